This is an optimization exercise on Yosys and OpenROAD, whose aim is small area, a short achievable clock period and few clock cycles per item, not a production implementation.
Where RTL was checked, it was by simulation tests only, not by an equivalence proof against the original.
Runs are listed by start time; runs that overlapped did not see each other's results, and the first one shown may already differ from the original design.
Some runs may be left out. An edit can pass the tests and still lose a function that they never use.
Only the layout flow was run in runs 10, 15, 18 and 19; the RTL was not checked for function there.
No activity file was given, so power comes from the tool's default toggle rates.

<file path="design/flow/flow/run.sh">
#!/bin/bash
# Standard layout, but with the smallest buffer on every port instead of
# the delay buffer that buffer_ports picks by default.
set -euo pipefail
export BUFFER_PORTS_ARGS="-buffer_cell sky130_fd_sc_hd__buf_1"
bash standard.sh > standard.log 2>&1
</file>
<file path="design/flow/standard.sh">
#!/bin/bash
# synth_recipe.tcl (not shown) runs the flow's synth.tcl, then flattens the netlist and writes it again
# the make line also repeats each setting of config.mk as NAME=value (left out here)
make -C /OpenROAD-flow-scripts/flow DESIGN_CONFIG=/design/flow/config.mk WORK_HOME=/design/flow/orfs CLKGATE_MAP_FILE= SYNTH_SCRIPT=/design/flow/synth_recipe.tcl "${@:-finish}"
</file>
<file path="design/flow/config.mk">
export PLATFORM = sky130hd
export DESIGN_NAME = bin2bcd
export DESIGN_NICKNAME = bin2bcd
export VERILOG_FILES = /design/flow/design.v
export SDC_FILE = /design/flow/constraint.sdc
export NUM_CORES = 4
export LEC_CHECK = 0
export ABC_AREA = 1
export CAP_MARGIN = 20
export CORE_AREA = 2.3 2.72 63.7 63.28
export CTS_BUF_LIST = sky130_fd_sc_hd__clkbuf_8
export CTS_CLUSTER_DIAMETER = 100
export CTS_CLUSTER_SIZE = 30
export DIE_AREA = 0 0 66 66
export PLACE_DENSITY = 0.6
export SLEW_MARGIN = 20
</file>
<file path="design/flow/constraint.sdc">
create_clock -name core_clock -period 5.0 [get_ports {clk}]
set_input_delay 1.0000 -clock core_clock [delete_from_list [all_inputs] [get_ports {clk}]]
set_output_delay 1.0000 -clock core_clock [all_outputs]
set_load 0.01 [all_outputs]
</file>
<file path="design/flow/design.v">
module bin2bcd(bin, en, clk, reset, bcd_out, rdy);
	input [11:0] bin;
	input clk;
	input en;
	output [15:0] bcd_out;
	output rdy;
	input reset;
	reg [14:0] mid;     
	reg result_rdy;
	wire [12:0] front_o;
	wire [14:0] back_o;
	front u_front(.v(bin[11:2]), .o(front_o));
	always @(posedge clk)
		mid <= {front_o, bin[1:0]};
	always @(posedge clk or posedge reset) begin
		if (reset) result_rdy <= 1'b0;
		else result_rdy <= en;
	end
	back u_back(.m(mid[14:2]), .l(mid[1:0]), .o(back_o));
	assign bcd_out = {1'b0, back_o};
	assign rdy = result_rdy;
endmodule
module front(v, o);
	input [9:0] v;
	output [12:0] o;
	wire new_n24, new_n25, new_n26, new_n27, new_n28, new_n29, new_n30, new_n31, new_n32, new_n33, new_n34, new_n35, new_n36, new_n37, new_n38, new_n39, new_n40, new_n41, new_n42, new_n43, new_n44, new_n45, new_n46, new_n47, new_n48, new_n49, new_n50, new_n51, new_n52, new_n53, new_n54, new_n55, new_n56, new_n57, new_n58, new_n59, new_n60, new_n61, new_n62, new_n63, new_n64, new_n65, new_n66, new_n67, new_n68, new_n69, new_n70, new_n71, new_n72, new_n73, new_n74, new_n75, new_n76, new_n77, new_n78, new_n79, new_n80, new_n81, new_n82, new_n83, new_n84, new_n85, new_n86, new_n87, new_n88, new_n89, new_n90, new_n91, new_n92, new_n93, new_n94, new_n95, new_n96, new_n97, new_n98, new_n100, new_n101, new_n103, new_n104, new_n105, new_n107, new_n108, new_n110, new_n111, new_n112, new_n113, new_n114, new_n115, new_n116, new_n117, new_n118, new_n119, new_n120, new_n121, new_n122, new_n123, new_n124, new_n125, new_n126, new_n127, new_n129, new_n130, new_n131, new_n132, new_n133, new_n134, new_n135, new_n136, new_n137, new_n138, new_n139, new_n140, new_n141, new_n142, new_n143, new_n144, new_n146, new_n147, new_n149, new_n150, new_n151, new_n153, new_n154;
	assign new_n24 = ~v[7] & v[9];
	assign new_n25 = ~v[8] & new_n24;
	assign new_n26 = v[6] & new_n25;
	assign new_n27 = v[8] & ~new_n24;
	assign new_n28 = ~v[6] & new_n27;
	assign new_n29 = v[7] & ~v[9];
	assign new_n30 = ~v[7] & ~v[8];
	assign new_n31 = v[9] & ~new_n30;
	assign new_n32 = ~v[7] & new_n31;
	assign new_n33 = ~new_n29 & ~new_n32;
	assign new_n34 = new_n28 & new_n33;
	assign new_n35 = ~new_n26 & ~new_n34;
	assign new_n36 = v[5] & ~new_n35;
	assign new_n37 = ~v[6] & new_n25;
	assign new_n38 = ~new_n28 & ~new_n33;
	assign new_n39 = ~new_n37 & ~new_n38;
	assign new_n40 = ~v[5] & ~new_n39;
	assign new_n41 = ~v[6] & ~new_n29;
	assign new_n42 = new_n27 & ~new_n41;
	assign new_n43 = ~new_n25 & ~new_n42;
	assign new_n44 = v[6] & ~new_n43;
	assign new_n45 = ~v[6] & new_n43;
	assign new_n46 = ~new_n44 & ~new_n45;
	assign new_n47 = new_n40 & ~new_n46;
	assign new_n48 = ~new_n36 & ~new_n47;
	assign new_n49 = v[4] & ~new_n48;
	assign new_n50 = ~v[5] & ~new_n35;
	assign new_n51 = ~new_n40 & new_n46;
	assign new_n52 = ~new_n50 & ~new_n51;
	assign new_n53 = ~v[5] & ~new_n46;
	assign new_n54 = ~new_n39 & ~new_n53;
	assign new_n55 = new_n35 & ~new_n54;
	assign new_n56 = v[5] & ~new_n55;
	assign new_n57 = ~v[5] & new_n55;
	assign new_n58 = ~new_n56 & ~new_n57;
	assign new_n59 = ~v[4] & ~new_n58;
	assign new_n60 = ~new_n52 & new_n59;
	assign new_n61 = ~new_n49 & ~new_n60;
	assign new_n62 = v[3] & ~new_n61;
	assign new_n63 = ~v[4] & ~new_n48;
	assign new_n64 = ~v[4] & ~new_n52;
	assign new_n65 = new_n58 & ~new_n64;
	assign new_n66 = ~new_n63 & ~new_n65;
	assign new_n67 = ~v[3] & ~new_n66;
	assign new_n68 = ~new_n52 & ~new_n59;
	assign new_n69 = new_n48 & ~new_n68;
	assign new_n70 = v[4] & ~new_n69;
	assign new_n71 = ~v[4] & new_n69;
	assign new_n72 = ~new_n70 & ~new_n71;
	assign new_n73 = new_n67 & ~new_n72;
	assign new_n74 = ~new_n62 & ~new_n73;
	assign new_n75 = ~v[2] & ~new_n74;
	assign new_n76 = ~v[3] & ~new_n61;
	assign new_n77 = ~new_n67 & new_n72;
	assign new_n78 = ~new_n76 & ~new_n77;
	assign new_n79 = ~v[2] & ~new_n78;
	assign new_n80 = ~v[3] & ~new_n72;
	assign new_n81 = ~new_n66 & ~new_n80;
	assign new_n82 = new_n61 & ~new_n81;
	assign new_n83 = v[3] & ~new_n82;
	assign new_n84 = ~v[3] & new_n82;
	assign new_n85 = ~new_n83 & ~new_n84;
	assign new_n86 = ~new_n79 & new_n85;
	assign new_n87 = ~new_n75 & ~new_n86;
	assign new_n88 = ~v[2] & ~new_n85;
	assign new_n89 = ~new_n78 & ~new_n88;
	assign new_n90 = new_n74 & ~new_n89;
	assign new_n91 = v[2] & ~new_n90;
	assign new_n92 = ~v[2] & new_n90;
	assign new_n93 = ~new_n91 & ~new_n92;
	assign new_n94 = ~v[1] & ~new_n93;
	assign new_n95 = ~new_n87 & ~new_n94;
	assign new_n96 = v[2] & ~new_n74;
	assign new_n97 = new_n79 & ~new_n85;
	assign new_n98 = ~new_n96 & ~new_n97;
	assign o[4] = new_n95 | ~new_n98;
	assign new_n100 = ~v[1] & o[4];
	assign new_n101 = v[1] & ~o[4];
	assign o[1] = new_n100 | new_n101;
	assign new_n103 = ~v[1] & ~new_n98;
	assign new_n104 = ~v[1] & ~new_n87;
	assign new_n105 = new_n93 & ~new_n104;
	assign o[2] = new_n103 | new_n105;
	assign new_n107 = v[1] & ~new_n98;
	assign new_n108 = ~new_n87 & new_n94;
	assign o[3] = new_n107 | new_n108;
	assign new_n110 = new_n43 & new_n55;
	assign new_n111 = new_n31 & new_n110;
	assign new_n112 = ~new_n69 & new_n111;
	assign new_n113 = ~new_n31 & ~new_n43;
	assign new_n114 = new_n31 & ~new_n55;
	assign new_n115 = new_n31 & ~new_n110;
	assign new_n116 = new_n55 & ~new_n115;
	assign new_n117 = ~new_n114 & ~new_n116;
	assign new_n118 = new_n69 & ~new_n117;
	assign new_n119 = new_n113 & new_n118;
	assign new_n120 = ~new_n112 & ~new_n119;
	assign new_n121 = new_n82 & ~new_n120;
	assign new_n122 = new_n69 & new_n111;
	assign new_n123 = new_n69 & new_n113;
	assign new_n124 = new_n117 & ~new_n123;
	assign new_n125 = ~new_n122 & ~new_n124;
	assign new_n126 = new_n82 & ~new_n125;
	assign new_n127 = new_n113 & ~new_n118;
	assign o[10] = new_n111 | new_n127;
	assign new_n129 = ~new_n69 & ~o[10];
	assign new_n130 = new_n69 & o[10];
	assign new_n131 = ~new_n129 & ~new_n130;
	assign new_n132 = ~new_n126 & ~new_n131;
	assign new_n133 = ~new_n121 & ~new_n132;
	assign new_n134 = new_n82 & new_n131;
	assign new_n135 = ~new_n125 & ~new_n134;
	assign new_n136 = new_n120 & ~new_n135;
	assign new_n137 = new_n82 & ~new_n136;
	assign new_n138 = ~new_n82 & new_n136;
	assign new_n139 = ~new_n137 & ~new_n138;
	assign new_n140 = new_n90 & new_n139;
	assign new_n141 = ~new_n133 & ~new_n140;
	assign new_n142 = ~new_n82 & ~new_n120;
	assign new_n143 = new_n126 & new_n131;
	assign new_n144 = ~new_n142 & ~new_n143;
	assign o[8] = new_n141 | ~new_n144;
	assign new_n146 = new_n90 & o[8];
	assign new_n147 = ~new_n90 & ~o[8];
	assign o[5] = new_n146 | new_n147;
	assign new_n149 = new_n90 & ~new_n144;
	assign new_n150 = new_n90 & ~new_n133;
	assign new_n151 = ~new_n139 & ~new_n150;
	assign o[6] = new_n149 | new_n151;
	assign new_n153 = ~new_n90 & ~new_n144;
	assign new_n154 = ~new_n133 & new_n140;
	assign o[7] = new_n153 | new_n154;
	assign o[9] = ~new_n115 & ~new_n136;
	assign o[11] = new_n115 & new_n136;
	assign o[12] = new_n115 & ~new_n136;
	assign o[0] = v[0];
endmodule
module back(m, l, o);
	input [12:0] m;
	input [1:0] l;
	output [14:0] o;
	wire new_n31, new_n32, new_n33, new_n34, new_n35, new_n36, new_n37, new_n38, new_n39, new_n40, new_n41, new_n42, new_n43, new_n44, new_n45, new_n47, new_n48, new_n50, new_n51, new_n52, new_n54, new_n55, new_n57, new_n58, new_n59, new_n60, new_n61, new_n62, new_n63, new_n64, new_n65, new_n66, new_n67, new_n68, new_n69, new_n70, new_n71, new_n73, new_n74, new_n76, new_n77, new_n78, new_n80, new_n81, new_n83, new_n84, new_n85, new_n86, new_n87, new_n88, new_n90, new_n91, new_n92, new_n93, new_n94, new_n95, new_n96, new_n97, new_n99, new_n100, new_n102, new_n103, new_n104, new_n106, new_n107;
	assign new_n31 = ~m[0] & m[3];
	assign new_n32 = ~m[0] & m[2];
	assign new_n33 = m[1] & ~new_n32;
	assign new_n34 = ~new_n31 & ~new_n33;
	assign new_n35 = ~m[0] & ~m[1];
	assign new_n36 = m[2] & ~new_n35;
	assign new_n37 = ~m[3] & ~new_n36;
	assign new_n38 = m[0] & ~new_n37;
	assign new_n39 = ~m[0] & new_n37;
	assign new_n40 = ~new_n38 & ~new_n39;
	assign new_n41 = ~l[1] & ~new_n40;
	assign new_n42 = ~new_n34 & ~new_n41;
	assign new_n43 = m[0] & m[3];
	assign new_n44 = m[2] & new_n35;
	assign new_n45 = ~new_n43 & ~new_n44;
	assign o[4] = new_n42 | ~new_n45;
	assign new_n47 = ~l[1] & o[4];
	assign new_n48 = l[1] & ~o[4];
	assign o[1] = new_n47 | new_n48;
	assign new_n50 = ~l[1] & ~new_n45;
	assign new_n51 = ~l[1] & ~new_n34;
	assign new_n52 = new_n40 & ~new_n51;
	assign o[2] = new_n50 | new_n52;
	assign new_n54 = l[1] & ~new_n45;
	assign new_n55 = ~new_n40 & new_n51;
	assign o[3] = new_n54 | new_n55;
	assign new_n57 = ~m[4] & m[7];
	assign new_n58 = ~m[4] & m[6];
	assign new_n59 = m[5] & ~new_n58;
	assign new_n60 = ~new_n57 & ~new_n59;
	assign new_n61 = ~m[4] & ~m[5];
	assign new_n62 = m[6] & ~new_n61;
	assign new_n63 = ~m[7] & ~new_n62;
	assign new_n64 = ~m[4] & ~new_n63;
	assign new_n65 = m[4] & new_n63;
	assign new_n66 = ~new_n64 & ~new_n65;
	assign new_n67 = new_n37 & new_n66;
	assign new_n68 = ~new_n60 & ~new_n67;
	assign new_n69 = m[4] & m[7];
	assign new_n70 = ~m[5] & new_n58;
	assign new_n71 = ~new_n69 & ~new_n70;
	assign o[8] = new_n68 | ~new_n71;
	assign new_n73 = new_n37 & o[8];
	assign new_n74 = ~new_n37 & ~o[8];
	assign o[5] = new_n73 | new_n74;
	assign new_n76 = new_n37 & ~new_n71;
	assign new_n77 = new_n37 & ~new_n60;
	assign new_n78 = ~new_n66 & ~new_n77;
	assign o[6] = new_n76 | new_n78;
	assign new_n80 = ~new_n37 & ~new_n71;
	assign new_n81 = ~new_n60 & new_n67;
	assign o[7] = new_n80 | new_n81;
	assign new_n83 = ~m[8] & m[11];
	assign new_n84 = ~m[8] & m[10];
	assign new_n85 = m[9] & ~new_n84;
	assign new_n86 = ~new_n83 & ~new_n85;
	assign new_n87 = ~m[8] & ~m[9];
	assign new_n88 = m[10] & ~new_n87;
	assign o[13] = m[11] | new_n88;
	assign new_n90 = m[8] & o[13];
	assign new_n91 = ~m[8] & ~o[13];
	assign new_n92 = ~new_n90 & ~new_n91;
	assign new_n93 = new_n63 & ~new_n92;
	assign new_n94 = ~new_n86 & ~new_n93;
	assign new_n95 = m[8] & m[11];
	assign new_n96 = m[10] & new_n87;
	assign new_n97 = ~new_n95 & ~new_n96;
	assign o[12] = new_n94 | ~new_n97;
	assign new_n99 = new_n63 & o[12];
	assign new_n100 = ~new_n63 & ~o[12];
	assign o[9] = new_n99 | new_n100;
	assign new_n102 = new_n63 & ~new_n97;
	assign new_n103 = new_n63 & ~new_n86;
	assign new_n104 = new_n92 & ~new_n103;
	assign o[10] = new_n102 | new_n104;
	assign new_n106 = ~new_n63 & ~new_n97;
	assign new_n107 = ~new_n92 & new_n103;
	assign o[11] = new_n106 | new_n107;
	assign o[0] = l[0];
	assign o[14] = m[12];
endmodule
</file>
==> flow_summary.json, run 1 <==
{
  "status": "complete, no violations",
  "cts_sinks": 16,
  "die-area_mm2": 0.004356,
  "place_inst": 285,
  "met3_usage_pct": 0.5111,
  "start_util_pct": 35.61,
  "crit_arrival_ps": 3110,
  "post-route-cell-area_mm2": 0.001499,
  "dp_hpwl_um": 1915,
  "gr-usage-met1_pct": 14.61,
  "drv_cap": 0,
  "rsz0062_at_grt": "false",
  "portBuffers": 30,
  "clk_pin_slew_ps": 60,
  "ys_seq_area_share_pct": 24.95,
  "ios": 32,
  "hold_class": "input pin to asynchronous set/reset pin",
  "netlist_instances": 210,
  "cp.required_ps": 5140,
  "overflow": 0,
  "coreArea_mm2": 0.003661,
  "syn_nets": 225,
  "hold_viol": 0,
  "path_class": "input pin to flop",
  "cts_root_buf": "clkbuf_8",
  "fin_crit_sh_pct": 59.41,
  "end_kind": "flop",
  "layout.cells.most_common": "inv_1",
  "n_antenna_cell": 0,
  "placed_area_mm2": 0.001454,
  "syn_avg_cell_area_um2": 6.208,
  "gp_congestion": 0.8360,
  "cts-resized-gates": 0,
  "period_minus_slack_ps": 2971,
  "cts_buffers": 3,
  "syn2layout_area_growth_pct": 14.97,
  "wl_per_cell_um": 7.837,
  "grt_pass1_wl_um": 3995,
  "htreeDepth": 1,
  "layoutNonFillerInstCount": 289,
  "busiest_layer": "met2",
  "ys_warn_count": 1,
  "vdd_drop_max_mv": 0.1383,
  "drt.antenna.violating_nets": 0,
  "startpoint_type": "input pin",
  "final_max_slew_viol_count": 0,
  "ys_seq_elements": 16,
  "finalSetupTns_ps": 0,
  "num_vias": 1280,
  "nFillCells": 387,
  "cp_max_fo": 5,
  "drc": 0,
  "final_cell_mix": "inv_1 (41), nand2_1 (37), buf_1 (30)",
  "layout-drive-gt1-share_pct": 15.35,
  "syn_area_mm2": 0.001304,
  "chipWidth_um": 66,
  "fmax_mhz": 336.6,
  "ctsHoldBuffers": 0,
  "nNetsFinal": 257,
  "dr.pass1.iters": 4,
  "power_density_mw_per_mm2": 437.5,
  "grtUsageTotal_pct": 11.11,
  "viasPerCell": 4.429,
  "grt_pass1_vias": 1073,
  "setup_violations": 0,
  "synth.distinct_cells": 25,
  "std_cell_rows": 22,
  "use_met2_pct": 18.56,
  "drt_iter0_markers": 42,
  "p_leak_nw": 0.7436,
  "clock_path_buffers": 2,
  "fp.dieH_um": 66,
  "cts_setup_buffers": 0,
  "wirelength_um": 2265,
  "grt_max_degree": 10,
  "antenna_found_initial": 0,
  "cts_tree": "built"
}
-- power by group --
group | switching (mW) | internal, mW
combinational | 0.246 | 0.138
clock | 0.0385 | 0.0543
sequential | 0.0189 | 0.159
total | 0.304 | 0.352
-- cell usage after synthesis, drive strengths merged --
| master | instances | area, um^2 |
|---|---|---|
| buf | 3 | 22.52 |
| nand4 | 3 | 18.77 |
| conb | 1 | 3.750 |
| o21ai | 24 | 131.4 |
| nor2 | 21 | 81.33 |
| xor2 | 6 | 52.55 |
| dfxtp | 15 | 300.3 |
| or2 | 1 | 6.260 |
| o21bai | 2 | 15.01 |
| a21oi | 2 | 10.01 |
| inv | 45 | 168.9 |
| a22oi | 4 | 30.03 |
| o22ai | 10 | 62.56 |
| nand2 | 57 | 274.0 |
| o211ai | 1 | 7.510 |
| nand3 | 13 | 85.08 |
| a22o | 1 | 8.760 |
| dfrtp | 1 | 25.02 |
-- stage by stage --
step                      setup slack, ps  hold slack, ps  util (%)  power [mW]
final                                2029           547.9     40.94      0.6558
after global routing                 1706           557.5     40.94      0.7348
after CTS                            2001           541.9     40.94      0.6674
after detailed placement             1767           812.0     39.71      0.5702
after global placement               1791           809.1     39.71      0.5643
after floorplan                      2174           728.7         -      0.4768
-- cell type report --
type,count,area [um^2],share of cell area (%)
Inverter,45,168.9,11.27
Tap cell,48,60.06,4.007
Sequential cell,16,325.3,21.70
Timing Repair Buffer,30,112.6,7.513
Multi-Input combinational cell,146,787.0,52.50
Clock buffer,3,41.29,2.755
Clock inverter,1,3.754,0.2504
-- worst max-delay path, cell delays in order --
cell     delay [ps]
buf_1           130
inv_2            60
nand2_2          70
nand2_1          70
nand2_1         100
nand2_2          80
nand2_2          70
nand3_2          60
nand2_2         100
nand2_4          70
nand2_2         100
nand3_2          70
nand2_2          90
nand2_4          70
nand2_2          80
nand3_1          70
nand2_1          80
nand2_2          80
nand2_2          70
nand3_1          60
nand2_1          70
nand2_2          90
nand2_2          90
nand3_2          70
nand2_2          70
nand2_2          50
nand2_1          50
nand2_1          40
-- registers in the layout, summed over array words and instances, names as in the netlist --
name        cells
mid            15
result_rdy      1
-- layer usage --
| layer | part of all wire [%] | wire [um] |
|---|---|---|
| met5 | 0 | 0 |
| met4 | 1.4 | 32 |
| met3 | 3.1 | 71 |
| met2 | 45 | 1020 |
| met1 | 50 | 1140 |
-- worst max path at each step --
stage | from | endpoint | slack, ps | cells after the start
final | bin[11] | mid[3]$_DFF_P_ | 2030 | 28
after global routing | bin[11] | mid[4]$_DFF_P_ | 1710 | 24
after CTS | mid[2]$_DFF_P_ | bcd_out[1] | 2000 | 7
after detailed placement | bin[11] | mid[3]$_DFF_P_ | 1770 | 28
after global placement | bin[11] | mid[3]$_DFF_P_ | 1790 | 28
after floorplan | bin[8] | mid[3]$_DFF_P_ | 2170 | 26
-- cell families after synthesis --
logic type | share of synthesized area (%)
flops | 24.95
xor+xnor | 4.031
compound gates | 20.35
buf+inv | 14.68
other cells | 0.2876
simple gates | 35.70
Testbench counts, summed over its fixed seeds: cycles 2,056, items 2,048.
==> run 2: changes to the inputs <==
--- a/design/flow/config.mk
+++ b/design/flow/config.mk
@@ -8,9 +8,7 @@
 export ABC_AREA = 1
 export CAP_MARGIN = 20
 export CORE_AREA = 2.3 2.72 63.7 63.28
-export CTS_BUF_LIST = sky130_fd_sc_hd__clkbuf_8
-export CTS_CLUSTER_DIAMETER = 100
-export CTS_CLUSTER_SIZE = 30
+export CTS_BUF_LIST = sky130_fd_sc_hd__clkbuf_4
 export DIE_AREA = 0 0 66 66
 export PLACE_DENSITY = 0.6
 export SLEW_MARGIN = 20
==> run 2 against run 1 <==
Against the previous run: combinational power hardly changed; final cell count stayed put; non-clock buffer count stayed put; hold slack worse by 34 ps; count of clock-buffer cells in the layout is 1 higher; global-route usage is 0.11 points lower; routed wire length is 1.7% lower; worst setup slack better by 10 ps; sequential cell count stayed put; largest cell class unchanged.
==> flow_summary.json, run 2 <==
{
  "status": "complete, no violations",
  "cts_sinks": 16,
  "cp_max_fo": 6,
  "synth_common_cells": "inv_1 (40), nand2_1 (37), nor2_1 (20), nand2_2 (18), o21ai_0 (16)",
  "rsz0062_at_grt": "false",
  "layout-drive-gt1-share_pct": 15.77,
  "utilization_pct": 40.53,
  "cts_root_buf": "clkbuf_4",
  "gp_congestion": 0.8360,
  "drt.antenna.violating_nets": 0,
  "p_leak_nw": 0.7351,
  "drc": 0,
  "dp_hpwl_um": 1915,
  "netlist_instances": 210,
  "place_ws_ps": 1767,
  "ios": 32,
  "overflow": 0,
  "fin_crit_sh_pct": 59.21,
  "num_vias": 1271,
  "chipWidth_um": 66,
  "fp.dieH_um": 66,
  "cts-resized-gates": 0,
  "layout.cells.most_common": "inv_1",
  "synth_edf_count": 0,
  "n_antenna_cell": 0,
  "hold_class": "input pin to asynchronous set/reset pin",
  "fmax_mhz": 337.8,
  "end_kind": "output pin",
  "htreeDepth": 1,
  "cts_tree": "built",
  "ys.flop_type": "dfxtp_1",
  "coreArea_mm2": 0.003661,
  "async_flop_share_pct": 6.250,
  "synth.distinct_cells": 25,
  "die-area_mm2": 0.004356,
  "ctsHoldBuffers": 0,
  "start_util_pct": 35.61,
  "grt_max_degree": 10,
  "syn2layout_area_growth_pct": 13.82,
  "syn_avg_cell_area_um2": 6.208,
  "cp.required_ps": 4000,
  "wl_per_cell_um": 7.702,
  "crit_arrival_ps": 1960,
  "syn_nets": 225,
  "synth_most_common_cell": "inv_1",
  "worst_slack_ps": 2040,
  "ys_seq_elements": 16,
  "grtUsageTotal_pct": 11.00,
  "clock_path_buffers": 2,
  "antenna_found_initial": 0,
  "wirelength_um": 2226,
  "power_density_mw_per_mm2": 426.2,
  "hold_viol": 0,
  "dr.pass1.iters": 4,
  "grt_pass1_wl_um": 3974,
  "cts_buffers": 3,
  "synth_top_area_share_pct": 23.03,
  "path_class": "flop to output pin",
  "grt_pass1_vias": 1078,
  "portBuffers": 30,
  "final_max_slew_viol_count": 0,
  "post-route-cell-area_mm2": 0.001484,
  "ys_warn_count": 1,
  "largest_register": "mid",
  "cts_setup_buffers": 0,
  "placed_area_mm2": 0.001454,
  "syn_area_mm2": 0.001304,
  "viasPerCell": 4.398,
  "setup_violations": 0,
  "layoutNonFillerInstCount": 289,
  "drt_iter0_markers": 50,
  "largestRegisters": "mid: 15 flops, result_rdy: 1 flops",
  "nNetsFinal": 257,
  "startpoint_type": "flop",
  "synth.area.top_cells": "dfxtp_1 (23%), inv_1 (12%), nand2_1 (11%), nand2_2 (8.6%), o21ai_0 (6.1%)",
  "final_cell_mix": "inv_1 (40), nand2_1 (37), buf_1 (30)",
  "finalSetupTns_ps": 0,
  "drv_cap": 0,
  "place_inst": 285,
  "clk_pin_slew_ps": 80,
  "synth_top_cell_by_area": "dfxtp_1",
  "std_cell_rows": 22,
  "vdd_drop_max_mv": 0.09933,
  "period_minus_slack_ps": 2960,
  "largest_register_ffs": 15,
  "ys_seq_area_share_pct": 24.95,
  "nFillCells": 391
}
==> run 2: cell counts after synthesis <==
No cell type changed its count.
==> run 2: layer usage <==
metal	GRT usage [%]	share of wire, %
met5	0	0
met4	4.592	1.1
met3	0.5111	3.3
met2	18.81	45
met1	14.40	50
==> run 2: kinds of logic after synthesis <==
kind of cell	share of synthesized area, %
simple gates	35.70
xor+xnor	4.031
compound gates	20.35
flops	24.95
buf+inv	14.68
other cells	0.2876
==> run 2: where the power goes <==
part / internal [mW] / leakage (nW) / switching [mW]
registers: 0.159 / 0.137 / 0.0188
logic: 0.138 / 0.579 / 0.247
clock network: 0.0363 / 0.0184 / 0.0334
==> run 2: worst paths after layout <==
path                           startpoint                    to  slack, ps  depth (start not counted)
min                                 reset  result_rdy$_DFF_PP0_        510                          2
min in group core_clock                en  result_rdy$_DFF_PP0_        820                          1
max                        mid[2]$_DFF_P_            bcd_out[1]       2040                          7
max in group asynchronous           reset  result_rdy$_DFF_PP0_       4400                          2
==> run 2: cell type report <==
| type | count | area (um^2) | area share [%] |
|---|---|---|---|
| clock buffers | 4 | 30.03 | 2.024 |
| inverters | 45 | 168.9 | 11.38 |
| multi-input cells | 146 | 787.0 | 53.04 |
| flip-flops and latches | 16 | 325.3 | 21.92 |
| well taps | 48 | 60.06 | 4.047 |
| repair buffers | 30 | 112.6 | 7.589 |
==> run 2: metrics by stage <==
| step | power, mW | hold slack [ps] |
|---|---|---|
| final | 0.6324 | 514.1 |
| after global routing | 0.7118 | 506.0 |
| after CTS | 0.6428 | 504.9 |
| after detailed placement | 0.5702 | 812.0 |
| after global placement | 0.5643 | 809.1 |
| after floorplan | 0.4768 | 728.7 |
==> run 2: critical path: stages, from the launching register on <==
cell	delay, ps
dfxtp_1	390
nor2_1	80
o21bai_1	350
xor2_1	260
nor2_1	60
o21ai_0	230
xor2_1	160
buf_1	160
==> run 3: changes to the inputs <==
--- a/design/flow/flow/run.sh
+++ b/design/flow/flow/run.sh
@@ -3,4 +3,5 @@
 # the delay buffer that buffer_ports picks by default.
 set -euo pipefail
 export BUFFER_PORTS_ARGS="-buffer_cell sky130_fd_sc_hd__buf_1"
+export CTS_ARGS="-sink_clustering_enable -repair_clock_nets -buf_list sky130_fd_sc_hd__clkbuf_4 -root_buf sky130_fd_sc_hd__clkbuf_4 -sink_clustering_size 50 -sink_clustering_max_diameter 500"
 bash standard.sh > standard.log 2>&1
--- a/design/flow/config.mk
+++ b/design/flow/config.mk
@@ -8,7 +8,6 @@
 export ABC_AREA = 1
 export CAP_MARGIN = 20
 export CORE_AREA = 2.3 2.72 63.7 63.28
-export CTS_BUF_LIST = sky130_fd_sc_hd__clkbuf_4
 export DIE_AREA = 0 0 66 66
 export PLACE_DENSITY = 0.6
 export SLEW_MARGIN = 20
==> run 3 against run 2 <==
Against the previous run: still clean on timing, DRC and antenna; sequential power is essentially flat; area after synthesis is the same; final cell count is the same; global-route usage is the same; sequential cell count is the same; combinational power is essentially flat; maximum frequency is the same; hold slack is the same; largest power group unchanged.
==> flow_summary.json, run 3 <==
{
  "status": "complete, no violations",
  "gp_congestion": 0.8360,
  "place_inst": 285,
  "cts_setup_buffers": 0,
  "cp_max_fo": 6,
  "p_sw_share_pct": 47.26,
  "whs_ps": 514.1,
  "dp_hpwl_um": 1915,
  "synth_edf_count": 0,
  "grt_max_degree": 10,
  "cpMaxStageDelayCell": "dfxtp_1",
  "grt_pass1_vias": 1078,
  "cpPeakStageDelay_ps": 390,
  "dr.pass1.iters": 4,
  "worstSetupPathDepth": 7,
  "vdd_drop_max_mv": 0.09933,
  "finalSetupTns_ps": 0,
  "path_delay_family": "compound AO/OA/AOI/OAI gates",
  "grtUsageTotal_pct": 11.00,
  "portBuffers": 30,
  "p_clk_share_pct": 11.0,
  "antenna_found_initial": 0,
  "startpoint_type": "flop",
  "utilization_pct": 40.53,
  "hold_viol": 0,
  "synth.area.top_cells": "dfxtp_1 (23%), inv_1 (12%), nand2_1 (11%), nand2_2 (8.6%), o21ai_0 (6.1%)",
  "die-area_mm2": 0.004356,
  "layout-drive-gt1-share_pct": 15.77,
  "wl_per_cell_um": 7.702,
  "chipWidth_um": 66,
  "fp.dieH_um": 66,
  "hold_class": "input pin to asynchronous set/reset pin",
  "viasPerCell": 4.398,
  "cts-resized-gates": 0,
  "drc": 0,
  "fin_crit_sh_pct": 59.21,
  "power_frac_seq_pct": 28.1,
  "ys_seq_elements": 16,
  "coreArea_mm2": 0.003661,
  "cp.required_ps": 4000,
  "drt.antenna.violating_nets": 0,
  "std_cell_rows": 22,
  "largestRegisters": "mid: 15 flops, result_rdy: 1 flops",
  "synth_most_common_cell": "inv_1",
  "syn_avg_cell_area_um2": 6.208,
  "synth_top_cell_by_area": "dfxtp_1",
  "clk_pin_slew_ps": 80,
  "largest_register": "mid",
  "p_int_mw": 0.3335,
  "setup_violations": 0,
  "start_util_pct": 35.61,
  "fmax_mhz": 337.8,
  "layoutNonFillerInstCount": 289,
  "clock_path_buffers": 2,
  "synth.distinct_cells": 25,
  "synth_common_cells": "inv_1 (40), nand2_1 (37), nor2_1 (20), nand2_2 (18), o21ai_0 (16)",
  "period_minus_slack_ps": 2960,
  "p_leak_nw": 0.7351,
  "comb_power_share_pct": 60.9,
  "end_kind": "output pin",
  "ys_warn_count": 1,
  "fin_total_pwr_mw": 0.6324,
  "async_flop_share_pct": 6.250,
  "n_antenna_cell": 0,
  "syn2layout_area_growth_pct": 13.82,
  "wirelength_um": 2226,
  "drv_cap": 0,
  "power_density_mw_per_mm2": 426.2,
  "synth_top_area_share_pct": 23.03,
  "cts_sinks": 16,
  "syn_area_mm2": 0.001304,
  "cts_root_buf": "clkbuf_4",
  "rsz0062_at_grt": "false",
  "netlist_instances": 210,
  "layout.cells.most_common": "inv_1",
  "htreeDepth": 1,
  "nFillCells": 391,
  "ys.flop_type": "dfxtp_1",
  "largest_register_ffs": 15,
  "ys_seq_area_share_pct": 24.95,
  "cp_cell_sequence": "nor2_1, o21bai_1, xor2_1, nor2_1, o21ai_0, xor2_1, buf_1",
  "syn_nets": 225,
  "path_buf_inv": 1,
  "ios": 32,
  "nNetsFinal": 257,
  "crit_arrival_ps": 1960,
  "cts_tree": "built",
  "grt_pass1_wl_um": 3974,
  "final_cell_mix": "inv_1 (40), nand2_1 (37), buf_1 (30)",
  "drt_iter0_markers": 50,
  "final_max_slew_viol_count": 0,
  "overflow": 0,
  "cts_buffers": 3,
  "ctsHoldBuffers": 0,
  "path_class": "flop to output pin",
  "num_vias": 1271,
  "p_switching_mw": 0.2989
}
## run 3: power groups by stage
stage / sequential, mW / clock, mW / combinational (mW)
global route: 0.183 / 0.0806 / 0.448
global placement: 0.181 / 0 / 0.384
finish: 0.178 / 0.0697 / 0.385
detailed placement: 0.181 / 0 / 0.389
floorplan: 0.177 / 0 / 0.300
CTS: 0.178 / 0.0746 / 0.390
## run 3: worst max path at each step
stage                     end  slack, ps      startpoint
6_report           bcd_out[1]       2040  mid[2]$_DFF_P_
3_3_place_gp   mid[3]$_DFF_P_       1790         bin[11]
3_5_place_dp   mid[3]$_DFF_P_       1770         bin[11]
4_1_cts            bcd_out[1]       1960  mid[2]$_DFF_P_
2_1_floorplan  mid[3]$_DFF_P_       2170          bin[8]
5_1_grt            bcd_out[1]       1670  mid[2]$_DFF_P_
## run 3: final cells by class
type	count	area (um^2)	area share (%)
flip-flops and latches	16	325.3	21.92
repair buffers	30	112.6	7.589
clock buffers	4	30.03	2.024
well taps	48	60.06	4.047
inverters	45	168.9	11.38
multi-input cells	146	787.0	53.04
## run 3: per-stage QoR
step / setup WS (ps) / cell area (um^2)
final: 2040 / 1484
after global routing: 1671 / 1484
after CTS: 1963 / 1484
after detailed placement: 1767 / 1454
after global placement: 1791 / 1454
after floorplan: 2174 / 1304
## run 3: kinds of logic after synthesis
logic type	share of synthesized area (%)
simple gates	35.70
buf+inv	14.68
compound gates	20.35
flops	24.95
xor+xnor	4.031
other cells	0.2876
## run 3: per-layer routing
layer  up-vias  share of wire, %  GRT usage, %
li1        726                 -             -
met1       522                50         14.40
met2        21                45         18.81
met3         2               3.3        0.5111
met4         0               1.1         4.592
met5         -                 0             0
==> run 4: changes to the inputs <==
==> design/flow/flow/run.sh (replaced) <==
#!/bin/bash
# Standard layout, but with the smallest buffer on every port instead of
# the delay buffer that buffer_ports picks by default.
set -euo pipefail
export BUFFER_PORTS_ARGS="-buffer_cell sky130_fd_sc_hd__buf_1"
export CTS_ARGS="-repair_clock_nets -buf_list sky130_fd_sc_hd__clkbuf_4 -root_buf sky130_fd_sc_hd__clkbuf_4"
bash standard.sh > standard.log 2>&1
==> run 4 against run 3 <==
Against the previous run: maximum frequency is the same; count of clock-buffer cells in the layout unchanged; synthesized cell count stayed put; combinational power about the same; global-route usage unchanged; routed wire length unchanged; largest cell class unchanged; largest power group unchanged.
==> flow_summary.json, run 4 <==
{
  "startpoint": "mid[2]$_DFF_P_",
  "drv_cap": 0,
  "period_minus_slack_ps": 2960,
  "end_kind": "output pin",
  "largest_register": "mid",
  "grt_pass1_wl_um": 3974,
  "cp_max_fo": 6,
  "syn_nets": 225,
  "layout.cells.most_common": "inv_1",
  "hold_viol": 0,
  "ys_seq_elements": 16,
  "nNetsFinal": 257,
  "clock_path_buffers": 2,
  "coreArea_mm2": 0.003661,
  "fin_crit_sh_pct": 59.21,
  "synth_common_cells": "inv_1 (40), nand2_1 (37), nor2_1 (20), nand2_2 (18), o21ai_0 (16)",
  "drt_iter0_markers": 50,
  "synth_edf_count": 0,
  "grt_max_degree": 10,
  "fmax_mhz": 337.8,
  "netlist_instances": 210,
  "drc": 0,
  "final_max_slew_viol_count": 0,
  "cts_sinks": 16,
  "clk_pin_slew_ps": 80,
  "wirelength_um": 2226,
  "fp.dieH_um": 66,
  "hold_class": "input pin to asynchronous set/reset pin",
  "portBuffers": 30,
  "ys.flop_type": "dfxtp_1",
  "p_leak_nw": 0.7351,
  "utilization_pct": 40.53,
  "cts-resized-gates": 0,
  "setup_violations": 0,
  "htreeDepth": 1,
  "syn_area_mm2": 0.001304,
  "gp_congestion": 0.8360,
  "syn2layout_area_growth_pct": 13.82,
  "chipWidth_um": 66,
  "finalSetupTns_ps": 0,
  "grtUsageTotal_pct": 11.00,
  "path_class": "flop to output pin",
  "synth.distinct_cells": 25,
  "drt.antenna.violating_nets": 0,
  "crit_arrival_ps": 1960,
  "viasPerCell": 4.398,
  "vdd_drop_max_mv": 0.09933,
  "ctsHoldBuffers": 0,
  "synth_most_common_cell": "inv_1",
  "die-area_mm2": 0.004356,
  "rsz0062_at_grt": "false",
  "cts_tree": "built",
  "status": "complete, no violations",
  "cts_setup_buffers": 0,
  "final_cell_mix": "inv_1 (40), nand2_1 (37), buf_1 (30)",
  "power_density_mw_per_mm2": 426.2,
  "antenna_found_initial": 0,
  "synth_top_cell_by_area": "dfxtp_1",
  "wl_per_cell_um": 7.702,
  "num_vias": 1271,
  "nFillCells": 391,
  "ys_warn_count": 1,
  "n_antenna_cell": 0,
  "std_cell_rows": 22,
  "start_util_pct": 35.61,
  "largest_register_ffs": 15,
  "layout-drive-gt1-share_pct": 15.77,
  "largestRegisters": "mid: 15 flops, result_rdy: 1 flops",
  "grt_pass1_vias": 1078,
  "async_flop_share_pct": 6.250,
  "ios": 32,
  "cp.required_ps": 4000,
  "cts_buffers": 3,
  "syn_avg_cell_area_um2": 6.208,
  "synth.area.top_cells": "dfxtp_1 (23%), inv_1 (12%), nand2_1 (11%), nand2_2 (8.6%), o21ai_0 (6.1%)",
  "dr.pass1.iters": 4,
  "cts_root_buf": "clkbuf_4",
  "fin_total_pwr_mw": 0.6324,
  "startpoint_type": "flop",
  "ys_seq_area_share_pct": 24.95,
  "dp_hpwl_um": 1915,
  "overflow": 0,
  "synth_top_area_share_pct": 23.03
}
==> run 4: report_power, final <==
part | internal [mW] | switching, mW
combinational | 0.138 | 0.247
clock | 0.0363 | 0.0334
sequential | 0.159 | 0.0188
total | 0.334 | 0.299
==> run 4: worst max path at each step <==
stage	slack, ps	to	depth (start not counted)
floorplan	2170	mid[3]$_DFF_P_	26
global placement	1790	mid[3]$_DFF_P_	28
detailed placement	1770	mid[3]$_DFF_P_	28
CTS	1960	bcd_out[1]	7
global route	1670	bcd_out[1]	7
finish	2040	bcd_out[1]	7
==> run 4: cell type report <==
class                      instances  area (um^2)  share of cell area, %
clock buffer                       4        30.03                  2.024
inverter                          45        168.9                  11.38
multi-input combinational        146        787.0                  53.04
sequential                        16        325.3                  21.92
tap                               48        60.06                  4.047
timing repair buffer              30        112.6                  7.589
==> run 4: kinds of logic after synthesis <==
| logic type | share of synthesized area, % |
|---|---|
| and+or+nand+nor | 35.70 |
| buffers and inverters | 14.68 |
| AOI/OAI and AO/OA | 20.35 |
| DFF | 24.95 |
| xor gates and xnor gates | 4.031 |
| other | 0.2876 |
==> run 4: metrics by stage <==
| step | std cells | instance area, um^2 | setup WS, ps | hold WS (ps) |
|---|---|---|---|---|
| 6_report | 289 | 1484 | 2040 | 514.1 |
| 5_1_grt | 289 | 1484 | 1671 | 506.0 |
| 4_1_cts | 289 | 1484 | 1963 | 504.9 |
| 3_5_place_dp | 285 | 1454 | 1767 | 812.0 |
| 3_3_place_gp | 285 | 1454 | 1791 | 809.1 |
| 2_1_floorplan | 210 | 1304 | 2174 | 728.7 |
==> run 4: layer usage <==
metal  up-vias  global-route usage (%)  routed length [um]
met5         -                       0                   0
met4         0                   4.592                  25
met3         2                  0.5111                  73
met2        21                   18.81                1003
met1       522                   14.40                1124
li1        726                       -                   -
==> run 4: worst max-delay path, cell delays in order, from the launching register on <==
cell and delay [ps]:
dfxtp_1 390, nor2_1 80, o21bai_1 350, xor2_1 260, nor2_1 60, o21ai_0 230, xor2_1 160, buf_1 160
==> run 5: changes to the inputs <==
==> design/flow/flow/run.sh (replaced) <==
#!/bin/bash
# Standard layout, but with the smallest buffer on every port instead of
# the delay buffer that buffer_ports picks by default.
set -euo pipefail
export BUFFER_PORTS_ARGS="-buffer_cell sky130_fd_sc_hd__buf_1"
export CTS_ARGS="-sink_clustering_enable -repair_clock_nets -dont_use_dummy_load -buf_list sky130_fd_sc_hd__clkbuf_4 -root_buf sky130_fd_sc_hd__clkbuf_4"
bash standard.sh > standard.log 2>&1
==> run 5 against run 4 <==
Against the previous run: still clean on timing, DRC and antenna; maximum frequency barely moved; synthesized cell count unchanged; final cell count decreased by 0.35%; worst setup slack lost 0.71 ps; global-route usage barely moved; final area fell by 0.51%; critical path type unchanged.
==> flow_summary.json, run 5 <==
{
  "startpoint_type": "flop",
  "status": "complete, no violations",
  "cts_root_buf": "clkbuf_4",
  "std_cell_rows": 22,
  "synth_top_area_share_pct": 23.03,
  "hold_viol": 0,
  "grt_max_degree": 9,
  "syn_nets": 225,
  "cts_buffers": 3,
  "cts_setup_buffers": 0,
  "grt_pass1_vias": 1074,
  "p_leak_nw": 0.7305,
  "ys.flop_type": "dfxtp_1",
  "nFillCells": 390,
  "seqCellArea_um2": 325.3,
  "cp.required_ps": 4000,
  "chipWidth_um": 66,
  "p_clk_share_pct": 9.6,
  "period_minus_slack_ps": 2961,
  "drt_iter0_markers": 42,
  "ys_warn_count": 1,
  "hold_class": "input pin to asynchronous set/reset pin",
  "fin_crit_sh_pct": 59.22,
  "netlist_instances": 210,
  "ctsHoldBuffers": 0,
  "cts_tree": "built",
  "multiInputGateArea_um2": 787.0,
  "largest_register_ffs": 15,
  "fmax_mhz": 337.7,
  "layout-drive-gt1-share_pct": 15.42,
  "cpPeakStageDelay_ps": 390,
  "setup_violations": 0,
  "cts_sinks": 16,
  "syn_avg_cell_area_um2": 6.208,
  "cp_max_fo": 6,
  "grt_pass1_wl_um": 3967,
  "cts-resized-gates": 0,
  "coreArea_mm2": 0.003661,
  "crit_arrival_ps": 1960,
  "dp_hpwl_um": 1915,
  "clk_pin_slew_ps": 80,
  "largestRegisters": "mid: 15 flops, result_rdy: 1 flops",
  "p_int_mw": 0.3251,
  "viasPerCell": 4.410,
  "synth_edf_count": 0,
  "synth_common_cells": "inv_1 (40), nand2_1 (37), nor2_1 (20), nand2_2 (18), o21ai_0 (16)",
  "whs_ps": 519.8,
  "p_sw_share_pct": 47.79,
  "wl_per_cell_um": 7.740,
  "power_density_mw_per_mm2": 421.7,
  "layout.cells.most_common": "inv_1",
  "dr.pass1.iters": 4,
  "nNetsFinal": 257,
  "synth.distinct_cells": 25,
  "p_switching_mw": 0.2976,
  "cp_cell_sequence": "nor2_1, o21bai_1, xor2_1, nor2_1, o21ai_0, xor2_1, buf_1",
  "antenna_found_initial": 0,
  "drv_cap": 0,
  "final_max_slew_viol_count": 0,
  "syn2layout_area_growth_pct": 13.24,
  "rsz0062_at_grt": "false",
  "portBuffers": 30,
  "fp.dieH_um": 66,
  "n_antenna_cell": 0,
  "start_util_pct": 35.61,
  "grtUsageTotal_pct": 10.97,
  "num_vias": 1270,
  "synth_most_common_cell": "inv_1",
  "ys_seq_area_share_pct": 24.95,
  "synth.area.top_cells": "dfxtp_1 (23%), inv_1 (12%), nand2_1 (11%), nand2_2 (8.6%), o21ai_0 (6.1%)",
  "comb_power_share_pct": 61.9,
  "final_cell_mix": "inv_1 (40), nand2_1 (37), buf_1 (30)",
  "end_kind": "output pin",
  "clock_path_buffers": 2,
  "ios": 32,
  "finalSetupTns_ps": 0,
  "drc": 0,
  "syn_area_mm2": 0.001304,
  "async_flop_share_pct": 6.250,
  "gp_congestion": 0.8360,
  "path_class": "flop to output pin",
  "power_frac_seq_pct": 28.5,
  "htreeDepth": 1,
  "vdd_drop_max_mv": 0.09547,
  "ys_seq_elements": 16,
  "wirelength_um": 2229,
  "largest_register": "mid",
  "die-area_mm2": 0.004356,
  "synth_top_cell_by_area": "dfxtp_1",
  "cpMaxStageDelayCell": "dfxtp_1",
  "drt.antenna.violating_nets": 0,
  "overflow": 0
}
[run 5: cell counts after synthesis]
Identical to the previous run, type by type.
[run 5: cells by family after synthesis]
group                     after synthesis  synth area share, %
other                                   1               0.2876
AOI/OAI and AO/OA                      44                20.35
xor gates and xnor gates                6                4.031
DFF                                    16                24.95
buffers and inverters                  48                14.68
and+or+nand+nor                        95                35.70
[run 5: power by group through the flow]
stage | registers (mW) | clock network (mW) | logic (mW)
after floorplan | 0.177 | 0 | 0.300
after global placement | 0.181 | 0 | 0.384
after detailed placement | 0.181 | 0 | 0.389
after CTS | 0.178 | 0.0655 | 0.390
after global routing | 0.183 | 0.0697 | 0.448
final | 0.178 | 0.0599 | 0.385
[run 5: worst max-delay path: cells and delay by family, from the launching register on]
family | cells | cell delay [ps]
XOR/XNOR | 2 | 420
buffers and inverters | 1 | 160
AND/OR/NAND/NOR | 2 | 140
flip-flops | 1 | 390
AO/OA/AOI/OAI | 2 | 580
[run 5: metal layers]
layer | track usage [%] | wire length, um | part of all wire [%] | up-vias
met3 | 0.5111 | 73 | 3.3 | 2
met5 | 0 | 0 | 0 | -
met1 | 14.40 | 1126 | 51 | 521
met2 | 18.69 | 1003 | 45 | 21
met4 | 4.592 | 25 | 1.1 | 0
li1 | - | - | - | 726
[run 5: final timing paths]
check                                from                   end  slack [ps]
min in group core_clock            bin[1]        mid[1]$_DFF_P_         820
max in group asynchronous           reset  result_rdy$_DFF_PP0_        4390
setup / recovery           mid[2]$_DFF_P_            bcd_out[1]        2040
hold / removal                      reset  result_rdy$_DFF_PP0_         520
[run 5: through the flow]
step                worst slack [ps]  std cells  area (um^2)  util [%]  power [mW]
floorplan                       2174        210         1304         -      0.4768
global placement                1791        285         1454     39.71      0.5643
detailed placement              1767        285         1454     39.71      0.5702
CTS                             1962        288         1476     40.33      0.6337
global route                    1671        288         1476     40.33      0.7008
finish                          2039        288         1476     40.33      0.6226
[run 5: area by class of cell]
class / instances / share of cell area (%)
sequential: 16 / 22.03
timing repair buffer: 30 / 7.627
multi-input combinational: 146 / 53.30
inverter: 45 / 11.44
clock buffer: 3 / 1.525
tap: 48 / 4.068
==> run 6: changes to the inputs <==
--- a/design/flow/config.mk
+++ b/design/flow/config.mk
@@ -9,5 +9,5 @@
 export CAP_MARGIN = 20
 export CORE_AREA = 2.3 2.72 63.7 63.28
 export DIE_AREA = 0 0 66 66
-export PLACE_DENSITY = 0.6
+export PLACE_DENSITY = 0.85
 export SLEW_MARGIN = 20
==> run 6 against run 5 <==
Against the previous run: global-route usage rose by 0.35 points; first-iteration DRC count fell by 48%; via count rose by 1.1%; largest cell class unchanged; hold slack improved by 8.9 ps; largest power group unchanged; still clean on timing, DRC and antenna; die area did not move; area after synthesis did not move; worst setup slack got worse by 33 ps; highest routed layer is now met3; sequential power barely moved; synthesized cell count did not move.
==> flow_summary.json, run 6 <==
{
  "ctsHoldBuffers": 0,
  "startpoint_type": "flop",
  "finalSetupTns_ps": 0,
  "synth_top_area_share_pct": 23.03,
  "gp_congestion": 0.8403,
  "start_util_pct": 35.61,
  "synth.area.top_cells": "dfxtp_1 (23%), inv_1 (12%), nand2_1 (11%), nand2_2 (8.6%), o21ai_0 (6.1%)",
  "grt_pass1_vias": 1155,
  "drv_cap": 0,
  "cp_max_fo": 6,
  "n_antenna_cell": 0,
  "largest_register": "mid",
  "viasPerCell": 4.458,
  "syn_nets": 225,
  "rsz0062_at_grt": "false",
  "fin_total_pwr_mw": 0.6254,
  "cts_tree": "built",
  "crit_arrival_ps": 1990,
  "grtUsageTotal_pct": 11.32,
  "chipWidth_um": 66,
  "cts_sinks": 16,
  "path_buf_inv": 1,
  "ys_seq_elements": 16,
  "wirelength_um": 2277,
  "netlist_instances": 210,
  "ys_warn_count": 1,
  "final_max_slew_viol_count": 0,
  "seqCellArea_um2": 325.3,
  "cts_buffers": 3,
  "async_flop_share_pct": 6.250,
  "cts_setup_buffers": 0,
  "drc": 0,
  "synth_edf_count": 0,
  "synth_top_cell_by_area": "dfxtp_1",
  "period_minus_slack_ps": 2995,
  "p_leak_nw": 0.7305,
  "multiInputGateArea_um2": 787.0,
  "drt_iter0_markers": 22,
  "place_ws_ps": 1786,
  "end_kind": "output pin",
  "overflow": 0,
  "clock_path_buffers": 2,
  "syn2layout_area_growth_pct": 13.24,
  "path_delay_family": "compound AO/OA/AOI/OAI gates",
  "worst_slack_ps": 2005,
  "cp_cell_sequence": "nor2_1, o21bai_1, xor2_1, nor2_1, o21ai_0, xor2_1, buf_1",
  "fp.dieH_um": 66,
  "drt.antenna.violating_nets": 0,
  "dp_hpwl_um": 1958,
  "die-area_mm2": 0.004356,
  "layout-drive-gt1-share_pct": 15.42,
  "hold_viol": 0,
  "path_class": "flop to output pin",
  "utilization_pct": 40.33,
  "wl_per_cell_um": 7.906,
  "final_cell_mix": "inv_1 (40), nand2_1 (37), buf_1 (30)",
  "status": "complete, no violations",
  "largest_register_ffs": 15,
  "vdd_drop_max_mv": 0.1198,
  "largestRegisters": "mid: 15 flops, result_rdy: 1 flops",
  "portBuffers": 30,
  "grt_max_degree": 10,
  "setup_violations": 0,
  "num_vias": 1284,
  "cts-resized-gates": 0,
  "clk_pin_slew_ps": 80,
  "synth_most_common_cell": "inv_1",
  "power_density_mw_per_mm2": 423.6,
  "whs_ps": 528.7,
  "hold_class": "input pin to asynchronous set/reset pin",
  "ios": 32,
  "std_cell_rows": 22,
  "ys_seq_area_share_pct": 24.95,
  "layout.cells.most_common": "inv_1",
  "coreArea_mm2": 0.003661,
  "htreeDepth": 1,
  "dr.pass1.iters": 4,
  "nNetsFinal": 257,
  "fmax_mhz": 333.9,
  "syn_avg_cell_area_um2": 6.208,
  "synth.distinct_cells": 25,
  "cpMaxStageDelayCell": "dfxtp_1",
  "synth_common_cells": "inv_1 (40), nand2_1 (37), nor2_1 (20), nand2_2 (18), o21ai_0 (16)",
  "fin_crit_sh_pct": 59.89,
  "cp.required_ps": 4000,
  "nFillCells": 400,
  "grt_pass1_wl_um": 4098,
  "ys.flop_type": "dfxtp_1",
  "cts_root_buf": "clkbuf_4",
  "antenna_found_initial": 0,
  "syn_area_mm2": 0.001304,
  "cpPeakStageDelay_ps": 390
}
## run 6: area by class of cell
type / count / share of cell area, %
multi-input cells: 146 / 53.30
flip-flops and latches: 16 / 22.03
inverters: 45 / 11.44
repair buffers: 30 / 7.627
well taps: 48 / 4.068
clock buffers: 3 / 1.525
## run 6: layer usage
| metal | GRT usage [%] | vias to the layer above | share of wire [%] |
|---|---|---|---|
| li1 | - | 722 | - |
| met1 | 12.62 | 541 | 47 |
| met2 | 22.10 | 21 | 49 |
| met3 | 0.5111 | 0 | 3.5 |
| met4 | 4.592 | 0 | 0 |
| met5 | 0 | - | 0 |
## run 6: worst max-delay path by stage
stage,to,startpoint,slack [ps],cells after the start
6_report,bcd_out[1],mid[2]$_DFF_P_,2010,7
5_1_grt,bcd_out[1],mid[2]$_DFF_P_,1710,7
4_1_cts,bcd_out[1],mid[2]$_DFF_P_,1960,7
3_5_place_dp,mid[3]$_DFF_P_,bin[11],1790,28
3_3_place_gp,mid[8]$_DFF_P_,bin[11],1870,22
2_1_floorplan,mid[3]$_DFF_P_,bin[8],2170,26
## run 6: kinds of logic after synthesis
kind of cell | Yosys count | share of synthesized area, %
AOI/OAI and AO/OA | 44 | 20.35
DFF | 16 | 24.95
xor gates and xnor gates | 6 | 4.031
and+or+nand+nor | 95 | 35.70
other | 1 | 0.2876
buffers and inverters | 48 | 14.68
## run 6: power by group
| group | internal (mW) | leakage (nW) | total (mW) | switching [mW] |
|---|---|---|---|---|
| Clock | 0.0278 | 0.0138 | 0.0612 | 0.0333 |
| Combinational | 0.138 | 0.579 | 0.387 | 0.248 |
| Sequential | 0.159 | 0.137 | 0.178 | 0.0189 |
## run 6: per-stage QoR
| stage | instance area, um^2 | cells |
|---|---|---|
| final | 1476 | 288 |
| after detailed placement | 1454 | 285 |
| after global routing | 1476 | 288 |
| after CTS | 1476 | 288 |
| after global placement | 1454 | 285 |
| after floorplan | 1304 | 210 |
==> run 7: changes to the inputs <==
--- a/design/flow/config.mk
+++ b/design/flow/config.mk
@@ -9,5 +9,5 @@
 export CAP_MARGIN = 20
 export CORE_AREA = 2.3 2.72 63.7 63.28
 export DIE_AREA = 0 0 66 66
-export PLACE_DENSITY = 0.85
+export PLACE_DENSITY = 0.4
 export SLEW_MARGIN = 20
==> run 7 against run 6 <==
Against the previous run: sequential power about the same; core utilization unchanged; critical path depth unchanged; power increased by 0.60%; combinational power about the same; area after synthesis unchanged; critical path type unchanged.
==> flow_summary.json, run 7 <==
{
  "status": "complete, no violations",
  "syn_area_mm2": 0.001304,
  "antenna_found_initial": 0,
  "grt_pass1_wl_um": 4188,
  "portBuffers": 30,
  "layout.cells.most_common": "inv_1",
  "drv_cap": 0,
  "rsz0062_at_grt": "false",
  "viasPerCell": 4.608,
  "wl_per_cell_um": 8.191,
  "synth_top_cell_by_area": "dfxtp_1",
  "fin_crit_sh_pct": 59.90,
  "cpMaxStageDelayCell": "dfxtp_1",
  "drt.antenna.violating_nets": 0,
  "ys_seq_elements": 16,
  "synth_top_area_share_pct": 23.03,
  "gp_congestion": 0.7289,
  "coreArea_mm2": 0.003661,
  "drt_iter0_markers": 23,
  "seqCellArea_um2": 325.3,
  "cp_cell_sequence": "nor2_1, o21bai_1, xor2_1, nor2_1, o21ai_0, xor2_1, buf_1",
  "synth_edf_count": 0,
  "finalSetupTns_ps": 0,
  "syn_avg_cell_area_um2": 6.208,
  "grt_max_degree": 10,
  "cts-resized-gates": 0,
  "clk_pin_slew_ps": 90,
  "ctsHoldBuffers": 0,
  "ys.flop_type": "dfxtp_1",
  "synth_most_common_cell": "inv_1",
  "setup_violations": 0,
  "largest_register": "mid",
  "path_class": "flop to output pin",
  "chipWidth_um": 66,
  "layout-drive-gt1-share_pct": 15.42,
  "fin_total_pwr_mw": 0.6292,
  "die-area_mm2": 0.004356,
  "cts_tree": "built",
  "fmax_mhz": 333.9,
  "p_sw_share_pct": 48.33,
  "grtUsageTotal_pct": 11.99,
  "async_flop_share_pct": 6.250,
  "overflow": 0,
  "dr.pass1.iters": 4,
  "cp.required_ps": 4000,
  "hold_class": "input pin to asynchronous set/reset pin",
  "startpoint_type": "flop",
  "n_antenna_cell": 0,
  "p_int_mw": 0.3251,
  "wirelength_um": 2359,
  "cp_max_fo": 6,
  "multiInputGateArea_um2": 787.0,
  "vdd_drop_max_mv": 0.1019,
  "whs_ps": 516.4,
  "largest_register_ffs": 15,
  "ys_seq_area_share_pct": 24.95,
  "hold_viol": 0,
  "place_inst": 285,
  "cts_root_buf": "clkbuf_4",
  "synth.distinct_cells": 25,
  "cts_buffers": 3,
  "syn_nets": 225,
  "layoutNonFillerInstCount": 288,
  "comb_power_share_pct": 62.0,
  "end_kind": "output pin",
  "clock_path_buffers": 2,
  "p_clk_share_pct": 9.7,
  "crit_arrival_ps": 2000,
  "post-route-cell-area_mm2": 0.001476,
  "p_switching_mw": 0.3041,
  "placed_area_mm2": 0.001454,
  "final_max_slew_viol_count": 0,
  "ys_warn_count": 1,
  "syn2layout_area_growth_pct": 13.24,
  "htreeDepth": 1,
  "cts_setup_buffers": 0,
  "synth_common_cells": "inv_1 (40), nand2_1 (37), nor2_1 (20), nand2_2 (18), o21ai_0 (16)",
  "fp.dieH_um": 66,
  "start_util_pct": 35.61,
  "std_cell_rows": 22,
  "largestRegisters": "mid: 15 flops, result_rdy: 1 flops",
  "path_buf_inv": 1,
  "path_delay_family": "compound AO/OA/AOI/OAI gates",
  "drc": 0,
  "nFillCells": 422,
  "dp_hpwl_um": 2074,
  "power_frac_seq_pct": 28.2,
  "final_cell_mix": "inv_1 (40), nand2_1 (37), buf_1 (30)",
  "synth.area.top_cells": "dfxtp_1 (23%), inv_1 (12%), nand2_1 (11%), nand2_2 (8.6%), o21ai_0 (6.1%)",
  "grt_pass1_vias": 1170,
  "num_vias": 1327,
  "ios": 32,
  "period_minus_slack_ps": 2995,
  "cpPeakStageDelay_ps": 380,
  "nNetsFinal": 257,
  "netlist_instances": 210,
  "cts_sinks": 16,
  "power_density_mw_per_mm2": 426.1,
  "p_leak_nw": 0.7305
}
run 7: cells by family (layout without fill, tap and decap cells):
logic type / count (synthesis) / in the layout / share of synthesized area, %
compound gates: 44 / 44 / 20.35
flops: 16 / 16 / 24.95
simple gates: 95 / 95 / 35.70
other cells: 1 / 1 / 0.2876
xor+xnor: 6 / 6 / 4.031
buf+inv: 48 / 78 / 14.68
run 7: cell type report:
type,count,share of cell area [%]
repair buffers,30,7.627
flip-flops and latches,16,22.03
clock buffers,3,1.525
inverters,45,11.44
well taps,48,4.068
multi-input cells,146,53.30
run 7: stage by stage:
stage	utilization, %	setup slack [ps]
global placement	39.71	1819
CTS	40.33	1979
floorplan	-	2174
finish	40.33	2005
global route	40.33	1691
detailed placement	39.71	1778
run 7: power groups by stage:
stage / clock network, mW / registers (mW) / logic, mW
3_5_place_dp: 0 / 0.181 / 0.395
2_1_floorplan: 0 / 0.177 / 0.300
3_3_place_gp: 0 / 0.181 / 0.384
6_report: 0.0612 / 0.178 / 0.390
5_1_grt: 0.0736 / 0.182 / 0.454
4_1_cts: 0.0655 / 0.178 / 0.395
run 7: how the worst max path moves through the flow:
stage	cells after the start	to	slack, ps	from
finish	7	bcd_out[1]	2000	mid[2]$_DFF_P_
global route	22	mid[4]$_DFF_P_	1690	bin[9]
detailed placement	28	mid[3]$_DFF_P_	1780	bin[11]
global placement	28	mid[3]$_DFF_P_	1820	bin[11]
floorplan	26	mid[3]$_DFF_P_	2170	bin[8]
CTS	7	bcd_out[1]	1980	mid[2]$_DFF_P_
run 7: per-layer routing:
| layer | GRT usage, % | wire, um | up-vias |
|---|---|---|---|
| li1 | - | - | 732 |
| met1 | 12.41 | 1133 | 569 |
| met2 | 23.23 | 1104 | 24 |
| met3 | 1.533 | 91 | 2 |
| met4 | 6.122 | 30 | 0 |
| met5 | 0 | 0 | - |
==> run 8: changes to the inputs <==
--- a/design/flow/config.mk
+++ b/design/flow/config.mk
@@ -9,5 +9,6 @@
 export CAP_MARGIN = 20
 export CORE_AREA = 2.3 2.72 63.7 63.28
 export DIE_AREA = 0 0 66 66
-export PLACE_DENSITY = 0.4
+export PLACE_DENSITY = 0.6
+export SETUP_SLACK_MARGIN = 2.15
 export SLEW_MARGIN = 20
==> run 8 against run 7 <==
Against the previous run: critical path type is now input pin to flop; critical path depth rose by 17; area after synthesis did not move; hold slack improved by 3.6 ps; highest routed layer unchanged; via count rose by 3.1%.
==> flow_summary.json, run 8 <==
{
  "status": "complete, no violations",
  "layout-drive-gt1-share_pct": 34.40,
  "path_buf_inv": 2,
  "grt_pass1_vias": 1111,
  "nNetsFinal": 267,
  "cpPeakStageDelay_ps": 210,
  "drv_cap": 0,
  "cp_cell_sequence": "buf_12, inv_6, nand2_4, nand2_4, nand2_4, nand2_4, nand2_4, nand3_4, nand2_4, nand2_4, nor2_2, nor2_2, o21ai_1, nand2_2, nand2_2, nand2_2, nand2_1, nand2_1, o211ai_1, nand2_1, nand2_2, nand2_2, nand3_1, nand2_1",
  "viasPerCell": 4.591,
  "ios": 32,
  "largest_register_ffs": 15,
  "path_delay_family": "simple AND/OR/NAND/NOR gates",
  "synthMuxAreaShare_pct": 0,
  "vdd_drop_max_mv": 0.1027,
  "synth.area.top_cells": "dfxtp_1 (23%), inv_1 (12%), nand2_1 (11%), nand2_2 (8.6%), o21ai_0 (6.1%)",
  "cts_root_buf": "clkbuf_4",
  "largestRegisters": "mid: 15 flops, result_rdy: 1 flops",
  "coreArea_mm2": 0.003661,
  "n_antenna_cell": 0,
  "clk_pin_slew_ps": 80,
  "finalSetupTns_ps": 0,
  "ctsHoldBuffers": 0,
  "setup_violations": 0,
  "synth.distinct_cells": 25,
  "ys.flop_type": "dfxtp_1",
  "synth_common_cells": "inv_1 (40), nand2_1 (37), nor2_1 (20), nand2_2 (18), o21ai_0 (16)",
  "syn_area_mm2": 0.001304,
  "hold_viol": 0,
  "cts_buffers": 3,
  "grt_max_degree": 9,
  "cpMaxStageDelayCell": "o21ai_1",
  "final_cell_mix": "inv_1 (35), nand2_1 (31), buf_1 (25)",
  "std_cell_rows": 22,
  "nFillCells": 364,
  "final_max_slew_viol_count": 0,
  "overflow": 0,
  "power_density_mw_per_mm2": 390.3,
  "syn_nets": 225,
  "syn_avg_cell_area_um2": 6.208,
  "num_vias": 1368,
  "synth_simple_gate_area_share_pct": 35.70,
  "period_minus_slack_ps": 2906,
  "cp.required_ps": 5170,
  "synth_top_family_by_area": "simple AND/OR/NAND/NOR gates",
  "die-area_mm2": 0.004356,
  "wirelength_um": 2845,
  "async_flop_share_pct": 6.250,
  "cp_max_fo": 4,
  "drt_iter0_markers": 32,
  "grtUsageTotal_pct": 11.50,
  "drc": 0,
  "cts_sinks": 16,
  "p_leak_nw": 0.8768,
  "dp_hpwl_um": 1915,
  "dr.pass1.iters": 4,
  "fin_crit_sh_pct": 58.11,
  "synth_most_common_cell": "inv_1",
  "cp_common_cell": "nand2_4",
  "synth_edf_count": 0,
  "hold_class": "input pin to asynchronous set/reset pin",
  "synth_top_area_share_pct": 23.03,
  "layout.cells.most_common": "inv_1",
  "syn2layout_area_growth_pct": 38.20,
  "portBuffers": 30,
  "start_util_pct": 35.61,
  "ys_seq_elements": 16,
  "rsz0062_at_grt": "true",
  "whs_ps": 519.9,
  "synth-compound-area-share_pct": 20.35,
  "path_class": "input pin to flop",
  "synth_xor_area_share_pct": 4.031,
  "antenna_found_initial": 0,
  "synth_top_cell_by_area": "dfxtp_1",
  "crit_arrival_ps": 3080,
  "ys_seq_area_share_pct": 24.95,
  "cts_tree": "built",
  "fp.dieH_um": 66,
  "wl_per_cell_um": 9.547,
  "largest_register": "mid",
  "drt.antenna.violating_nets": 0,
  "grt_pass1_wl_um": 4167,
  "netlist_instances": 210,
  "clock_path_buffers": 2,
  "htreeDepth": 1,
  "end_kind": "flop",
  "startpoint_type": "input pin",
  "synth_adder_area_share_pct": 0,
  "gp_congestion": 0.8360,
  "chipWidth_um": 66,
  "fmax_mhz": 344.2,
  "ys_warn_count": 1
}
==> run 8: cell types whose count changed in the layout (fill, tap and decap cells not counted), sizes merged <==
cell | before | now
clkbuf | 3 | 4
buf | 30 | 39
==> run 8: final cells by class <==
class / count / area, um^2 / area share (%)
Clock buffer: 3 / 22.52 / 1.250
Multi-Input combinational cell: 146 / 977.2 / 54.24
Inverter: 45 / 181.4 / 10.07
Timing Repair Buffer: 40 / 231.5 / 12.85
Tap cell: 48 / 60.06 / 3.333
Sequential cell: 16 / 329.1 / 18.26
==> run 8: kinds of logic (layout without fill, tap and decap cells) <==
kind of cell              after synthesis  in the layout
DFF                                    16             16
other                                   1              1
and+or+nand+nor                        95             95
buffers and inverters                  48             88
xor gates and xnor gates                6              6
AOI/OAI and AO/OA                      44             44
==> run 8: timing repair <==
action / 4_1_cts / 5_1_grt
resized for setup: 9 / 68
endpoints found under the setup margin: 8 / 15
setup buffers: 2 / 8
pin swaps: 4 / 18
gates cloned: 0 / 0
==> run 8: per-stage QoR <==
stage               instances  cell area [um^2]  utilization [%]  setup WS [ps]  power [mW]
floorplan                 210              1304                -           2174      0.4768
global placement          285              1454            39.71           1791      0.5643
detailed placement        285              1454            39.71           1767      0.5702
CTS                       290              1514            41.35           2155      0.6446
global route              298              1802            49.21           1961      0.7813
finish                    298              1802            49.21           2094      0.7031
==> run 8: power breakdown <==
| part | total, mW | switching [mW] | internal, mW |
|---|---|---|---|
| clock | 0.0603 | 0.0324 | 0.0278 |
| sequential | 0.182 | 0.0212 | 0.160 |
| combinational | 0.461 | 0.282 | 0.179 |
==> run 8: per-layer routing <==
layer / part of all wire (%) / vias up / global-route usage [%]
met4: 0.88 / 0 / 4.847
li1: - / 745 / -
met3: 2.5 / 2 / 0.5111
met1: 44 / 600 / 14.92
met2: 52 / 21 / 19.82
met5: 0 / - / 0
==> run 8: path summary, 6_finish.rpt <==
| path | startpoint | endpoint | slack (ps) | depth (start not counted) |
|---|---|---|---|---|
| max | bin[11] | mid[7]$_DFF_P_ | 2090 | 24 |
| min | reset | result_rdy$_DFF_PP0_ | 520 | 2 |
| max in group asynchronous | reset | result_rdy$_DFF_PP0_ | 4390 | 2 |
| min in group core_clock | bin[1] | mid[1]$_DFF_P_ | 820 | 1 |
==> run 9: changes to the inputs <==
--- a/design/flow/config.mk
+++ b/design/flow/config.mk
@@ -10,5 +10,5 @@
 export CORE_AREA = 2.3 2.72 63.7 63.28
 export DIE_AREA = 0 0 66 66
 export PLACE_DENSITY = 0.6
-export SETUP_SLACK_MARGIN = 2.15
+export SETUP_SLACK_MARGIN = 2.3
 export SLEW_MARGIN = 20
==> run 9 against run 8 <==
Against the previous run: via count rose by 5.9%; sequential cell count unchanged; worst setup slack improved by 31 ps; final area up 5.9%; count of clock-buffer cells in the layout unchanged; maximum frequency is 1.1% higher; area after synthesis is the same; highest routed layer unchanged; global-route usage is 1.6 points higher; critical path depth decreased by 4.
==> flow_summary.json, run 9 <==
{
  "status": "complete, no violations",
  "utilization_pct": 52.12,
  "ys.flop_type": "dfxtp_1",
  "ios": 32,
  "clk_pin_slew_ps": 80,
  "htreeDepth": 1,
  "largest_register": "mid",
  "startpoint_type": "input pin",
  "ys_seq_elements": 16,
  "finalSetupTns_ps": 0,
  "p_leak_nw": 0.9590,
  "final_max_slew_viol_count": 0,
  "layout-drive-gt1-share_pct": 39.77,
  "synth_top_cell_by_area": "dfxtp_1",
  "grtUsageTotal_pct": 13.10,
  "wirelength_um": 2861,
  "syn_area_mm2": 0.001304,
  "portBuffers": 30,
  "place_ws_ps": 1589,
  "layoutNonFillerInstCount": 312,
  "syn_nets": 225,
  "place_inst": 285,
  "synth_edf_count": 0,
  "coreArea_mm2": 0.003661,
  "nFillCells": 377,
  "final_cell_mix": "inv_1 (35), nand2_1 (32), buf_4 (23)",
  "setup_violations": 0,
  "ys_warn_count": 1,
  "wl_per_cell_um": 9.170,
  "synth_common_cells": "inv_1 (40), nand2_1 (37), nor2_1 (20), nand2_2 (18), o21ai_0 (16)",
  "grt_pass1_vias": 1254,
  "syn2layout_area_growth_pct": 46.35,
  "cts_root_buf": "clkbuf_4",
  "rsz0062_at_grt": "true",
  "synth_top_area_share_pct": 23.03,
  "crit_arrival_ps": 3080,
  "start_util_pct": 35.61,
  "async_flop_share_pct": 6.250,
  "viasPerCell": 4.644,
  "clock_path_buffers": 2,
  "n_antenna_cell": 0,
  "cp_max_fo": 5,
  "path_class": "input pin to flop",
  "fp.dieH_um": 66,
  "fmax_mhz": 347.8,
  "grt_max_degree": 10,
  "overflow": 0,
  "gp_congestion": 0.7929,
  "dp_hpwl_um": 1983,
  "hold_viol": 0,
  "antenna_found_initial": 0,
  "hold_class": "input pin to asynchronous set/reset pin",
  "fin_crit_sh_pct": 57.50,
  "std_cell_rows": 22,
  "drt_iter0_markers": 39,
  "die-area_mm2": 0.004356,
  "cts_buffers": 3,
  "dr.pass1.iters": 4,
  "syn_avg_cell_area_um2": 6.208,
  "chipWidth_um": 66,
  "num_vias": 1449,
  "cts_tree": "built",
  "cts_sinks": 16,
  "period_minus_slack_ps": 2875,
  "drc": 0,
  "grt_pass1_wl_um": 4685,
  "synth_most_common_cell": "inv_1",
  "vdd_drop_max_mv": 0.1169,
  "synth.distinct_cells": 25,
  "synth.area.top_cells": "dfxtp_1 (23%), inv_1 (12%), nand2_1 (11%), nand2_2 (8.6%), o21ai_0 (6.1%)",
  "cp.required_ps": 5200,
  "drv_cap": 0,
  "worst_slack_ps": 2125,
  "largestRegisters": "mid: 15 flops, result_rdy: 1 flops",
  "largest_register_ffs": 15,
  "layout.cells.most_common": "inv_1",
  "drt.antenna.violating_nets": 0,
  "ctsHoldBuffers": 0,
  "end_kind": "flop",
  "power_density_mw_per_mm2": 401.9,
  "ys_seq_area_share_pct": 24.95,
  "netlist_instances": 210,
  "nNetsFinal": 281
}
==> run 9: final cells by class <==
type	count	area, um^2	share of cell area [%]
sequential	16	330.3	17.31
inverter	45	188.9	9.902
clock buffer	3	22.52	1.180
multi-input combinational	146	957.2	50.16
tap	48	60.06	3.148
timing repair buffer	54	349.1	18.30
==> run 9: cell families (layout without fill, tap and decap cells) <==
group                     after synthesis  count (layout)  synth area share (%)
other                                   1               1                0.2876
AOI/OAI and AO/OA                      44              44                 20.35
DFF                                    16              16                 24.95
xor gates and xnor gates                6               6                 4.031
and+or+nand+nor                        95              95                 35.70
buffers and inverters                  48             102                 14.68
==> run 9: how the worst max path moves through the flow <==
stage | from | end | slack, ps | depth (start not counted)
floorplan | bin[11] | mid[3]$_DFF_P_ | 2180 | 27
global placement | bin[11] | mid[3]$_DFF_P_ | 1630 | 24
detailed placement | bin[11] | mid[3]$_DFF_P_ | 1590 | 28
CTS | bin[11] | mid[3]$_DFF_P_ | 2220 | 28
global route | bin[11] | mid[7]$_DFF_P_ | 1990 | 25
finish | bin[11] | mid[8]$_DFF_P_ | 2130 | 20
==> run 9: repair_timing <==
item / CTS / global route
endpoints found under the setup margin: 16 / 16
gates resized for setup: 40 / 35
setup buffers: 14 / 10
pin swaps: 20 / 21
==> run 9: routing by layer <==
metal,routed length [um],up-vias,GRT usage [%]
met1,1217,650,14.99
met2,1514,20,24.37
met4,50,0,6.122
li1,-,775,-
met5,0,-,0
met3,79,4,1.022
==> run 9: through the flow <==
step	hold WS, ps	instance area (um^2)	power, mW
after floorplan	728.7	1340	0.4800
after global placement	808.5	1490	0.5696
after detailed placement	807.6	1490	0.5741
after CTS	502.2	1728	0.6944
after global routing	486.6	1908	0.8504
final	516.6	1908	0.7669
==> run 9: critical path, stage by stage <==
cell and delay [ps]:
buf_12 120, a21oi_4 160, nand2_4 70, nand2_2 80
nand2_2 60, nand3_2 80, nand2_4 60, nand2_4 100
nand2_4 60, buf_6 110, a22o_1 200, o21ai_2 80
inv_1 80, o21ai_1 150, nand2_1 100, nand2_2 90
nand2_4 80, buf_4 130, buf_4 120, o22ai_2 150
==> run 9: power by group <==
group	leakage (nW)	internal (mW)	switching (mW)	total [mW]
sequential	0.138	0.161	0.0224	0.184
combinational	0.808	0.228	0.293	0.521
clock	0.0138	0.0278	0.0342	0.0620
total	0.959	0.417	0.350	0.767
==> run 10: changes to the inputs <==
--- a/design/flow/design.v
+++ b/design/flow/design.v
@@ -165,7 +165,7 @@
 	input [12:0] m;
 	input [1:0] l;
 	output [14:0] o;
-	wire new_n31, new_n32, new_n33, new_n34, new_n35, new_n36, new_n37, new_n38, new_n39, new_n40, new_n41, new_n42, new_n43, new_n44, new_n45, new_n47, new_n48, new_n50, new_n51, new_n52, new_n54, new_n55, new_n57, new_n58, new_n59, new_n60, new_n61, new_n62, new_n63, new_n64, new_n65, new_n66, new_n67, new_n68, new_n69, new_n70, new_n71, new_n73, new_n74, new_n76, new_n77, new_n78, new_n80, new_n81, new_n83, new_n84, new_n85, new_n86, new_n87, new_n88, new_n90, new_n91, new_n92, new_n93, new_n94, new_n95, new_n96, new_n97, new_n99, new_n100, new_n102, new_n103, new_n104, new_n106, new_n107;
+	wire new_n31, new_n32, new_n33, new_n34, new_n35, new_n36, new_n37, new_n38, new_n39, new_n40, new_n41, new_n42, new_n43, new_n44, new_n45, new_n47, new_n48, new_n50, new_n51, new_n52, new_n54, new_n55, new_n57, new_n58, new_n59, new_n60, new_n61, new_n62, new_n63, new_n64, new_n65, new_n66, new_n67, new_n68, new_n69, new_n70, new_n71, new_n73, new_n74, new_n76, new_n77, new_n78, new_n79, new_n80, new_n81, new_n83, new_n84, new_n86, new_n87, new_n88, new_n89, new_n90, new_n91, new_n93, new_n94, new_n95, new_n96, new_n97, new_n98, new_n99, new_n100, new_n102, new_n103, new_n105, new_n106, new_n107, new_n109, new_n110;
 	assign new_n31 = ~m[0] & m[3];
 	assign new_n32 = ~m[0] & m[2];
 	assign new_n33 = m[1] & ~new_n32;
@@ -173,77 +173,80 @@
 	assign new_n35 = ~m[0] & ~m[1];
 	assign new_n36 = m[2] & ~new_n35;
 	assign new_n37 = ~m[3] & ~new_n36;
-	assign new_n38 = m[0] & ~new_n37;
-	assign new_n39 = ~m[0] & new_n37;
+	assign new_n38 = ~m[0] & ~new_n37;
+	assign new_n39 = m[0] & new_n37;
 	assign new_n40 = ~new_n38 & ~new_n39;
-	assign new_n41 = ~l[1] & ~new_n40;
+	assign new_n41 = ~l[1] & new_n40;
 	assign new_n42 = ~new_n34 & ~new_n41;
 	assign new_n43 = m[0] & m[3];
 	assign new_n44 = m[2] & new_n35;
 	assign new_n45 = ~new_n43 & ~new_n44;
 	assign o[4] = new_n42 | ~new_n45;
-	assign new_n47 = ~l[1] & o[4];
-	assign new_n48 = l[1] & ~o[4];
-	assign o[1] = new_n47 | new_n48;
+	assign new_n47 = l[1] & o[4];
+	assign new_n48 = ~l[1] & ~o[4];
+	assign o[1] = ~new_n47 & ~new_n48;
 	assign new_n50 = ~l[1] & ~new_n45;
 	assign new_n51 = ~l[1] & ~new_n34;
-	assign new_n52 = new_n40 & ~new_n51;
+	assign new_n52 = ~new_n40 & ~new_n51;
 	assign o[2] = new_n50 | new_n52;
 	assign new_n54 = l[1] & ~new_n45;
-	assign new_n55 = ~new_n40 & new_n51;
+	assign new_n55 = new_n40 & new_n51;
 	assign o[3] = new_n54 | new_n55;
-	assign new_n57 = ~m[4] & m[7];
+	assign new_n57 = m[4] & m[7];
 	assign new_n58 = ~m[4] & m[6];
-	assign new_n59 = m[5] & ~new_n58;
+	assign new_n59 = ~m[5] & new_n58;
 	assign new_n60 = ~new_n57 & ~new_n59;
-	assign new_n61 = ~m[4] & ~m[5];
-	assign new_n62 = m[6] & ~new_n61;
-	assign new_n63 = ~m[7] & ~new_n62;
-	assign new_n64 = ~m[4] & ~new_n63;
-	assign new_n65 = m[4] & new_n63;
-	assign new_n66 = ~new_n64 & ~new_n65;
-	assign new_n67 = new_n37 & new_n66;
-	assign new_n68 = ~new_n60 & ~new_n67;
-	assign new_n69 = m[4] & m[7];
-	assign new_n70 = ~m[5] & new_n58;
-	assign new_n71 = ~new_n69 & ~new_n70;
-	assign o[8] = new_n68 | ~new_n71;
-	assign new_n73 = new_n37 & o[8];
-	assign new_n74 = ~new_n37 & ~o[8];
-	assign o[5] = new_n73 | new_n74;
-	assign new_n76 = new_n37 & ~new_n71;
-	assign new_n77 = new_n37 & ~new_n60;
-	assign new_n78 = ~new_n66 & ~new_n77;
-	assign o[6] = new_n76 | new_n78;
-	assign new_n80 = ~new_n37 & ~new_n71;
-	assign new_n81 = ~new_n60 & new_n67;
-	assign o[7] = new_n80 | new_n81;
-	assign new_n83 = ~m[8] & m[11];
-	assign new_n84 = ~m[8] & m[10];
-	assign new_n85 = m[9] & ~new_n84;
-	assign new_n86 = ~new_n83 & ~new_n85;
-	assign new_n87 = ~m[8] & ~m[9];
-	assign new_n88 = m[10] & ~new_n87;
-	assign o[13] = m[11] | new_n88;
-	assign new_n90 = m[8] & o[13];
-	assign new_n91 = ~m[8] & ~o[13];
-	assign new_n92 = ~new_n90 & ~new_n91;
-	assign new_n93 = new_n63 & ~new_n92;
-	assign new_n94 = ~new_n86 & ~new_n93;
-	assign new_n95 = m[8] & m[11];
-	assign new_n96 = m[10] & new_n87;
-	assign new_n97 = ~new_n95 & ~new_n96;
-	assign o[12] = new_n94 | ~new_n97;
-	assign new_n99 = new_n63 & o[12];
-	assign new_n100 = ~new_n63 & ~o[12];
-	assign o[9] = new_n99 | new_n100;
-	assign new_n102 = new_n63 & ~new_n97;
-	assign new_n103 = new_n63 & ~new_n86;
-	assign new_n104 = new_n92 & ~new_n103;
-	assign o[10] = new_n102 | new_n104;
-	assign new_n106 = ~new_n63 & ~new_n97;
-	assign new_n107 = ~new_n92 & new_n103;
-	assign o[11] = new_n106 | new_n107;
+	assign new_n61 = ~m[4] & m[7];
+	assign new_n62 = m[5] & ~new_n58;
+	assign new_n63 = ~new_n61 & ~new_n62;
+	assign new_n64 = ~m[4] & ~m[5];
+	assign new_n65 = m[6] & ~new_n64;
+	assign new_n66 = ~m[7] & ~new_n65;
+	assign new_n67 = m[4] & new_n66;
+	assign new_n68 = ~m[4] & ~new_n66;
+	assign new_n69 = new_n37 & ~new_n68;
+	assign new_n70 = ~new_n67 & new_n69;
+	assign new_n71 = ~new_n63 & ~new_n70;
+	assign o[8] = ~new_n60 | new_n71;
+	assign new_n73 = new_n37 & ~o[8];
+	assign new_n74 = ~new_n37 & o[8];
+	assign o[5] = ~new_n73 & ~new_n74;
+	assign new_n76 = new_n37 & ~new_n60;
+	assign new_n77 = new_n37 & ~new_n63;
+	assign new_n78 = m[4] & ~new_n66;
+	assign new_n79 = ~m[4] & new_n66;
+	assign new_n80 = ~new_n78 & ~new_n79;
+	assign new_n81 = ~new_n77 & new_n80;
+	assign o[6] = new_n76 | new_n81;
+	assign new_n83 = ~new_n37 & ~new_n60;
+	assign new_n84 = ~new_n63 & new_n70;
+	assign o[7] = new_n83 | new_n84;
+	assign new_n86 = ~m[8] & m[11];
+	assign new_n87 = ~m[8] & m[10];
+	assign new_n88 = m[9] & ~new_n87;
+	assign new_n89 = ~new_n86 & ~new_n88;
+	assign new_n90 = ~m[8] & ~m[9];
+	assign new_n91 = m[10] & ~new_n90;
+	assign o[13] = m[11] | new_n91;
+	assign new_n93 = ~m[8] & o[13];
+	assign new_n94 = m[8] & ~o[13];
+	assign new_n95 = ~new_n93 & ~new_n94;
+	assign new_n96 = new_n66 & new_n95;
+	assign new_n97 = ~new_n89 & ~new_n96;
+	assign new_n98 = m[8] & m[11];
+	assign new_n99 = m[10] & new_n90;
+	assign new_n100 = ~new_n98 & ~new_n99;
+	assign o[12] = new_n97 | ~new_n100;
+	assign new_n102 = ~new_n66 & o[12];
+	assign new_n103 = new_n66 & ~o[12];
+	assign o[9] = ~new_n102 & ~new_n103;
+	assign new_n105 = new_n66 & ~new_n100;
+	assign new_n106 = new_n66 & ~new_n89;
+	assign new_n107 = ~new_n95 & ~new_n106;
+	assign o[10] = new_n105 | new_n107;
+	assign new_n109 = ~new_n66 & ~new_n100;
+	assign new_n110 = new_n95 & new_n106;
+	assign o[11] = new_n109 | new_n110;
 	assign o[0] = l[0];
 	assign o[14] = m[12];
 endmodule
--- a/design/flow/config.mk
+++ b/design/flow/config.mk
@@ -10,5 +10,4 @@
 export CORE_AREA = 2.3 2.72 63.7 63.28
 export DIE_AREA = 0 0 66 66
 export PLACE_DENSITY = 0.6
-export SETUP_SLACK_MARGIN = 2.3
 export SLEW_MARGIN = 20
==> run 10 against run 9 <==
Against the previous run: power is 19% lower; global-route usage is 1.4 points lower; worst setup slack worse by 89 ps; final area is 22% lower; largest power group unchanged; sequential power is 3% lower; first-iteration DRC count is 18% lower; critical endpoint is now bcd_out[1]; final cell count is 9.3% lower; critical path type is now flop to output pin; sequential cell count stayed put; via count is 12% lower; largest cell class unchanged.
==> flow_summary.json, run 10 <==
{
  "drc": 0,
  "wl_per_cell_um": 7.823,
  "drt.antenna.violating_nets": 0,
  "largestRegisters": "mid: 15 flops, result_rdy: 1 flops",
  "setup_violations": 0,
  "cts_tree": "built",
  "p_leak_nw": 0.7244,
  "fmax_mhz": 337.4,
  "portBuffers": 30,
  "netlist_instances": 205,
  "cts_setup_buffers": 0,
  "hold_viol": 0,
  "largest_register": "mid",
  "n_antenna_cell": 0,
  "finalSetupTns_ps": 0,
  "comb_power_share_pct": 61.7,
  "gp_congestion": 0.8477,
  "place_inst": 280,
  "syn_area_mm2": 0.001310,
  "synth_top_cell_by_area": "dfxtp_1",
  "synth.distinct_cells": 26,
  "std_cell_rows": 22,
  "clock_path_buffers": 2,
  "ios": 32,
  "path_class": "flop to output pin",
  "drt_iter0_markers": 32,
  "drv_cap": 0,
  "period_minus_slack_ps": 2964,
  "layout-drive-gt1-share_pct": 16.60,
  "nNetsFinal": 254,
  "syn2layout_area_growth_pct": 13.18,
  "cpMaxStageDelayCell": "o21bai_1",
  "p_int_mw": 0.3232,
  "p_switching_mw": 0.2974,
  "syn_nets": 222,
  "slew_headroom_pct": 66.37,
  "fp.dieH_um": 66,
  "dr.pass1.iters": 4,
  "clk_pin_slew_ps": 80,
  "power_density_mw_per_mm2": 418.5,
  "layoutNonFillerInstCount": 283,
  "final_max_slew_viol_count": 0,
  "tightest_slew_ps": 503.4,
  "grt_pass1_wl_um": 4243,
  "cp_cell_sequence": "nor2_1, o21bai_1, xor2_1, inv_1, nor2_1, o21ai_0, xor2_1, buf_1",
  "synth_common_cells": "nand2_1 (38), inv_1 (35), nand2_2 (18), nor2_1 (18), dfxtp_1 (15)",
  "async_flop_share_pct": 6.250,
  "overflow": 0,
  "p_sw_share_pct": 47.92,
  "cp.required_ps": 4000,
  "synth_edf_count": 0,
  "synth_most_common_cell": "nand2_1",
  "ys_seq_area_share_pct": 24.83,
  "dp_hpwl_um": 1950,
  "start_util_pct": 35.78,
  "cts_sinks": 16,
  "syn_avg_cell_area_um2": 6.390,
  "layout.cells.most_common": "nand2_1",
  "cts-resized-gates": 0,
  "power_frac_seq_pct": 28.6,
  "ctsHoldBuffers": 0,
  "vdd_drop_max_mv": 0.09653,
  "crit_arrival_ps": 1960,
  "synth_top_area_share_pct": 22.92,
  "status": "complete, no violations",
  "cts_buffers": 3,
  "grt_pass1_vias": 1146,
  "viasPerCell": 4.498,
  "ys_warn_count": 1,
  "end_kind": "output pin",
  "grt_max_degree": 9,
  "startpoint_type": "flop",
  "multiInputGateArea_um2": 812.0,
  "p_clk_share_pct": 9.6,
  "wirelength_um": 2214,
  "cpPeakStageDelay_ps": 410,
  "htreeDepth": 1,
  "synth.area.top_cells": "dfxtp_1 (23%), nand2_1 (11%), inv_1 (10%), nand2_2 (8.6%), nor2_1 (5.2%)",
  "cp_max_fo": 6,
  "ys_seq_elements": 16,
  "antenna_found_initial": 0,
  "final_cell_mix": "nand2_1 (38), inv_1 (35), buf_1 (30)",
  "rsz0062_at_grt": "false",
  "chipWidth_um": 66,
  "fin_crit_sh_pct": 59.28,
  "cts_root_buf": "clkbuf_4",
  "ys.flop_type": "dfxtp_1",
  "grtUsageTotal_pct": 11.74,
  "hold_class": "input pin to asynchronous set/reset pin",
  "coreArea_mm2": 0.003661,
  "nFillCells": 409,
  "num_vias": 1273,
  "seqCellArea_um2": 325.3,
  "largest_register_ffs": 15,
  "die-area_mm2": 0.004356
}
## run 10: cell count changes after synthesis, moves of 2 or more
cell | before | now
nand3_2 | 4 | 2
o21ai_0 | 16 | 13
o21ai_2 | 3 | 7
inv_1 | 40 | 35
nor2_1 | 20 | 18
ha_1 | 0 | 2
## run 10: how the worst max path moves through the flow
stage / from / end / slack (ps) / cells after the start
floorplan: bin[8] / mid[3]$_DFF_P_ / 2200 / 26
global placement: bin[11] / mid[3]$_DFF_P_ / 1860 / 18
detailed placement: bin[11] / mid[8]$_DFF_P_ / 1830 / 24
CTS: mid[2]$_DFF_P_ / bcd_out[1] / 1980 / 8
global route: bin[11] / mid[8]$_DFF_P_ / 1730 / 24
finish: mid[2]$_DFF_P_ / bcd_out[1] / 2040 / 8
## run 10: cell families (layout without fill, tap and decap cells)
| group | count (synthesis) | after routing | synth area share, % |
|---|---|---|---|
| buffers and inverters | 43 | 73 | 13.18 |
| adder cells (fa/ha/maj) | 2 | 2 | 1.910 |
| AND/OR/NAND/NOR | 92 | 92 | 33.52 |
| flip-flops | 16 | 16 | 24.83 |
| AO/OA/AOI/OAI | 46 | 46 | 22.92 |
| other | 1 | 1 | 0.2863 |
| XOR/XNOR | 5 | 5 | 3.343 |
## run 10: per-layer routing
layer	wire length [um]	track usage, %	vias up
met5	0	0	-
met2	1040	21.34	17
li1	-	-	720
met3	50	0.5111	2
met4	23	4.592	0
met1	1100	14.46	534
## run 10: critical path, delay by kind of cell (launching register included)
| kind | cells | cell delay, ps |
|---|---|---|
| flip-flops | 1 | 350 |
| buffers and inverters | 2 | 240 |
| AND/OR/NAND/NOR | 2 | 110 |
| AO/OA/AOI/OAI | 2 | 650 |
| XOR/XNOR | 2 | 350 |
## run 10: layout make-up
class | count | share of cell area [%]
multi-input cells | 146 | 54.77
clock buffers | 3 | 1.519
well taps | 48 | 4.051
repair buffers | 30 | 7.595
flip-flops and latches | 16 | 21.94
inverters | 40 | 10.13
## run 10: power groups by stage
stage                     sequential, mW  combinational, mW  clock, mW
after floorplan                    0.177              0.296          0
after global placement             0.181              0.380          0
after detailed placement           0.181              0.386          0
after CTS                          0.178              0.387     0.0642
after global routing               0.184              0.450     0.0710
final                              0.178              0.383     0.0598
## run 10: per-stage QoR
stage                     hold WS (ps)  util (%)  area, um^2  setup WS [ps]  power [mW]
after floorplan                  728.7         -        1310           2202      0.4727
after global placement           807.1     39.88        1460           1864      0.5612
after detailed placement         809.0     39.88        1460           1831      0.5674
after CTS                        510.9     40.50        1483           1979      0.6295
after global routing             499.8     40.50        1483           1734      0.7048
final                            520.8     40.50        1483           2036      0.6205
==> run 11: changes to the inputs <==
==> design/flow/design.v (replaced) <==
module bin2bcd(bin, en, clk, reset, bcd_out, rdy);
	input [11:0] bin;
	input clk;
	input en;
	output [15:0] bcd_out;
	output rdy;
	input reset;
	reg [14:0] mid;     
	reg result_rdy;
	wire [12:0] front_o;
	wire [14:0] back_o;
	front u_front(.v(bin[11:2]), .o(front_o));
	always @(posedge clk)
		mid <= {front_o, bin[1:0]};
	always @(posedge clk or posedge reset) begin
		if (reset) result_rdy <= 1'b0;
		else result_rdy <= en;
	end
	back u_back(.m(mid[14:2]), .l(mid[1:0]), .o(back_o));
	assign bcd_out = {1'b0, back_o};
	assign rdy = result_rdy;
endmodule
module front(v, o);
	input [9:0] v;
	output [12:0] o;
	wire new_n24, new_n25, new_n26, new_n27, new_n28, new_n29, new_n30, new_n31, new_n32, new_n33, new_n34, new_n35, new_n36, new_n37, new_n38, new_n39, new_n40, new_n41, new_n42, new_n43, new_n44, new_n45, new_n46, new_n47, new_n48, new_n49, new_n50, new_n51, new_n52, new_n53, new_n54, new_n55, new_n56, new_n57, new_n58, new_n59, new_n60, new_n61, new_n62, new_n63, new_n64, new_n65, new_n66, new_n67, new_n68, new_n69, new_n70, new_n71, new_n72, new_n73, new_n74, new_n75, new_n76, new_n77, new_n78, new_n79, new_n80, new_n81, new_n82, new_n83, new_n84, new_n85, new_n86, new_n87, new_n88, new_n89, new_n90, new_n91, new_n92, new_n93, new_n94, new_n95, new_n97, new_n98, new_n100, new_n101, new_n102, new_n104, new_n105, new_n107, new_n108, new_n109, new_n110, new_n111, new_n112, new_n113, new_n114, new_n115, new_n116, new_n117, new_n118, new_n119, new_n120, new_n121, new_n122, new_n123, new_n124, new_n125, new_n126, new_n128, new_n129, new_n130, new_n131, new_n132, new_n133, new_n134, new_n135, new_n136, new_n137, new_n138, new_n139, new_n140, new_n141, new_n142, new_n143, new_n145, new_n146, new_n148, new_n149, new_n150, new_n152, new_n153;
	assign new_n24 = ~v[7] & v[9];
	assign new_n25 = v[7] & ~v[9];
	assign new_n26 = ~v[6] & ~new_n25;
	assign new_n27 = ~new_n24 & ~new_n26;
	assign new_n28 = v[6] & ~v[8];
	assign new_n29 = v[8] & ~new_n24;
	assign new_n30 = ~new_n28 & ~new_n29;
	assign new_n31 = ~new_n27 & ~new_n30;
	assign new_n32 = v[5] & new_n31;
	assign new_n33 = new_n24 & ~new_n28;
	assign new_n34 = ~v[6] & v[8];
	assign new_n35 = new_n25 & ~new_n34;
	assign new_n36 = ~new_n33 & ~new_n35;
	assign new_n37 = ~v[5] & ~new_n36;
	assign new_n38 = ~new_n26 & new_n29;
	assign new_n39 = ~v[8] & new_n24;
	assign new_n40 = ~new_n38 & ~new_n39;
	assign new_n41 = v[6] & ~new_n40;
	assign new_n42 = ~v[6] & new_n40;
	assign new_n43 = ~new_n41 & ~new_n42;
	assign new_n44 = new_n37 & ~new_n43;
	assign new_n45 = ~new_n32 & ~new_n44;
	assign new_n46 = v[4] & ~new_n45;
	assign new_n47 = ~v[5] & new_n31;
	assign new_n48 = ~new_n37 & new_n43;
	assign new_n49 = ~new_n47 & ~new_n48;
	assign new_n50 = ~v[5] & ~new_n43;
	assign new_n51 = ~new_n36 & ~new_n50;
	assign new_n52 = ~new_n31 & ~new_n51;
	assign new_n53 = v[5] & ~new_n52;
	assign new_n54 = ~v[5] & new_n52;
	assign new_n55 = ~new_n53 & ~new_n54;
	assign new_n56 = ~v[4] & ~new_n55;
	assign new_n57 = ~new_n49 & new_n56;
	assign new_n58 = ~new_n46 & ~new_n57;
	assign new_n59 = v[3] & ~new_n58;
	assign new_n60 = ~v[4] & ~new_n45;
	assign new_n61 = ~v[4] & ~new_n49;
	assign new_n62 = new_n55 & ~new_n61;
	assign new_n63 = ~new_n60 & ~new_n62;
	assign new_n64 = ~v[3] & ~new_n63;
	assign new_n65 = ~new_n49 & ~new_n56;
	assign new_n66 = new_n45 & ~new_n65;
	assign new_n67 = v[4] & ~new_n66;
	assign new_n68 = ~v[4] & new_n66;
	assign new_n69 = ~new_n67 & ~new_n68;
	assign new_n70 = new_n64 & ~new_n69;
	assign new_n71 = ~new_n59 & ~new_n70;
	assign new_n72 = ~v[2] & ~new_n71;
	assign new_n73 = ~v[3] & ~new_n58;
	assign new_n74 = ~new_n64 & new_n69;
	assign new_n75 = ~new_n73 & ~new_n74;
	assign new_n76 = ~v[2] & ~new_n75;
	assign new_n77 = ~v[3] & ~new_n69;
	assign new_n78 = ~new_n63 & ~new_n77;
	assign new_n79 = new_n58 & ~new_n78;
	assign new_n80 = v[3] & ~new_n79;
	assign new_n81 = ~v[3] & new_n79;
	assign new_n82 = ~new_n80 & ~new_n81;
	assign new_n83 = ~new_n76 & new_n82;
	assign new_n84 = ~new_n72 & ~new_n83;
	assign new_n85 = ~v[2] & ~new_n82;
	assign new_n86 = ~new_n75 & ~new_n85;
	assign new_n87 = new_n71 & ~new_n86;
	assign new_n88 = ~v[2] & ~new_n87;
	assign new_n89 = v[2] & new_n87;
	assign new_n90 = ~new_n88 & ~new_n89;
	assign new_n91 = ~v[1] & new_n90;
	assign new_n92 = ~new_n84 & ~new_n91;
	assign new_n93 = v[2] & ~new_n71;
	assign new_n94 = new_n76 & ~new_n82;
	assign new_n95 = ~new_n93 & ~new_n94;
	assign o[4] = new_n92 | ~new_n95;
	assign new_n97 = ~v[1] & o[4];
	assign new_n98 = v[1] & ~o[4];
	assign o[1] = new_n97 | new_n98;
	assign new_n100 = ~v[1] & ~new_n95;
	assign new_n101 = ~v[1] & ~new_n84;
	assign new_n102 = ~new_n90 & ~new_n101;
	assign o[2] = new_n100 | new_n102;
	assign new_n104 = v[1] & ~new_n95;
	assign new_n105 = ~new_n84 & new_n91;
	assign o[3] = new_n104 | new_n105;
	assign new_n107 = ~v[7] & ~v[8];
	assign new_n108 = v[9] & ~new_n107;
	assign new_n109 = new_n40 & new_n52;
	assign new_n110 = new_n108 & new_n109;
	assign new_n111 = ~new_n66 & new_n110;
	assign new_n112 = ~new_n40 & ~new_n108;
	assign new_n113 = ~new_n52 & new_n108;
	assign new_n114 = new_n108 & ~new_n109;
	assign new_n115 = new_n52 & ~new_n114;
	assign new_n116 = ~new_n113 & ~new_n115;
	assign new_n117 = new_n66 & ~new_n116;
	assign new_n118 = new_n112 & new_n117;
	assign new_n119 = ~new_n111 & ~new_n118;
	assign new_n120 = new_n79 & ~new_n119;
	assign new_n121 = new_n66 & new_n110;
	assign new_n122 = new_n66 & new_n112;
	assign new_n123 = new_n116 & ~new_n122;
	assign new_n124 = ~new_n121 & ~new_n123;
	assign new_n125 = new_n79 & ~new_n124;
	assign new_n126 = new_n112 & ~new_n117;
	assign o[10] = new_n110 | new_n126;
	assign new_n128 = ~new_n66 & ~o[10];
	assign new_n129 = new_n66 & o[10];
	assign new_n130 = ~new_n128 & ~new_n129;
	assign new_n131 = ~new_n125 & ~new_n130;
	assign new_n132 = ~new_n120 & ~new_n131;
	assign new_n133 = new_n79 & new_n130;
	assign new_n134 = ~new_n124 & ~new_n133;
	assign new_n135 = new_n119 & ~new_n134;
	assign new_n136 = new_n79 & ~new_n135;
	assign new_n137 = ~new_n79 & new_n135;
	assign new_n138 = ~new_n136 & ~new_n137;
	assign new_n139 = new_n87 & new_n138;
	assign new_n140 = ~new_n132 & ~new_n139;
	assign new_n141 = ~new_n79 & ~new_n119;
	assign new_n142 = new_n125 & new_n130;
	assign new_n143 = ~new_n141 & ~new_n142;
	assign o[8] = new_n140 | ~new_n143;
	assign new_n145 = new_n87 & o[8];
	assign new_n146 = ~new_n87 & ~o[8];
	assign o[5] = new_n145 | new_n146;
	assign new_n148 = new_n87 & ~new_n143;
	assign new_n149 = new_n87 & ~new_n132;
	assign new_n150 = ~new_n138 & ~new_n149;
	assign o[6] = new_n148 | new_n150;
	assign new_n152 = ~new_n87 & ~new_n143;
	assign new_n153 = ~new_n132 & new_n139;
	assign o[7] = new_n152 | new_n153;
	assign o[9] = ~new_n114 & ~new_n135;
	assign o[11] = new_n114 & new_n135;
	assign o[12] = new_n114 & ~new_n135;
	assign o[0] = v[0];
endmodule
module back(m, l, o);
	input [12:0] m;
	input [1:0] l;
	output [14:0] o;
	wire new_n31, new_n32, new_n33, new_n34, new_n35, new_n36, new_n37, new_n38, new_n39, new_n40, new_n41, new_n42, new_n43, new_n44, new_n45, new_n47, new_n48, new_n50, new_n51, new_n52, new_n54, new_n55, new_n57, new_n58, new_n59, new_n60, new_n61, new_n62, new_n63, new_n64, new_n65, new_n66, new_n67, new_n68, new_n69, new_n70, new_n71, new_n73, new_n74, new_n76, new_n77, new_n78, new_n79, new_n80, new_n81, new_n83, new_n84, new_n86, new_n87, new_n88, new_n89, new_n90, new_n91, new_n93, new_n94, new_n95, new_n96, new_n97, new_n98, new_n99, new_n100, new_n102, new_n103, new_n105, new_n106, new_n107, new_n109, new_n110;
	assign new_n31 = ~m[0] & m[3];
	assign new_n32 = ~m[0] & m[2];
	assign new_n33 = m[1] & ~new_n32;
	assign new_n34 = ~new_n31 & ~new_n33;
	assign new_n35 = ~m[0] & ~m[1];
	assign new_n36 = m[2] & ~new_n35;
	assign new_n37 = ~m[3] & ~new_n36;
	assign new_n38 = ~m[0] & ~new_n37;
	assign new_n39 = m[0] & new_n37;
	assign new_n40 = ~new_n38 & ~new_n39;
	assign new_n41 = ~l[1] & new_n40;
	assign new_n42 = ~new_n34 & ~new_n41;
	assign new_n43 = m[0] & m[3];
	assign new_n44 = m[2] & new_n35;
	assign new_n45 = ~new_n43 & ~new_n44;
	assign o[4] = new_n42 | ~new_n45;
	assign new_n47 = l[1] & o[4];
	assign new_n48 = ~l[1] & ~o[4];
	assign o[1] = ~new_n47 & ~new_n48;
	assign new_n50 = ~l[1] & ~new_n45;
	assign new_n51 = ~l[1] & ~new_n34;
	assign new_n52 = ~new_n40 & ~new_n51;
	assign o[2] = new_n50 | new_n52;
	assign new_n54 = l[1] & ~new_n45;
	assign new_n55 = new_n40 & new_n51;
	assign o[3] = new_n54 | new_n55;
	assign new_n57 = m[4] & m[7];
	assign new_n58 = ~m[4] & m[6];
	assign new_n59 = ~m[5] & new_n58;
	assign new_n60 = ~new_n57 & ~new_n59;
	assign new_n61 = ~m[4] & m[7];
	assign new_n62 = m[5] & ~new_n58;
	assign new_n63 = ~new_n61 & ~new_n62;
	assign new_n64 = ~m[4] & ~m[5];
	assign new_n65 = m[6] & ~new_n64;
	assign new_n66 = ~m[7] & ~new_n65;
	assign new_n67 = m[4] & new_n66;
	assign new_n68 = ~m[4] & ~new_n66;
	assign new_n69 = new_n37 & ~new_n68;
	assign new_n70 = ~new_n67 & new_n69;
	assign new_n71 = ~new_n63 & ~new_n70;
	assign o[8] = ~new_n60 | new_n71;
	assign new_n73 = new_n37 & ~o[8];
	assign new_n74 = ~new_n37 & o[8];
	assign o[5] = ~new_n73 & ~new_n74;
	assign new_n76 = new_n37 & ~new_n60;
	assign new_n77 = new_n37 & ~new_n63;
	assign new_n78 = m[4] & ~new_n66;
	assign new_n79 = ~m[4] & new_n66;
	assign new_n80 = ~new_n78 & ~new_n79;
	assign new_n81 = ~new_n77 & new_n80;
	assign o[6] = new_n76 | new_n81;
	assign new_n83 = ~new_n37 & ~new_n60;
	assign new_n84 = ~new_n63 & new_n70;
	assign o[7] = new_n83 | new_n84;
	assign new_n86 = ~m[8] & m[11];
	assign new_n87 = ~m[8] & m[10];
	assign new_n88 = m[9] & ~new_n87;
	assign new_n89 = ~new_n86 & ~new_n88;
	assign new_n90 = ~m[8] & ~m[9];
	assign new_n91 = m[10] & ~new_n90;
	assign o[13] = m[11] | new_n91;
	assign new_n93 = ~m[8] & o[13];
	assign new_n94 = m[8] & ~o[13];
	assign new_n95 = ~new_n93 & ~new_n94;
	assign new_n96 = new_n66 & new_n95;
	assign new_n97 = ~new_n89 & ~new_n96;
	assign new_n98 = m[8] & m[11];
	assign new_n99 = m[10] & new_n90;
	assign new_n100 = ~new_n98 & ~new_n99;
	assign o[12] = new_n97 | ~new_n100;
	assign new_n102 = ~new_n66 & o[12];
	assign new_n103 = new_n66 & ~o[12];
	assign o[9] = ~new_n102 & ~new_n103;
	assign new_n105 = new_n66 & ~new_n100;
	assign new_n106 = new_n66 & ~new_n89;
	assign new_n107 = ~new_n95 & ~new_n106;
	assign o[10] = new_n105 | new_n107;
	assign new_n109 = ~new_n66 & ~new_n100;
	assign new_n110 = new_n95 & new_n106;
	assign o[11] = new_n109 | new_n110;
	assign o[0] = l[0];
	assign o[14] = m[12];
endmodule
==> run 11 against run 10 <==
Against the previous run: clock power grew 3%; final cell count grew 0.71%; first-iteration DRC count grew 22%; routed wire length shrank 1.5%; still clean on timing, DRC and antenna; maximum frequency grew 0.29%; synthesized cell count grew 0.98%; power shrank 0.94%; core utilization shrank 0.55 points; critical endpoint unchanged; hold slack gained 2.2 ps.
==> flow_summary.json, run 11 <==
{
  "status": "complete, no violations",
  "largestRegisters": "mid: 15 flops, result_rdy: 1 flops",
  "syn2layout_area_growth_pct": 13.38,
  "syn_area_mm2": 0.001290,
  "cpPeakStageDelay_ps": 410,
  "synth_xor_area_share_pct": 3.395,
  "nNetsFinal": 256,
  "drt.antenna.violating_nets": 0,
  "synth_top_family_by_area": "simple AND/OR/NAND/NOR gates",
  "clock_path_buffers": 2,
  "largest_register_ffs": 15,
  "p_int_mw": 0.3215,
  "ios": 32,
  "synth_common_cells": "nand2_1 (44), inv_1 (35), dfxtp_1 (15), nor2_1 (15), o21ai_0 (15)",
  "n_antenna_cell": 0,
  "p_sw_share_pct": 47.69,
  "grt_pass1_vias": 1194,
  "ys_seq_elements": 16,
  "htreeDepth": 1,
  "final_cell_mix": "nand2_1 (44), inv_1 (35), buf_1 (30)",
  "wl_per_cell_um": 7.649,
  "largest_register": "mid",
  "synth-compound-area-share_pct": 22.79,
  "coreArea_mm2": 0.003661,
  "dr.pass1.iters": 4,
  "start_util_pct": 35.24,
  "synth_top_area_share_pct": 23.28,
  "num_vias": 1278,
  "wirelength_um": 2180,
  "p_clk_share_pct": 10.0,
  "overflow": 0,
  "cp_max_fo": 6,
  "final_max_slew_viol_count": 0,
  "power_frac_seq_pct": 29.0,
  "drt_iter0_markers": 39,
  "cts_buffers": 3,
  "cp_cell_sequence": "inv_1, o21bai_1, xor2_1, inv_1, nor2_1, o21ai_0, xor2_1, buf_1",
  "async_flop_share_pct": 6.250,
  "cp.required_ps": 4000,
  "synthMuxAreaShare_pct": 0,
  "cts_sinks": 16,
  "drc": 0,
  "netlist_instances": 207,
  "fin_total_pwr_mw": 0.6147,
  "fp.dieH_um": 66,
  "period_minus_slack_ps": 2956,
  "startpoint_type": "flop",
  "hold_viol": 0,
  "synth_top_cell_by_area": "dfxtp_1",
  "synth.area.top_cells": "dfxtp_1 (23%), nand2_1 (13%), inv_1 (10%), nand2_2 (6.8%), o21ai_0 (5.8%)",
  "synth_edf_count": 0,
  "comb_power_share_pct": 61.1,
  "syn_avg_cell_area_um2": 6.232,
  "ys_seq_area_share_pct": 25.22,
  "hold_class": "input pin to asynchronous set/reset pin",
  "grtUsageTotal_pct": 11.95,
  "gp_congestion": 0.7930,
  "std_cell_rows": 22,
  "chipWidth_um": 66,
  "grt_max_degree": 10,
  "viasPerCell": 4.484,
  "antenna_found_initial": 0,
  "cts-resized-gates": 0,
  "synth_adder_area_share_pct": 1.940,
  "path_delay_family": "compound AO/OA/AOI/OAI gates",
  "cts_tree": "built",
  "p_switching_mw": 0.2932,
  "ys.flop_type": "dfxtp_1",
  "setup_violations": 0,
  "layout-drive-gt1-share_pct": 13.08,
  "portBuffers": 30,
  "rsz0062_at_grt": "false",
  "cts_root_buf": "clkbuf_4",
  "grt_pass1_wl_um": 4333,
  "fin_crit_sh_pct": 59.11,
  "cpMaxStageDelayCell": "o21bai_1",
  "clk_pin_slew_ps": 80,
  "fmax_mhz": 338.3,
  "ys_warn_count": 1,
  "path_class": "flop to output pin",
  "drv_cap": 0,
  "syn_nets": 224,
  "synth_simple_gate_area_share_pct": 32.69,
  "end_kind": "output pin",
  "synth.distinct_cells": 29,
  "layout.cells.most_common": "nand2_1",
  "die-area_mm2": 0.004356,
  "nFillCells": 436,
  "cts_setup_buffers": 0,
  "finalSetupTns_ps": 0,
  "dp_hpwl_um": 1910,
  "path_buf_inv": 3,
  "crit_arrival_ps": 1960,
  "ctsHoldBuffers": 0,
  "p_leak_nw": 0.7200,
  "synth_most_common_cell": "nand2_1",
  "vdd_drop_max_mv": 0.1031,
  "power_density_mw_per_mm2": 420.3
}
run 11: layout make-up:
type / instances / area (um^2) / area share [%]
Inverter: 41 / 153.9 / 10.52
Sequential cell: 16 / 325.3 / 22.24
Tap cell: 48 / 60.06 / 4.106
Clock buffer: 3 / 22.52 / 1.540
Timing Repair Buffer: 30 / 112.6 / 7.699
Multi-Input combinational cell: 147 / 788.3 / 53.89
run 11: metrics by stage:
step	utilization (%)	hold slack [ps]	cell area, um^2	worst slack [ps]	std cells
finish	39.95	523.0	1463	2044	285
global route	39.95	499.8	1463	1731	285
CTS	39.95	514.3	1463	1988	285
detailed placement	39.34	813.0	1440	1840	282
global placement	39.34	805.3	1440	1863	282
floorplan	-	728.7	1290	2198	207
run 11: power groups by stage:
stage | registers (mW) | clock network (mW) | logic [mW]
4_1_cts | 0.178 | 0.0650 | 0.381
3_3_place_gp | 0.181 | 0 | 0.377
3_5_place_dp | 0.182 | 0 | 0.380
6_report | 0.178 | 0.0613 | 0.375
2_1_floorplan | 0.177 | 0 | 0.291
5_1_grt | 0.184 | 0.0731 | 0.443
run 11: final timing paths:
check | start | endpoint | cells after the start
min in group core_clock | bin[1] | mid[1]$_DFF_P_ | 1
min | reset | result_rdy$_DFF_PP0_ | 2
max | mid[4]$_DFF_P_ | bcd_out[1] | 8
max in group asynchronous | reset | result_rdy$_DFF_PP0_ | 2
run 11: kinds of logic (layout without fill, tap and decap cells):
family | Yosys count | count (layout)
other cells | 1 | 1
xor+xnor | 5 | 5
buf+inv | 44 | 74
flops | 16 | 16
fa+ha+maj | 2 | 2
compound gates | 47 | 47
simple gates | 92 | 92
run 11: metal layers:
layer / part of all wire, % / GRT usage [%] / up-vias / wire [um]
met1: 49 / 14.57 / 527 / 1078
met2: 44 / 21.59 / 23 / 964
met3: 3.9 / 0.5111 / 5 / 84
li1: - / - / 723 / -
met5: 0 / 0 / - / 0
met4: 2.4 / 5.357 / 0 / 52
Testbench counts for the RTL of run 11, summed over its fixed seeds: cycles 2,056, items 2,048.
==> run 12: changes to the inputs <==
--- a/design/flow/flow/run.sh
+++ b/design/flow/flow/run.sh
@@ -4,4 +4,5 @@
 set -euo pipefail
 export BUFFER_PORTS_ARGS="-buffer_cell sky130_fd_sc_hd__buf_1"
 export CTS_ARGS="-sink_clustering_enable -repair_clock_nets -dont_use_dummy_load -buf_list sky130_fd_sc_hd__clkbuf_4 -root_buf sky130_fd_sc_hd__clkbuf_4"
+export SETUP_MOVE_SEQUENCE="sizeup,swap"
 bash standard.sh > standard.log 2>&1
--- a/design/flow/config.mk
+++ b/design/flow/config.mk
@@ -10,4 +10,5 @@
 export CORE_AREA = 2.3 2.72 63.7 63.28
 export DIE_AREA = 0 0 66 66
 export PLACE_DENSITY = 0.6
+export SETUP_SLACK_MARGIN = 2.1
 export SLEW_MARGIN = 20
==> run 12 against run 11 <==
Against the previous run: largest power group unchanged; sequential cell count unchanged; power increased by 11%; still clean on timing, DRC and antenna; combinational power increased by 18%; global-route usage unchanged; area after synthesis unchanged; sequential share of layout area decreased by 3.2 points; sequential power about the same; critical path depth increased by 19; synthesized cell count unchanged; final cell count unchanged; non-clock buffer count unchanged.
==> flow_summary.json, run 12 <==
{
  "vdd_drop_max_mv": 0.1174,
  "coreArea_mm2": 0.003661,
  "grt_pass1_wl_um": 4333,
  "start_util_pct": 35.24,
  "wirelength_um": 2427,
  "cpPeakStageDelay_ps": 120,
  "cts_sinks": 16,
  "status": "complete, no violations",
  "netlist_instances": 207,
  "layout-drive-gt1-share_pct": 30.80,
  "gr-usage-met1_pct": 14.57,
  "synth_common_cells": "nand2_1 (44), inv_1 (35), dfxtp_1 (15), nor2_1 (15), o21ai_0 (15)",
  "largest_register_ffs": 15,
  "num_vias": 1327,
  "syn_avg_cell_area_um2": 6.232,
  "async_flop_share_pct": 6.250,
  "period_minus_slack_ps": 2817,
  "cpMaxStageDelayCell": "buf_4",
  "largestRegisters": "mid: 15 flops, result_rdy: 1 flops",
  "ys.flop_type": "dfxtp_1",
  "viasPerCell": 4.656,
  "cts_tree": "built",
  "drv_cap": 0,
  "cp.required_ps": 5190,
  "std_cell_rows": 22,
  "startpoint_type": "input pin",
  "cts_root_buf": "clkbuf_4",
  "ios": 32,
  "overflow": 0,
  "htreeDepth": 1,
  "n_antenna_cell": 0,
  "setup_violations": 0,
  "largest_register": "mid",
  "drc": 0,
  "cp_common_cell": "nand2_2",
  "syn_nets": 224,
  "crit_arrival_ps": 3000,
  "grt_max_degree": 10,
  "antenna_found_initial": 0,
  "p_leak_nw": 0.8171,
  "dr.pass1.iters": 4,
  "ys_seq_area_share_pct": 25.22,
  "power_density_mw_per_mm2": 397.7,
  "clk_pin_slew_ps": 80,
  "fin_total_pwr_mw": 0.6832,
  "cp_max_fo": 5,
  "final_cell_mix": "inv_1 (31), nand2_1 (30), buf_1 (24)",
  "grt_pass1_vias": 1194,
  "ctsHoldBuffers": 0,
  "rsz0062_at_grt": "true",
  "gp_congestion": 0.7930,
  "hold_viol": 0,
  "fmax_mhz": 355.0,
  "ys_seq_elements": 16,
  "nNetsFinal": 256,
  "syn2layout_area_growth_pct": 33.17,
  "end_kind": "flop",
  "synth_most_common_cell": "nand2_1",
  "portBuffers": 30,
  "synth.area.top_cells": "dfxtp_1 (23%), nand2_1 (13%), inv_1 (10%), nand2_2 (6.8%), o21ai_0 (5.8%)",
  "cts_setup_buffers": 0,
  "syn_area_mm2": 0.001290,
  "dp_hpwl_um": 1910,
  "startpoint": "bin[10]",
  "die-area_mm2": 0.004356,
  "busiest_layer": "met2",
  "chipWidth_um": 66,
  "layout.cells.most_common": "inv_1",
  "finalSetupTns_ps": 0,
  "fp.dieH_um": 66,
  "clock_path_buffers": 2,
  "hold_class": "input pin to asynchronous set/reset pin",
  "final_max_slew_viol_count": 0,
  "synth_top_area_share_pct": 23.28,
  "cts_buffers": 3,
  "grtUsageTotal_pct": 11.95,
  "met3_usage_pct": 0.5111,
  "seqCellArea_um2": 326.6,
  "wl_per_cell_um": 8.516,
  "synth_top_cell_by_area": "dfxtp_1",
  "nFillCells": 400,
  "fin_crit_sh_pct": 56.34,
  "multiInputGateArea_um2": 980.9,
  "path_class": "input pin to flop",
  "ys_warn_count": 1,
  "use_met2_pct": 21.59,
  "drt_iter0_markers": 37,
  "drt.antenna.violating_nets": 0,
  "synth.distinct_cells": 29,
  "synth_edf_count": 0
}
-- run 12: changes by cell type in the layout (fill, tap and decap cells not counted), moves of 3 or more --
| cell | delta |
|---|---|
| inv_4 | +5 |
| nand2_4 | +12 |
| nand3_2 | +6 |
| o21ai_2 | +3 |
| nand3_1 | -6 |
| o21ai_0 | -6 |
| inv_1 | -4 |
| nand2_1 | -14 |
| buf_1 | -6 |
-- run 12: timing repair --
action | 4_1_cts | 5_1_grt
setup endpoints to repair | 2 | 16
gates resized for setup | 2 | 83
hold endpoints to repair | 0 | 0
pin swaps | 1 | 15
-- run 12: cell type report --
type                            count  share of cell area [%]
Inverter                           41                   10.12
Multi-Input combinational cell    147                   57.10
Tap cell                           48                   3.496
Timing Repair Buffer               30                   8.958
Clock buffer                        3                   1.311
Sequential cell                    16                   19.01
-- run 12: worst paths after layout --
kind	slack, ps	cells past startpoint	to
max	2180	27	mid[3]$_DFF_P_
min	520	2	result_rdy$_DFF_PP0_
max in group asynchronous	4390	2	result_rdy$_DFF_PP0_
min in group core_clock	810	1	mid[1]$_DFF_P_
-- run 12: per-stage QoR --
stage | worst slack [ps] | hold WS, ps | utilization [%] | area [um^2] | cells
detailed placement | 1840 | 813.0 | 39.34 | 1440 | 282
global placement | 1863 | 805.3 | 39.34 | 1440 | 282
CTS | 2130 | 514.3 | 40.19 | 1471 | 285
global route | 2004 | 499.8 | 46.92 | 1718 | 285
floorplan | 2198 | 728.7 | - | 1290 | 207
finish | 2183 | 523.1 | 46.92 | 1718 | 285
-- run 12: power by group --
part / switching (mW) / internal, mW
registers: 0.0195 / 0.160
logic: 0.275 / 0.167
clock network: 0.0339 / 0.0279
total: 0.329 / 0.355
-- run 12: kinds of logic (layout without fill, tap and decap cells) --
family	count (synthesis)	in the layout	synth area share, %
flip-flops	16	16	25.22
AND/OR/NAND/NOR	92	92	32.69
AO/OA/AOI/OAI	47	47	22.79
XOR/XNOR	5	5	3.395
buffers and inverters	44	74	13.68
adder cells (fa/ha/maj)	2	2	1.940
other	1	1	0.2907
-- run 12: critical path, delay by kind of cell --
kind | cells | cell delay [ps]
AO/OA/AOI/OAI | 1 | 40
buffers and inverters | 2 | 190
AND/OR/NAND/NOR | 24 | 1720
-- run 12: per-layer routing --
metal | vias to the layer above | share of wire (%)
met4 | 0 | 2.4
met2 | 29 | 50
li1 | 724 | -
met1 | 567 | 44
met3 | 7 | 3.7
met5 | - | 0
==> run 13: changes to the inputs <==
--- a/design/flow/config.mk
+++ b/design/flow/config.mk
@@ -10,5 +10,5 @@
 export CORE_AREA = 2.3 2.72 63.7 63.28
 export DIE_AREA = 0 0 66 66
 export PLACE_DENSITY = 0.6
-export SETUP_SLACK_MARGIN = 2.1
+export SETUP_SLACK_MARGIN = 2.3
 export SLEW_MARGIN = 20
==> run 13 against run 12 <==
Against the previous run: sequential cell count stayed put; final area is 3.1% higher; via count is 1.1% lower; global-route usage is 0.61 points lower.
==> flow_summary.json, run 13 <==
{
  "wirelength_um": 2523,
  "overflow": 0,
  "grt_pass1_vias": 1096,
  "htreeDepth": 1,
  "synth_most_common_cell": "nand2_1",
  "fmax_mhz": 358.9,
  "synth_top_cell_by_area": "dfxtp_1",
  "cts_tree": "built",
  "place_ws_ps": 1571,
  "wl_per_cell_um": 8.853,
  "viasPerCell": 4.607,
  "period_minus_slack_ps": 2786,
  "synth_edf_count": 0,
  "hold_class": "input pin to asynchronous set/reset pin",
  "cp_max_fo": 5,
  "post-route-cell-area_mm2": 0.001772,
  "layout.cells.most_common": "inv_1",
  "ios": 32,
  "grtUsageTotal_pct": 11.33,
  "ys.flop_type": "dfxtp_1",
  "synth_common_cells": "nand2_1 (44), inv_1 (35), dfxtp_1 (15), nor2_1 (15), o21ai_0 (15)",
  "cts_buffers": 3,
  "largest_register": "mid",
  "largestRegisters": "mid: 15 flops, result_rdy: 1 flops",
  "nFillCells": 385,
  "ys_seq_elements": 16,
  "async_flop_share_pct": 6.250,
  "utilization_pct": 48.39,
  "drc": 0,
  "clk_pin_slew_ps": 80,
  "start_util_pct": 35.24,
  "cts_setup_buffers": 0,
  "clock_path_buffers": 2,
  "num_vias": 1313,
  "gp_congestion": 0.8225,
  "dr.pass1.iters": 6,
  "std_cell_rows": 22,
  "cts_sinks": 16,
  "portBuffers": 30,
  "worst_slack_ps": 2214,
  "status": "complete, no violations",
  "synth.area.top_cells": "dfxtp_1 (23%), nand2_1 (13%), inv_1 (10%), nand2_2 (6.8%), o21ai_0 (5.8%)",
  "final_max_slew_viol_count": 0,
  "fp.dieH_um": 66,
  "ys_seq_area_share_pct": 25.22,
  "syn2layout_area_growth_pct": 37.34,
  "power_density_mw_per_mm2": 404.4,
  "drv_cap": 0,
  "chipWidth_um": 66,
  "path_class": "input pin to flop",
  "nNetsFinal": 256,
  "layout-drive-gt1-share_pct": 38.82,
  "fin_crit_sh_pct": 55.72,
  "cts_root_buf": "clkbuf_4",
  "syn_avg_cell_area_um2": 6.232,
  "whs_ps": 516.6,
  "setup_violations": 0,
  "place_inst": 282,
  "antenna_found_initial": 0,
  "netlist_instances": 207,
  "grt_max_degree": 9,
  "drt.antenna.violating_nets": 0,
  "final_cell_mix": "inv_1 (30), nand2_1 (29), nand2_2 (24)",
  "dp_hpwl_um": 1963,
  "n_antenna_cell": 0,
  "syn_nets": 224,
  "startpoint_type": "input pin",
  "syn_area_mm2": 0.001290,
  "fin_total_pwr_mw": 0.7165,
  "crit_arrival_ps": 2950,
  "largest_register_ffs": 15,
  "placed_area_mm2": 0.001501,
  "synth.distinct_cells": 29,
  "hold_viol": 0,
  "layoutNonFillerInstCount": 285,
  "die-area_mm2": 0.004356,
  "p_leak_nw": 0.8220,
  "finalSetupTns_ps": 0,
  "ys_warn_count": 1,
  "end_kind": "flop",
  "coreArea_mm2": 0.003661,
  "ctsHoldBuffers": 0,
  "cp.required_ps": 5160,
  "synth_top_area_share_pct": 23.28,
  "vdd_drop_max_mv": 0.1039,
  "grt_pass1_wl_um": 4008,
  "rsz0062_at_grt": "true",
  "drt_iter0_markers": 18
}
## run 13: path summary, 6_finish.rpt
| path | start | cells after the start | end |
|---|---|---|---|
| max in group asynchronous | reset | 2 | result_rdy$_DFF_PP0_ |
| worst max-delay path | bin[9] | 24 | mid[8]$_DFF_P_ |
| min in group core_clock | bin[0] | 1 | mid[0]$_DFF_P_ |
| worst min-delay path | reset | 2 | result_rdy$_DFF_PP0_ |
## run 13: what timing repair did
item	CTS	global route
setup endpoints to repair	17	15
pin swaps	18	19
gates resized for setup	37	48
## run 13: critical path, stage by stage
cell and delay [ps]:
buf_12 90, inv_6 30, a21oi_4 160, nand2_2 90, nand2_2 100, nand2_2 70
nand3_2 50, nand2_1 60, nand2_2 100, nand2_2 80, nand3_2 80, nand2_4 70
nand2_8 110, nand2_4 60, nand3_2 60, nand2_2 50, nand2_1 150, inv_2 70
nand2_1 90, nand2_1 70, o21ai_2 70, inv_1 70, nor2_1 90, o22ai_1 70
## run 13: metal layers
layer  part of all wire, %  GRT usage [%]
met4                     0          5.867
met1                    46          13.60
met3                   2.3          1.533
met2                    52          19.57
met5                     0              0
## run 13: cells by family (layout without fill, tap and decap cells)
logic type / count (synthesis) / in the layout / synth area share, %
AOI/OAI and AO/OA: 47 / 47 / 22.79
adders and majority gates: 2 / 2 / 1.940
and+or+nand+nor: 92 / 92 / 32.69
xor gates and xnor gates: 5 / 5 / 3.395
other: 1 / 1 / 0.2907
buffers and inverters: 44 / 74 / 13.68
DFF: 16 / 16 / 25.22
## run 13: area by class of cell
class / instances / area [um^2] / area share (%)
Clock buffer: 3 / 22.52 / 1.271
Inverter: 41 / 185.2 / 10.45
Multi-Input combinational cell: 147 / 1006 / 56.78
Sequential cell: 16 / 332.8 / 18.79
Tap cell: 48 / 60.06 / 3.390
Timing Repair Buffer: 30 / 165.2 / 9.322
## run 13: report_power, final
group	total [mW]	internal, mW	switching, mW
clock network	0.0610	0.0279	0.0332
registers	0.186	0.162	0.0241
logic	0.469	0.184	0.285
total	0.716	0.374	0.342
==> run 14: changes to the inputs <==
--- a/design/flow/flow/run.sh
+++ b/design/flow/flow/run.sh
@@ -4,5 +4,5 @@
 set -euo pipefail
 export BUFFER_PORTS_ARGS="-buffer_cell sky130_fd_sc_hd__buf_1"
 export CTS_ARGS="-sink_clustering_enable -repair_clock_nets -dont_use_dummy_load -buf_list sky130_fd_sc_hd__clkbuf_4 -root_buf sky130_fd_sc_hd__clkbuf_4"
-export SETUP_MOVE_SEQUENCE="sizeup,swap"
+export SETUP_MOVE_SEQUENCE="unbuffer,swap"
 bash standard.sh > standard.log 2>&1
--- a/design/flow/config.mk
+++ b/design/flow/config.mk
@@ -10,5 +10,5 @@
 export CORE_AREA = 2.3 2.72 63.7 63.28
 export DIE_AREA = 0 0 66 66
 export PLACE_DENSITY = 0.6
-export SETUP_SLACK_MARGIN = 2.3
+export SETUP_SLACK_MARGIN = 2.5
 export SLEW_MARGIN = 20
==> run 14 against run 13 <==
Against the previous run: still clean on timing, DRC and antenna; first-iteration DRC count grew to 2.9 times the previous value; sequential cell count stayed put; power is 12% lower; non-clock buffer count stayed put; routed wire length is 7.5% lower; synthesized cell count stayed put; count of clock-buffer cells in the layout stayed put; area after synthesis stayed put; global-route usage is 0.45 points higher; highest routed layer is now met4.
==> flow_summary.json, run 14 <==
{
  "num_vias": 1321,
  "grt_pass1_wl_um": 4284,
  "chipWidth_um": 66,
  "cpMaxStageDelayCell": "buf_1",
  "end_kind": "flop",
  "ys_seq_elements": 16,
  "cp_max_fo": 5,
  "cpPeakStageDelay_ps": 400,
  "syn_nets": 224,
  "layout.cells.most_common": "nand2_1",
  "path_class": "input pin to flop",
  "period_minus_slack_ps": 3136,
  "p_int_mw": 0.3267,
  "ys_seq_area_share_pct": 25.22,
  "top_layer": "met4",
  "syn2layout_area_growth_pct": 18.72,
  "setup_violations": 0,
  "drt_iter0_markers": 52,
  "layoutNonFillerInstCount": 285,
  "viasPerCell": 4.635,
  "ys.flop_type": "dfxtp_1",
  "dr.pass1.iters": 7,
  "cts_tree": "built",
  "final_max_slew_viol_count": 0,
  "ctsHoldBuffers": 0,
  "clk_pin_slew_ps": 80,
  "netlist_instances": 207,
  "synth.distinct_cells": 29,
  "cts_setup_buffers": 0,
  "dp_hpwl_um": 2044,
  "worst_slack_ps": 1864,
  "hold_viol": 0,
  "cp_common_cell": "nand2_1",
  "synth.area.top_cells": "dfxtp_1 (23%), nand2_1 (13%), inv_1 (10%), nand2_2 (6.8%), o21ai_0 (5.8%)",
  "largest_register_ffs": 15,
  "synth_top_area_share_pct": 23.28,
  "cts_sinks": 16,
  "p_clk_share_pct": 9.7,
  "vdd_drop_max_mv": 0.1080,
  "overflow": 0,
  "synthMuxAreaShare_pct": 0,
  "slew_headroom_pct": 65.28,
  "p_sw_share_pct": 48.09,
  "antenna_found_initial": 0,
  "route.met3.wl_um": 66,
  "startpoint_type": "input pin",
  "syn_avg_cell_area_um2": 6.232,
  "finalSetupTns_ps": 0,
  "synth-compound-area-share_pct": 22.79,
  "fp.dieH_um": 66,
  "grtUsageTotal_pct": 11.79,
  "start_util_pct": 35.24,
  "rsz0062_at_grt": "true",
  "die-area_mm2": 0.004356,
  "crit_arrival_ps": 3300,
  "clock_path_buffers": 2,
  "synth_edf_count": 0,
  "path_buf_inv": 1,
  "synth_top_family_by_area": "simple AND/OR/NAND/NOR gates",
  "cts_root_buf": "clkbuf_4",
  "place_inst": 282,
  "cp.required_ps": 5170,
  "post-route-cell-area_mm2": 0.001531,
  "largestRegisters": "mid: 15 flops, result_rdy: 1 flops",
  "ios": 32,
  "comb_power_share_pct": 62.0,
  "drt.antenna.violating_nets": 0,
  "power_frac_seq_pct": 28.3,
  "drv_cap": 0,
  "status": "complete, no violations",
  "synth_simple_gate_area_share_pct": 32.69,
  "place_ws_ps": 1565,
  "grt_pass1_vias": 1173,
  "synth_most_common_cell": "nand2_1",
  "synth_xor_area_share_pct": 3.395,
  "async_flop_share_pct": 6.250,
  "hold_class": "input pin to asynchronous set/reset pin",
  "met2_length_um": 1100,
  "synth_top_cell_by_area": "dfxtp_1",
  "coreArea_mm2": 0.003661,
  "utilization_pct": 41.83,
  "p_leak_nw": 0.7398,
  "wl_met1_um": 1142,
  "power_density_mw_per_mm2": 411.0,
  "nNetsFinal": 256,
  "largest_register": "mid",
  "placed_area_mm2": 0.001509,
  "wirelength_um": 2334,
  "portBuffers": 30,
  "fin_crit_sh_pct": 62.72,
  "layout-drive-gt1-share_pct": 17.72,
  "path_delay_family": "simple AND/OR/NAND/NOR gates",
  "fmax_mhz": 318.9,
  "synth_adder_area_share_pct": 1.940,
  "syn_area_mm2": 0.001290,
  "nFillCells": 410,
  "wl_per_cell_um": 8.189,
  "ys_warn_count": 1,
  "final_cell_mix": "nand2_1 (40), inv_1 (32), buf_1 (30)",
  "drc": 0,
  "grt_max_degree": 9,
  "n_antenna_cell": 0,
  "tightest_slew_ps": 520.8,
  "p_switching_mw": 0.3027,
  "std_cell_rows": 22,
  "htreeDepth": 1,
  "gp_congestion": 0.8213,
  "synth_common_cells": "nand2_1 (44), inv_1 (35), dfxtp_1 (15), nor2_1 (15), o21ai_0 (15)",
  "cts_buffers": 3
}
run 14: cell counts after synthesis:
No cell type changed its count.
run 14: how the worst max path moves through the flow:
| stage | start | to | slack, ps | cells past startpoint |
|---|---|---|---|---|
| final | bin[9] | mid[3]$_DFF_P_ | 1860 | 26 |
| after global routing | bin[11] | mid[3]$_DFF_P_ | 1520 | 26 |
| after CTS | bin[11] | mid[3]$_DFF_P_ | 1890 | 26 |
| after detailed placement | bin[9] | mid[3]$_DFF_P_ | 1560 | 26 |
| after global placement | bin[9] | mid[3]$_DFF_P_ | 1610 | 26 |
| after floorplan | bin[11] | mid[3]$_DFF_P_ | 2210 | 27 |
run 14: layout make-up:
type / instances / area [um^2] / area share, %
repair buffers: 30 / 112.6 / 7.353
inverters: 41 / 182.7 / 11.93
flip-flops and latches: 16 / 325.3 / 21.24
well taps: 48 / 60.06 / 3.922
multi-input cells: 147 / 828.3 / 54.08
clock buffers: 3 / 22.52 / 1.471
run 14: routing by layer:
metal  up-vias  GRT usage (%)
met4         0          4.592
met5         -              0
met1       575          14.72
met2        19          21.21
met3         2         0.5111
li1        725              -
run 14: logic make-up after synthesis:
logic type               after synthesis
buffers and inverters                 44
AND/OR/NAND/NOR                       92
adder cells (fa/ha/maj)                2
AO/OA/AOI/OAI                         47
XOR/XNOR                               5
other                                  1
flip-flops                            16
run 14: what timing repair did:
item / CTS / global route
gates resized for setup: 0 / 0
pin swaps: 16 / 17
setup endpoints to repair: 21 / 24
run 14: power by group through the flow:
stage	Clock, mW	Combinational, mW	Sequential, mW
5_1_grt	0.0709	0.458	0.184
2_1_floorplan	0	0.302	0.177
6_report	0.0607	0.391	0.178
3_5_place_dp	0	0.394	0.181
3_3_place_gp	0	0.389	0.181
4_1_cts	0.0644	0.395	0.178
run 14: metrics by stage:
stage | hold WS, ps | power (mW)
4_1_cts | 508.5 | 0.6378
3_5_place_dp | 813.7 | 0.5758
2_1_floorplan | 728.7 | 0.4789
5_1_grt | 515.1 | 0.7126
6_report | 518.5 | 0.6294
3_3_place_gp | 811.1 | 0.5701
==> run 15: changes to the inputs <==
--- a/design/flow/design.v
+++ b/design/flow/design.v
@@ -164,7 +164,7 @@
 	input [12:0] m;
 	input [1:0] l;
 	output [14:0] o;
-	wire new_n31, new_n32, new_n33, new_n34, new_n35, new_n36, new_n37, new_n38, new_n39, new_n40, new_n41, new_n42, new_n43, new_n44, new_n45, new_n47, new_n48, new_n50, new_n51, new_n52, new_n54, new_n55, new_n57, new_n58, new_n59, new_n60, new_n61, new_n62, new_n63, new_n64, new_n65, new_n66, new_n67, new_n68, new_n69, new_n70, new_n71, new_n73, new_n74, new_n76, new_n77, new_n78, new_n79, new_n80, new_n81, new_n83, new_n84, new_n86, new_n87, new_n88, new_n89, new_n90, new_n91, new_n93, new_n94, new_n95, new_n96, new_n97, new_n98, new_n99, new_n100, new_n102, new_n103, new_n105, new_n106, new_n107, new_n109, new_n110;
+	wire new_n31, new_n32, new_n33, new_n34, new_n35, new_n36, new_n37, new_n38, new_n39, new_n40, new_n41, new_n42, new_n43, new_n44, new_n45, new_n47, new_n48, new_n50, new_n51, new_n52, new_n54, new_n55, new_n57, new_n58, new_n59, new_n60, new_n61, new_n62, new_n63, new_n64, new_n65, new_n66, new_n67, new_n68, new_n69, new_n70, new_n71, new_n73, new_n74, new_n76, new_n77, new_n78, new_n80, new_n81, new_n83, new_n84, new_n85, new_n86, new_n87, new_n88, new_n90, new_n91, new_n92, new_n93, new_n94, new_n95, new_n96, new_n97, new_n99, new_n100, new_n102, new_n103, new_n104, new_n106, new_n107;
 	assign new_n31 = ~m[0] & m[3];
 	assign new_n32 = ~m[0] & m[2];
 	assign new_n33 = m[1] & ~new_n32;
@@ -172,80 +172,77 @@
 	assign new_n35 = ~m[0] & ~m[1];
 	assign new_n36 = m[2] & ~new_n35;
 	assign new_n37 = ~m[3] & ~new_n36;
-	assign new_n38 = ~m[0] & ~new_n37;
-	assign new_n39 = m[0] & new_n37;
+	assign new_n38 = m[0] & ~new_n37;
+	assign new_n39 = ~m[0] & new_n37;
 	assign new_n40 = ~new_n38 & ~new_n39;
-	assign new_n41 = ~l[1] & new_n40;
+	assign new_n41 = ~l[1] & ~new_n40;
 	assign new_n42 = ~new_n34 & ~new_n41;
 	assign new_n43 = m[0] & m[3];
-	assign new_n44 = m[2] & new_n35;
+	assign new_n44 = ~m[1] & new_n32;
 	assign new_n45 = ~new_n43 & ~new_n44;
 	assign o[4] = new_n42 | ~new_n45;
-	assign new_n47 = l[1] & o[4];
-	assign new_n48 = ~l[1] & ~o[4];
-	assign o[1] = ~new_n47 & ~new_n48;
+	assign new_n47 = ~l[1] & o[4];
+	assign new_n48 = l[1] & ~o[4];
+	assign o[1] = new_n47 | new_n48;
 	assign new_n50 = ~l[1] & ~new_n45;
 	assign new_n51 = ~l[1] & ~new_n34;
-	assign new_n52 = ~new_n40 & ~new_n51;
+	assign new_n52 = new_n40 & ~new_n51;
 	assign o[2] = new_n50 | new_n52;
 	assign new_n54 = l[1] & ~new_n45;
-	assign new_n55 = new_n40 & new_n51;
+	assign new_n55 = ~new_n40 & new_n51;
 	assign o[3] = new_n54 | new_n55;
-	assign new_n57 = m[4] & m[7];
+	assign new_n57 = ~m[4] & m[7];
 	assign new_n58 = ~m[4] & m[6];
-	assign new_n59 = ~m[5] & new_n58;
+	assign new_n59 = m[5] & ~new_n58;
 	assign new_n60 = ~new_n57 & ~new_n59;
-	assign new_n61 = ~m[4] & m[7];
-	assign new_n62 = m[5] & ~new_n58;
-	assign new_n63 = ~new_n61 & ~new_n62;
-	assign new_n64 = ~m[4] & ~m[5];
-	assign new_n65 = m[6] & ~new_n64;
-	assign new_n66 = ~m[7] & ~new_n65;
-	assign new_n67 = m[4] & new_n66;
-	assign new_n68 = ~m[4] & ~new_n66;
-	assign new_n69 = new_n37 & ~new_n68;
-	assign new_n70 = ~new_n67 & new_n69;
-	assign new_n71 = ~new_n63 & ~new_n70;
-	assign o[8] = ~new_n60 | new_n71;
-	assign new_n73 = new_n37 & ~o[8];
-	assign new_n74 = ~new_n37 & o[8];
+	assign new_n61 = ~m[4] & ~m[5];
+	assign new_n62 = m[6] & ~new_n61;
+	assign new_n63 = ~m[7] & ~new_n62;
+	assign new_n64 = ~m[4] & ~new_n63;
+	assign new_n65 = m[4] & new_n63;
+	assign new_n66 = ~new_n64 & ~new_n65;
+	assign new_n67 = new_n37 & new_n66;
+	assign new_n68 = ~new_n60 & ~new_n67;
+	assign new_n69 = m[4] & m[7];
+	assign new_n70 = m[6] & new_n61;
+	assign new_n71 = ~new_n69 & ~new_n70;
+	assign o[8] = new_n68 | ~new_n71;
+	assign new_n73 = ~new_n37 & o[8];
+	assign new_n74 = new_n37 & ~o[8];
 	assign o[5] = ~new_n73 & ~new_n74;
-	assign new_n76 = new_n37 & ~new_n60;
-	assign new_n77 = new_n37 & ~new_n63;
-	assign new_n78 = m[4] & ~new_n66;
-	assign new_n79 = ~m[4] & new_n66;
-	assign new_n80 = ~new_n78 & ~new_n79;
-	assign new_n81 = ~new_n77 & new_n80;
-	assign o[6] = new_n76 | new_n81;
-	assign new_n83 = ~new_n37 & ~new_n60;
-	assign new_n84 = ~new_n63 & new_n70;
-	assign o[7] = new_n83 | new_n84;
-	assign new_n86 = ~m[8] & m[11];
-	assign new_n87 = ~m[8] & m[10];
-	assign new_n88 = m[9] & ~new_n87;
-	assign new_n89 = ~new_n86 & ~new_n88;
-	assign new_n90 = ~m[8] & ~m[9];
-	assign new_n91 = m[10] & ~new_n90;
-	assign o[13] = m[11] | new_n91;
-	assign new_n93 = ~m[8] & o[13];
-	assign new_n94 = m[8] & ~o[13];
-	assign new_n95 = ~new_n93 & ~new_n94;
-	assign new_n96 = new_n66 & new_n95;
-	assign new_n97 = ~new_n89 & ~new_n96;
-	assign new_n98 = m[8] & m[11];
-	assign new_n99 = m[10] & new_n90;
-	assign new_n100 = ~new_n98 & ~new_n99;
-	assign o[12] = new_n97 | ~new_n100;
-	assign new_n102 = ~new_n66 & o[12];
-	assign new_n103 = new_n66 & ~o[12];
-	assign o[9] = ~new_n102 & ~new_n103;
-	assign new_n105 = new_n66 & ~new_n100;
-	assign new_n106 = new_n66 & ~new_n89;
-	assign new_n107 = ~new_n95 & ~new_n106;
-	assign o[10] = new_n105 | new_n107;
-	assign new_n109 = ~new_n66 & ~new_n100;
-	assign new_n110 = new_n95 & new_n106;
-	assign o[11] = new_n109 | new_n110;
+	assign new_n76 = new_n37 & ~new_n71;
+	assign new_n77 = new_n37 & ~new_n60;
+	assign new_n78 = ~new_n66 & ~new_n77;
+	assign o[6] = new_n76 | new_n78;
+	assign new_n80 = ~new_n37 & ~new_n71;
+	assign new_n81 = ~new_n60 & new_n67;
+	assign o[7] = new_n80 | new_n81;
+	assign new_n83 = ~m[8] & m[11];
+	assign new_n84 = ~m[8] & m[10];
+	assign new_n85 = m[9] & ~new_n84;
+	assign new_n86 = ~new_n83 & ~new_n85;
+	assign new_n87 = ~m[8] & ~m[9];
+	assign new_n88 = m[10] & ~new_n87;
+	assign o[13] = m[11] | new_n88;
+	assign new_n90 = m[8] & o[13];
+	assign new_n91 = ~m[8] & ~o[13];
+	assign new_n92 = ~new_n90 & ~new_n91;
+	assign new_n93 = new_n63 & ~new_n92;
+	assign new_n94 = ~new_n86 & ~new_n93;
+	assign new_n95 = m[8] & m[11];
+	assign new_n96 = ~m[9] & new_n84;
+	assign new_n97 = ~new_n95 & ~new_n96;
+	assign o[12] = new_n94 | ~new_n97;
+	assign new_n99 = ~new_n63 & o[12];
+	assign new_n100 = new_n63 & ~o[12];
+	assign o[9] = ~new_n99 & ~new_n100;
+	assign new_n102 = new_n63 & ~new_n97;
+	assign new_n103 = new_n63 & ~new_n86;
+	assign new_n104 = new_n92 & ~new_n103;
+	assign o[10] = new_n102 | new_n104;
+	assign new_n106 = ~new_n63 & ~new_n97;
+	assign new_n107 = ~new_n92 & new_n103;
+	assign o[11] = new_n106 | new_n107;
 	assign o[0] = l[0];
 	assign o[14] = m[12];
 endmodule
--- a/design/flow/flow/run.sh
+++ b/design/flow/flow/run.sh
@@ -4,5 +4,4 @@
 set -euo pipefail
 export BUFFER_PORTS_ARGS="-buffer_cell sky130_fd_sc_hd__buf_1"
 export CTS_ARGS="-sink_clustering_enable -repair_clock_nets -dont_use_dummy_load -buf_list sky130_fd_sc_hd__clkbuf_4 -root_buf sky130_fd_sc_hd__clkbuf_4"
-export SETUP_MOVE_SEQUENCE="unbuffer,swap"
 bash standard.sh > standard.log 2>&1
--- a/design/flow/config.mk
+++ b/design/flow/config.mk
@@ -10,5 +10,4 @@
 export CORE_AREA = 2.3 2.72 63.7 63.28
 export DIE_AREA = 0 0 66 66
 export PLACE_DENSITY = 0.6
-export SETUP_SLACK_MARGIN = 2.5
 export SLEW_MARGIN = 20
==> run 15 against run 14 <==
Against the previous run: clock power is 3.6% higher; highest routed layer is now met3; worst setup slack improved by 150 ps; core utilization is 1.8 points lower; sequential power hardly changed; critical path type is now flop to output pin.
==> flow_summary.json, run 15 <==
{
  "syn_avg_cell_area_um2": 6.184,
  "grt_pass1_vias": 1132,
  "hold_viol": 0,
  "synth_edf_count": 0,
  "cp.required_ps": 4000,
  "nFillCells": 432,
  "synth_most_common_cell": "nand2_1",
  "htreeDepth": 1,
  "critPathCapture": "bcd_out[5]",
  "cts_tree": "built",
  "rsz0062_at_grt": "false",
  "setup_violations": 0,
  "finalSetupTns_ps": 0,
  "startpoint": "mid[6]$_DFF_P_",
  "ctsHoldBuffers": 0,
  "dp_hpwl_um": 1914,
  "synth_common_cells": "nand2_1 (48), inv_1 (33), o21ai_0 (17), dfxtp_1 (15), nor2_1 (15)",
  "p_leak_nw": 0.7231,
  "std_cell_rows": 22,
  "worst_slack_ps": 2010,
  "synth_top_cell_by_area": "dfxtp_1",
  "cts_sinks": 16,
  "ys_seq_area_share_pct": 25.17,
  "final_cell_mix": "nand2_1 (48), inv_1 (33), buf_1 (30)",
  "cts_root_buf": "clkbuf_4",
  "clk_pin_slew_ps": 80,
  "largestRegisters": "mid: 15 flops, result_rdy: 1 flops",
  "startpoint_type": "flop",
  "clock_path_buffers": 2,
  "path_class": "flop to output pin",
  "grt_max_degree": 9,
  "async_flop_share_pct": 6.250,
  "wirelength_um": 2181,
  "synth.distinct_cells": 28,
  "grtUsageTotal_pct": 11.77,
  "cpMaxStageDelayCell": "dfxtp_1",
  "largest_register": "mid",
  "n_antenna_cell": 0,
  "ys_seq_elements": 16,
  "fp.dieH_um": 66,
  "drc": 0,
  "fmax_mhz": 334.4,
  "fin_total_pwr_mw": 0.6158,
  "synth_top_area_share_pct": 23.23,
  "vdd_drop_max_mv": 0.09393,
  "cp_cell_sequence": "nor2_1, o21bai_1, xor2_1, nor2_1, o21ai_0, xor2_1, buf_1",
  "crit_arrival_ps": 1990,
  "gp_congestion": 0.7253,
  "largest_register_ffs": 15,
  "start_util_pct": 35.30,
  "multiInputGateArea_um2": 787.0,
  "synth.area.top_cells": "dfxtp_1 (23%), nand2_1 (14%), inv_1 (9.6%), o21ai_0 (6.6%), nand2_2 (5.3%)",
  "ios": 32,
  "drv_cap": 0,
  "die-area_mm2": 0.004356,
  "period_minus_slack_ps": 2990,
  "status": "complete, no violations",
  "final_max_slew_viol_count": 0,
  "ys_warn_count": 1,
  "whs_ps": 512.0,
  "cts_buffers": 3,
  "grt_pass1_wl_um": 4264,
  "post-route-cell-area_mm2": 0.001465,
  "netlist_instances": 209,
  "syn2layout_area_growth_pct": 13.36,
  "viasPerCell": 4.474,
  "drt_iter0_markers": 31,
  "placed_area_mm2": 0.001443,
  "layout-drive-gt1-share_pct": 14.64,
  "power_density_mw_per_mm2": 420.3,
  "overflow": 0,
  "syn_nets": 224,
  "coreArea_mm2": 0.003661,
  "seqCellArea_um2": 325.3,
  "chipWidth_um": 66,
  "dr.pass1.iters": 4,
  "fin_crit_sh_pct": 59.80,
  "cp_max_fo": 6,
  "cts-resized-gates": 0,
  "nNetsFinal": 256,
  "hold_class": "input pin to asynchronous set/reset pin",
  "wl_per_cell_um": 7.599,
  "syn_area_mm2": 0.001292,
  "drt.antenna.violating_nets": 0,
  "ys.flop_type": "dfxtp_1",
  "cts_setup_buffers": 0,
  "antenna_found_initial": 0,
  "portBuffers": 30,
  "end_kind": "output pin",
  "cpPeakStageDelay_ps": 390,
  "num_vias": 1284,
  "layout.cells.most_common": "nand2_1",
  "place_ws_ps": 1826
}
-- run 15: worst min path at each step --
stage	endpoint	depth (start not counted)	slack [ps]
6_report	result_rdy$_DFF_PP0_	2	510
2_1_floorplan	result_rdy$_DFF_PP0_	1	730
5_1_grt	result_rdy$_DFF_PP0_	2	490
4_1_cts	result_rdy$_DFF_PP0_	2	490
3_5_place_dp	result_rdy$_DFF_PP0_	2	810
3_3_place_gp	result_rdy$_DFF_PP0_	2	810
-- run 15: report_power, final --
group          internal (mW)  switching [mW]  total [mW]
logic                  0.134           0.242       0.376
registers              0.159          0.0180       0.177
clock network         0.0279          0.0350      0.0629
-- run 15: logic make-up after synthesis --
family | synth area share [%]
other cells | 0.2901
simple gates | 33.01
compound gates | 23.52
buf+inv | 13.94
xor+xnor | 4.066
flops | 25.17
-- run 15: critical path: cells and delay by family (launching register included) --
kind                   cells  cell delay [ps]
AO/OA/AOI/OAI              2              630
AND/OR/NAND/NOR            2              150
buffers and inverters      1              160
XOR/XNOR                   2              380
flip-flops                 1              390
-- run 15: per-stage QoR --
stage                     utilization (%)  std cells
after global routing                40.02        287
after global placement              39.41        284
final                               40.02        287
after detailed placement            39.41        284
after CTS                           40.02        287
after floorplan                         -        209
-- run 15: cell type report --
class | instances | area share, %
multi-input cells | 148 | 53.71
flip-flops and latches | 16 | 22.20
inverters | 42 | 10.76
repair buffers | 30 | 7.686
well taps | 48 | 4.099
clock buffers | 3 | 1.537
-- run 15: per-layer routing --
layer	vias up	wire length, um	global-route usage, %
li1	724	-	-
met1	538	1041	14.33
met2	22	1046	21.09
met3	0	92	1.193
met4	0	0	4.592
met5	-	0	0
==> run 16: changes to the inputs <==
--- a/design/flow/design.v
+++ b/design/flow/design.v
@@ -172,24 +172,24 @@
 	assign new_n35 = ~m[0] & ~m[1];
 	assign new_n36 = m[2] & ~new_n35;
 	assign new_n37 = ~m[3] & ~new_n36;
-	assign new_n38 = m[0] & ~new_n37;
-	assign new_n39 = ~m[0] & new_n37;
+	assign new_n38 = ~m[0] & ~new_n37;
+	assign new_n39 = m[0] & new_n37;
 	assign new_n40 = ~new_n38 & ~new_n39;
-	assign new_n41 = ~l[1] & ~new_n40;
+	assign new_n41 = ~l[1] & new_n40;
 	assign new_n42 = ~new_n34 & ~new_n41;
 	assign new_n43 = m[0] & m[3];
-	assign new_n44 = ~m[1] & new_n32;
+	assign new_n44 = m[2] & new_n35;
 	assign new_n45 = ~new_n43 & ~new_n44;
 	assign o[4] = new_n42 | ~new_n45;
-	assign new_n47 = ~l[1] & o[4];
-	assign new_n48 = l[1] & ~o[4];
-	assign o[1] = new_n47 | new_n48;
+	assign new_n47 = l[1] & o[4];
+	assign new_n48 = ~l[1] & ~o[4];
+	assign o[1] = ~new_n47 & ~new_n48;
 	assign new_n50 = ~l[1] & ~new_n45;
 	assign new_n51 = ~l[1] & ~new_n34;
-	assign new_n52 = new_n40 & ~new_n51;
+	assign new_n52 = ~new_n40 & ~new_n51;
 	assign o[2] = new_n50 | new_n52;
 	assign new_n54 = l[1] & ~new_n45;
-	assign new_n55 = ~new_n40 & new_n51;
+	assign new_n55 = new_n40 & new_n51;
 	assign o[3] = new_n54 | new_n55;
 	assign new_n57 = ~m[4] & m[7];
 	assign new_n58 = ~m[4] & m[6];
@@ -198,21 +198,21 @@
 	assign new_n61 = ~m[4] & ~m[5];
 	assign new_n62 = m[6] & ~new_n61;
 	assign new_n63 = ~m[7] & ~new_n62;
-	assign new_n64 = ~m[4] & ~new_n63;
-	assign new_n65 = m[4] & new_n63;
+	assign new_n64 = m[4] & ~new_n63;
+	assign new_n65 = ~m[4] & new_n63;
 	assign new_n66 = ~new_n64 & ~new_n65;
-	assign new_n67 = new_n37 & new_n66;
+	assign new_n67 = new_n37 & ~new_n66;
 	assign new_n68 = ~new_n60 & ~new_n67;
 	assign new_n69 = m[4] & m[7];
-	assign new_n70 = m[6] & new_n61;
+	assign new_n70 = ~m[5] & new_n58;
 	assign new_n71 = ~new_n69 & ~new_n70;
 	assign o[8] = new_n68 | ~new_n71;
-	assign new_n73 = ~new_n37 & o[8];
-	assign new_n74 = new_n37 & ~o[8];
-	assign o[5] = ~new_n73 & ~new_n74;
+	assign new_n73 = new_n37 & o[8];
+	assign new_n74 = ~new_n37 & ~o[8];
+	assign o[5] = new_n73 | new_n74;
 	assign new_n76 = new_n37 & ~new_n71;
 	assign new_n77 = new_n37 & ~new_n60;
-	assign new_n78 = ~new_n66 & ~new_n77;
+	assign new_n78 = new_n66 & ~new_n77;
 	assign o[6] = new_n76 | new_n78;
 	assign new_n80 = ~new_n37 & ~new_n71;
 	assign new_n81 = ~new_n60 & new_n67;
@@ -224,24 +224,24 @@
 	assign new_n87 = ~m[8] & ~m[9];
 	assign new_n88 = m[10] & ~new_n87;
 	assign o[13] = m[11] | new_n88;
-	assign new_n90 = m[8] & o[13];
-	assign new_n91 = ~m[8] & ~o[13];
+	assign new_n90 = ~m[8] & o[13];
+	assign new_n91 = m[8] & ~o[13];
 	assign new_n92 = ~new_n90 & ~new_n91;
-	assign new_n93 = new_n63 & ~new_n92;
+	assign new_n93 = new_n63 & new_n92;
 	assign new_n94 = ~new_n86 & ~new_n93;
 	assign new_n95 = m[8] & m[11];
-	assign new_n96 = ~m[9] & new_n84;
+	assign new_n96 = m[10] & new_n87;
 	assign new_n97 = ~new_n95 & ~new_n96;
 	assign o[12] = new_n94 | ~new_n97;
-	assign new_n99 = ~new_n63 & o[12];
-	assign new_n100 = new_n63 & ~o[12];
-	assign o[9] = ~new_n99 & ~new_n100;
+	assign new_n99 = new_n63 & o[12];
+	assign new_n100 = ~new_n63 & ~o[12];
+	assign o[9] = new_n99 | new_n100;
 	assign new_n102 = new_n63 & ~new_n97;
 	assign new_n103 = new_n63 & ~new_n86;
-	assign new_n104 = new_n92 & ~new_n103;
+	assign new_n104 = ~new_n92 & ~new_n103;
 	assign o[10] = new_n102 | new_n104;
 	assign new_n106 = ~new_n63 & ~new_n97;
-	assign new_n107 = ~new_n92 & new_n103;
+	assign new_n107 = new_n92 & new_n103;
 	assign o[11] = new_n106 | new_n107;
 	assign o[0] = l[0];
 	assign o[14] = m[12];
==> run 16 against run 15 <==
Against the previous run: core utilization up 0.24 points; largest power group unchanged; sequential cell count unchanged; still clean; via count about the same; global-route usage shrank 1.0 points; count of clock-buffer cells in the layout unchanged; maximum frequency rose by 2.6%; power is 1.8% higher; hold slack improved by 4.8 ps; first-iteration DRC count grew 90%; synthesized cell count rose by 0.48%; routed wire length decreased by 0.64%.
==> flow_summary.json, run 16 <==
{
  "status": "complete, no violations",
  "syn2layout_area_growth_pct": 13.27,
  "synth_top_cell_by_area": "dfxtp_1",
  "htreeDepth": 1,
  "drc": 0,
  "whs_ps": 516.8,
  "num_vias": 1285,
  "dr.pass1.iters": 4,
  "grt_max_degree": 9,
  "synth_top_area_share_pct": 23.08,
  "largest_register": "mid",
  "placed_area_mm2": 0.001451,
  "grt_pass1_wl_um": 3836,
  "overflow": 0,
  "syn_nets": 225,
  "drt_iter0_markers": 59,
  "dp_hpwl_um": 1899,
  "layout-drive-gt1-share_pct": 15.00,
  "syn_avg_cell_area_um2": 6.196,
  "path_buf_inv": 2,
  "cpPeakStageDelay_ps": 360,
  "cts_setup_buffers": 0,
  "fin_crit_sh_pct": 58.30,
  "cts-resized-gates": 0,
  "path_delay_family": "compound AO/OA/AOI/OAI gates",
  "gp_congestion": 0.7931,
  "p_leak_nw": 0.7296,
  "chipWidth_um": 66,
  "grt_pass1_vias": 1011,
  "largest_register_ffs": 15,
  "netlist_instances": 210,
  "nNetsFinal": 257,
  "async_flop_share_pct": 6.250,
  "cpMaxStageDelayCell": "dfxtp_1",
  "grtUsageTotal_pct": 10.74,
  "cts_buffers": 3,
  "ys_warn_count": 1,
  "n_antenna_cell": 0,
  "ys_seq_area_share_pct": 25.00,
  "finalSetupTns_ps": 0,
  "multiInputGateArea_um2": 792.0,
  "die-area_mm2": 0.004356,
  "vdd_drop_max_mv": 0.09349,
  "coreArea_mm2": 0.003661,
  "fmax_mhz": 343.0,
  "cp_max_fo": 6,
  "largestRegisters": "mid: 15 flops, result_rdy: 1 flops",
  "power_density_mw_per_mm2": 425.3,
  "viasPerCell": 4.462,
  "cp_cell_sequence": "nor2_1, o21bai_1, xor2_1, inv_1, nor2_1, o21ai_0, xor2_1, buf_1",
  "cts_root_buf": "clkbuf_4",
  "fin_total_pwr_mw": 0.6268,
  "wl_per_cell_um": 7.524,
  "synth_most_common_cell": "nand2_1",
  "startpoint_type": "flop",
  "cts_tree": "built",
  "final_cell_mix": "nand2_1 (46), inv_1 (34), buf_1 (30)",
  "synth.area.top_cells": "dfxtp_1 (23%), nand2_1 (13%), inv_1 (9.8%), o21ai_0 (5.4%), nand2_2 (5.3%)",
  "clk_pin_slew_ps": 80,
  "fp.dieH_um": 66,
  "final_max_slew_viol_count": 0,
  "std_cell_rows": 22,
  "drt.antenna.violating_nets": 0,
  "hold_viol": 0,
  "end_kind": "output pin",
  "place_ws_ps": 1814,
  "cts_sinks": 16,
  "synth_common_cells": "nand2_1 (46), inv_1 (34), nor2_1 (17), dfxtp_1 (15), o21ai_0 (14)",
  "place_inst": 285,
  "antenna_found_initial": 0,
  "hold_class": "input pin to asynchronous set/reset pin",
  "ctsHoldBuffers": 0,
  "utilization_pct": 40.26,
  "synth.distinct_cells": 29,
  "period_minus_slack_ps": 2915,
  "ios": 32,
  "cp.required_ps": 4000,
  "nFillCells": 425,
  "path_class": "flop to output pin",
  "clock_path_buffers": 2,
  "wirelength_um": 2167,
  "worst_slack_ps": 2085,
  "start_util_pct": 35.54,
  "layoutNonFillerInstCount": 288,
  "ys.flop_type": "dfxtp_1",
  "layout.cells.most_common": "nand2_1",
  "rsz0062_at_grt": "false",
  "syn_area_mm2": 0.001301,
  "drv_cap": 0,
  "setup_violations": 0,
  "post-route-cell-area_mm2": 0.001474,
  "crit_arrival_ps": 1920,
  "portBuffers": 30,
  "synth_edf_count": 0,
  "seqCellArea_um2": 325.3,
  "ys_seq_elements": 16
}
-- run 16: cell types whose count changed after synthesis, sizes merged --
cell   previous run  this run
a22oi             3         4
o22ai             9        10
o21ai            24        21
or2               0         1
nor2             17        19
inv              42        43
nand2            61        59
-- run 16: layer usage --
metal | wire length [um] | vias up | global-route usage (%)
li1 | - | 728 | -
met2 | 985 | 22 | 17.30
met3 | 97 | 0 | 1.193
met4 | 0 | 0 | 5.357
met1 | 1084 | 535 | 14.12
met5 | 0 | - | 0
-- run 16: logic make-up (layout without fill, tap and decap cells) --
family | count (synthesis) | after routing | share of synthesized area [%]
simple gates | 94 | 94 | 33.27
buf+inv | 46 | 76 | 14.13
flops | 16 | 16 | 25.00
compound gates | 47 | 47 | 23.27
xor+xnor | 6 | 6 | 4.038
other cells | 1 | 1 | 0.2882
-- run 16: path summary, 6_finish.rpt --
check,cells after the start,endpoint,slack (ps),start
min in group core_clock,1,mid[1]$_DFF_P_,820,bin[1]
max,8,bcd_out[1],2080,mid[2]$_DFF_P_
min,2,result_rdy$_DFF_PP0_,520,reset
max in group asynchronous,2,result_rdy$_DFF_PP0_,4390,reset
-- run 16: cell type report --
cell class,count,share of cell area (%)
well taps,48,4.075
repair buffers,30,7.640
flip-flops and latches,16,22.07
clock buffers,3,1.528
inverters,43,10.95
multi-input cells,148,53.74
-- run 16: power breakdown --
group / internal, mW / leakage, nW / switching (mW)
sequential: 0.159 / 0.137 / 0.0172
combinational: 0.141 / 0.578 / 0.248
clock: 0.0278 / 0.0138 / 0.0341
Testbench counts for the RTL of run 16, summed over its fixed seeds: cycles 2,056, items 2,048.
==> run 17: changes to the inputs <==
--- a/design/flow/design.v
+++ b/design/flow/design.v
@@ -33,131 +33,131 @@
 	assign new_n30 = ~new_n28 & ~new_n29;
 	assign new_n31 = ~new_n27 & ~new_n30;
 	assign new_n32 = v[5] & new_n31;
-	assign new_n33 = new_n24 & ~new_n28;
-	assign new_n34 = ~v[6] & v[8];
-	assign new_n35 = new_n25 & ~new_n34;
-	assign new_n36 = ~new_n33 & ~new_n35;
-	assign new_n37 = ~v[5] & ~new_n36;
-	assign new_n38 = ~new_n26 & new_n29;
-	assign new_n39 = ~v[8] & new_n24;
-	assign new_n40 = ~new_n38 & ~new_n39;
-	assign new_n41 = v[6] & ~new_n40;
-	assign new_n42 = ~v[6] & new_n40;
-	assign new_n43 = ~new_n41 & ~new_n42;
-	assign new_n44 = new_n37 & ~new_n43;
+	assign new_n33 = v[8] & new_n27;
+	assign new_n34 = ~v[8] & new_n24;
+	assign new_n35 = ~new_n33 & ~new_n34;
+	assign new_n36 = ~v[6] & new_n35;
+	assign new_n37 = v[6] & ~new_n35;
+	assign new_n38 = ~new_n36 & ~new_n37;
+	assign new_n39 = new_n24 & ~new_n28;
+	assign new_n40 = ~v[6] & v[8];
+	assign new_n41 = new_n25 & ~new_n40;
+	assign new_n42 = ~new_n39 & ~new_n41;
+	assign new_n43 = ~v[5] & ~new_n42;
+	assign new_n44 = ~new_n38 & new_n43;
 	assign new_n45 = ~new_n32 & ~new_n44;
 	assign new_n46 = v[4] & ~new_n45;
-	assign new_n47 = ~v[5] & new_n31;
-	assign new_n48 = ~new_n37 & new_n43;
-	assign new_n49 = ~new_n47 & ~new_n48;
-	assign new_n50 = ~v[5] & ~new_n43;
-	assign new_n51 = ~new_n36 & ~new_n50;
-	assign new_n52 = ~new_n31 & ~new_n51;
-	assign new_n53 = v[5] & ~new_n52;
-	assign new_n54 = ~v[5] & new_n52;
+	assign new_n47 = ~v[5] & ~new_n38;
+	assign new_n48 = ~new_n42 & ~new_n47;
+	assign new_n49 = ~new_n31 & ~new_n48;
+	assign new_n50 = ~v[5] & new_n49;
+	assign new_n51 = v[5] & ~new_n49;
+	assign new_n52 = ~new_n50 & ~new_n51;
+	assign new_n53 = ~v[5] & new_n31;
+	assign new_n54 = new_n38 & ~new_n43;
 	assign new_n55 = ~new_n53 & ~new_n54;
 	assign new_n56 = ~v[4] & ~new_n55;
-	assign new_n57 = ~new_n49 & new_n56;
+	assign new_n57 = ~new_n52 & new_n56;
 	assign new_n58 = ~new_n46 & ~new_n57;
 	assign new_n59 = v[3] & ~new_n58;
-	assign new_n60 = ~v[4] & ~new_n45;
-	assign new_n61 = ~v[4] & ~new_n49;
-	assign new_n62 = new_n55 & ~new_n61;
-	assign new_n63 = ~new_n60 & ~new_n62;
-	assign new_n64 = ~v[3] & ~new_n63;
-	assign new_n65 = ~new_n49 & ~new_n56;
-	assign new_n66 = new_n45 & ~new_n65;
-	assign new_n67 = v[4] & ~new_n66;
-	assign new_n68 = ~v[4] & new_n66;
-	assign new_n69 = ~new_n67 & ~new_n68;
-	assign new_n70 = new_n64 & ~new_n69;
+	assign new_n60 = ~v[4] & ~new_n52;
+	assign new_n61 = ~new_n55 & ~new_n60;
+	assign new_n62 = new_n45 & ~new_n61;
+	assign new_n63 = ~v[4] & new_n62;
+	assign new_n64 = v[4] & ~new_n62;
+	assign new_n65 = ~new_n63 & ~new_n64;
+	assign new_n66 = ~v[4] & ~new_n45;
+	assign new_n67 = new_n52 & ~new_n56;
+	assign new_n68 = ~new_n66 & ~new_n67;
+	assign new_n69 = ~v[3] & ~new_n68;
+	assign new_n70 = ~new_n65 & new_n69;
 	assign new_n71 = ~new_n59 & ~new_n70;
 	assign new_n72 = ~v[2] & ~new_n71;
 	assign new_n73 = ~v[3] & ~new_n58;
-	assign new_n74 = ~new_n64 & new_n69;
+	assign new_n74 = new_n65 & ~new_n69;
 	assign new_n75 = ~new_n73 & ~new_n74;
 	assign new_n76 = ~v[2] & ~new_n75;
-	assign new_n77 = ~v[3] & ~new_n69;
-	assign new_n78 = ~new_n63 & ~new_n77;
+	assign new_n77 = ~v[3] & ~new_n65;
+	assign new_n78 = ~new_n68 & ~new_n77;
 	assign new_n79 = new_n58 & ~new_n78;
-	assign new_n80 = v[3] & ~new_n79;
-	assign new_n81 = ~v[3] & new_n79;
+	assign new_n80 = ~v[3] & new_n79;
+	assign new_n81 = v[3] & ~new_n79;
 	assign new_n82 = ~new_n80 & ~new_n81;
 	assign new_n83 = ~new_n76 & new_n82;
 	assign new_n84 = ~new_n72 & ~new_n83;
 	assign new_n85 = ~v[2] & ~new_n82;
 	assign new_n86 = ~new_n75 & ~new_n85;
 	assign new_n87 = new_n71 & ~new_n86;
-	assign new_n88 = ~v[2] & ~new_n87;
-	assign new_n89 = v[2] & new_n87;
+	assign new_n88 = ~v[2] & new_n87;
+	assign new_n89 = v[2] & ~new_n87;
 	assign new_n90 = ~new_n88 & ~new_n89;
-	assign new_n91 = ~v[1] & new_n90;
+	assign new_n91 = ~v[1] & ~new_n90;
 	assign new_n92 = ~new_n84 & ~new_n91;
 	assign new_n93 = v[2] & ~new_n71;
 	assign new_n94 = new_n76 & ~new_n82;
 	assign new_n95 = ~new_n93 & ~new_n94;
 	assign o[4] = new_n92 | ~new_n95;
-	assign new_n97 = ~v[1] & o[4];
-	assign new_n98 = v[1] & ~o[4];
-	assign o[1] = new_n97 | new_n98;
+	assign new_n97 = ~v[1] & ~o[4];
+	assign new_n98 = v[1] & o[4];
+	assign o[1] = ~new_n97 & ~new_n98;
 	assign new_n100 = ~v[1] & ~new_n95;
 	assign new_n101 = ~v[1] & ~new_n84;
-	assign new_n102 = ~new_n90 & ~new_n101;
+	assign new_n102 = new_n90 & ~new_n101;
 	assign o[2] = new_n100 | new_n102;
 	assign new_n104 = v[1] & ~new_n95;
-	assign new_n105 = ~new_n84 & new_n91;
+	assign new_n105 = ~new_n90 & new_n101;
 	assign o[3] = new_n104 | new_n105;
 	assign new_n107 = ~v[7] & ~v[8];
 	assign new_n108 = v[9] & ~new_n107;
-	assign new_n109 = new_n40 & new_n52;
+	assign new_n109 = new_n35 & new_n49;
 	assign new_n110 = new_n108 & new_n109;
-	assign new_n111 = ~new_n66 & new_n110;
-	assign new_n112 = ~new_n40 & ~new_n108;
-	assign new_n113 = ~new_n52 & new_n108;
-	assign new_n114 = new_n108 & ~new_n109;
-	assign new_n115 = new_n52 & ~new_n114;
-	assign new_n116 = ~new_n113 & ~new_n115;
-	assign new_n117 = new_n66 & ~new_n116;
-	assign new_n118 = new_n112 & new_n117;
+	assign new_n111 = ~new_n62 & new_n110;
+	assign new_n112 = ~new_n49 & ~new_n108;
+	assign new_n113 = new_n108 & ~new_n109;
+	assign new_n114 = new_n49 & new_n113;
+	assign new_n115 = ~new_n112 & ~new_n114;
+	assign new_n116 = ~new_n35 & ~new_n108;
+	assign new_n117 = new_n62 & new_n116;
+	assign new_n118 = new_n115 & new_n117;
 	assign new_n119 = ~new_n111 & ~new_n118;
 	assign new_n120 = new_n79 & ~new_n119;
-	assign new_n121 = new_n66 & new_n110;
-	assign new_n122 = new_n66 & new_n112;
-	assign new_n123 = new_n116 & ~new_n122;
-	assign new_n124 = ~new_n121 & ~new_n123;
-	assign new_n125 = new_n79 & ~new_n124;
-	assign new_n126 = new_n112 & ~new_n117;
+	assign new_n121 = new_n62 & new_n110;
+	assign new_n122 = ~new_n115 & ~new_n117;
+	assign new_n123 = ~new_n121 & ~new_n122;
+	assign new_n124 = new_n79 & ~new_n123;
+	assign new_n125 = new_n62 & new_n115;
+	assign new_n126 = new_n116 & ~new_n125;
 	assign o[10] = new_n110 | new_n126;
-	assign new_n128 = ~new_n66 & ~o[10];
-	assign new_n129 = new_n66 & o[10];
+	assign new_n128 = ~new_n62 & ~o[10];
+	assign new_n129 = new_n62 & o[10];
 	assign new_n130 = ~new_n128 & ~new_n129;
-	assign new_n131 = ~new_n125 & ~new_n130;
+	assign new_n131 = ~new_n124 & ~new_n130;
 	assign new_n132 = ~new_n120 & ~new_n131;
 	assign new_n133 = new_n79 & new_n130;
-	assign new_n134 = ~new_n124 & ~new_n133;
+	assign new_n134 = ~new_n123 & ~new_n133;
 	assign new_n135 = new_n119 & ~new_n134;
-	assign new_n136 = new_n79 & ~new_n135;
-	assign new_n137 = ~new_n79 & new_n135;
+	assign new_n136 = ~new_n79 & new_n135;
+	assign new_n137 = new_n79 & ~new_n135;
 	assign new_n138 = ~new_n136 & ~new_n137;
 	assign new_n139 = new_n87 & new_n138;
 	assign new_n140 = ~new_n132 & ~new_n139;
 	assign new_n141 = ~new_n79 & ~new_n119;
-	assign new_n142 = new_n125 & new_n130;
+	assign new_n142 = new_n124 & new_n130;
 	assign new_n143 = ~new_n141 & ~new_n142;
 	assign o[8] = new_n140 | ~new_n143;
-	assign new_n145 = new_n87 & o[8];
-	assign new_n146 = ~new_n87 & ~o[8];
+	assign new_n145 = ~new_n87 & ~o[8];
+	assign new_n146 = new_n87 & o[8];
 	assign o[5] = new_n145 | new_n146;
 	assign new_n148 = new_n87 & ~new_n143;
 	assign new_n149 = new_n87 & ~new_n132;
 	assign new_n150 = ~new_n138 & ~new_n149;
 	assign o[6] = new_n148 | new_n150;
 	assign new_n152 = ~new_n87 & ~new_n143;
-	assign new_n153 = ~new_n132 & new_n139;
+	assign new_n153 = new_n138 & new_n149;
 	assign o[7] = new_n152 | new_n153;
-	assign o[9] = ~new_n114 & ~new_n135;
-	assign o[11] = new_n114 & new_n135;
-	assign o[12] = new_n114 & ~new_n135;
+	assign o[9] = ~new_n113 & ~new_n135;
+	assign o[11] = new_n113 & new_n135;
+	assign o[12] = new_n113 & ~new_n135;
 	assign o[0] = v[0];
 endmodule
 module back(m, l, o);
==> run 17 against run 16 <==
Against the previous run: critical path type is now input pin to flop; worst setup slack worse by 9.1 ps; still clean on timing, DRC and antenna; clock power hardly changed; sequential share of layout area is 0.50 points higher; via count is 0.23% lower; critical endpoint is now mid[7]$_DFF_P_.
==> flow_summary.json, run 17 <==
{
  "async_flop_share_pct": 6.250,
  "status": "complete, no violations",
  "die-area_mm2": 0.004356,
  "drc": 0,
  "worstSetupPathDepth": 24,
  "drt_iter0_markers": 59,
  "path_buf_inv": 4,
  "final_max_slew_viol_count": 0,
  "dp_hpwl_um": 1885,
  "grt_pass1_vias": 1031,
  "end_kind": "flop",
  "whs_ps": 511.8,
  "nNetsFinal": 259,
  "layout-drive-gt1-share_pct": 9.504,
  "dr.pass1.iters": 4,
  "startpoint_type": "input pin",
  "ys_warn_count": 1,
  "grt_pass1_wl_um": 3864,
  "synth.distinct_cells": 26,
  "start_util_pct": 34.65,
  "fp.dieH_um": 66,
  "antenna_found_initial": 0,
  "ctsHoldBuffers": 0,
  "cts-resized-gates": 0,
  "wl_per_cell_um": 7.676,
  "synth_common_cells": "nand2_1 (54), inv_1 (40), o21ai_0 (18), dfxtp_1 (15), nor2_1 (15)",
  "largestRegisters": "mid: 15 flops, result_rdy: 1 flops",
  "cp_common_cell": "nand2_1",
  "p_leak_nw": 0.7329,
  "seqCellArea_um2": 325.3,
  "ys_seq_area_share_pct": 25.64,
  "path_delay_family": "simple AND/OR/NAND/NOR gates",
  "fin_crit_sh_pct": 58.49,
  "cp_cell_sequence": "buf_1, inv_1, nor2_1, or2_1, nand2_1, inv_1, o21ai_0, nand2_1, nand2_1, nand2_1, nand2_1, inv_1, o211ai_1, nand2_2, nand3_1, nand2_2, nand2_2, nand2_1, nand2_1, nand2_1, nand2_2, nand2_2, nand2_1, nand2_1",
  "viasPerCell": 4.421,
  "nFillCells": 412,
  "largest_register": "mid",
  "cp_max_fo": 4,
  "critPathCapture": "mid[7]$_DFF_P_",
  "htreeDepth": 1,
  "cp.required_ps": 5180,
  "power_density_mw_per_mm2": 426.1,
  "multiInputGateArea_um2": 755.7,
  "layoutNonFillerInstCount": 290,
  "place_inst": 287,
  "path_class": "input pin to flop",
  "clk_pin_slew_ps": 80,
  "setup_violations": 0,
  "synth_edf_count": 0,
  "layout.cells.most_common": "nand2_1",
  "post-route-cell-area_mm2": 0.001441,
  "ys_seq_elements": 16,
  "syn_nets": 227,
  "std_cell_rows": 22,
  "hold_viol": 0,
  "cts_buffers": 3,
  "chipWidth_um": 66,
  "grt_max_degree": 10,
  "synth.area.top_cells": "dfxtp_1 (24%), nand2_1 (16%), inv_1 (12%), o21ai_0 (7.1%), nand2_2 (4.9%)",
  "crit_arrival_ps": 3100,
  "cts_sinks": 16,
  "drt.antenna.violating_nets": 0,
  "cts_root_buf": "clkbuf_4",
  "cpMaxStageDelayCell": "or2_1",
  "ios": 32,
  "fmax_mhz": 342.0,
  "netlist_instances": 212,
  "coreArea_mm2": 0.003661,
  "final_cell_mix": "nand2_1 (54), inv_1 (40), buf_1 (30)",
  "clock_path_buffers": 2,
  "cts_tree": "built",
  "placed_area_mm2": 0.001419,
  "syn_area_mm2": 0.001269,
  "n_antenna_cell": 0,
  "grtUsageTotal_pct": 10.95,
  "gp_congestion": 0.7959,
  "cts_setup_buffers": 0,
  "startpoint": "bin[8]",
  "synth_top_area_share_pct": 23.67,
  "synth_most_common_cell": "nand2_1",
  "synth_top_cell_by_area": "dfxtp_1",
  "drv_cap": 0,
  "rsz0062_at_grt": "false",
  "num_vias": 1282,
  "vdd_drop_max_mv": 0.09223,
  "portBuffers": 30,
  "ys.flop_type": "dfxtp_1",
  "overflow": 0,
  "hold_class": "input pin to asynchronous set/reset pin",
  "cpPeakStageDelay_ps": 220,
  "syn2layout_area_growth_pct": 13.61,
  "period_minus_slack_ps": 2924,
  "wirelength_um": 2226,
  "largest_register_ffs": 15,
  "finalSetupTns_ps": 0,
  "syn_avg_cell_area_um2": 5.985
}
-- run 17: report_power, final --
group	total [mW]	switching (mW)	internal [mW]	leakage, nW
combinational	0.377	0.243	0.134	0.582
sequential	0.176	0.0171	0.159	0.137
clock	0.0619	0.0340	0.0279	0.0138
total	0.614	0.294	0.320	0.733
-- run 17: worst min-delay path by stage --
stage / start / to / cells past startpoint / slack, ps
6_report: reset / result_rdy$_DFF_PP0_ / 2 / 510
5_1_grt: reset / result_rdy$_DFF_PP0_ / 2 / 490
4_1_cts: reset / result_rdy$_DFF_PP0_ / 2 / 500
3_5_place_dp: reset / result_rdy$_DFF_PP0_ / 2 / 810
3_3_place_gp: reset / result_rdy$_DFF_PP0_ / 2 / 810
2_1_floorplan: reset / result_rdy$_DFF_PP0_ / 1 / 730
-- run 17: area by class of cell --
| type | instances | area share [%] |
|---|---|---|
| multi-input cells | 149 | 52.43 |
| well taps | 48 | 4.167 |
| inverters | 44 | 11.46 |
| flip-flops and latches | 16 | 22.57 |
| repair buffers | 30 | 7.813 |
| clock buffers | 3 | 1.563 |
-- run 17: through the flow --
step                power [mW]  utilization [%]  setup WS [ps]
floorplan               0.4663                -           2174
global placement        0.5566            38.76           1761
detailed placement      0.5580            38.76           1800
CTS                     0.6230            39.37           2048
global route            0.6924            39.37           1691
finish                  0.6142            39.37           2076
-- run 17: cells by family (layout without fill, tap and decap cells) --
logic type / count (synthesis) / after routing / synth area share (%)
other: 1 / 1 / 0.2956
flip-flops: 16 / 16 / 25.64
AND/OR/NAND/NOR: 94 / 94 / 32.54
AO/OA/AOI/OAI: 48 / 48 / 22.58
XOR/XNOR: 6 / 6 / 4.142
buffers and inverters: 47 / 77 / 14.79
-- run 17: routing by layer --
metal  GRT usage [%]  part of all wire, %  wire length [um]  up-vias
met5               0                    0                 0        -
met1           14.33                   53              1169      517
met4           6.122                 0.81                18        0
li1                -                    -                 -      733
met2           17.55                   42               939       30
met3           1.022                  4.4                98        2
Testbench counts for the RTL of run 17, summed over its fixed seeds: cycles 2,056, items 2,048.
==> run 18: changes to the inputs <==
--- a/design/flow/design.v
+++ b/design/flow/design.v
@@ -172,24 +172,24 @@
 	assign new_n35 = ~m[0] & ~m[1];
 	assign new_n36 = m[2] & ~new_n35;
 	assign new_n37 = ~m[3] & ~new_n36;
-	assign new_n38 = ~m[0] & ~new_n37;
-	assign new_n39 = m[0] & new_n37;
+	assign new_n38 = ~m[0] & new_n37;
+	assign new_n39 = m[0] & ~new_n37;
 	assign new_n40 = ~new_n38 & ~new_n39;
-	assign new_n41 = ~l[1] & new_n40;
+	assign new_n41 = ~l[1] & ~new_n40;
 	assign new_n42 = ~new_n34 & ~new_n41;
 	assign new_n43 = m[0] & m[3];
-	assign new_n44 = m[2] & new_n35;
+	assign new_n44 = ~m[1] & new_n32;
 	assign new_n45 = ~new_n43 & ~new_n44;
 	assign o[4] = new_n42 | ~new_n45;
-	assign new_n47 = l[1] & o[4];
-	assign new_n48 = ~l[1] & ~o[4];
+	assign new_n47 = ~l[1] & ~o[4];
+	assign new_n48 = l[1] & o[4];
 	assign o[1] = ~new_n47 & ~new_n48;
 	assign new_n50 = ~l[1] & ~new_n45;
 	assign new_n51 = ~l[1] & ~new_n34;
-	assign new_n52 = ~new_n40 & ~new_n51;
+	assign new_n52 = new_n40 & ~new_n51;
 	assign o[2] = new_n50 | new_n52;
 	assign new_n54 = l[1] & ~new_n45;
-	assign new_n55 = new_n40 & new_n51;
+	assign new_n55 = ~new_n40 & new_n51;
 	assign o[3] = new_n54 | new_n55;
 	assign new_n57 = ~m[4] & m[7];
 	assign new_n58 = ~m[4] & m[6];
@@ -198,8 +198,8 @@
 	assign new_n61 = ~m[4] & ~m[5];
 	assign new_n62 = m[6] & ~new_n61;
 	assign new_n63 = ~m[7] & ~new_n62;
-	assign new_n64 = m[4] & ~new_n63;
-	assign new_n65 = ~m[4] & new_n63;
+	assign new_n64 = ~m[4] & new_n63;
+	assign new_n65 = m[4] & ~new_n63;
 	assign new_n66 = ~new_n64 & ~new_n65;
 	assign new_n67 = new_n37 & ~new_n66;
 	assign new_n68 = ~new_n60 & ~new_n67;
@@ -207,15 +207,15 @@
 	assign new_n70 = ~m[5] & new_n58;
 	assign new_n71 = ~new_n69 & ~new_n70;
 	assign o[8] = new_n68 | ~new_n71;
-	assign new_n73 = new_n37 & o[8];
-	assign new_n74 = ~new_n37 & ~o[8];
+	assign new_n73 = ~new_n37 & ~o[8];
+	assign new_n74 = new_n37 & o[8];
 	assign o[5] = new_n73 | new_n74;
 	assign new_n76 = new_n37 & ~new_n71;
 	assign new_n77 = new_n37 & ~new_n60;
 	assign new_n78 = new_n66 & ~new_n77;
 	assign o[6] = new_n76 | new_n78;
 	assign new_n80 = ~new_n37 & ~new_n71;
-	assign new_n81 = ~new_n60 & new_n67;
+	assign new_n81 = ~new_n66 & new_n77;
 	assign o[7] = new_n80 | new_n81;
 	assign new_n83 = ~m[8] & m[11];
 	assign new_n84 = ~m[8] & m[10];
@@ -224,24 +224,24 @@
 	assign new_n87 = ~m[8] & ~m[9];
 	assign new_n88 = m[10] & ~new_n87;
 	assign o[13] = m[11] | new_n88;
-	assign new_n90 = ~m[8] & o[13];
-	assign new_n91 = m[8] & ~o[13];
+	assign new_n90 = ~m[8] & ~o[13];
+	assign new_n91 = m[8] & o[13];
 	assign new_n92 = ~new_n90 & ~new_n91;
-	assign new_n93 = new_n63 & new_n92;
+	assign new_n93 = new_n63 & ~new_n92;
 	assign new_n94 = ~new_n86 & ~new_n93;
 	assign new_n95 = m[8] & m[11];
-	assign new_n96 = m[10] & new_n87;
+	assign new_n96 = ~m[9] & new_n84;
 	assign new_n97 = ~new_n95 & ~new_n96;
 	assign o[12] = new_n94 | ~new_n97;
-	assign new_n99 = new_n63 & o[12];
-	assign new_n100 = ~new_n63 & ~o[12];
+	assign new_n99 = ~new_n63 & ~o[12];
+	assign new_n100 = new_n63 & o[12];
 	assign o[9] = new_n99 | new_n100;
 	assign new_n102 = new_n63 & ~new_n97;
 	assign new_n103 = new_n63 & ~new_n86;
-	assign new_n104 = ~new_n92 & ~new_n103;
+	assign new_n104 = new_n92 & ~new_n103;
 	assign o[10] = new_n102 | new_n104;
 	assign new_n106 = ~new_n63 & ~new_n97;
-	assign new_n107 = new_n92 & new_n103;
+	assign new_n107 = ~new_n92 & new_n103;
 	assign o[11] = new_n106 | new_n107;
 	assign o[0] = l[0];
 	assign o[14] = m[12];
==> run 18 against run 17 <==
Against the previous run: still clean; global-route usage hardly changed; combinational power hardly changed; maximum frequency is 0.32% lower; synthesized cell count is 0.94% higher; worst setup slack worse by 9.4 ps; count of clock-buffer cells in the layout stayed put; hold slack worse by 5.4 ps; sequential cell count stayed put; core utilization is 0.068 points lower; routed wire length is 1.9% higher; non-clock buffer count stayed put; final area is 0.17% lower.
==> flow_summary.json, run 18 <==
{
  "status": "complete, no violations",
  "ys_seq_elements": 16,
  "cpPeakStageDelay_ps": 220,
  "drc": 0,
  "htreeDepth": 1,
  "coreArea_mm2": 0.003661,
  "finalSetupTns_ps": 0,
  "drt.antenna.violating_nets": 0,
  "ys_warn_count": 1,
  "synth_adder_area_share_pct": 0,
  "synth-compound-area-share_pct": 22.04,
  "netlist_instances": 214,
  "p_leak_nw": 0.7372,
  "grt_max_degree": 10,
  "viasPerCell": 4.394,
  "drv_cap": 0,
  "cts_root_buf": "clkbuf_4",
  "wirelength_um": 2269,
  "synth_common_cells": "nand2_1 (57), inv_1 (42), o21ai_0 (19), dfxtp_1 (15), nor2_1 (13)",
  "cp_max_fo": 4,
  "path_class": "input pin to flop",
  "synth_simple_gate_area_share_pct": 32.41,
  "syn_nets": 229,
  "wl_per_cell_um": 7.771,
  "utilization_pct": 39.30,
  "grt_pass1_vias": 1031,
  "fin_crit_sh_pct": 58.67,
  "largest_register": "mid",
  "dr.pass1.iters": 4,
  "cts_sinks": 16,
  "cp.required_ps": 5170,
  "dp_hpwl_um": 1923,
  "clk_pin_slew_ps": 90,
  "drt_iter0_markers": 19,
  "rsz0062_at_grt": "false",
  "ios": 32,
  "start_util_pct": 34.59,
  "synthMuxAreaShare_pct": 0,
  "std_cell_rows": 22,
  "largest_register_ffs": 15,
  "fmax_mhz": 340.9,
  "synth_edf_count": 0,
  "final_cell_mix": "nand2_1 (57), inv_1 (42), buf_1 (30)",
  "cpMaxStageDelayCell": "or2_1",
  "cts_buffers": 3,
  "nNetsFinal": 261,
  "chipWidth_um": 66,
  "synth_top_cell_by_area": "dfxtp_1",
  "n_antenna_cell": 0,
  "place_ws_ps": 1819,
  "startpoint_type": "input pin",
  "grt_pass1_wl_um": 3898,
  "synth.distinct_cells": 25,
  "synth_xor_area_share_pct": 4.150,
  "antenna_found_initial": 0,
  "synth_top_family_by_area": "simple AND/OR/NAND/NOR gates",
  "path_delay_family": "simple AND/OR/NAND/NOR gates",
  "layout-drive-gt1-share_pct": 9.016,
  "layout.cells.most_common": "nand2_1",
  "setup_violations": 0,
  "portBuffers": 30,
  "cp_cell_sequence": "buf_1, inv_1, nor2_1, or2_1, nand2_1, inv_1, o21ai_0, nand2_1, nand2_1, nand2_1, nand2_1, inv_1, o211ai_1, nand2_2, nand3_1, nand2_2, nand2_2, nand2_1, nand2_1, nand2_1, nand2_2, nand2_2, nand2_1, nand2_1",
  "fin_total_pwr_mw": 0.6119,
  "syn_avg_cell_area_um2": 5.917,
  "cts-resized-gates": 0,
  "gp_congestion": 0.8322,
  "place_inst": 289,
  "syn_area_mm2": 0.001266,
  "ys.flop_type": "dfxtp_1",
  "synth_most_common_cell": "nand2_1",
  "ctsHoldBuffers": 0,
  "hold_viol": 0,
  "die-area_mm2": 0.004356,
  "worst_slack_ps": 2066,
  "hold_class": "input pin to asynchronous set/reset pin",
  "syn2layout_area_growth_pct": 13.64,
  "layoutNonFillerInstCount": 292,
  "crit_arrival_ps": 3100,
  "largestRegisters": "mid: 15 flops, result_rdy: 1 flops",
  "ys_seq_area_share_pct": 25.69,
  "num_vias": 1283,
  "cp_common_cell": "nand2_1",
  "end_kind": "flop",
  "clock_path_buffers": 2,
  "synth.area.top_cells": "dfxtp_1 (24%), nand2_1 (17%), inv_1 (12%), o21ai_0 (7.5%), o22ai_1 (5.4%)",
  "vdd_drop_max_mv": 0.09567,
  "grtUsageTotal_pct": 10.95,
  "power_density_mw_per_mm2": 425.3,
  "synth_top_area_share_pct": 23.72,
  "async_flop_share_pct": 6.250,
  "overflow": 0,
  "worstSetupPathDepth": 24,
  "cts_tree": "built",
  "final_max_slew_viol_count": 0,
  "fp.dieH_um": 66,
  "cts_setup_buffers": 0,
  "path_buf_inv": 4,
  "nFillCells": 408,
  "period_minus_slack_ps": 2934
}
## run 18: cell count changes after synthesis
cell / delta
inv_1: +2
a22oi_1: -3
or2_2: -1
o21ai_0: +1
o21bai_1: -1
o22ai_1: +2
nand2_1: +3
nor2_1: -2
a21oi_1: +1
## run 18: path summary, 6_finish.rpt
path	start	endpoint	slack [ps]
min in group core_clock	bin[2]	mid[2]$_DFF_P_	810
hold / removal	reset	result_rdy$_DFF_PP0_	510
max in group asynchronous	reset	result_rdy$_DFF_PP0_	4410
setup / recovery	bin[8]	mid[7]$_DFF_P_	2070
## run 18: layout make-up
class	count	area, um^2	share of cell area [%]
multi-input cells	149	745.7	51.83
clock buffers	3	22.52	1.565
well taps	48	60.06	4.174
repair buffers	30	112.6	7.826
inverters	46	172.7	12.00
flip-flops and latches	16	325.3	22.61
## run 18: cell families (layout without fill, tap and decap cells)
kind of cell	Yosys count	in the layout
compound gates	48	48
xor+xnor	6	6
buf+inv	49	79
flops	16	16
other cells	1	1
simple gates	94	94
## run 18: stage by stage
stage / hold WS, ps / instance area, um^2
detailed placement: 811.9 / 1416
finish: 506.3 / 1439
global route: 486.2 / 1439
global placement: 806.8 / 1416
floorplan: 728.7 / 1266
CTS: 492.1 / 1439
## run 18: report_power, final
group	switching [mW]	total, mW	internal, mW
Sequential	0.0129	0.171	0.158
Clock	0.0340	0.0619	0.0279
Combinational	0.248	0.379	0.131
Total	0.295	0.612	0.317
## run 18: layer usage
layer  share of wire, %  GRT usage (%)  wire length (um)  vias up
li1                   -              -                 -      735
met1                 52          14.42              1169      524
met2                 44          17.68              1002       24
met3                4.3          1.193                97        0
met4                  0          5.357                 0        0
met5                  0              0                 0        -
==> run 19: changes to the inputs <==
==> design/flow/design.v (replaced) <==
module bin2bcd(bin, en, clk, reset, bcd_out, rdy);
	input [11:0] bin;
	input clk;
	input en;
	output [15:0] bcd_out;
	output rdy;
	input reset;
	reg [14:0] mid;     
	reg result_rdy;
	wire [12:0] front_o;
	wire [14:0] back_o;
	front u_front(.v(bin[11:2]), .o(front_o));
	always @(posedge clk)
		mid <= {front_o, bin[1:0]};
	always @(posedge clk or posedge reset) begin
		if (reset) result_rdy <= 1'b0;
		else result_rdy <= en;
	end
	back u_back(.m(mid[14:2]), .l(mid[1:0]), .o(back_o));
	assign bcd_out = {1'b0, back_o};
	assign rdy = result_rdy;
endmodule
module front(v, o);
	input [9:0] v;
	output [12:0] o;
	wire new_n24, new_n25, new_n26, new_n27, new_n28, new_n29, new_n30, new_n31, new_n32, new_n33, new_n34, new_n35, new_n36, new_n37, new_n38, new_n39, new_n40, new_n41, new_n42, new_n43, new_n44, new_n45, new_n46, new_n47, new_n48, new_n49, new_n50, new_n51, new_n52, new_n53, new_n54, new_n55, new_n56, new_n57, new_n58, new_n59, new_n60, new_n61, new_n62, new_n63, new_n64, new_n65, new_n66, new_n67, new_n68, new_n69, new_n70, new_n71, new_n72, new_n73, new_n74, new_n75, new_n76, new_n77, new_n78, new_n79, new_n80, new_n81, new_n82, new_n83, new_n84, new_n85, new_n86, new_n87, new_n88, new_n89, new_n90, new_n91, new_n92, new_n93, new_n94, new_n95, new_n97, new_n98, new_n100, new_n101, new_n102, new_n104, new_n105, new_n107, new_n108, new_n109, new_n110, new_n111, new_n112, new_n113, new_n114, new_n115, new_n116, new_n117, new_n119, new_n120, new_n121, new_n122, new_n123, new_n124, new_n125, new_n126, new_n127, new_n128, new_n129, new_n130, new_n131, new_n132, new_n133, new_n134, new_n135, new_n136, new_n137, new_n138, new_n139, new_n140, new_n141, new_n142, new_n143, new_n145, new_n146, new_n148, new_n149, new_n150, new_n152, new_n153;
	assign new_n24 = ~v[7] & v[9];
	assign new_n25 = v[6] & ~v[8];
	assign new_n26 = new_n24 & ~new_n25;
	assign new_n27 = v[7] & ~v[9];
	assign new_n28 = ~v[6] & v[8];
	assign new_n29 = ~new_n27 & new_n28;
	assign new_n30 = ~new_n24 & ~new_n29;
	assign new_n31 = ~new_n26 & ~new_n30;
	assign new_n32 = v[5] & new_n31;
	assign new_n33 = ~v[6] & ~new_n27;
	assign new_n34 = v[8] & ~new_n24;
	assign new_n35 = ~new_n33 & new_n34;
	assign new_n36 = ~v[8] & new_n24;
	assign new_n37 = ~new_n35 & ~new_n36;
	assign new_n38 = ~v[6] & new_n37;
	assign new_n39 = v[6] & ~new_n37;
	assign new_n40 = ~new_n38 & ~new_n39;
	assign new_n41 = new_n27 & ~new_n28;
	assign new_n42 = ~new_n26 & ~new_n41;
	assign new_n43 = ~v[5] & ~new_n42;
	assign new_n44 = ~new_n40 & new_n43;
	assign new_n45 = ~new_n32 & ~new_n44;
	assign new_n46 = v[4] & ~new_n45;
	assign new_n47 = ~v[5] & ~new_n40;
	assign new_n48 = ~new_n42 & ~new_n47;
	assign new_n49 = ~new_n31 & ~new_n48;
	assign new_n50 = ~v[5] & new_n49;
	assign new_n51 = v[5] & ~new_n49;
	assign new_n52 = ~new_n50 & ~new_n51;
	assign new_n53 = ~v[5] & new_n31;
	assign new_n54 = new_n40 & ~new_n43;
	assign new_n55 = ~new_n53 & ~new_n54;
	assign new_n56 = ~v[4] & ~new_n55;
	assign new_n57 = ~new_n52 & new_n56;
	assign new_n58 = ~new_n46 & ~new_n57;
	assign new_n59 = v[3] & ~new_n58;
	assign new_n60 = ~v[4] & ~new_n52;
	assign new_n61 = ~new_n55 & ~new_n60;
	assign new_n62 = new_n45 & ~new_n61;
	assign new_n63 = ~v[4] & new_n62;
	assign new_n64 = v[4] & ~new_n62;
	assign new_n65 = ~new_n63 & ~new_n64;
	assign new_n66 = ~v[4] & ~new_n45;
	assign new_n67 = new_n52 & ~new_n56;
	assign new_n68 = ~new_n66 & ~new_n67;
	assign new_n69 = ~v[3] & ~new_n68;
	assign new_n70 = ~new_n65 & new_n69;
	assign new_n71 = ~new_n59 & ~new_n70;
	assign new_n72 = ~v[2] & ~new_n71;
	assign new_n73 = ~v[3] & ~new_n65;
	assign new_n74 = ~new_n68 & ~new_n73;
	assign new_n75 = new_n58 & ~new_n74;
	assign new_n76 = ~v[3] & new_n75;
	assign new_n77 = v[3] & ~new_n75;
	assign new_n78 = ~new_n76 & ~new_n77;
	assign new_n79 = ~v[3] & ~new_n58;
	assign new_n80 = new_n65 & ~new_n69;
	assign new_n81 = ~new_n79 & ~new_n80;
	assign new_n82 = ~v[2] & ~new_n81;
	assign new_n83 = new_n78 & ~new_n82;
	assign new_n84 = ~new_n72 & ~new_n83;
	assign new_n85 = ~v[2] & ~new_n78;
	assign new_n86 = ~new_n81 & ~new_n85;
	assign new_n87 = new_n71 & ~new_n86;
	assign new_n88 = ~v[2] & new_n87;
	assign new_n89 = v[2] & ~new_n87;
	assign new_n90 = ~new_n88 & ~new_n89;
	assign new_n91 = ~v[1] & ~new_n90;
	assign new_n92 = ~new_n84 & ~new_n91;
	assign new_n93 = v[2] & ~new_n71;
	assign new_n94 = ~new_n78 & new_n82;
	assign new_n95 = ~new_n93 & ~new_n94;
	assign o[4] = new_n92 | ~new_n95;
	assign new_n97 = ~v[1] & ~o[4];
	assign new_n98 = v[1] & o[4];
	assign o[1] = ~new_n97 & ~new_n98;
	assign new_n100 = ~v[1] & ~new_n95;
	assign new_n101 = ~v[1] & ~new_n84;
	assign new_n102 = new_n90 & ~new_n101;
	assign o[2] = new_n100 | new_n102;
	assign new_n104 = v[1] & ~new_n95;
	assign new_n105 = ~new_n90 & new_n101;
	assign o[3] = new_n104 | new_n105;
	assign new_n107 = ~v[7] & ~v[8];
	assign new_n108 = v[9] & ~new_n107;
	assign new_n109 = new_n37 & new_n49;
	assign new_n110 = new_n108 & new_n109;
	assign new_n111 = ~new_n62 & new_n110;
	assign new_n112 = ~new_n37 & ~new_n108;
	assign new_n113 = new_n49 & new_n62;
	assign new_n114 = new_n112 & new_n113;
	assign new_n115 = ~new_n111 & ~new_n114;
	assign new_n116 = ~new_n75 & ~new_n115;
	assign new_n117 = new_n112 & ~new_n113;
	assign o[10] = new_n110 | new_n117;
	assign new_n119 = ~new_n62 & ~o[10];
	assign new_n120 = new_n62 & o[10];
	assign new_n121 = ~new_n119 & ~new_n120;
	assign new_n122 = new_n62 & new_n110;
	assign new_n123 = new_n62 & new_n112;
	assign new_n124 = ~new_n49 & ~new_n108;
	assign new_n125 = new_n108 & ~new_n109;
	assign new_n126 = new_n49 & new_n125;
	assign new_n127 = ~new_n124 & ~new_n126;
	assign new_n128 = ~new_n123 & ~new_n127;
	assign new_n129 = ~new_n122 & ~new_n128;
	assign new_n130 = new_n75 & ~new_n129;
	assign new_n131 = new_n121 & new_n130;
	assign new_n132 = ~new_n116 & ~new_n131;
	assign new_n133 = new_n75 & ~new_n115;
	assign new_n134 = ~new_n121 & ~new_n130;
	assign new_n135 = ~new_n133 & ~new_n134;
	assign new_n136 = new_n75 & new_n121;
	assign new_n137 = ~new_n129 & ~new_n136;
	assign new_n138 = new_n115 & ~new_n137;
	assign new_n139 = ~new_n75 & new_n138;
	assign new_n140 = new_n75 & ~new_n138;
	assign new_n141 = ~new_n139 & ~new_n140;
	assign new_n142 = new_n87 & new_n141;
	assign new_n143 = ~new_n135 & ~new_n142;
	assign o[8] = ~new_n132 | new_n143;
	assign new_n145 = ~new_n87 & ~o[8];
	assign new_n146 = new_n87 & o[8];
	assign o[5] = new_n145 | new_n146;
	assign new_n148 = new_n87 & ~new_n132;
	assign new_n149 = new_n87 & ~new_n135;
	assign new_n150 = ~new_n141 & ~new_n149;
	assign o[6] = new_n148 | new_n150;
	assign new_n152 = ~new_n87 & ~new_n132;
	assign new_n153 = new_n141 & new_n149;
	assign o[7] = new_n152 | new_n153;
	assign o[9] = ~new_n125 & ~new_n138;
	assign o[11] = new_n125 & new_n138;
	assign o[12] = new_n125 & ~new_n138;
	assign o[0] = v[0];
endmodule
module back(m, l, o);
	input [12:0] m;
	input [1:0] l;
	output [14:0] o;
	wire new_n31, new_n32, new_n33, new_n34, new_n35, new_n36, new_n37, new_n38, new_n39, new_n40, new_n41, new_n42, new_n43, new_n44, new_n45, new_n47, new_n48, new_n50, new_n51, new_n52, new_n54, new_n55, new_n57, new_n58, new_n59, new_n60, new_n61, new_n62, new_n63, new_n64, new_n65, new_n66, new_n67, new_n68, new_n69, new_n70, new_n71, new_n73, new_n74, new_n76, new_n77, new_n78, new_n80, new_n81, new_n83, new_n84, new_n85, new_n86, new_n87, new_n88, new_n90, new_n91, new_n92, new_n93, new_n94, new_n95, new_n96, new_n97, new_n99, new_n100, new_n102, new_n103, new_n104, new_n106, new_n107;
	assign new_n31 = ~m[0] & m[3];
	assign new_n32 = ~m[0] & m[2];
	assign new_n33 = m[1] & ~new_n32;
	assign new_n34 = ~new_n31 & ~new_n33;
	assign new_n35 = ~m[0] & ~m[1];
	assign new_n36 = m[2] & ~new_n35;
	assign new_n37 = ~m[3] & ~new_n36;
	assign new_n38 = ~m[0] & ~new_n37;
	assign new_n39 = m[0] & new_n37;
	assign new_n40 = ~new_n38 & ~new_n39;
	assign new_n41 = ~l[1] & new_n40;
	assign new_n42 = ~new_n34 & ~new_n41;
	assign new_n43 = m[0] & m[3];
	assign new_n44 = m[2] & new_n35;
	assign new_n45 = ~new_n43 & ~new_n44;
	assign o[4] = new_n42 | ~new_n45;
	assign new_n47 = l[1] & o[4];
	assign new_n48 = ~l[1] & ~o[4];
	assign o[1] = ~new_n47 & ~new_n48;
	assign new_n50 = ~l[1] & ~new_n45;
	assign new_n51 = ~l[1] & ~new_n34;
	assign new_n52 = ~new_n40 & ~new_n51;
	assign o[2] = new_n50 | new_n52;
	assign new_n54 = l[1] & ~new_n45;
	assign new_n55 = new_n40 & new_n51;
	assign o[3] = new_n54 | new_n55;
	assign new_n57 = ~m[4] & m[7];
	assign new_n58 = ~m[4] & m[6];
	assign new_n59 = m[5] & ~new_n58;
	assign new_n60 = ~new_n57 & ~new_n59;
	assign new_n61 = ~m[4] & ~m[5];
	assign new_n62 = m[6] & ~new_n61;
	assign new_n63 = ~m[7] & ~new_n62;
	assign new_n64 = m[4] & ~new_n63;
	assign new_n65 = ~m[4] & new_n63;
	assign new_n66 = ~new_n64 & ~new_n65;
	assign new_n67 = new_n37 & ~new_n66;
	assign new_n68 = ~new_n60 & ~new_n67;
	assign new_n69 = m[4] & m[7];
	assign new_n70 = ~m[5] & new_n58;
	assign new_n71 = ~new_n69 & ~new_n70;
	assign o[8] = new_n68 | ~new_n71;
	assign new_n73 = new_n37 & o[8];
	assign new_n74 = ~new_n37 & ~o[8];
	assign o[5] = new_n73 | new_n74;
	assign new_n76 = new_n37 & ~new_n71;
	assign new_n77 = new_n37 & ~new_n60;
	assign new_n78 = new_n66 & ~new_n77;
	assign o[6] = new_n76 | new_n78;
	assign new_n80 = ~new_n37 & ~new_n71;
	assign new_n81 = ~new_n60 & new_n67;
	assign o[7] = new_n80 | new_n81;
	assign new_n83 = ~m[8] & m[11];
	assign new_n84 = ~m[8] & m[10];
	assign new_n85 = m[9] & ~new_n84;
	assign new_n86 = ~new_n83 & ~new_n85;
	assign new_n87 = ~m[8] & ~m[9];
	assign new_n88 = m[10] & ~new_n87;
	assign o[13] = m[11] | new_n88;
	assign new_n90 = ~m[8] & o[13];
	assign new_n91 = m[8] & ~o[13];
	assign new_n92 = ~new_n90 & ~new_n91;
	assign new_n93 = new_n63 & new_n92;
	assign new_n94 = ~new_n86 & ~new_n93;
	assign new_n95 = m[8] & m[11];
	assign new_n96 = m[10] & new_n87;
	assign new_n97 = ~new_n95 & ~new_n96;
	assign o[12] = new_n94 | ~new_n97;
	assign new_n99 = new_n63 & o[12];
	assign new_n100 = ~new_n63 & ~o[12];
	assign o[9] = new_n99 | new_n100;
	assign new_n102 = new_n63 & ~new_n97;
	assign new_n103 = new_n63 & ~new_n86;
	assign new_n104 = ~new_n92 & ~new_n103;
	assign o[10] = new_n102 | new_n104;
	assign new_n106 = ~new_n63 & ~new_n97;
	assign new_n107 = new_n92 & new_n103;
	assign o[11] = new_n106 | new_n107;
	assign o[0] = l[0];
	assign o[14] = m[12];
endmodule
==> run 19 against run 18 <==
Against the previous run: maximum frequency up 1.5%; global-route usage down 0.17 points; first-iteration DRC count grew 53%; combinational power decreased by 5.8%; non-clock buffer count did not move; critical endpoint is now bcd_out[1]; largest cell class unchanged.
==> flow_summary.json, run 19 <==
{
  "cp.required_ps": 4000,
  "synth_adder_area_share_pct": 0,
  "p_leak_nw": 0.7284,
  "syn2layout_area_growth_pct": 13.91,
  "syn_avg_cell_area_um2": 5.882,
  "hold_viol": 0,
  "vdd_drop_max_mv": 0.1014,
  "fmax_mhz": 346.0,
  "fin_crit_sh_pct": 57.81,
  "p_sw_share_pct": 47.23,
  "drv_cap": 0,
  "busiest_layer": "met2",
  "die-area_mm2": 0.004356,
  "ys_warn_count": 1,
  "synth_xor_area_share_pct": 4.234,
  "syn_nets": 226,
  "n_antenna_cell": 0,
  "cts_sinks": 16,
  "cts_setup_buffers": 0,
  "wirelength_um": 2094,
  "synthMuxAreaShare_pct": 0,
  "gr-usage-met1_pct": 13.33,
  "comb_power_share_pct": 60.2,
  "nFillCells": 403,
  "cts_root_buf": "clkbuf_4",
  "gp_congestion": 0.7400,
  "cts-resized-gates": 0,
  "use_met2_pct": 18.43,
  "status": "complete, no violations",
  "layout.cells.most_common": "nand2_1",
  "htreeDepth": 1,
  "placed_area_mm2": 0.001391,
  "drc": 0,
  "grt_pass1_wl_um": 3836,
  "clock_path_buffers": 2,
  "viasPerCell": 4.398,
  "cts_tree": "built",
  "ys.flop_type": "dfxtp_1",
  "startpoint_type": "flop",
  "ctsHoldBuffers": 0,
  "fin_total_pwr_mw": 0.5928,
  "rsz0062_at_grt": "false",
  "fp.dieH_um": 66,
  "synth_top_cell_by_area": "dfxtp_1",
  "path_class": "flop to output pin",
  "synth.area.top_cells": "dfxtp_1 (24%), nand2_1 (15%), inv_1 (13%), o21ai_0 (6.9%), nand2_2 (6.6%)",
  "p_switching_mw": 0.2800,
  "final_max_slew_viol_count": 0,
  "setup_violations": 0,
  "wl_per_cell_um": 7.246,
  "final_cell_mix": "nand2_1 (51), inv_1 (42), buf_1 (30)",
  "largestRegisters": "mid: 15 flops, result_rdy: 1 flops",
  "drt_iter0_markers": 29,
  "period_minus_slack_ps": 2890,
  "end_kind": "output pin",
  "clk_pin_slew_ps": 90,
  "grtUsageTotal_pct": 10.78,
  "nNetsFinal": 258,
  "chipWidth_um": 66,
  "syn_area_mm2": 0.001241,
  "startpoint": "mid[4]$_DFF_P_",
  "met3_usage_pct": 1.193,
  "crit_arrival_ps": 1890,
  "num_vias": 1271,
  "critPathCapture": "bcd_out[1]",
  "portBuffers": 30,
  "power_density_mw_per_mm2": 419.3,
  "dr.pass1.iters": 4,
  "hold_class": "input pin to asynchronous set/reset pin",
  "synth_top_area_share_pct": 24.19,
  "antenna_found_initial": 0,
  "synth_edf_count": 0,
  "synth-compound-area-share_pct": 20.67,
  "start_util_pct": 33.90,
  "p_clk_share_pct": 10.3,
  "synth_common_cells": "nand2_1 (51), inv_1 (42), o21ai_0 (17), dfxtp_1 (15), nor2_1 (14)",
  "netlist_instances": 211,
  "std_cell_rows": 22,
  "p_int_mw": 0.3128,
  "drt.antenna.violating_nets": 0,
  "post-route-cell-area_mm2": 0.001414,
  "synth_top_family_by_area": "simple AND/OR/NAND/NOR gates",
  "cp_max_fo": 6,
  "overflow": 0,
  "coreArea_mm2": 0.003661,
  "grt_max_degree": 10,
  "synth_simple_gate_area_share_pct": 33.17,
  "ys_seq_elements": 16,
  "async_flop_share_pct": 6.250,
  "ys_seq_area_share_pct": 26.21,
  "dp_hpwl_um": 1836,
  "largest_register_ffs": 15,
  "cts_buffers": 3,
  "synth.distinct_cells": 21,
  "ios": 32,
  "layout-drive-gt1-share_pct": 8.714,
  "grt_pass1_vias": 1065,
  "synth_most_common_cell": "nand2_1",
  "largest_register": "mid",
  "finalSetupTns_ps": 0,
  "power_frac_seq_pct": 29.4
}
run 19: cell types whose count changed after synthesis, sizes merged:
| cell | change |
|---|---|
| nand2 | -3 |
| nand3 | +3 |
| o22ai | -3 |
| a22oi | +2 |
| o21ai | -2 |
| a21oi | +1 |
| inv | -1 |
| nand4 | -1 |
| or2 | +1 |
run 19: cells by family (layout without fill, tap and decap cells):
family	after synthesis	in the layout
compound gates	46	46
xor+xnor	6	6
buf+inv	48	78
flops	16	16
other cells	1	1
simple gates	94	94
run 19: cell type report:
class	count	area (um^2)	share of cell area, %
Timing Repair Buffer	30	112.6	7.965
Tap cell	48	60.06	4.248
Clock buffer	3	22.52	1.593
Sequential cell	16	325.3	23.01
Multi-Input combinational cell	147	724.4	51.24
Inverter	45	168.9	11.95
run 19: worst min-delay path by stage:
stage	end	cells after the start
2_1_floorplan	result_rdy$_DFF_PP0_	1
3_3_place_gp	result_rdy$_DFF_PP0_	2
3_5_place_dp	result_rdy$_DFF_PP0_	2
4_1_cts	result_rdy$_DFF_PP0_	2
5_1_grt	result_rdy$_DFF_PP0_	2
6_report	result_rdy$_DFF_PP0_	2
run 19: critical path, cell delays in order (launching register included):
cell      delay (ps)
dfxtp_1          360
inv_1             50
o21bai_1         360
xor2_1           170
inv_1             80
nor2_1            30
o21ai_0          230
xor2_1           170
buf_1            160
run 19: per-layer routing:
layer  wire [um]  up-vias  part of all wire [%]
met4          31        0                   1.5
met2         956       23                    46
li1            -      726                     -
met5           0        -                     0
met1        1015      520                    48
met3          91        2                   4.3
run 19: power by group through the flow:
| stage | sequential [mW] | combinational, mW | clock, mW |
|---|---|---|---|
| after floorplan | 0.174 | 0.277 | 0 |
| after global placement | 0.176 | 0.360 | 0 |
| after detailed placement | 0.177 | 0.361 | 0 |
| after CTS | 0.174 | 0.362 | 0.0659 |
| after global routing | 0.178 | 0.424 | 0.0701 |
| final | 0.174 | 0.357 | 0.0613 |
run 19: through the flow:
stage	cells	utilization, %	worst slack (ps)	hold slack (ps)
after floorplan	211	-	2222	728.7
after global placement	286	38.00	1829	808.1
after detailed placement	286	38.00	1855	810.0
after CTS	289	38.62	2052	497.2
after global routing	289	38.62	1691	495.7
final	289	38.62	2110	510.7
==> run 20: changes to the inputs <==
--- a/design/flow/design.v
+++ b/design/flow/design.v
@@ -23,7 +23,7 @@
 module front(v, o);
 	input [9:0] v;
 	output [12:0] o;
-	wire new_n24, new_n25, new_n26, new_n27, new_n28, new_n29, new_n30, new_n31, new_n32, new_n33, new_n34, new_n35, new_n36, new_n37, new_n38, new_n39, new_n40, new_n41, new_n42, new_n43, new_n44, new_n45, new_n46, new_n47, new_n48, new_n49, new_n50, new_n51, new_n52, new_n53, new_n54, new_n55, new_n56, new_n57, new_n58, new_n59, new_n60, new_n61, new_n62, new_n63, new_n64, new_n65, new_n66, new_n67, new_n68, new_n69, new_n70, new_n71, new_n72, new_n73, new_n74, new_n75, new_n76, new_n77, new_n78, new_n79, new_n80, new_n81, new_n82, new_n83, new_n84, new_n85, new_n86, new_n87, new_n88, new_n89, new_n90, new_n91, new_n92, new_n93, new_n94, new_n95, new_n97, new_n98, new_n100, new_n101, new_n102, new_n104, new_n105, new_n107, new_n108, new_n109, new_n110, new_n111, new_n112, new_n113, new_n114, new_n115, new_n116, new_n117, new_n119, new_n120, new_n121, new_n122, new_n123, new_n124, new_n125, new_n126, new_n127, new_n128, new_n129, new_n130, new_n131, new_n132, new_n133, new_n134, new_n135, new_n136, new_n137, new_n138, new_n139, new_n140, new_n141, new_n142, new_n143, new_n145, new_n146, new_n148, new_n149, new_n150, new_n152, new_n153;
+	wire new_n24, new_n25, new_n26, new_n27, new_n28, new_n29, new_n30, new_n31, new_n32, new_n33, new_n34, new_n35, new_n36, new_n37, new_n38, new_n39, new_n40, new_n41, new_n42, new_n43, new_n44, new_n45, new_n46, new_n47, new_n48, new_n49, new_n50, new_n51, new_n52, new_n53, new_n54, new_n55, new_n56, new_n57, new_n58, new_n59, new_n60, new_n61, new_n62, new_n63, new_n64, new_n65, new_n66, new_n67, new_n68, new_n69, new_n70, new_n71, new_n72, new_n73, new_n74, new_n75, new_n76, new_n77, new_n78, new_n79, new_n80, new_n81, new_n82, new_n83, new_n84, new_n85, new_n86, new_n87, new_n88, new_n89, new_n90, new_n91, new_n92, new_n93, new_n94, new_n95, new_n97, new_n98, new_n100, new_n101, new_n102, new_n104, new_n105, new_n107, new_n108, new_n109, new_n110, new_n111, new_n112, new_n113, new_n114, new_n115, new_n116, new_n117, new_n118, new_n119, new_n120, new_n121, new_n122, new_n124, new_n125, new_n126, new_n127, new_n128, new_n129, new_n130, new_n131, new_n132, new_n133, new_n134, new_n135, new_n136, new_n137, new_n138, new_n139, new_n140, new_n141, new_n142, new_n143, new_n145, new_n146, new_n148, new_n149, new_n150, new_n152, new_n153;
 	assign new_n24 = ~v[7] & v[9];
 	assign new_n25 = v[6] & ~v[8];
 	assign new_n26 = new_n24 & ~new_n25;
@@ -33,11 +33,11 @@
 	assign new_n30 = ~new_n24 & ~new_n29;
 	assign new_n31 = ~new_n26 & ~new_n30;
 	assign new_n32 = v[5] & new_n31;
-	assign new_n33 = ~v[6] & ~new_n27;
-	assign new_n34 = v[8] & ~new_n24;
-	assign new_n35 = ~new_n33 & new_n34;
-	assign new_n36 = ~v[8] & new_n24;
-	assign new_n37 = ~new_n35 & ~new_n36;
+	assign new_n33 = ~v[8] & new_n24;
+	assign new_n34 = ~v[6] & ~new_n27;
+	assign new_n35 = v[8] & ~new_n24;
+	assign new_n36 = ~new_n34 & new_n35;
+	assign new_n37 = ~new_n33 & ~new_n36;
 	assign new_n38 = ~v[6] & new_n37;
 	assign new_n39 = v[6] & ~new_n37;
 	assign new_n40 = ~new_n38 & ~new_n39;
@@ -72,7 +72,7 @@
 	assign new_n69 = ~v[3] & ~new_n68;
 	assign new_n70 = ~new_n65 & new_n69;
 	assign new_n71 = ~new_n59 & ~new_n70;
-	assign new_n72 = ~v[2] & ~new_n71;
+	assign new_n72 = v[2] & ~new_n71;
 	assign new_n73 = ~v[3] & ~new_n65;
 	assign new_n74 = ~new_n68 & ~new_n73;
 	assign new_n75 = new_n58 & ~new_n74;
@@ -83,81 +83,81 @@
 	assign new_n80 = new_n65 & ~new_n69;
 	assign new_n81 = ~new_n79 & ~new_n80;
 	assign new_n82 = ~v[2] & ~new_n81;
-	assign new_n83 = new_n78 & ~new_n82;
+	assign new_n83 = ~new_n78 & new_n82;
 	assign new_n84 = ~new_n72 & ~new_n83;
-	assign new_n85 = ~v[2] & ~new_n78;
-	assign new_n86 = ~new_n81 & ~new_n85;
-	assign new_n87 = new_n71 & ~new_n86;
-	assign new_n88 = ~v[2] & new_n87;
-	assign new_n89 = v[2] & ~new_n87;
-	assign new_n90 = ~new_n88 & ~new_n89;
-	assign new_n91 = ~v[1] & ~new_n90;
-	assign new_n92 = ~new_n84 & ~new_n91;
-	assign new_n93 = v[2] & ~new_n71;
-	assign new_n94 = ~new_n78 & new_n82;
-	assign new_n95 = ~new_n93 & ~new_n94;
-	assign o[4] = new_n92 | ~new_n95;
+	assign new_n85 = ~v[2] & ~new_n71;
+	assign new_n86 = new_n78 & ~new_n82;
+	assign new_n87 = ~new_n85 & ~new_n86;
+	assign new_n88 = ~v[2] & ~new_n78;
+	assign new_n89 = ~new_n81 & ~new_n88;
+	assign new_n90 = new_n71 & ~new_n89;
+	assign new_n91 = ~v[2] & new_n90;
+	assign new_n92 = v[2] & ~new_n90;
+	assign new_n93 = ~new_n91 & ~new_n92;
+	assign new_n94 = ~v[1] & ~new_n93;
+	assign new_n95 = ~new_n87 & ~new_n94;
+	assign o[4] = ~new_n84 | new_n95;
 	assign new_n97 = ~v[1] & ~o[4];
 	assign new_n98 = v[1] & o[4];
 	assign o[1] = ~new_n97 & ~new_n98;
-	assign new_n100 = ~v[1] & ~new_n95;
-	assign new_n101 = ~v[1] & ~new_n84;
-	assign new_n102 = new_n90 & ~new_n101;
+	assign new_n100 = ~v[1] & ~new_n84;
+	assign new_n101 = ~v[1] & ~new_n87;
+	assign new_n102 = new_n93 & ~new_n101;
 	assign o[2] = new_n100 | new_n102;
-	assign new_n104 = v[1] & ~new_n95;
-	assign new_n105 = ~new_n90 & new_n101;
+	assign new_n104 = v[1] & ~new_n84;
+	assign new_n105 = ~new_n93 & new_n101;
 	assign o[3] = new_n104 | new_n105;
 	assign new_n107 = ~v[7] & ~v[8];
 	assign new_n108 = v[9] & ~new_n107;
 	assign new_n109 = new_n37 & new_n49;
 	assign new_n110 = new_n108 & new_n109;
 	assign new_n111 = ~new_n62 & new_n110;
-	assign new_n112 = ~new_n37 & ~new_n108;
-	assign new_n113 = new_n49 & new_n62;
-	assign new_n114 = new_n112 & new_n113;
-	assign new_n115 = ~new_n111 & ~new_n114;
-	assign new_n116 = ~new_n75 & ~new_n115;
-	assign new_n117 = new_n112 & ~new_n113;
-	assign o[10] = new_n110 | new_n117;
-	assign new_n119 = ~new_n62 & ~o[10];
-	assign new_n120 = new_n62 & o[10];
-	assign new_n121 = ~new_n119 & ~new_n120;
-	assign new_n122 = new_n62 & new_n110;
-	assign new_n123 = new_n62 & new_n112;
-	assign new_n124 = ~new_n49 & ~new_n108;
-	assign new_n125 = new_n108 & ~new_n109;
-	assign new_n126 = new_n49 & new_n125;
-	assign new_n127 = ~new_n124 & ~new_n126;
-	assign new_n128 = ~new_n123 & ~new_n127;
-	assign new_n129 = ~new_n122 & ~new_n128;
+	assign new_n112 = ~new_n49 & ~new_n108;
+	assign new_n113 = new_n108 & ~new_n109;
+	assign new_n114 = new_n49 & new_n113;
+	assign new_n115 = ~new_n112 & ~new_n114;
+	assign new_n116 = ~new_n37 & ~new_n108;
+	assign new_n117 = new_n62 & new_n116;
+	assign new_n118 = new_n115 & new_n117;
+	assign new_n119 = ~new_n111 & ~new_n118;
+	assign new_n120 = ~new_n75 & ~new_n119;
+	assign new_n121 = new_n62 & new_n115;
+	assign new_n122 = new_n116 & ~new_n121;
+	assign o[10] = new_n110 | new_n122;
+	assign new_n124 = ~new_n62 & ~o[10];
+	assign new_n125 = new_n62 & o[10];
+	assign new_n126 = ~new_n124 & ~new_n125;
+	assign new_n127 = new_n62 & new_n110;
+	assign new_n128 = ~new_n115 & ~new_n117;
+	assign new_n129 = ~new_n127 & ~new_n128;
 	assign new_n130 = new_n75 & ~new_n129;
-	assign new_n131 = new_n121 & new_n130;
-	assign new_n132 = ~new_n116 & ~new_n131;
-	assign new_n133 = new_n75 & ~new_n115;
-	assign new_n134 = ~new_n121 & ~new_n130;
+	assign new_n131 = new_n126 & new_n130;
+	assign new_n132 = ~new_n120 & ~new_n131;
+	assign new_n133 = new_n75 & ~new_n119;
+	assign new_n134 = ~new_n126 & ~new_n130;
 	assign new_n135 = ~new_n133 & ~new_n134;
-	assign new_n136 = new_n75 & new_n121;
+	assign new_n136 = new_n75 & new_n126;
 	assign new_n137 = ~new_n129 & ~new_n136;
-	assign new_n138 = new_n115 & ~new_n137;
+	assign new_n138 = new_n119 & ~new_n137;
 	assign new_n139 = ~new_n75 & new_n138;
 	assign new_n140 = new_n75 & ~new_n138;
 	assign new_n141 = ~new_n139 & ~new_n140;
-	assign new_n142 = new_n87 & new_n141;
+	assign new_n142 = new_n90 & new_n141;
 	assign new_n143 = ~new_n135 & ~new_n142;
 	assign o[8] = ~new_n132 | new_n143;
-	assign new_n145 = ~new_n87 & ~o[8];
-	assign new_n146 = new_n87 & o[8];
+	assign new_n145 = ~new_n90 & ~o[8];
+	assign new_n146 = new_n90 & o[8];
 	assign o[5] = new_n145 | new_n146;
-	assign new_n148 = new_n87 & ~new_n132;
-	assign new_n149 = new_n87 & ~new_n135;
+	assign new_n148 = new_n90 & ~new_n132;
+	assign new_n149 = new_n90 & ~new_n135;
 	assign new_n150 = ~new_n141 & ~new_n149;
 	assign o[6] = new_n148 | new_n150;
-	assign new_n152 = ~new_n87 & ~new_n132;
+	assign new_n152 = ~new_n90 & ~new_n132;
 	assign new_n153 = new_n141 & new_n149;
 	assign o[7] = new_n152 | new_n153;
-	assign o[9] = ~new_n125 & ~new_n138;
-	assign o[11] = new_n125 & new_n138;
-	assign o[12] = new_n125 & ~new_n138;
+	assign o[9] = ~new_n113 & ~new_n138;
+	assign o[11] = new_n113 & new_n138;
+	assign o[12] = new_n113 & ~new_n138;
 	assign o[0] = v[0];
 endmodule
 module back(m, l, o);
==> run 20 against run 19 <==
Against the previous run: non-clock buffer count stayed put; clock power up 3%; critical path type unchanged; sequential share of layout area rose by 0.33 points; count of clock-buffer cells in the layout stayed put; still clean; sequential cell count stayed put; first-iteration DRC count up 69%; largest power group unchanged; via count up 1.3%; power is 0.62% higher; final cell count is 0.35% higher.
==> flow_summary.json, run 20 <==
{
  "period_minus_slack_ps": 2931,
  "layout.cells.most_common": "nand2_1",
  "htreeDepth": 1,
  "wl_per_cell_um": 7.514,
  "clk_pin_slew_ps": 90,
  "final_max_slew_viol_count": 0,
  "num_vias": 1288,
  "start_util_pct": 33.36,
  "overflow": 0,
  "drv_cap": 0,
  "cts-resized-gates": 0,
  "viasPerCell": 4.441,
  "fmax_mhz": 341.2,
  "whs_ps": 508.2,
  "startpoint": "mid[2]$_DFF_P_",
  "cts_sinks": 16,
  "fin_total_pwr_mw": 0.5965,
  "portBuffers": 30,
  "drc": 0,
  "finalSetupTns_ps": 0,
  "crit_arrival_ps": 1930,
  "netlist_instances": 212,
  "power_density_mw_per_mm2": 427.9,
  "end_kind": "output pin",
  "syn_avg_cell_area_um2": 5.760,
  "rsz0062_at_grt": "false",
  "clock_path_buffers": 2,
  "synth_most_common_cell": "nand2_1",
  "cts_root_buf": "clkbuf_4",
  "synth_common_cells": "nand2_1 (61), inv_1 (39), nor2_1 (17), o21ai_0 (17), dfxtp_1 (15)",
  "ys_seq_elements": 16,
  "cts_setup_buffers": 0,
  "fin_crit_sh_pct": 58.62,
  "syn_nets": 227,
  "p_leak_nw": 0.7338,
  "chipWidth_um": 66,
  "wl_met1_um": 1119,
  "cts_tree": "built",
  "ys_warn_count": 1,
  "ys_seq_area_share_pct": 26.64,
  "startpoint_type": "flop",
  "cp.required_ps": 4000,
  "grt_max_degree": 10,
  "nFillCells": 426,
  "grtUsageTotal_pct": 10.57,
  "setup_violations": 0,
  "top_layer": "met4",
  "drt_iter0_markers": 49,
  "synth.area.top_cells": "dfxtp_1 (25%), nand2_1 (19%), inv_1 (12%), o21ai_0 (7.0%), nor2_1 (5.2%)",
  "largest_register": "mid",
  "vdd_drop_max_mv": 0.1067,
  "gp_congestion": 0.7413,
  "ys.flop_type": "dfxtp_1",
  "drt.antenna.violating_nets": 0,
  "cts_buffers": 3,
  "path_class": "flop to output pin",
  "hold_class": "input pin to asynchronous set/reset pin",
  "grt_pass1_wl_um": 3774,
  "syn_area_mm2": 0.001221,
  "status": "complete, no violations",
  "synth_top_area_share_pct": 24.59,
  "cp_max_fo": 6,
  "grt_pass1_vias": 1050,
  "met2_length_um": 925,
  "syn2layout_area_growth_pct": 14.14,
  "largest_register_ffs": 15,
  "wirelength_um": 2179,
  "layout-drive-gt1-share_pct": 6.198,
  "route.met3.wl_um": 94,
  "coreArea_mm2": 0.003661,
  "ctsHoldBuffers": 0,
  "synth_top_cell_by_area": "dfxtp_1",
  "largestRegisters": "mid: 15 flops, result_rdy: 1 flops",
  "nNetsFinal": 259,
  "dp_hpwl_um": 1878,
  "n_antenna_cell": 0,
  "antenna_found_initial": 0,
  "dr.pass1.iters": 4,
  "fp.dieH_um": 66,
  "hold_viol": 0,
  "std_cell_rows": 22,
  "final_cell_mix": "nand2_1 (61), inv_1 (39), buf_1 (30)",
  "async_flop_share_pct": 6.250,
  "synth.distinct_cells": 20,
  "ios": 32,
  "synth_edf_count": 0,
  "die-area_mm2": 0.004356
}
-- run 20: changes by cell type in the layout (fill, tap and decap cells not counted) --
cell	previous run	this run
inv_2	3	5
or2_4	1	0
nand2_2	13	6
inv_1	42	39
nor2_1	14	17
a22oi_1	4	5
nand3_1	13	10
nand2_1	51	61
o21ai_1	5	9
a21oi_1	9	4
-- run 20: cells by family after synthesis --
logic type,count (synthesis),share of synthesized area [%]
and+or+nand+nor,96,32.17
buffers and inverters,47,15.37
AOI/OAI and AO/OA,46,21.21
DFF,16,26.64
xor gates and xnor gates,6,4.303
other,1,0.3071
-- run 20: cell type report --
class	instances	area [um^2]	share of cell area [%]
inverters	44	165.2	11.85
well taps	48	60.06	4.309
clock buffers	3	22.52	1.616
flip-flops and latches	16	325.3	23.34
multi-input cells	149	708.2	50.81
repair buffers	30	112.6	8.079
-- run 20: metal layers --
metal  vias up  GRT usage [%]
met5         -              0
met4         0          5.357
met3         4          1.022
met2        25          18.18
met1       532          13.02
li1        727              -
-- run 20: final timing paths --
kind / endpoint / slack [ps] / depth (start not counted)
worst min-delay path: result_rdy$_DFF_PP0_ / 510 / 2
max in group asynchronous: result_rdy$_DFF_PP0_ / 4410 / 2
worst max-delay path: bcd_out[1] / 2070 / 8
min in group core_clock: mid[2]$_DFF_P_ / 800 / 1
-- run 20: critical path, cell delays in order, from the launching register on --
cell	delay, ps
dfxtp_1	360
nor2_1	70
o21bai_1	360
xor2_1	170
inv_1	80
nor2_1	30
o21ai_0	250
xor2_1	170
buf_1	160
-- run 20: where the power goes --
group | switching, mW | internal [mW] | leakage, nW
sequential | 0.0174 | 0.158 | 0.137
clock | 0.0351 | 0.0279 | 0.0138
combinational | 0.231 | 0.127 | 0.583
-- run 20: stage by stage --
stage / utilization [%] / instances / cell area (um^2) / setup slack, ps
6_report: 38.07 / 290 / 1394 / 2069
5_1_grt: 38.07 / 290 / 1394 / 1729
4_1_cts: 38.07 / 290 / 1394 / 2031
3_5_place_dp: 37.46 / 287 / 1371 / 1850
3_3_place_gp: 37.46 / 287 / 1371 / 1872
2_1_floorplan: - / 212 / 1221 / 2197
Testbench counts for the RTL of run 20, summed over its fixed seeds: cycles 2,056, items 2,048.

-- separate check: timing with driven ports --
How much do the figures lean on ideal ports? The routed layouts below were timed once more, with nothing changed but the port constraints.
Step 1 assumes that a clkbuf_16 drives the clock port and a buf_2 every other input.
Step 2 moves the port delays by t, midway between the first and last clock arrival at a register: inputs arrive t later, outputs are due t later. That takes back most of the time a late clock gives input paths.
Three values: ideal ports, drivers, drivers and shift; two values: the first two.
run	t, ns	setup slack, ns	hold WS [ns]	worst setup path at the end	worst register clock-pin slew, ns
run 1	0.263	2.029 / 2.027 / 1.764	0.548 / 0.548 / 0.811	input to register	0.06 / 0.06
run 2	0.288	2.040 / 2.019 / 1.767	0.514 / 0.513 / 0.801	input to register	0.08 / 0.08
run 3	0.288	2.040 / 2.019 / 1.767	0.514 / 0.513 / 0.801	input to register	0.08 / 0.08
run 4	0.288	2.040 / 2.019 / 1.767	0.514 / 0.513 / 0.801	input to register	0.08 / 0.08
run 5	0.286	2.039 / 2.018 / 1.769	0.520 / 0.519 / 0.805	input to register	0.08 / 0.08
run 6	0.285	2.005 / 1.988 / 1.802	0.529 / 0.531 / 0.817	input to register	0.08 / 0.08
run 7	0.289	2.005 / 1.983 / 1.770	0.516 / 0.514 / 0.804	input to register	0.09 / 0.09
run 8	0.287	2.094 / 2.051 / 1.764	0.520 / 0.519 / 0.806	input to register	0.08 / 0.08
run 9	0.289	2.125 / 2.075 / 1.786	0.517 / 0.516 / 0.805	input to register	0.08 / 0.08
run 10	0.283	2.036 / 2.017 / 1.828	0.521 / 0.521 / 0.805	input to register	0.08 / 0.08
run 11	0.293	2.044 / 2.024 / 1.844	0.523 / 0.522 / 0.815	input to register	0.08 / 0.08
run 12	0.294	2.183 / 2.150 / 1.856	0.523 / 0.522 / 0.816	input to register	0.08 / 0.08
run 13	0.288	2.214 / 2.171 / 1.883	0.517 / 0.518 / 0.807	input to register	0.08 / 0.08
run 14	0.288	1.864 / 1.862 / 1.574	0.518 / 0.520 / 0.808	input to register	0.08 / 0.08
run 15	0.290	2.010 / 1.992 / 1.824	0.512 / 0.514 / 0.804	input to register	0.08 / 0.08
run 16	0.288	2.085 / 2.065 / 1.833	0.517 / 0.518 / 0.806	input to register	0.08 / 0.08
run 17	0.290	2.076 / 2.074 / 1.783	0.512 / 0.514 / 0.805	input to register	0.08 / 0.08
run 18	0.289	2.066 / 2.065 / 1.775	0.506 / 0.508 / 0.798	input to register	0.09 / 0.09
run 19	0.289	2.110 / 2.088 / 1.880	0.511 / 0.511 / 0.800	input to register	0.09 / 0.09
run 20	0.294	2.069 / 2.048 / 1.851	0.508 / 0.507 / 0.801	input to register	0.09 / 0.09
After both steps setup and hold are still met in every run listed. For run 9, which loses most, drivers alone change the setup slack by -0.050 ns; drivers and shift together by -0.339 ns.
